Source: an optimization exercise on an open RTL-to-GDS flow (aim: small area). Production flows keep margins and buffers that such runs may drop.
Where RTL was checked, it was by simulation tests only, not by an equivalence proof against the original.
Runs are listed by start time; runs that overlapped did not see each other's results, and the first one shown may already differ from the original design.
Some runs may be left out. An edit can pass the tests and still lose a function that they never use.
The RTL of runs 5, 23 and 24 was laid out without a check of its function.
The flow treats the clock pin as an ideal source, which a real chip does not have.
Power is estimated from default activity; no workload was simulated.

===== config.mk =====
export PLATFORM = sky130hd
export DESIGN_NAME = BankTicketMachineFSM
export DESIGN_NICKNAME = BankTicketMachineFSM
export VERILOG_FILES = /design/flow/design.v
export SDC_FILE = /design/flow/constraint.sdc
export NUM_CORES = 4
export LEC_CHECK = 0
export CAP_MARGIN = 20
export CORE_MARGIN = 2
export CORE_UTILIZATION = 40
export SLEW_MARGIN = 20

===== constraint.sdc =====
create_clock -name core_clock -period 5.0 [get_ports {clk}]
set_input_delay 1.0000 -clock core_clock [delete_from_list [all_inputs] [get_ports {clk}]]
set_output_delay 1.0000 -clock core_clock [all_outputs]
set_load 0.01 [all_outputs]

===== design.v =====
module BankTicketMachineFSM (
    input clk,
    input rst_n,
    input [2:0] service_ButtonPress,  
    input [3:0] officer_ButtonPress,    
    output reg [6:0] Tickernum,   
    output reg [1:0] Desknum,    
    output reg [15:0] ticket_WaitingCustomers,   
    output reg [2:0] ticket_ServiceType  
    );
parameter IDLE = 3'b001;
parameter SERVICE = 3'b010;   
parameter DISPLAY = 3'b100;   
parameter General_Serivces = 3'b001;
parameter Loan_Services = 3'b010;
parameter Coustemer_Service = 3'b100;
parameter Officer1 = 4'b0001;
parameter Officer2 = 4'b0010;
parameter Officer3 = 4'b0100;
parameter Officer4 = 4'b1000;
reg [2:0] service_ButtonPress_reg;
reg [3:0] officer_ButtonPress_reg;
reg [15:0] queuingNumber[2:0];  
reg [2:0] state, nextState;  
always @(posedge clk or negedge rst_n) begin
    if(!rst_n)begin
        service_ButtonPress_reg <= 'b0;
        officer_ButtonPress_reg <= 'b0;
    end
    else begin
        service_ButtonPress_reg <= service_ButtonPress;
        officer_ButtonPress_reg <= officer_ButtonPress;
    end
end
always @(posedge clk or negedge rst_n) begin
    if (!rst_n) begin
        state <= IDLE;  
    end 
    else begin
        state <= nextState;  
    end
end
always @(*)begin
    if(!rst_n)begin
        nextState <= IDLE;
    end
    else begin
        if(service_ButtonPress!=3'b000)begin
            nextState <= SERVICE;
        end
        else if (officer_ButtonPress!=4'b0000) begin
            nextState <= DISPLAY;
        end
        else begin
            nextState <= IDLE;
        end
    end
end
always@(posedge clk or negedge rst_n)begin
    if (!rst_n) begin
        Tickernum <= 'b0;
        Desknum <= 'b0;
        ticket_WaitingCustomers <= 'b0;
        ticket_ServiceType <= 'b0;
        queuingNumber[0] <= 'b0;  
        queuingNumber[1] <= 'b0;  
        queuingNumber[2] <= 'b0;  
    end
    else begin
        case(state)
        IDLE:begin
            Tickernum <= Tickernum;
            Desknum <= Desknum;
            ticket_WaitingCustomers <= ticket_WaitingCustomers;
            ticket_ServiceType <= ticket_ServiceType;
            queuingNumber[0] <= queuingNumber[0];  
            queuingNumber[1] <= queuingNumber[1];  
            queuingNumber[2] <= queuingNumber[2];  
        end
        SERVICE:begin
            case(service_ButtonPress_reg)
                General_Serivces:begin
                    queuingNumber[0] <= queuingNumber[0] + 1'b1;
                    ticket_WaitingCustomers <= queuingNumber[0];
                    ticket_ServiceType <= General_Serivces;
                end
                Loan_Services:begin
                    queuingNumber[1] <= queuingNumber[1] + 1'b1;
                    ticket_WaitingCustomers <= queuingNumber[1];
                    ticket_ServiceType <= Loan_Services;
                end
                Coustemer_Service:begin
                    queuingNumber[2] <= queuingNumber[2] + 1'b1;
                    ticket_WaitingCustomers <= queuingNumber[2];
                    ticket_ServiceType <= Coustemer_Service;
                end
                default:begin
                    ticket_WaitingCustomers <= ticket_WaitingCustomers;
                    ticket_ServiceType <= ticket_ServiceType;
                end
            endcase
        end
        DISPLAY:begin
            case(officer_ButtonPress_reg)
                Officer1:begin
                    Desknum <= 2'd0;
                    if(queuingNumber[0]>0)begin
                        queuingNumber[0]<=queuingNumber[0]-1'b1;
                        Tickernum <= Tickernum + 1'b1;
                    end
                    else if(queuingNumber[1]>0)begin
                        queuingNumber[1]<=queuingNumber[1]-1'b1;
                        Tickernum <= Tickernum + 1'b1;
                    end
                    else if(queuingNumber[2]>0)begin
                        queuingNumber[2]<=queuingNumber[2]-1'b1;
                        Tickernum <= Tickernum + 1'b1;
                    end
                    else begin
                        Tickernum <= Tickernum;
                    end
                end
                Officer2:begin
                    Desknum <= 2'd1;
                    if(queuingNumber[1]>0)begin
                        queuingNumber[1]<=queuingNumber[1]-1'b1;
                        Tickernum <= Tickernum + 1'b1;
                    end
                    else if(queuingNumber[2]>0)begin
                        queuingNumber[2]<=queuingNumber[2]-1'b1;
                        Tickernum <= Tickernum + 1'b1;
                    end
                    else if(queuingNumber[2]>0)begin
                        queuingNumber[0]<=queuingNumber[0]-1'b1;
                        Tickernum <= Tickernum + 1'b1;
                    end
                    else begin
                        Tickernum <= Tickernum;
                    end
                end
                Officer3:begin
                    Desknum <= 2'd2;
                    if(queuingNumber[2]>0)begin
                        queuingNumber[2]<=queuingNumber[2]-1'b1;
                        Tickernum <= Tickernum + 1'b1;
                    end
                    else if(queuingNumber[0]>0)begin
                        queuingNumber[0]<=queuingNumber[0]-1'b1;
                        Tickernum <= Tickernum + 1'b1;
                    end
                    else if(queuingNumber[1]>0)begin
                        queuingNumber[1]<=queuingNumber[1]-1'b1;
                        Tickernum <= Tickernum + 1'b1;
                    end
                    else begin
                        Tickernum <= Tickernum;
                    end
                end
                Officer4:begin
                    if(queuingNumber[0]>0)begin
                        queuingNumber[0]<=queuingNumber[0]-1'b1;
                        Tickernum <= Tickernum + 1'b1;
                    end
                    else if(queuingNumber[2]>0)begin
                        queuingNumber[2]<=queuingNumber[2]-1'b1;
                        Tickernum <= Tickernum + 1'b1;
                    end
                    else if(queuingNumber[2]>0)begin
                        queuingNumber[1]<=queuingNumber[1]-1'b1;
                        Tickernum <= Tickernum + 1'b1;
                    end
                    else begin
                        Tickernum <= Tickernum;
                    end
                end
                default:begin
                    Tickernum <= Tickernum;
                    Desknum <= Desknum;
                end
            endcase
        end
        endcase
    end
end
endmodule

===== run.sh =====
#!/bin/bash
# synth_recipe.tcl (not shown) runs the flow's synth.tcl, then flattens the netlist and writes it again
# the make line also repeats each setting of config.mk as NAME=value (left out here)
make -C /OpenROAD-flow-scripts/flow DESIGN_CONFIG=/design/flow/config.mk WORK_HOME=/design/flow/orfs CLKGATE_MAP_FILE= SYNTH_SCRIPT=/design/flow/synth_recipe.tcl finish

==> results of run 1 <==
==> cells by family (layout without fill, tap and decap cells) <==
| group | after synthesis | after routing | synth area share |
|---|---|---|---|
| AO/OA/AOI/OAI | 203 | 203 | 0.227 |
| XOR/XNOR | 48 | 48 | 0.0738 |
| adder cells (fa/ha/maj) | 46 | 46 | 0.105 |
| buffers and inverters | 34 | 71 | 0.0253 |
| flip-flops | 86 | 86 | 0.378 |
| multiplexers | 7 | 7 | 0.0149 |
| AND/OR/NAND/NOR | 201 | 201 | 0.176 |
==> worst paths after layout <==
check	startpoint	endpoint	slack, ns	depth (start not counted)
max	state[0]	queuingNumber[1][14]	1.32	14
min	Tickernum[6]	Tickernum[6]	0.48	1
max reg2reg	state[0]	queuingNumber[1][14]	1.32	14
min reg2reg	Tickernum[6]	Tickernum[6]	0.48	1
max in group asynchronous	rst_n	ticket_WaitingCustomers[7]	3.36	2
min in group asynchronous	rst_n	Tickernum[1]	0.74	1
==> placed cells by master, fill, tap and decap left out, types with 8 or more instances in the layout <==
| cell | n |
|---|---|
| clkdlybuf4s50_1 | 35 |
| xor2_1 | 22 |
| nor4_1 | 12 |
| nor2_1 | 28 |
| o22ai_1 | 19 |
| dfrtp_1 | 85 |
| xnor2_1 | 26 |
| nand3_1 | 13 |
| clkbuf_16 | 9 |
| o21ai_0 | 67 |
| o22a_1 | 16 |
| inv_1 | 11 |
| o31ai_1 | 8 |
| a21oi_1 | 33 |
| nand2b_1 | 10 |
| nor3_1 | 17 |
| a21o_1 | 8 |
| nand2_1 | 80 |
| ha_1 | 43 |
| buf_4 | 8 |
==> power breakdown <==
| part | switching (uW) | internal [uW] |
|---|---|---|
| combinational | 369 | 375 |
| sequential | 198 | 844 |
| clock | 283 | 350 |
==> through the flow <==
stage / setup WS (ns) / utilization / power (uW) / std cells
after floorplan: 0.867 / - / 1510 / 625
after global placement: 1.48 / 0.449 / 1770 / 826
after detailed placement: 1.35 / 0.449 / 1800 / 826
after CTS: 1.34 / 0.469 / 2440 / 842
after global routing: 1.09 / 0.470 / 2590 / 842
final: 1.32 / 0.470 / 2420 / 842
==> routing by layer <==
layer	track usage	routed length, um	share of wire	up-vias
met4	0.0689	340	0.024	0
met3	0.0392	461	0.033	22
met5	0	0	0	-
met2	0.335	6680	0.48	78
met1	0.254	6550	0.47	2286
li1	-	-	-	2371
==> layout make-up <==
class | instances | area (um2)
fill | 1313 | 7360
multi-input combinational | 505 | 3410
sequential | 86 | 2150
tap | 180 | 225
clock buffer | 11 | 243
inverter | 12 | 45.0
clock inverter | 5 | 33.8
timing repair buffer | 43 | 410
==> impl_metrics.py, run 1 <==
metrics = {
    "synth": {
        "synth-seq-area-share": 0.378,
        "synth_ff_type": "dfrtp_1",
        "synth_top_area_share": 0.373,
        "synthTopCellsByArea": "dfrtp_1 (37%), ha_1 (9.4%), o21ai_0 (5.9%)",
        "synth_warnings": 2,
        "yosysMostFrequentCell": "dfrtp_1",
        "ys_seq_elements": 86,
        "synth_commonest_cells": "dfrtp_1 (85), nand2_1 (80), o21ai_0 (67)",
        "syn_inst": 625,
        "synth-edff-count": 0,
        "synth_cell_types": 65,
        "syn_area_um2": 5700,
        "async_flop_share": 1.00,
        "syn_avg_cell_area_um2": 9.12,
        "yosys.area.top_type": "dfrtp_1",
    },
    "placed_design": {
        "place_congestion": 0.850,
        "placed_area_um2": 6240,
        "io_buffers": 36,
        "dpl.hpwl_um": 10100,
    },
    "critical_path": {
        "crit_slowest_cell": "dfstp_2",
        "critPathMaxFanout": 31,
        "crit_buf_inv": 3,
        "timing.critical_path.cells": "nor2_1 -> nand2_1 -> clkinv_1 -> buf_4 -> buf_4 -> fa_1 -> a21o_1 -> a21oi_1 -> o21ai_0 -> a21o_1 -> a211o_1 -> a31oi_1 -> xor2_1 -> o21ai_0",
        "crit_family": "compound AO/OA/AOI/OAI gates",
        "worstSetupEndpointType": "flop",
        "max_stage_delay_ns": 0.54,
        "crit_path_start_kind": "flop",
        "crit_type": "flop to flop",
        "cp.arrival_ns": 3.90,
        "cp.required_ns": 5.22,
    },
    "sta": {
        "skew_ns": 0.00550,
        "rsz0062_at_grt": "false",
        "hold_violations": 0,
        "maxSlewViolCount": 0,
        "tightestPinTransition_ns": 0.853,
        "fin_crit_ns": 3.68,
        "max-slew-margin-rel": 0.432,
        "fin_crit_sh": 0.736,
        "max_freq_mhz": 272,
        "setup-violations-final": 0,
        "holdWs_ns": 0.476,
        "tns_ns": 0,
    },
    "grt": {
        "grt_max_degree": 64,
        "antenna_found_initial": 0,
        "gr-total-overflow": 0,
        "grt_pass1_wl_um": 23600,
        "grt_pass1_vias": 4763,
        "grtUsageTotal": 0.199,
    },
    "clock_tree": {
        "hold_buffers": 0,
        "clock_latency_ns": 0.35,
        "postCtsSetupBuffers": 0,
        "cts.sinks": 86,
        "ctsRootBufferMaster": "clkbuf_16",
        "cts-resized-gates": 0,
        "cts_made_buffers": 9,
        "htreeDepth": 3,
        "cts.path.max_buffers": 2,
        "clkTransAtPathRegs_ns": 0.06,
        "cts_tree": "done",
    },
    "detailed_routing": {
        "drc": 0,
        "wl_um": 14000,
        "vias_per_cell": 5.65,
        "dr.pass1.iters": 4,
        "first_iter_violations": 315,
        "ant_nets": 0,
        "dr_total_vias": 4757,
        "wire_per_inst_um": 16.7,
    },
    "floorplan": {
        "rows": 43,
        "ios": 37,
        "fp.dieArea_um2": 15200,
        "core_um2": 13900,
        "initial_core_util": 0.410,
        "die_w_um": 123,
        "die_height_um": 123,
    },
    "cells_and_area": {
        "top_regs": "queuingNumber (48), ticket_WaitingCustomers (16), Tickernum (7)",
        "postLayoutCellArea_um2": 6520,
        "regMostFlops": "queuingNumber",
        "nNetsFinal": 712,
        "area_growth_pct": 14.5,
        "drive_gt1_frac": 0.0680,
        "n_antenna_cell": 0,
        "largest_reg_flops": 48,
    },
    "run": {
        "max_cap_viol_count": 0,
    },
    "hold_path": {
        "hp-class": "flop to flop",
    },
    "pwr": {
        "pwr_density_cell_nw_per_um2": 371,
        "ir_drop_mv": 0.222,
        "p_leak_uw": 0.00291,
    },
    "outcome": {
        "outcome": "no timing/DRC/antenna violations",
    },
}
==> run 2: changes to the inputs <==
==> design.v (replaced) <==
module BankTicketMachineFSM (
    input clk,
    input rst_n,
    input [2:0] service_ButtonPress,
    input [3:0] officer_ButtonPress,
    output reg [6:0] Tickernum,
    output reg [1:0] Desknum,
    output reg [15:0] ticket_WaitingCustomers,
    output reg [2:0] ticket_ServiceType
    );
wire [2:0] s = service_ButtonPress;
wire [3:0] o = officer_ButtonPress;
wire s_oh = (s == 3'b001) | (s == 3'b010) | (s == 3'b100);
wire o_oh = (o == 4'b0001) | (o == 4'b0010) | (o == 4'b0100) | (o == 4'b1000);
wire [2:0] act_d = (s != 3'b000) ? (s_oh ? {1'b0, s[2] | s[1], s[2] | s[0]} : 3'b000)
                                 : (o_oh ? {1'b1, o[3] | o[2], o[3] | o[1]} : 3'b000);
reg [2:0] act;
reg vld;
always @(posedge clk or negedge rst_n) begin
    if (!rst_n) begin
        act <= 3'b000;
        vld <= 1'b0;
    end else begin
        act <= act_d;
        vld <= 1'b1;
    end
end
reg [15:0] q0, q1, q2;
wire nz0 = |q0;
wire nz1 = |q1;
wire nz2 = |q2;
wire isS = ~act[2] & (act[1] | act[0]);
wire S0 = (act == 3'b001);
wire S1 = (act == 3'b010);
wire S2 = (act == 3'b011);
wire O1 = (act == 3'b100);
wire O2 = (act == 3'b101);
wire O3 = (act == 3'b110);
wire O4 = (act == 3'b111);
wire sel0 = S0 | ((O1 | O4) & nz0) | (O3 & ~nz2 & nz0);
wire sel1 = S1 | (O1 & ~nz0 & nz1) | (O2 & nz1) | (O3 & ~nz2 & ~nz0 & nz1);
wire sel2 = S2 | (O1 & ~nz0 & ~nz1 & nz2) | (O2 & ~nz1 & nz2) | (O3 & nz2) | (O4 & ~nz0 & nz2);
wire found = act[2] & (sel0 | sel1 | sel2);
wire [15:0] qs = ({16{sel0}} & q0) | ({16{sel1}} & q1) | ({16{sel2}} & q2);
wire [15:0] x = qs ^ {16{act[2]}};
wire [15:0] t;
assign t[0] = vld;
genvar i;
generate for (i = 1; i < 16; i = i + 1) begin : chain
    assign t[i] = t[i-1] & x[i-1];
end endgenerate
wire [15:0] nq = qs ^ t;
always @(posedge clk) begin
    if (sel0 | ~vld) q0 <= nq;
    if (sel1 | ~vld) q1 <= nq;
    if (sel2 | ~vld) q2 <= nq;
end
always @(posedge clk or negedge rst_n) begin
    if (!rst_n) begin
        Tickernum <= 7'd0;
        Desknum <= 2'd0;
        ticket_WaitingCustomers <= 16'd0;
        ticket_ServiceType <= 3'b000;
    end else begin
        if (found) Tickernum <= Tickernum + 1'b1;
        if (O1) Desknum <= 2'd0;
        if (O2) Desknum <= 2'd1;
        if (O3) Desknum <= 2'd2;
        if (isS) begin
            ticket_WaitingCustomers <= qs;
            ticket_ServiceType <= {S2, S1, S0};
        end
    end
end
endmodule
==> run 2 against run 1 <==
Effect of this change: largest cell class is now sequential cells; die area is 37% lower; core utilization grew 2.5 points; via count shrank 47%; synthesized cell count decreased by 55%; highest routed layer unchanged; clock skew rose by 0.0048 ns; largest power group unchanged; combinational power is 57% lower; sequential power decreased by 13%; global-route usage fell by 1.6 points.
==> impl_metrics.py, run 2 <==
metrics = {
    "grt": {
        "gr-total-overflow": 0,
        "grt_pass1_vias": 2486,
        "grt_max_degree": 33,
        "grtUsageTotal": 0.183,
        "grt_pass1_wl_um": 13600,
        "antenna_found_initial": 0,
    },
    "critical_path": {
        "worstSetupEndpointType": "flop",
        "critPathMaxFanout": 16,
        "r2r-start": "q0[0]",
        "crit_type": "flop to flop",
        "r2r_cells": 12,
        "r2r_slack_ns": 1.01,
        "r2r-end": "q0[15]",
        "critPathLaunch": "q0[0]",
        "cp.arrival_ns": 4.04,
        "cp-endpoint": "q0[15]",
        "crit_path_start_kind": "flop",
        "cp.required_ns": 5.05,
    },
    "pwr": {
        "pwr-share-comb": 0.188,
        "pwr_density_cell_nw_per_um2": 399,
        "p_int_uw": 1210,
        "finalPower_uw": 1700,
        "p_leak_uw": 0.00157,
        "swShare": 0.285,
        "clockPowerShare": 0.281,
        "ir_drop_mv": 0.166,
        "p_seq_frac": 0.532,
        "switchingPower_uw": 483,
    },
    "run": {
        "max_cap_viol_count": 0,
    },
    "outcome": {
        "outcome": "no timing/DRC/antenna violations",
    },
    "sta": {
        "fin_crit_ns": 3.99,
        "fin_crit_sh": 0.797,
        "max_freq_mhz": 251,
        "max-slew-margin-rel": 0.373,
        "tightestPinTransition_ns": 0.937,
        "skew_ns": 0.0103,
        "maxSlewViolCount": 0,
        "rsz0062_at_grt": "false",
        "hold_violations": 0,
        "tns_ns": 0,
        "setup-violations-final": 0,
    },
    "synth": {
        "synth-edff-count": 48,
        "syn_inst": 279,
        "syn_avg_cell_area_um2": 12.6,
        "syn_area_um2": 3510,
        "yosys.area.top_type": "edfxtp_1",
        "synth_commonest_cells": "edfxtp_1 (48), dfrtp_1 (32), nand2_1 (22)",
        "async_flop_share": 0.400,
        "synth_cell_types": 40,
        "synth-seq-area-share": 0.639,
        "synthTopCellsByArea": "edfxtp_1 (41%), dfrtp_1 (23%), a222oi_1 (4.6%)",
        "synth_ff_type": "edfxtp_1",
        "yosysMostFrequentCell": "edfxtp_1",
        "synth_top_area_share": 0.411,
        "synth_warnings": 1,
        "ys_seq_elements": 80,
    },
    "clock_tree": {
        "ctsRootBufferMaster": "clkbuf_8",
        "clkTransAtPathRegs_ns": 0.09,
        "cts.sinks": 80,
        "cts_made_buffers": 9,
        "htreeDepth": 3,
        "clock_latency_ns": 0.35,
        "hold_buffers": 0,
        "cts.path.max_buffers": 2,
        "cts-resized-gates": 0,
        "cts_tree": "done",
        "postCtsSetupBuffers": 0,
    },
    "detailed_routing": {
        "wire_per_inst_um": 18.6,
        "ant_nets": 0,
        "vias_per_cell": 5.77,
        "wl_um": 8140,
        "first_iter_violations": 227,
        "dr.pass1.iters": 8,
        "drc": 0,
        "dr_total_vias": 2531,
    },
    "placed_design": {
        "place_congestion": 0.833,
        "io_buffers": 36,
        "dpl.hpwl_um": 5860,
    },
    "floorplan": {
        "initial_core_util": 0.408,
        "rows": 34,
        "fp.dieArea_um2": 9540,
        "die_height_um": 97.7,
        "core_um2": 8590,
        "die_w_um": 97.7,
        "ios": 37,
    },
    "cells_and_area": {
        "drive_gt1_frac": 0.103,
        "nNetsFinal": 336,
        "seqCellArea_um2": 2240,
        "utilization": 0.495,
        "most-common-layout-cells": "edfxtp_1 (48), clkdlybuf4s50_1 (36), dfrtp_1 (32)",
        "layout_commonest_cell": "edfxtp_1",
        "num-fill-cells": 790,
        "n_antenna_cell": 0,
        "area_growth_pct": 21.1,
        "multi_input_area_um2": 1210,
    },
    "hold_path": {
        "hp-class": "flop to flop",
    },
}
run 2: cell count changes after synthesis, sizes merged, moves of 9 or more:
cell	delta
nand2	-59
xnor2	-11
dfrtp	-53
edfxtp	+48
o22ai	-18
o21ai	-50
a21oi	-31
nand2b	-9
nand3	-9
a222oi	+16
nor3	-10
ha	-42
o22a	-16
run 2: power groups by stage:
| stage | clock, uW | sequential, uW | combinational [uW] |
|---|---|---|---|
| CTS | 493 | 902 | 320 |
| global route | 520 | 915 | 346 |
| finish | 477 | 902 | 318 |
| global placement | 0 | 914 | 316 |
| floorplan | 0 | 912 | 133 |
| detailed placement | 0 | 914 | 321 |
run 2: final cells by class:
type	count	share of cell area
Timing Repair Buffer	47	0.104
Tap cell	108	0.0318
Multi-Input combinational cell	184	0.286
Inverter	4	0.00353
Clock buffer	9	0.0291
Sequential cell	80	0.528
Clock inverter	7	0.0180
run 2: how the worst min path moves through the flow:
stage,startpoint,end,slack [ns],cells after the start
floorplan,Tickernum[6],Tickernum[6],0.51,1
global placement,Tickernum[6],Tickernum[6],0.46,1
detailed placement,Tickernum[6],Tickernum[6],0.47,1
CTS,Tickernum[6],Tickernum[6],0.48,1
global route,Tickernum[6],Tickernum[6],0.49,1
finish,Tickernum[6],Tickernum[6],0.47,1
run 2: stage by stage:
stage               std cells  hold slack [ns]  worst slack [ns]  instance area [um2]
floorplan                 279            0.508              1.87                 3510
global placement          423            0.463              1.13                 4040
detailed placement        423            0.467              1.07                 4040
CTS                       439            0.479              1.04                 4240
global route              439            0.487             0.684                 4250
finish                    439            0.472              1.01                 4250
run 2: per-layer routing:
layer,routed length (um),GRT usage
met3,384,0.0396
met1,3570,0.247
met4,110,0.0641
met5,0,0
met2,4080,0.293
run 2: critical path, stage by stage (launching register included):
cell and delay [ns]:
edfxtp_1 0.42, nor4_1 0.48, nand4_1 0.26, nor2_1 0.22
o211ai_1 0.12, nand2_1 0.45, a222oi_1 0.14, buf_4 0.22
or4_1 0.55, a221oi_2 0.29, buf_4 0.22, o2111ai_1 0.14
xor2_1 0.19
run 2: cells by family (layout without fill, tap and decap cells):
| kind of cell | Yosys count | after routing | share of synthesized area |
|---|---|---|---|
| and+or+nand+nor | 94 | 94 | 0.137 |
| buffers and inverters | 15 | 67 | 0.0175 |
| muxes | 3 | 3 | 0.00963 |
| adders and majority gates | 1 | 1 | 0.00357 |
| AOI/OAI and AO/OA | 56 | 56 | 0.120 |
| DFF | 80 | 80 | 0.639 |
| xor gates and xnor gates | 29 | 29 | 0.0724 |
| other | 1 | 1 | 0.00107 |
==> run 3: changes to the inputs <==
==> design.v (replaced) <==
module BankTicketMachineFSM (
    input clk,
    input rst_n,
    input [2:0] service_ButtonPress,
    input [3:0] officer_ButtonPress,
    output reg [6:0] Tickernum,
    output reg [1:0] Desknum,
    output reg [15:0] ticket_WaitingCustomers,
    output reg [2:0] ticket_ServiceType
    );
reg [2:0] act;
reg vld;
reg [15:0] q0, q1, q2;
wire [2:0] act_d;
wire nz0, nz1, nz2;
wire sel0, sel1, sel2, en0, en1, en2, up, ld_n;
wire [6:0] tn_d;
wire [1:0] dk_d;
wire [2:0] st_d;
bank_ctrl ctrl (
    .s(service_ButtonPress), .o(officer_ButtonPress), .act(act), .vld(vld),
    .nz0(nz0), .nz1(nz1), .nz2(nz2), .tn(Tickernum), .dk(Desknum), .st(ticket_ServiceType),
    .act_d(act_d), .sel0(sel0), .sel1(sel1), .sel2(sel2), .en0(en0), .en1(en1), .en2(en2),
    .up(up), .ld_n(ld_n), .tn_d(tn_d), .dk_d(dk_d), .st_d(st_d));
bank_nz z0 (.q(q0), .nz(nz0));
bank_nz z1 (.q(q1), .nz(nz1));
bank_nz z2 (.q(q2), .nz(nz2));
wire [15:0] qs_n, nq, wc_d;
wire [16:0] tc;
assign tc[0] = vld;
genvar i;
generate for (i = 0; i < 16; i = i + 1) begin : bits
    wire wc_h;
    bank_aoi222 mx (.a1(sel0), .a2(q0[i]), .b1(sel1), .b2(q1[i]), .c1(sel2), .c2(q2[i]), .y(qs_n[i]));
    if (i % 2 == 0) begin : e
        wire x;
        bank_xor2 xg (.a(qs_n[i]), .b(up), .y(x));
        bank_nand2 tg (.a(tc[i]), .b(x), .y(tc[i+1]));
        bank_xnor2 ng (.a(qs_n[i]), .b(tc[i]), .y(nq[i]));
    end else begin : o
        wire x_n;
        bank_xnor2 xg (.a(qs_n[i]), .b(up), .y(x_n));
        bank_nor2 tg (.a(tc[i]), .b(x_n), .y(tc[i+1]));
        bank_xor2 ng (.a(qs_n[i]), .b(tc[i]), .y(nq[i]));
    end
    bank_nand2 wh (.a(ticket_WaitingCustomers[i]), .b(ld_n), .y(wc_h));
    bank_o21ai wm (.a1(qs_n[i]), .a2(ld_n), .b1(wc_h), .y(wc_d[i]));
end endgenerate
always @(posedge clk or negedge rst_n) begin
    if (!rst_n) begin
        act <= 3'b000;
        vld <= 1'b0;
    end else begin
        act <= act_d;
        vld <= 1'b1;
    end
end
always @(posedge clk) begin
    if (en0) q0 <= nq;
    if (en1) q1 <= nq;
    if (en2) q2 <= nq;
end
always @(posedge clk or negedge rst_n) begin
    if (!rst_n) begin
        Tickernum <= 7'd0;
        Desknum <= 2'd0;
        ticket_WaitingCustomers <= 16'd0;
        ticket_ServiceType <= 3'b000;
    end else begin
        Tickernum <= tn_d;
        Desknum <= dk_d;
        ticket_WaitingCustomers <= wc_d;
        ticket_ServiceType <= st_d;
    end
end
endmodule
module bank_ctrl (
    input [2:0] s, input [3:0] o, input [2:0] act, input vld,
    input nz0, input nz1, input nz2,
    input [6:0] tn, input [1:0] dk, input [2:0] st,
    output [2:0] act_d,
    output sel0, output sel1, output sel2, output en0, output en1, output en2,
    output up, output ld_n,
    output [6:0] tn_d, output [1:0] dk_d, output [2:0] st_d
    );
wire s_oh = (s == 3'b001) | (s == 3'b010) | (s == 3'b100);
wire o_oh = (o == 4'b0001) | (o == 4'b0010) | (o == 4'b0100) | (o == 4'b1000);
assign act_d = (s != 3'b000) ? (s_oh ? {1'b0, s[2] | s[1], s[2] | s[0]} : 3'b000)
                             : (o_oh ? {1'b1, o[3] | o[2], o[3] | o[1]} : 3'b000);
wire isS = ~act[2] & (act[1] | act[0]);
wire S0 = (act == 3'b001);
wire S1 = (act == 3'b010);
wire S2 = (act == 3'b011);
wire O1 = (act == 3'b100);
wire O2 = (act == 3'b101);
wire O3 = (act == 3'b110);
wire O4 = (act == 3'b111);
assign sel0 = S0 | ((O1 | O4) & nz0) | (O3 & ~nz2 & nz0);
assign sel1 = S1 | (O1 & ~nz0 & nz1) | (O2 & nz1) | (O3 & ~nz2 & ~nz0 & nz1);
assign sel2 = S2 | (O1 & ~nz0 & ~nz1 & nz2) | (O2 & ~nz1 & nz2) | (O3 & nz2) | (O4 & ~nz0 & nz2);
assign en0 = sel0 | ~vld;
assign en1 = sel1 | ~vld;
assign en2 = sel2 | ~vld;
assign up = ~act[2];
assign ld_n = ~isS;
wire found = act[2] & (sel0 | sel1 | sel2);
assign tn_d = tn + found;
assign dk_d = O1 ? 2'd0 : O2 ? 2'd1 : O3 ? 2'd2 : dk;
assign st_d = isS ? {S2, S1, S0} : st;
endmodule
module bank_nz (input [15:0] q, output nz);
assign nz = |q;
endmodule
module bank_aoi222 (input a1, input a2, input b1, input b2, input c1, input c2, output y);
assign y = ~((a1 & a2) | (b1 & b2) | (c1 & c2));
endmodule
module bank_xor2 (input a, input b, output y);
assign y = a ^ b;
endmodule
module bank_xnor2 (input a, input b, output y);
assign y = ~(a ^ b);
endmodule
module bank_nand2 (input a, input b, output y);
assign y = ~(a & b);
endmodule
module bank_nor2 (input a, input b, output y);
assign y = ~(a | b);
endmodule
module bank_o21ai (input a1, input a2, input b1, output y);
assign y = ~((a1 | a2) & b1);
endmodule
--- a/config.mk
+++ b/config.mk
@@ -10,2 +10,5 @@
 export CORE_UTILIZATION = 40
+export GPL_TIMING_DRIVEN = 0
 export SLEW_MARGIN = 20
+export SYNTH_HIERARCHICAL = 1
+export SYNTH_MINIMUM_KEEP_SIZE = 0
==> run 3 against run 2 <==
Effect of this change: wire length down 7.6%; register-to-register slack lost 0.65 ns; flip-flop and latch count is the same; area after synthesis is 3.2% lower; clock-buffer cell count increased by 1; synthesized cell count down 7.9%; critical path depth rose by 12; highest routed layer unchanged.
==> impl_metrics.py, run 3 <==
metrics = {
    "outcome": {
        "outcome": "no timing/DRC/antenna violations",
    },
    "placed_design": {
        "placed_area_um2": 3940,
        "dpl.hpwl_um": 4910,
        "io_buffers": 36,
        "place_congestion": 0.789,
    },
    "sta": {
        "fin_crit_ns": 4.63,
        "setup-violations-final": 0,
        "maxSlewViolCount": 0,
        "max-slew-margin-rel": 0.513,
        "skew_ns": 0.0114,
        "hold_violations": 0,
        "tightestPinTransition_ns": 0.728,
        "fin_crit_sh": 0.926,
        "max_freq_mhz": 216,
    },
    "critical_path": {
        "crit_family": "simple AND/OR/NAND/NOR gates",
        "max_stage_delay_ns": 0.43,
        "critPathMaxFanout": 4,
        "r2r_slack_ns": 0.37,
        "crit_slowest_cell": "edfxtp_1",
        "timing.critical_path.cells": "nor4_2 -> nand4_1 -> nor3b_1 -> o21ai_1 -> o21ai_4 -> a222oi_1 -> buf_4 -> xor2_1 -> nand2_1 -> nor2_2 -> nand2_1 -> nor2_2 -> nand2_1 -> nor2_2 -> nand2_1 -> nor2_2 -> nand2_1 -> nor2_4 -> nand2_1 -> nor2_2 -> nand2_1 -> nor2_2 -> nand2_1 -> xor2_1",
        "worstSetupEndpointType": "flop",
        "r2r_cells": 24,
        "crit_path_start_kind": "flop",
        "crit_type": "flop to flop",
        "r2r-end": "q0[15]",
        "cp.required_ns": 5.07,
        "crit_buf_inv": 1,
        "path_common_cell": "nand2_1",
        "critPathLaunch": "q1[11]",
        "cp.arrival_ns": 4.70,
        "r2r-start": "q1[11]",
    },
    "synth": {
        "synthTopCellsByArea": "edfxtp_1 (42%), dfrtp_1 (24%), xnor2_1 (5.4%)",
        "syn_area_um2": 3400,
        "synth_commonest_cells": "edfxtp_1 (48), dfrtp_1 (32), nand2_1 (29)",
        "yosys.area.top_type": "edfxtp_1",
        "yosysMostFrequentCell": "edfxtp_1",
        "syn_avg_cell_area_um2": 13.2,
        "synth-seq-area-share": 0.660,
        "synth_warnings": 7,
        "ys_seq_elements": 80,
        "synth-edff-count": 48,
        "synth_ff_type": "edfxtp_1",
        "synth_top_area_share": 0.424,
        "async_flop_share": 0.400,
        "syn_inst": 257,
        "synth_cell_types": 33,
    },
    "hold_path": {
        "min_from": "Tickernum[6]",
        "min_path_cells": 1,
        "hold_end": "Tickernum[6]",
        "hp-class": "flop to flop",
    },
    "cells_and_area": {
        "layout_commonest_cell": "edfxtp_1",
        "area_growth_pct": 30.3,
        "postLayoutCellArea_um2": 4420,
        "n_antenna_cell": 0,
        "nNetsFinal": 340,
        "drive_gt1_frac": 0.186,
        "most-common-layout-cells": "edfxtp_1 (48), clkdlybuf4s50_1 (35), dfrtp_1 (32)",
    },
    "pwr": {
        "p_leak_uw": 0.00164,
        "swShare": 0.262,
        "ir_drop_mv": 0.226,
        "clockPowerShare": 0.297,
        "pwr-share-comb": 0.183,
        "switchingPower_uw": 444,
        "p_seq_frac": 0.520,
        "pwr_density_cell_nw_per_um2": 383,
        "p_int_uw": 1250,
        "finalPower_uw": 1700,
    },
    "floorplan": {
        "fp.dieArea_um2": 9240,
        "die_w_um": 96.1,
        "initial_core_util": 0.413,
        "core_um2": 8220,
        "die_height_um": 96.1,
        "rows": 33,
        "ios": 37,
    },
    "clock_tree": {
        "clkTransAtPathRegs_ns": 0.08,
        "cts_tree": "done",
        "hold_buffers": 0,
        "cts.sinks": 80,
        "ctsRootBufferMaster": "clkbuf_8",
        "cts.path.max_buffers": 2,
        "cts_made_buffers": 9,
        "htreeDepth": 3,
        "clock_latency_ns": 0.35,
    },
    "grt": {
        "antenna_found_initial": 0,
        "grt_use_met3": 0.0501,
        "grtUsageMet1": 0.212,
        "grt_pass1_wl_um": 11900,
        "grt_most_used_layer": "met2",
        "gr-total-overflow": 0,
        "grt_pass1_vias": 2409,
        "grt_max_degree": 34,
        "grtUsageTotal": 0.176,
        "use_met2": 0.304,
    },
    "detailed_routing": {
        "drc": 0,
        "dr.pass1.iters": 5,
        "wl_um": 7530,
        "vias_per_cell": 5.53,
        "wire_per_inst_um": 17.1,
        "dr_total_vias": 2429,
        "ant_nets": 0,
        "first_iter_violations": 218,
    },
    "run": {
        "max_cap_viol_count": 0,
    },
}
==> run 3: final cells by class <==
cell class | instances | area [um2]
Fill cell | 690 | 3790
Sequential cell | 80 | 2240
Multi-Input combinational cell | 172 | 1260
Timing Repair Buffer | 61 | 558
Tap cell | 105 | 131
Clock buffer | 10 | 128
Clock inverter | 6 | 83.8
Inverter | 3 | 11.3
Buffer | 2 | 10.0
==> run 3: worst max-delay path by stage <==
stage,cells past startpoint,slack (ns),to
floorplan,23,0.71,q0[15]
global placement,23,-0.93,q1[15]
detailed placement,23,-0.77,q2[15]
CTS,24,0.008,q1[15]
global route,24,-0.02,q2[15]
finish,24,0.37,q0[15]
==> run 3: metal layers <==
metal  part of all wire  routed length [um]
met1               0.43                3270
met4              0.016                 122
met5                  0                   0
met2               0.49                3720
met3              0.055                 412
==> run 3: logic make-up (layout without fill, tap and decap cells) <==
logic type | count (synthesis) | after routing | share of synthesized area
mux | 1 | 1 | 0.00295
simple gates | 82 | 82 | 0.118
compound gates | 48 | 48 | 0.106
other cells | 1 | 1 | 0.00110
flops | 80 | 80 | 0.660
buf+inv | 5 | 82 | 0.00626
xor+xnor | 38 | 38 | 0.0980
fa+ha+maj | 2 | 2 | 0.00737
==> run 3: per-module statistics from Yosys, one instance, submodules excluded, a selection <==
module / times used / flops+latches / cell area (um2) / cells inside
BankTicketMachineFSM: 1 / 80 / 2250 / 81
bank_aoi222: 16 / 0 / 10.0 / 1
bank_ctrl: 1 / 0 / 428 / 67
bank_nand2: 24 / 0 / 3.75 / 1
bank_nor2: 7 / 0 / 3.75 / 1
bank_nz: 3 / 0 / 31.3 / 5
bank_xnor2: 15 / 0 / 8.76 / 1
bank_xor2: 16 / 0 / 8.76 / 1
==> run 3: repair_timing <==
item | 4_1_cts | 5_1_grt
gates resized for setup | 9 | 11
endpoints found under the setup margin | 18 | 12
pin swaps | 7 | 5
setup buffers | 13 | 8
==> run 3: per-stage QoR <==
stage | setup TNS (ns) | hold slack [ns] | setup WS (ns) | utilization | std cells
floorplan | 0 | 0.507 | 0.714 | - | 257
global placement | -10.19 | 0.460 | -0.925 | 0.473 | 398
detailed placement | -7.29 | 0.471 | -0.770 | 0.479 | 401
CTS | 0 | 0.486 | 0.00766 | 0.523 | 430
global route | -0.0511 | 0.510 | -0.0171 | 0.538 | 439
finish | 0 | 0.481 | 0.368 | 0.538 | 439
==> run 3: worst register-to-register path, delay by kind of cell, from the launching register on <==
family                 cells  cell delay [ns]
XOR/XNOR                   2             0.33
AND/OR/NAND/NOR           18             2.70
flip-flops                 1             0.43
buffers and inverters      1             0.19
AO/OA/AOI/OAI              3             0.69
==> run 3: power groups by stage <==
stage               Combinational [uW]  Clock [uW]  Sequential, uW
floorplan                          122           0             893
global placement                   268           0             885
detailed placement                 280           0             888
CTS                                297         512             877
global route                       338         543             894
finish                             310         504             882
==> run 4: changes to the inputs <==
==> flow/run.sh (new file) <==
#!/bin/bash
# The standard ORFS layout (standard.sh) with three changes:
#  - the port buffers are sky130_fd_sc_hd__buf_1 cells;
#  - the clock is buffered by flow/clkbuf.tcl before CTS: a root buffer on
#    the clock port drives one buffer per group of registers. The clock net
#    then has a single sink and clock_tree_synthesis leaves it as it is;
#  - no dummy clock loads.
# make's output goes to flow_make.log; each ORFS step logs to orfs/logs.
set -euo pipefail
here=$(pwd)
export BUFFER_PORTS_ARGS="-buffer_cell sky130_fd_sc_hd__buf_1"
export PRE_CTS_TCL="$here/flow/clkbuf.tcl"
export CTS_ARGS="-clk_nets clk -dont_use_dummy_load -buf_list sky130_fd_sc_hd__clkbuf_16"
export CLKROOT_CELL=sky130_fd_sc_hd__clkbuf_4
export CLKLEAF_CELL=sky130_fd_sc_hd__clkbuf_8
export CLK_COLS=3
export CLK_ROWS=2
bash standard.sh > flow_make.log 2>&1
==> flow/clkbuf.tcl (new file) <==
# Clock buffering in place of the H-tree: split the register clock pins into
# CLK_COLS x CLK_ROWS groups of equal size by position, drive each group from
# one CLKLEAF_CELL buffer at the group's centre, and drive those buffers from
# one CLKROOT_CELL buffer on the clock port. The clock net then has a single
# sink, so clock_tree_synthesis leaves it alone.
set block [ord::get_db_block]
set clknet [$block findNet clk]
set leafm [[ord::get_db] findMaster $::env(CLKLEAF_CELL)]
set rootm [[ord::get_db] findMaster $::env(CLKROOT_CELL)]
set cols $::env(CLK_COLS)
set rows $::env(CLK_ROWS)
set pins {}
foreach it [$clknet getITerms] {
  set bb [[$it getInst] getBBox]
  lappend pins [list $it [expr {([$bb xMin] + [$bb xMax]) / 2}] [expr {([$bb yMin] + [$bb yMax]) / 2}]]
}
set n [llength $pins]
set groups {}
set byx [lsort -integer -index 1 $pins]
for {set c 0} {$c < $cols} {incr c} {
  set slice [lrange $byx [expr {$c * $n / $cols}] [expr {($c + 1) * $n / $cols - 1}]]
  set m [llength $slice]
  set byy [lsort -integer -index 2 $slice]
  for {set r 0} {$r < $rows} {incr r} {
    lappend groups [lrange $byy [expr {$r * $m / $rows}] [expr {($r + 1) * $m / $rows - 1}]]
  }
}
set root [odb::dbInst_create $block $rootm clkbuf_root]
set rnet [odb::dbNet_create $block clknet_root]
$rnet setSigType CLOCK
[$root findITerm A] connect $clknet
[$root findITerm X] connect $rnet
set ax 0; set ay 0; set k 0; set sizes {}
foreach g $groups {
  set sx 0; set sy 0
  foreach p $g { incr sx [lindex $p 1]; incr sy [lindex $p 2] }
  set gx [expr {$sx / [llength $g]}]; set gy [expr {$sy / [llength $g]}]
  incr ax $gx; incr ay $gy
  set inst [odb::dbInst_create $block $leafm clkbuf_leaf_$k]
  set net [odb::dbNet_create $block clknet_leaf_$k]
  $net setSigType CLOCK
  [$inst findITerm A] connect $rnet
  [$inst findITerm X] connect $net
  $inst setLocation [expr {$gx - [$leafm getWidth] / 2}] [expr {$gy - [$leafm getHeight] / 2}]
  $inst setPlacementStatus PLACED
  foreach p $g {
    set it [lindex $p 0]
    $it disconnect
    $it connect $net
  }
  lappend sizes [llength $g]
  incr k
}
$root setLocation [expr {$ax / $k - [$rootm getWidth] / 2}] [expr {$ay / $k - [$rootm getHeight] / 2}]
$root setPlacementStatus PLACED
puts "clkbuf: $n clock pins in groups of $sizes"
==> standard.sh (new file) <==
#!/bin/bash
# synth_recipe.tcl (not shown) runs the flow's synth.tcl, then flattens the netlist and writes it again
# the make line also repeats each setting of config.mk as NAME=value (left out here)
make -C /OpenROAD-flow-scripts/flow DESIGN_CONFIG=/design/flow/config.mk WORK_HOME=/design/flow/orfs CLKGATE_MAP_FILE= SYNTH_SCRIPT=/design/flow/synth_recipe.tcl "${@:-finish}"
removed: run.sh
==> run 4 against run 3 <==
Effect of this change: still clean; total power is 15% lower; die area unchanged; first-iteration DRC count down 22%; clock skew is 0.0028 ns lower; area after synthesis did not move; wire length decreased by 6.9%; worst setup slack improved by 0.059 ns; core utilization decreased by 4.7 points; maximum frequency is 1.3% higher; final cell count shrank 3.9%; combinational power shrank 21%; global-route usage decreased by 2.3 points; largest cell class unchanged.
==> impl_metrics.py, run 4 <==
metrics = {
    "grt": {
        "grtUsageMet1": 0.229,
        "grt_use_met3": 0.0180,
        "use_met2": 0.241,
        "grtUsageTotal": 0.153,
        "grt_max_degree": 34,
        "grt_pass1_vias": 2141,
        "gr-total-overflow": 0,
        "grt_pass1_wl_um": 11200,
        "antenna_found_initial": 0,
        "grt_most_used_layer": "met2",
    },
    "run": {
        "max_cap_viol_count": 0,
    },
    "pwr": {
        "swShare": 0.283,
        "p_leak_uw": 0.00147,
        "pwr-share-comb": 0.170,
        "pwr_density_cell_nw_per_um2": 355,
        "clockPowerShare": 0.213,
        "ir_drop_mv": 0.173,
        "p_seq_frac": 0.617,
        "switchingPower_uw": 406,
        "p_int_uw": 1030,
    },
    "floorplan": {
        "initial_core_util": 0.413,
        "core_um2": 8220,
        "ios": 37,
        "fp.dieArea_um2": 9240,
        "die_w_um": 96.1,
        "rows": 33,
        "die_height_um": 96.1,
    },
    "synth": {
        "synth_cell_types": 33,
        "yosys.area.top_type": "edfxtp_1",
        "syn_inst": 257,
        "synth_warnings": 7,
        "yosysMostFrequentCell": "edfxtp_1",
        "synth_commonest_cells": "edfxtp_1 (48), dfrtp_1 (32), nand2_1 (29)",
        "ys_seq_elements": 80,
        "synthTopCellsByArea": "edfxtp_1 (42%), dfrtp_1 (24%), xnor2_1 (5.4%)",
        "syn_avg_cell_area_um2": 13.2,
        "synth_top_area_share": 0.424,
        "syn_area_um2": 3400,
        "synth_ff_type": "edfxtp_1",
        "synth-seq-area-share": 0.660,
        "async_flop_share": 0.400,
        "synth-edff-count": 48,
    },
    "cells_and_area": {
        "area_growth_pct": 19.0,
        "most-common-layout-cells": "edfxtp_1 (48), buf_1 (35), dfrtp_1 (32)",
        "layout_commonest_cell": "edfxtp_1",
        "layoutNonFillerInstCount": 422,
        "drive_gt1_frac": 0.151,
        "n_antenna_cell": 0,
        "nNetsFinal": 330,
    },
    "sta": {
        "setup_ws_ns": 0.426,
        "hold_violations": 0,
        "maxSlewViolCount": 0,
        "fin_crit_sh": 0.915,
        "fin_crit_ns": 4.57,
        "tightestPinTransition_ns": 0.976,
        "setup-violations-final": 0,
        "max-slew-margin-rel": 0.348,
        "skew_ns": 0.00859,
        "max_freq_mhz": 219,
    },
    "hold_path": {
        "hp-class": "flop to flop",
        "min_from": "Tickernum[6]",
        "hold_end": "Tickernum[6]",
        "min_path_cells": 1,
    },
    "critical_path": {
        "crit_path_start_kind": "flop",
        "crit_type": "flop to flop",
        "cp.required_ns": 5.15,
        "cp.arrival_ns": 4.72,
        "r2r-end": "q2[15]",
        "r2r-start": "q2[11]",
        "worstSetupEndpointType": "flop",
        "critPathMaxFanout": 9,
        "r2r_slack_ns": 0.43,
        "r2r_cells": 22,
        "critPathLaunch": "q2[11]",
    },
    "detailed_routing": {
        "ant_nets": 0,
        "vias_per_cell": 5.45,
        "dr.pass1.iters": 4,
        "wl_um": 7010,
        "drc": 0,
        "dr_total_vias": 2300,
        "first_iter_violations": 171,
        "wire_per_inst_um": 16.6,
    },
    "placed_design": {
        "dp_slack_ns": -0.718,
        "dpl.hpwl_um": 4650,
        "place_congestion": 0.799,
        "dp_cells": 401,
        "io_buffers": 36,
    },
    "clock_tree": {
        "clkTransAtPathRegs_ns": 0.09,
        "clock_latency_ns": 0.42,
    },
    "outcome": {
        "outcome": "no timing/DRC/antenna violations",
    },
}
==> run 4: logic make-up (layout without fill, tap and decap cells) <==
kind of cell | Yosys count | count (layout) | share of synthesized area
simple gates | 82 | 82 | 0.118
flops | 80 | 80 | 0.660
compound gates | 48 | 48 | 0.106
xor+xnor | 38 | 38 | 0.0980
buf+inv | 5 | 65 | 0.00626
fa+ha+maj | 2 | 2 | 0.00737
other cells | 1 | 1 | 0.00110
mux | 1 | 1 | 0.00295
==> run 4: critical path, cell delays in order, from the launching register on <==
cell,delay (ns)
edfxtp_1,0.43
nor4_2,0.35
nand4_1,0.12
buf_4,0.18
inv_1,0.07
a2111o_1,0.15
nand3_4,0.16
buf_4,0.21
a222oi_1,0.68
xnor2_1,0.17
nor2_2,0.17
nand2_1,0.12
nor2_2,0.13
nand2_1,0.10
nor2_2,0.15
nand2_1,0.14
nor2_4,0.15
nand2_1,0.10
nor2_1,0.18
nand2_1,0.13
nor2_2,0.15
nand2_1,0.09
xor2_1,0.18
==> run 4: power groups by stage <==
stage	logic, uW	clock network [uW]	registers, uW
CTS	236	230	888
detailed placement	225	0	885
finish	244	306	885
global route	274	344	896
floorplan	122	0	893
global placement	213	0	884
==> run 4: timing repair <==
action,4_1_cts,5_1_grt
endpoints found under the setup margin,15,12
pin swaps,6,4
gates resized for setup,7,15
buffers inserted,8,6
hold buffers,0,0
==> run 4: stage by stage <==
| step | instance area, um2 | TNS (ns) | utilization | total power (uW) | hold WS (ns) |
|---|---|---|---|---|---|
| global route | 4040 | -0.0917 | 0.492 | 1510 | 0.504 |
| detailed placement | 3720 | -6.53 | 0.452 | 1110 | 0.462 |
| finish | 4040 | 0 | 0.492 | 1430 | 0.477 |
| CTS | 3910 | 0 | 0.476 | 1350 | 0.467 |
| floorplan | 3400 | 0 | - | 1020 | 0.507 |
| global placement | 3660 | -9.82 | 0.446 | 1100 | 0.459 |
==> run 4: worst max-delay path by stage <==
stage	end	slack, ns	cells after the start
floorplan	q0[15]	0.71	23
global placement	q1[15]	-0.90	23
detailed placement	q1[15]	-0.72	23
CTS	q1[15]	0.01	25
global route	q1[15]	-0.03	25
finish	q2[15]	0.43	22
==> run 4: per-module statistics from Yosys, one instance, submodules excluded <==
module / copies in the design / cells / flops+latches / cell area, um2
BankTicketMachineFSM: 1 / 81 / 80 / 2250
bank_o21ai: 16 / 1 / 0 / 5.00
bank_xnor2: 15 / 1 / 0 / 8.76
bank_nand2: 24 / 1 / 0 / 3.75
bank_nor2: 7 / 1 / 0 / 3.75
bank_nz: 3 / 5 / 0 / 31.3
bank_aoi222: 16 / 1 / 0 / 10.0
bank_xor2: 16 / 1 / 0 / 8.76
bank_ctrl: 1 / 67 / 0 / 428
==> run 4: area by class of cell <==
| cell class | instances | area, um2 |
|---|---|---|
| buffer | 9 | 100 |
| fill | 740 | 4180 |
| inverter | 3 | 11.3 |
| multi-input combinational | 172 | 1280 |
| sequential | 80 | 2240 |
| tap | 105 | 131 |
| timing repair buffer | 53 | 272 |
==> run 4: layer usage <==
metal / wire, um / vias to the layer above / share of wire
met2: 3200 / 77 / 0.46
met1: 3160 / 1108 / 0.45
met3: 499 / 13 / 0.071
met5: 0 / - / 0
li1: - / 1102 / -
met4: 153 / 0 / 0.022
==> run 5: changes to the inputs <==
--- a/design.v
+++ b/design.v
@@ -15,3 +15,3 @@
 wire nz0, nz1, nz2;
-wire sel0, sel1, sel2, en0, en1, en2, up, ld_n;
+wire sel0, sel1, sel2, en0, en1, en2, dn, ld_n, vld_n;
 wire [6:0] tn_d;
@@ -23,3 +23,3 @@
     .act_d(act_d), .sel0(sel0), .sel1(sel1), .sel2(sel2), .en0(en0), .en1(en1), .en2(en2),
-    .up(up), .ld_n(ld_n), .tn_d(tn_d), .dk_d(dk_d), .st_d(st_d));
+    .dn(dn), .ld_n(ld_n), .vld_n(vld_n), .tn_d(tn_d), .dk_d(dk_d), .st_d(st_d));
 bank_nz z0 (.q(q0), .nz(nz0));
@@ -27,5 +27,4 @@
 bank_nz z2 (.q(q2), .nz(nz2));
-wire [15:0] qs_n, nq, wc_d;
-wire [16:0] tc;
-assign tc[0] = vld;
+wire [15:0] qs_n, x, t_n, nq, wc_d;
+wire [3:0] tg, pg_n;
 genvar i;
@@ -34,12 +33,19 @@
     bank_aoi222 mx (.a1(sel0), .a2(q0[i]), .b1(sel1), .b2(q1[i]), .c1(sel2), .c2(q2[i]), .y(qs_n[i]));
-    if (i % 2 == 0) begin : e
-        wire x;
-        bank_xor2 xg (.a(qs_n[i]), .b(up), .y(x));
-        bank_nand2 tg (.a(tc[i]), .b(x), .y(tc[i+1]));
-        bank_xnor2 ng (.a(qs_n[i]), .b(tc[i]), .y(nq[i]));
-    end else begin : o
-        wire x_n;
-        bank_xnor2 xg (.a(qs_n[i]), .b(up), .y(x_n));
-        bank_nor2 tg (.a(tc[i]), .b(x_n), .y(tc[i+1]));
-        bank_xor2 ng (.a(qs_n[i]), .b(tc[i]), .y(nq[i]));
+    if (i < 15) begin : xb
+        bank_xnor2 xg (.a(qs_n[i]), .b(dn), .y(x[i]));
+    end else begin : xn
+        assign x[i] = 1'b0;
+    end
+    if (i % 4 == 0) begin : g0
+        bank_xnor2 ng (.a(qs_n[i]), .b(tg[i/4]), .y(nq[i]));
+        assign t_n[i] = 1'b0;
+    end else begin : gn
+        if (i % 4 == 1) begin : n1
+            bank_nand2 tg1 (.a(tg[i/4]), .b(x[i-1]), .y(t_n[i]));
+        end else if (i % 4 == 2) begin : n2
+            bank_nand3 tg2 (.a(tg[i/4]), .b(x[i-2]), .c(x[i-1]), .y(t_n[i]));
+        end else begin : n3
+            bank_nand4 tg3 (.a(tg[i/4]), .b(x[i-3]), .c(x[i-2]), .d(x[i-1]), .y(t_n[i]));
+        end
+        bank_xor2 ng (.a(qs_n[i]), .b(t_n[i]), .y(nq[i]));
     end
@@ -48,2 +54,10 @@
 end endgenerate
+generate for (i = 0; i < 3; i = i + 1) begin : grp
+    bank_nand4 pg (.a(x[4*i]), .b(x[4*i+1]), .c(x[4*i+2]), .d(x[4*i+3]), .y(pg_n[i]));
+end endgenerate
+assign pg_n[3] = 1'b1;
+assign tg[0] = vld;
+bank_nor2 tg1 (.a(vld_n), .b(pg_n[0]), .y(tg[1]));
+bank_nor3 tg2 (.a(vld_n), .b(pg_n[0]), .c(pg_n[1]), .y(tg[2]));
+bank_nor4 tg3 (.a(vld_n), .b(pg_n[0]), .c(pg_n[1]), .d(pg_n[2]), .y(tg[3]));
 always @(posedge clk or negedge rst_n) begin
@@ -82,3 +96,3 @@
     output sel0, output sel1, output sel2, output en0, output en1, output en2,
-    output up, output ld_n,
+    output dn, output ld_n, output vld_n,
     output [6:0] tn_d, output [1:0] dk_d, output [2:0] st_d
@@ -100,6 +114,7 @@
 assign sel2 = S2 | (O1 & ~nz0 & ~nz1 & nz2) | (O2 & ~nz1 & nz2) | (O3 & nz2) | (O4 & ~nz0 & nz2);
-assign en0 = sel0 | ~vld;
-assign en1 = sel1 | ~vld;
-assign en2 = sel2 | ~vld;
-assign up = ~act[2];
+assign vld_n = ~vld;
+assign en0 = sel0 | vld_n;
+assign en1 = sel1 | vld_n;
+assign en2 = sel2 | vld_n;
+assign dn = act[2];
 assign ld_n = ~isS;
@@ -131 +146,13 @@
 endmodule
+module bank_nand3 (input a, input b, input c, output y);
+assign y = ~(a & b & c);
+endmodule
+module bank_nand4 (input a, input b, input c, input d, output y);
+assign y = ~(a & b & c & d);
+endmodule
+module bank_nor3 (input a, input b, input c, output y);
+assign y = ~(a | b | c);
+endmodule
+module bank_nor4 (input a, input b, input c, input d, output y);
+assign y = ~(a | b | c | d);
+endmodule
--- a/flow/run.sh
+++ b/flow/run.sh
@@ -6,3 +6,6 @@
 #    then has a single sink and clock_tree_synthesis leaves it as it is;
-#  - no dummy clock loads.
+#  - no dummy clock loads;
+#  - after synthesis, flow/downsize.tcl gives each gate its smallest drive
+#    strength, and the buffers synthesis added are removed; the repairs
+#    size up what the layout needs.
 # make's output goes to flow_make.log; each ORFS step logs to orfs/logs.
@@ -13,2 +16,4 @@
 export CTS_ARGS="-clk_nets clk -dont_use_dummy_load -buf_list sky130_fd_sc_hd__clkbuf_16"
+export PRE_FLOORPLAN_TCL="$here/flow/downsize.tcl"
+export REMOVE_ABC_BUFFERS=1
 export CLKROOT_CELL=sky130_fd_sc_hd__clkbuf_4
==> flow/downsize.tcl (new file) <==
# Synthesis sizes some gates for speed it does not need. Give every
# combinational cell the smallest-area drive strength of its kind; the
# timing repairs that follow size up whatever the layout needs.
set n 0
foreach inst [get_cells *] {
  set m [get_property $inst ref_name]
  if {![regexp {^(sky130_fd_sc_hd__[a-z0-9]+)_([0-9]+)$} $m -> base drive]} continue
  if {[regexp {__(df|edf|sdf|dl|conb|tap|fill|decap)} $base]} continue
  set best $m
  set best_area [get_property [get_lib_cells */$m] area]
  foreach d {0 1 2} {
    set c [get_lib_cells -quiet */${base}_$d]
    if {$c eq ""} continue
    if {[get_property $c dont_use]} continue
    set a [get_property $c area]
    if {$a < $best_area - 1e-6} { set best ${base}_$d; set best_area $a }
  }
  if {$best ne $m} {
    replace_cell $inst [get_lib_cells */$best]
    incr n
  }
}
puts "downsize: replaced $n cells"
==> run 5 against run 4 <==
Effect of this change: sequential power fell by 1%; final cell count shrank 1.2%; wire length is 1.3% higher; critical path depth is 11 lower; combinational power barely moved; global-route usage is 0.57 points higher; via count about the same; first-iteration DRC count grew 34%; total power decreased by 0.74%; sequential share of layout area up 1.3 points.
==> impl_metrics.py, run 5 <==
metrics = {
    "sta": {
        "hold_violations": 0,
        "max-slew-margin-rel": 0.392,
        "fin_crit_sh": 0.910,
        "skew_ns": 0.00701,
        "maxSlewViolCount": 0,
        "setup-violations-final": 0,
        "fin_crit_ns": 4.55,
        "tightestPinTransition_ns": 0.909,
        "setup_ws_ns": 0.452,
        "tns_ns": 0,
        "max_freq_mhz": 220,
        "rsz0062_at_grt": "false",
    },
    "grt": {
        "grt_max_degree": 25,
        "grtUsageTotal": 0.159,
        "gr-total-overflow": 0,
        "grt_pass1_wl_um": 11600,
        "antenna_found_initial": 0,
        "grt_pass1_vias": 2235,
    },
    "critical_path": {
        "crit_type": "flop to flop",
        "worstSetupEndpointType": "flop",
        "r2r_slack_ns": 0.45,
        "timing.critical_path.cells": "nor4_1 -> nand4_1 -> and4bb_1 -> o21ai_0 -> nand2_1 -> a222oi_1 -> xnor2_1 -> nand4_1 -> nor3_1 -> nand4_1 -> xor2_1",
        "crit_path_start_kind": "flop",
        "r2r_cells": 11,
        "path_common_cell": "nand4_1",
        "crit_slowest_cell": "a222oi_1",
        "critPathLaunch": "q2[15]",
        "r2r-end": "q2[11]",
        "critPathMaxFanout": 16,
        "cp.required_ns": 5.12,
        "r2r-start": "q2[15]",
        "max_stage_delay_ns": 0.76,
        "cp-endpoint": "q2[11]",
        "cp.arrival_ns": 4.67,
    },
    "detailed_routing": {
        "vias_per_cell": 5.51,
        "dr_total_vias": 2298,
        "ant_nets": 0,
        "wire_per_inst_um": 17.0,
        "dr.pass1.iters": 5,
        "drc": 0,
        "first_iter_violations": 229,
        "wl_um": 7100,
    },
    "floorplan": {
        "core_um2": 8260,
        "fp.dieArea_um2": 9310,
        "die_height_um": 96.5,
        "die_w_um": 96.5,
        "initial_core_util": 0.415,
        "rows": 33,
        "ios": 37,
    },
    "cells_and_area": {
        "num-fill-cells": 784,
        "nNetsFinal": 325,
        "layout_commonest_cell": "edfxtp_1",
        "seqCellArea_um2": 2240,
        "utilization": 0.478,
        "most-common-layout-cells": "edfxtp_1 (48), buf_1 (35), dfrtp_1 (32)",
        "drive_gt1_frac": 0.0769,
        "n_antenna_cell": 0,
        "multi_input_area_um2": 1180,
    },
    "pwr": {
        "p_int_uw": 1030,
        "pwr_density_cell_nw_per_um2": 361,
        "swShare": 0.279,
        "clockPowerShare": 0.214,
        "p_leak_uw": 0.00142,
        "switchingPower_uw": 398,
        "p_seq_frac": 0.614,
        "pwr-share-comb": 0.173,
        "ir_drop_mv": 0.153,
    },
    "placed_design": {
        "io_buffers": 36,
        "dp_slack_ns": 0.109,
        "place_congestion": 0.770,
        "dpl.hpwl_um": 5050,
    },
    "outcome": {
        "outcome": "no timing/DRC/antenna violations",
    },
    "hold_path": {
        "hp-class": "input pin to asynchronous set/reset pin",
    },
    "clock_tree": {
        "clkTransAtPathRegs_ns": 0.08,
        "clock_latency_ns": 0.41,
    },
    "synth": {
        "synth_warnings": 7,
        "syn_inst": 261,
    },
    "run": {
        "max_cap_viol_count": 0,
    },
}
## run 5: changes by cell type in the layout (fill, tap and decap cells not counted), moves of 4 or more
| cell | change |
|---|---|
| xor2_1 | -4 |
| nand3_1 | +5 |
| xnor2_1 | +4 |
| buf_4 | -8 |
| nor4_1 | +9 |
| nor2_2 | -4 |
| nand2_1 | -6 |
| nor4_2 | -5 |
| nand4_1 | +6 |
## run 5: stage by stage
stage	power, uW	hold slack, ns	area (um2)	std cells
after floorplan	1020	0.507	3410	257
final	1420	0.459	3950	417
after detailed placement	1120	0.466	3800	404
after CTS	1360	0.466	3890	411
after global routing	1500	0.448	3950	417
after global placement	1100	0.459	3670	398
## run 5: final cells by class
cell class,count,area share
Timing Repair Buffer,48,0.0745
Tap cell,105,0.0333
Buffer,7,0.0228
Multi-Input combinational cell,175,0.299
Sequential cell,80,0.568
Inverter,2,0.00190
## run 5: worst max-delay path, delay by kind of cell (launching register included)
kind	cells	cell delay (ns)
flip-flops	1	0.41
AO/OA/AOI/OAI	2	0.99
XOR/XNOR	2	0.48
AND/OR/NAND/NOR	7	2.37
## run 5: per-layer routing
| layer | global-route usage | share of wire | vias to the layer above |
|---|---|---|---|
| met3 | 0.0178 | 0.052 | 8 |
| met2 | 0.270 | 0.49 | 58 |
| met1 | 0.228 | 0.45 | 1121 |
| met4 | 0.0188 | 0.012 | 0 |
| li1 | - | - | 1111 |
| met5 | 0 | 0 | - |
## run 5: power groups by stage
| stage | clock network (uW) | logic (uW) | registers (uW) |
|---|---|---|---|
| 6_report | 304 | 246 | 874 |
| 3_5_place_dp | 0 | 237 | 887 |
| 4_1_cts | 230 | 238 | 889 |
| 2_1_floorplan | 0 | 124 | 894 |
| 3_3_place_gp | 0 | 217 | 887 |
| 5_1_grt | 342 | 274 | 886 |
## run 5: worst min-delay path by stage
stage / startpoint / to / slack (ns) / depth (start not counted)
after floorplan: Tickernum[6] / Tickernum[6] / 0.51 / 1
after global placement: Tickernum[6] / Tickernum[6] / 0.46 / 1
after CTS: Tickernum[6] / Tickernum[6] / 0.47 / 1
final: rst_n / ticket_WaitingCustomers[9] / 0.46 / 1
after detailed placement: Tickernum[6] / Tickernum[6] / 0.47 / 1
after global routing: rst_n / ticket_WaitingCustomers[9] / 0.45 / 1
## run 5: repair_timing
action                                  CTS  global route
endpoints found under the setup margin    0            21
gates resized for setup                   0             1
hold buffers                              0             0
buffers inserted                          0             6
endpoints found under the hold margin     0             0
==> run 6: changes to the inputs <==
==> design.v (replaced) <==
module BankTicketMachineFSM (
    input clk,
    input rst_n,
    input [2:0] service_ButtonPress,
    input [3:0] officer_ButtonPress,
    output reg [6:0] Tickernum,
    output reg [1:0] Desknum,
    output reg [15:0] ticket_WaitingCustomers,
    output reg [2:0] ticket_ServiceType
    );
wire [2:0] s = service_ButtonPress;
wire [3:0] o = officer_ButtonPress;
wire s_oh = (s == 3'b001) | (s == 3'b010) | (s == 3'b100);
wire o_oh = (o == 4'b0001) | (o == 4'b0010) | (o == 4'b0100) | (o == 4'b1000);
wire [2:0] act_d = (s != 3'b000) ? (s_oh ? {1'b0, s[2] | s[1], s[2] | s[0]} : 3'b000)
                                 : (o_oh ? {1'b1, o[3] | o[2], o[3] | o[1]} : 3'b000);
reg [2:0] act;
reg vld;
always @(posedge clk or negedge rst_n) begin
    if (!rst_n) begin
        act <= 3'b000;
        vld <= 1'b0;
    end else begin
        act <= act_d;
        vld <= 1'b1;
    end
end
reg [15:0] q0, q1, q2;
wire nz0 = |q0;
wire nz1 = |q1;
wire nz2 = |q2;
wire isS = ~act[2] & (act[1] | act[0]);
wire S0 = (act == 3'b001);
wire S1 = (act == 3'b010);
wire S2 = (act == 3'b011);
wire O1 = (act == 3'b100);
wire O2 = (act == 3'b101);
wire O3 = (act == 3'b110);
wire O4 = (act == 3'b111);
wire sel0 = S0 | ((O1 | O4) & nz0) | (O3 & ~nz2 & nz0);
wire sel1 = S1 | (O1 & ~nz0 & nz1) | (O2 & nz1) | (O3 & ~nz2 & ~nz0 & nz1);
wire sel2 = S2 | (O1 & ~nz0 & ~nz1 & nz2) | (O2 & ~nz1 & nz2) | (O3 & nz2) | (O4 & ~nz0 & nz2);
wire found = act[2] & (sel0 | sel1 | sel2);
wire [15:0] qs = ({16{sel0}} & q0) | ({16{sel1}} & q1) | ({16{sel2}} & q2);
wire [15:0] x = qs ^ {16{act[2]}};
wire [15:0] t;
assign t[0] = vld;
genvar i;
generate for (i = 1; i < 16; i = i + 1) begin : chain
    assign t[i] = t[i-1] & x[i-1];
end endgenerate
wire [15:0] nq = qs ^ t;
always @(posedge clk) begin
    if (sel0 | ~vld) q0 <= nq;
    if (sel1 | ~vld) q1 <= nq;
    if (sel2 | ~vld) q2 <= nq;
end
always @(posedge clk or negedge rst_n) begin
    if (!rst_n) begin
        Tickernum <= 7'd0;
        Desknum <= 2'd0;
        ticket_WaitingCustomers <= 16'd0;
        ticket_ServiceType <= 3'b000;
    end else begin
        if (found) Tickernum <= Tickernum + 1'b1;
        if (O1) Desknum <= 2'd0;
        if (O2) Desknum <= 2'd1;
        if (O3) Desknum <= 2'd2;
        if (isS) begin
            ticket_WaitingCustomers <= qs;
            ticket_ServiceType <= {S2, S1, S0};
        end
    end
end
endmodule
--- a/config.mk
+++ b/config.mk
@@ -12,3 +12 @@
 export SLEW_MARGIN = 20
-export SYNTH_HIERARCHICAL = 1
-export SYNTH_MINIMUM_KEEP_SIZE = 0
==> run 6 against run 5 <==
Effect of this change: core utilization fell by 2.5 points; synthesized cell count increased by 6.9%; via count grew 7.9%; critical endpoint is now q0[15]; clock power increased by 3%; sequential share of layout area up 0.80 points; wire length is 4.6% higher; design area shrank 1.3%; register-to-register slack gained 0.03 ns; sequential power increased by 2.4%; final cell count grew 1.7%; global-route usage down 0.34 points.
==> impl_metrics.py, run 6 <==
metrics = {
    "outcome": {
        "outcome": "no timing/DRC/antenna violations",
    },
    "cells_and_area": {
        "most-common-layout-cells": "edfxtp_1 (48), buf_1 (35), dfrtp_1 (31)",
        "utilization": 0.453,
        "nNetsFinal": 328,
        "n_antenna_cell": 0,
        "layout_commonest_cell": "edfxtp_1",
        "drive_gt1_frac": 0.0696,
    },
    "run": {
        "max_cap_viol_count": 0,
    },
    "sta": {
        "max-slew-margin-rel": 0.251,
        "skew_ns": 0.0141,
        "rsz0062_at_grt": "false",
        "holdWs_ns": 0.373,
        "fin_crit_ns": 4.52,
        "setup-violations-final": 0,
        "hold_violations": 0,
        "maxSlewViolCount": 0,
        "tightestPinTransition_ns": 1.12,
        "fin_crit_sh": 0.904,
        "max_freq_mhz": 221,
    },
    "synth": {
        "synth-area-yosys_um2": 3510,
        "synth_commonest_cells": "edfxtp_1 (48), dfrtp_1 (32), nand2_1 (22)",
        "yosys.area.top_type": "edfxtp_1",
        "synth_top_area_share": 0.411,
        "synth_cell_types": 40,
        "syn_inst": 279,
        "ys_seq_elements": 80,
        "async_flop_share": 0.400,
        "synth-seq-area-share": 0.639,
        "synth_warnings": 1,
        "synth-edff-count": 48,
        "yosysMostFrequentCell": "edfxtp_1",
        "synthTopCellsByArea": "edfxtp_1 (41%), dfrtp_1 (23%), a222oi_1 (4.6%)",
        "synth_ff_type": "edfxtp_1",
    },
    "clock_tree": {
        "postCtsSetupBuffers": 0,
        "clock_latency_ns": 0.42,
        "hold_buffers": 0,
        "cts-resized-gates": 0,
        "clkTransAtPathRegs_ns": 0.08,
    },
    "floorplan": {
        "die_w_um": 97.3,
        "die_height_um": 97.3,
        "ios": 37,
        "fp.dieArea_um2": 9470,
        "rows": 34,
        "core_um2": 8590,
        "initial_core_util": 0.406,
    },
    "critical_path": {
        "r2r_cells": 11,
        "worstSetupEndpointType": "flop",
        "cp.required_ns": 5.12,
        "critPathMaxFanout": 16,
        "r2r-start": "q0[12]",
        "timing.critical_path.cells": "nor4_1 -> nand4_1 -> o22ai_1 -> a31oi_1 -> nand2_1 -> a222oi_1 -> or4_1 -> a221oi_2 -> buf_4 -> o2111ai_1 -> xor2_1",
        "max_stage_delay_ns": 0.63,
        "crit_path_start_kind": "flop",
        "crit_slowest_cell": "or4_1",
        "cp.arrival_ns": 4.65,
        "r2r-end": "q0[15]",
        "r2r_slack_ns": 0.48,
        "crit_type": "flop to flop",
    },
    "detailed_routing": {
        "ant_nets": 0,
        "wl_um": 7430,
        "drc": 0,
        "vias_per_cell": 5.85,
        "first_iter_violations": 153,
        "wire_per_inst_um": 17.5,
        "dr.pass1.iters": 7,
        "dr_total_vias": 2480,
    },
    "placed_design": {
        "place_congestion": 0.796,
        "dpl.hpwl_um": 5200,
        "io_buffers": 36,
    },
    "pwr": {
        "p_leak_uw": 0.00140,
        "pwr_density_cell_nw_per_um2": 373,
        "ir_drop_mv": 0.217,
    },
    "grt": {
        "gr-total-overflow": 0,
        "grtUsageTotal": 0.156,
        "grt_max_degree": 36,
        "grt_pass1_wl_um": 12400,
        "grt_pass1_vias": 2404,
        "antenna_found_initial": 0,
    },
    "hold_path": {
        "hp-class": "input pin to asynchronous set/reset pin",
    },
}
## run 6: kinds of logic after synthesis
family / after synthesis / share of synthesized area
AOI/OAI and AO/OA: 56 / 0.120
xor gates and xnor gates: 29 / 0.0724
adders and majority gates: 1 / 0.00357
buffers and inverters: 15 / 0.0175
DFF: 80 / 0.639
muxes: 3 / 0.00963
other: 1 / 0.00107
and+or+nand+nor: 94 / 0.137
## run 6: how the worst max path moves through the flow
stage,cells past startpoint,startpoint,to
finish,11,q0[12],q0[15]
global route,10,act[2],q1[15]
CTS,10,act[2],q0[15]
detailed placement,10,act[2],q0[15]
global placement,6,act[2],q0[12]
floorplan,6,act[2],q0[15]
## run 6: critical path, delay by kind of cell (launching register included)
kind,cells,cell delay [ns]
flip-flops,1,0.42
AO/OA/AOI/OAI,5,1.38
AND/OR/NAND/NOR,4,1.99
buffers and inverters,1,0.25
XOR/XNOR,1,0.19
## run 6: layout make-up
cell class	instances	area, um2
inverters	4	15.0
flip-flops and latches	80	2240
well taps	108	135
multi-input cells	184	1210
plain buffers	7	90.1
fillers	822	4700
repair buffers	41	201
## run 6: layer usage
metal	vias to the layer above	GRT usage	part of all wire
met4	0	0.0256	0.016
met2	80	0.264	0.48
met3	10	0.0187	0.063
li1	1160	-	-
met1	1230	0.221	0.44
met5	-	0	0
## run 6: report_power, final
group          switching, uW  internal [uW]  leakage, uW  total [uW]
Combinational            157           87.4     0.000440         244
Clock                    195            117    0.0000477         312
Sequential              71.6            824     0.000913         895
## run 6: through the flow
step	cell area, um2	power (uW)	TNS [ns]	instances	setup slack [ns]
6_report	3890	1450	0	424	0.479
4_1_cts	3890	1390	0	424	0.0508
3_5_place_dp	3800	1160	0	417	0.0618
2_1_floorplan	3440	1040	0	268	0.127
5_1_grt	3890	1530	0	424	0.0541
3_3_place_gp	3710	1140	-69.32	412	-2.06
==> run 7: changes to the inputs <==
==> design.v (replaced) <==
module BankTicketMachineFSM (
    input clk,
    input rst_n,
    input [2:0] service_ButtonPress,
    input [3:0] officer_ButtonPress,
    output reg [6:0] Tickernum,
    output reg [1:0] Desknum,
    output reg [15:0] ticket_WaitingCustomers,
    output reg [2:0] ticket_ServiceType
    );
reg [2:0] act;
reg vld;
reg [15:0] q0, q1, q2;
wire [2:0] act_d;
wire nz0, nz1, nz2;
wire sel0, sel1, sel2, en0, en1, en2, dn, ld_n;
wire [6:0] tn_d;
wire [1:0] dk_d;
wire [2:0] st_d;
bank_ctrl ctrl (
    .s(service_ButtonPress), .o(officer_ButtonPress), .act(act), .vld(vld),
    .nz0(nz0), .nz1(nz1), .nz2(nz2), .tn(Tickernum), .dk(Desknum), .st(ticket_ServiceType),
    .act_d(act_d), .sel0(sel0), .sel1(sel1), .sel2(sel2), .en0(en0), .en1(en1), .en2(en2),
    .dn(dn), .ld_n(ld_n), .tn_d(tn_d), .dk_d(dk_d), .st_d(st_d));
bank_nz z0 (.q(q0), .nz(nz0));
bank_nz z1 (.q(q1), .nz(nz1));
bank_nz z2 (.q(q2), .nz(nz2));
wire [15:0] qs_n, x, t_n, nq, wc_d;
wire [3:0] tg, pg_n;
genvar i;
generate for (i = 0; i < 16; i = i + 1) begin : bits
    wire wc_h;
    bank_aoi222 mx (.a1(sel0), .a2(q0[i]), .b1(sel1), .b2(q1[i]), .c1(sel2), .c2(q2[i]), .y(qs_n[i]));
    if (i < 15) begin : xb
        bank_xnor2 xg (.a(qs_n[i]), .b(dn), .y(x[i]));
    end else begin : xn
        assign x[i] = 1'b0;
    end
    if (i % 4 == 0) begin : g0
        bank_xnor2 ng (.a(qs_n[i]), .b(tg[i/4]), .y(nq[i]));
        assign t_n[i] = 1'b0;
    end else begin : gn
        if (i % 4 == 1) begin : n1
            bank_nand2 tg1 (.a(tg[i/4]), .b(x[i-1]), .y(t_n[i]));
        end else if (i % 4 == 2) begin : n2
            bank_nand3 tg2 (.a(tg[i/4]), .b(x[i-2]), .c(x[i-1]), .y(t_n[i]));
        end else begin : n3
            bank_nand4 tg3 (.a(tg[i/4]), .b(x[i-3]), .c(x[i-2]), .d(x[i-1]), .y(t_n[i]));
        end
        bank_xor2 ng (.a(qs_n[i]), .b(t_n[i]), .y(nq[i]));
    end
    bank_nand2 wh (.a(ticket_WaitingCustomers[i]), .b(ld_n), .y(wc_h));
    bank_o21ai wm (.a1(qs_n[i]), .a2(ld_n), .b1(wc_h), .y(wc_d[i]));
end endgenerate
generate for (i = 0; i < 3; i = i + 1) begin : grp
    bank_nand4 pg (.a(x[4*i]), .b(x[4*i+1]), .c(x[4*i+2]), .d(x[4*i+3]), .y(pg_n[i]));
end endgenerate
assign pg_n[3] = 1'b1;
assign tg[0] = vld;
bank_inv tg1 (.a(pg_n[0]), .y(tg[1]));
bank_nor2 tg2 (.a(pg_n[0]), .b(pg_n[1]), .y(tg[2]));
bank_nor3 tg3 (.a(pg_n[0]), .b(pg_n[1]), .c(pg_n[2]), .y(tg[3]));
always @(posedge clk or negedge rst_n) begin
    if (!rst_n) begin
        act <= 3'b000;
        vld <= 1'b0;
    end else begin
        act <= act_d;
        vld <= 1'b1;
    end
end
always @(posedge clk) begin
    if (en0) q0 <= nq;
    if (en1) q1 <= nq;
    if (en2) q2 <= nq;
end
always @(posedge clk or negedge rst_n) begin
    if (!rst_n) begin
        Tickernum <= 7'd0;
        Desknum <= 2'd0;
        ticket_WaitingCustomers <= 16'd0;
        ticket_ServiceType <= 3'b000;
    end else begin
        Tickernum <= tn_d;
        Desknum <= dk_d;
        ticket_WaitingCustomers <= wc_d;
        ticket_ServiceType <= st_d;
    end
end
endmodule
module bank_ctrl (
    input [2:0] s, input [3:0] o, input [2:0] act, input vld,
    input nz0, input nz1, input nz2,
    input [6:0] tn, input [1:0] dk, input [2:0] st,
    output [2:0] act_d,
    output sel0, output sel1, output sel2, output en0, output en1, output en2,
    output dn, output ld_n,
    output [6:0] tn_d, output [1:0] dk_d, output [2:0] st_d
    );
wire s_oh = (s == 3'b001) | (s == 3'b010) | (s == 3'b100);
wire o_oh = (o == 4'b0001) | (o == 4'b0010) | (o == 4'b0100) | (o == 4'b1000);
assign act_d = (s != 3'b000) ? (s_oh ? {1'b0, s[2] | s[1], s[2] | s[0]} : 3'b000)
                             : (o_oh ? {1'b1, o[3] | o[2], o[3] | o[1]} : 3'b000);
wire isS = ~act[2] & (act[1] | act[0]);
wire S0 = (act == 3'b001);
wire S1 = (act == 3'b010);
wire S2 = (act == 3'b011);
wire O1 = (act == 3'b100);
wire O2 = (act == 3'b101);
wire O3 = (act == 3'b110);
wire O4 = (act == 3'b111);
assign sel0 = S0 | ((O1 | O4) & nz0) | (O3 & ~nz2 & nz0);
assign sel1 = S1 | (O1 & ~nz0 & nz1) | (O2 & nz1) | (O3 & ~nz2 & ~nz0 & nz1);
assign sel2 = S2 | (O1 & ~nz0 & ~nz1 & nz2) | (O2 & ~nz1 & nz2) | (O3 & nz2) | (O4 & ~nz0 & nz2);
assign en0 = sel0 | ~vld;
assign en1 = sel1 | ~vld;
assign en2 = sel2 | ~vld;
assign dn = act[2];
assign ld_n = ~isS;
wire found = act[2] & (sel0 | sel1 | sel2);
assign tn_d = tn + found;
assign dk_d = O1 ? 2'd0 : O2 ? 2'd1 : O3 ? 2'd2 : dk;
assign st_d = isS ? {S2, S1, S0} : st;
endmodule
module bank_nz (input [15:0] q, output nz);
assign nz = |q;
endmodule
module bank_aoi222 (input a1, input a2, input b1, input b2, input c1, input c2, output y);
assign y = ~((a1 & a2) | (b1 & b2) | (c1 & c2));
endmodule
module bank_xor2 (input a, input b, output y);
assign y = a ^ b;
endmodule
module bank_xnor2 (input a, input b, output y);
assign y = ~(a ^ b);
endmodule
module bank_nand2 (input a, input b, output y);
assign y = ~(a & b);
endmodule
module bank_nor2 (input a, input b, output y);
assign y = ~(a | b);
endmodule
module bank_o21ai (input a1, input a2, input b1, output y);
assign y = ~((a1 | a2) & b1);
endmodule
module bank_nand3 (input a, input b, input c, output y);
assign y = ~(a & b & c);
endmodule
module bank_nand4 (input a, input b, input c, input d, output y);
assign y = ~(a & b & c & d);
endmodule
module bank_nor3 (input a, input b, input c, output y);
assign y = ~(a | b | c);
endmodule
module bank_nor4 (input a, input b, input c, input d, output y);
assign y = ~(a | b | c | d);
endmodule
module bank_inv (input a, output y);
assign y = ~a;
endmodule
--- a/config.mk
+++ b/config.mk
@@ -12 +12,3 @@
 export SLEW_MARGIN = 20
+export SYNTH_HIERARCHICAL = 1
+export SYNTH_MINIMUM_KEEP_SIZE = 0
==> run 7 against run 6 <==
Effect of this change: largest power group unchanged; first-iteration DRC count fell by 6.5%; critical path type unchanged; highest routed layer unchanged; total power fell by 2.9%; hold slack improved by 0.088 ns; die area fell by 1.9%; core utilization rose by 1.6 points; sequential power fell by 2.3%.
==> impl_metrics.py, run 7 <==
metrics = {
    "sta": {
        "max-slew-margin-rel": 0.390,
        "setup-violations-final": 0,
        "hold_violations": 0,
        "tightestPinTransition_ns": 0.912,
        "rsz0062_at_grt": "false",
        "fin_crit_sh": 0.908,
        "skew_ns": 0.00920,
        "max_freq_mhz": 220,
        "fin_crit_ns": 4.54,
        "maxSlewViolCount": 0,
        "tns_ns": 0,
    },
    "critical_path": {
        "r2r_cells": 11,
        "crit_type": "flop to flop",
        "crit_path_start_kind": "flop",
        "r2r_slack_ns": 0.46,
        "worstSetupEndpointType": "flop",
        "cp.arrival_ns": 4.67,
        "cp.required_ns": 5.13,
        "critPathMaxFanout": 16,
    },
    "grt": {
        "grt_pass1_wl_um": 11100,
        "grt_pass1_vias": 2211,
        "antenna_found_initial": 0,
        "grt_max_degree": 29,
        "grtUsageTotal": 0.152,
        "gr-total-overflow": 0,
    },
    "pwr": {
        "pwr-share-comb": 0.164,
        "switchingPower_uw": 392,
        "pwr_density_cell_nw_per_um2": 364,
        "p_leak_uw": 0.00139,
        "clockPowerShare": 0.216,
        "swShare": 0.278,
        "p_int_uw": 1020,
        "p_seq_frac": 0.620,
        "finalPower_uw": 1410,
        "ir_drop_mv": 0.203,
    },
    "clock_tree": {
        "clkTransAtPathRegs_ns": 0.09,
        "clock_latency_ns": 0.40,
        "postCtsSetupBuffers": 0,
    },
    "placed_design": {
        "dpl.hpwl_um": 4930,
        "io_buffers": 36,
        "place_congestion": 0.745,
    },
    "detailed_routing": {
        "dr_total_vias": 2295,
        "drc": 0,
        "wl_um": 6960,
        "vias_per_cell": 5.61,
        "dr.pass1.iters": 5,
        "wire_per_inst_um": 17.0,
        "ant_nets": 0,
        "first_iter_violations": 143,
    },
    "cells_and_area": {
        "nNetsFinal": 317,
        "most-common-layout-cells": "edfxtp_1 (48), buf_1 (35), dfrtp_1 (31)",
        "num-fill-cells": 775,
        "n_antenna_cell": 0,
        "drive_gt1_frac": 0.0592,
        "layout_commonest_cell": "edfxtp_1",
    },
    "floorplan": {
        "core_um2": 8260,
        "fp.dieArea_um2": 9300,
        "rows": 33,
        "initial_core_util": 0.414,
        "ios": 37,
        "die_height_um": 96.4,
        "die_w_um": 96.4,
    },
    "synth": {
        "syn_inst": 260,
        "synth_warnings": 7,
    },
    "run": {
        "max_cap_viol_count": 0,
    },
    "outcome": {
        "outcome": "no timing/DRC/antenna violations",
    },
    "hold_path": {
        "hp-class": "input pin to asynchronous set/reset pin",
    },
}
run 7: path summary, 6_finish.rpt:
| kind | startpoint | endpoint |
|---|---|---|
| max | q2[15] | q2[15] |
| max in group asynchronous | rst_n | act[2] |
| max reg2reg | q2[15] | q2[15] |
| min reg2reg | Tickernum[6] | Tickernum[6] |
| min in group core_clock | Tickernum[6] | Tickernum[6] |
| min | rst_n | ticket_WaitingCustomers[12] |
run 7: cell type report:
class                   count  area, um2  share of cell area
flip-flops and latches     80       2240               0.580
inverters                   2       7.51             0.00194
plain buffers               7       90.1              0.0233
well taps                 105        131              0.0339
multi-input cells         174       1170               0.303
repair buffers             41        225              0.0582
run 7: per-layer routing:
| metal | up-vias | wire length [um] | GRT usage |
|---|---|---|---|
| met5 | - | 0 | 0 |
| met4 | 0 | 89 | 0.0164 |
| met3 | 10 | 388 | 0.0186 |
| met2 | 65 | 3380 | 0.267 |
| met1 | 1128 | 3110 | 0.210 |
| li1 | 1092 | - | - |
run 7: repair_timing:
item,in CTS,in global routing
gates resized for setup,0,1
hold buffers,0,0
endpoints found under the hold margin,0,0
setup endpoints to repair,0,9
run 7: stage by stage:
stage          instance area (um2)  cells  hold slack (ns)  setup WS [ns]  utilization
2_1_floorplan                 3400    256            0.507           1.35            -
3_3_place_gp                  3670    397            0.458         -0.169        0.444
3_5_place_dp                  3770    402            0.467          0.300        0.457
4_1_cts                       3860    409            0.467          0.296        0.468
5_1_grt                       3870    409            0.456         0.0734        0.469
6_report                      3870    409            0.461          0.462        0.469
run 7: power by group through the flow:
| stage | combinational, uW | clock, uW | sequential [uW] |
|---|---|---|---|
| 2_1_floorplan | 124 | 0 | 894 |
| 3_3_place_gp | 215 | 0 | 887 |
| 3_5_place_dp | 233 | 0 | 890 |
| 4_1_cts | 234 | 230 | 890 |
| 5_1_grt | 259 | 339 | 888 |
| 6_report | 231 | 304 | 874 |
run 7: critical path, cell delays in order, from the launching register on:
cell and delay (ns):
edfxtp_1 0.40, nor4_1 0.43, nand4_1 0.40, and4bb_1 0.33, o21ai_0 0.24, nand2_1 0.42
a222oi_1 0.75, xnor2_1 0.24, nand4_1 0.25, nor3_2 0.41, nand4_1 0.17, xor2_1 0.21
==> run 8: changes to the inputs <==
--- a/config.mk
+++ b/config.mk
@@ -7,3 +7,3 @@
 export LEC_CHECK = 0
-export CAP_MARGIN = 20
+export CAP_MARGIN = 0
 export CORE_MARGIN = 2
@@ -11,3 +11,3 @@
 export GPL_TIMING_DRIVEN = 0
-export SLEW_MARGIN = 20
+export SLEW_MARGIN = 0
 export SYNTH_HIERARCHICAL = 1
==> run 8 against run 7 <==
Effect of this change: combinational power about the same; final cell count increased by 0.49%; die area unchanged; global-route usage increased by 0.11 points; total power increased by 0.14%; flip-flop and latch count unchanged; first-iteration DRC count decreased by 5.6%; synthesized cell count unchanged; hold slack improved by 0.021 ns; via count decreased by 0.74%; highest routed layer unchanged.
==> impl_metrics.py, run 8 <==
metrics = {
    "critical_path": {
        "r2r-start": "q2[15]",
        "max_stage_delay_ns": 0.70,
        "path_common_cell": "nand4_1",
        "crit_path_start_kind": "flop",
        "crit_slowest_cell": "a222oi_1",
        "cp.required_ns": 5.13,
        "timing.critical_path.cells": "nor4_1 -> nand4_1 -> and4bb_1 -> o21ai_0 -> nand2_1 -> a222oi_1 -> xnor2_1 -> nand4_1 -> nor3_2 -> nand4_1 -> xor2_1",
        "crit_type": "flop to flop",
        "critPathMaxFanout": 16,
        "crit_family": "simple AND/OR/NAND/NOR gates",
        "crit_buf_inv": 0,
        "critPathLaunch": "q2[15]",
        "cp.arrival_ns": 4.58,
        "worstSetupEndpointType": "flop",
    },
    "floorplan": {
        "fp.dieArea_um2": 9300,
        "rows": 33,
        "core_um2": 8260,
        "die_w_um": 96.4,
        "initial_core_util": 0.414,
        "ios": 37,
        "die_height_um": 96.4,
    },
    "placed_design": {
        "dpl.hpwl_um": 4880,
        "place_congestion": 0.745,
        "dp_slack_ns": 0.156,
        "placed_area_um2": 3750,
        "io_buffers": 36,
        "dp_cells": 402,
    },
    "run": {
        "max_cap_viol_count": 0,
    },
    "pwr": {
        "p_leak_uw": 0.00139,
        "pwr_density_cell_nw_per_um2": 365,
        "ir_drop_mv": 0.226,
    },
    "sta": {
        "hold_violations": 0,
        "tightestPinTransition_ns": 1.19,
        "max-slew-margin-rel": 0.206,
        "fin_crit_sh": 0.889,
        "setup_ws_ns": 0.555,
        "rsz0062_at_grt": "false",
        "fin_crit_ns": 4.45,
        "max_freq_mhz": 225,
        "maxSlewViolCount": 0,
        "skew_ns": 0.0101,
        "setup-violations-final": 0,
    },
    "grt": {
        "antenna_found_initial": 0,
        "grt_max_degree": 33,
        "grt_pass1_wl_um": 11200,
        "gr-total-overflow": 0,
        "grt_pass1_vias": 2189,
        "grtUsageTotal": 0.153,
    },
    "cells_and_area": {
        "most-common-layout-cells": "edfxtp_1 (48), buf_1 (35), dfrtp_1 (32)",
        "drive_gt1_frac": 0.0588,
        "layoutNonFillerInstCount": 411,
        "n_antenna_cell": 0,
        "nNetsFinal": 319,
        "postLayoutCellArea_um2": 3860,
        "layout_commonest_cell": "edfxtp_1",
    },
    "clock_tree": {
        "clkTransAtPathRegs_ns": 0.09,
        "hold_buffers": 0,
        "clock_latency_ns": 0.41,
    },
    "outcome": {
        "outcome": "no timing/DRC/antenna violations",
    },
    "detailed_routing": {
        "wl_um": 6940,
        "vias_per_cell": 5.54,
        "wire_per_inst_um": 16.9,
        "first_iter_violations": 135,
        "dr_total_vias": 2278,
        "ant_nets": 0,
        "drc": 0,
        "dr.pass1.iters": 5,
    },
    "hold_path": {
        "min_from": "Tickernum[6]",
        "hp-class": "flop to flop",
    },
    "synth": {
        "syn_inst": 260,
        "synth_warnings": 7,
    },
}
run 8: what timing repair did:
| action | in CTS | in global routing |
|---|---|---|
| setup buffers | 0 | 2 |
| endpoints found under the setup margin | 0 | 9 |
| gates resized for setup | 0 | 1 |
run 8: final timing paths:
check / to / slack (ns) / depth (start not counted)
max: q2[15] / 0.55 / 11
min: Tickernum[6] / 0.48 / 1
max reg2reg: q2[15] / 0.55 / 11
min reg2reg: Tickernum[6] / 0.48 / 1
max in group asynchronous: ticket_WaitingCustomers[8] / 3.88 / 1
min in group asynchronous: Tickernum[6] / 0.64 / 1
run 8: cell type report:
type / count / area, um2
Sequential cell: 80 / 2240
Tap cell: 105 / 131
Fill cell: 772 / 4390
Inverter: 2 / 7.51
Buffer: 7 / 90.1
Multi-Input combinational cell: 174 / 1170
Timing Repair Buffer: 43 / 224
run 8: where the power goes:
part / switching (uW) / internal, uW / leakage (uW) / total [uW]
registers: 59.9 / 815 / 0.000921 / 875
clock network: 189 / 117 / 0.0000477 / 305
logic: 144 / 87.1 / 0.000421 / 231
run 8: metrics by stage:
stage | setup TNS, ns | power (uW) | util | hold slack, ns
floorplan | 0 | 1020 | - | 0.507
global placement | -1.28 | 1100 | 0.444 | 0.458
detailed placement | 0 | 1120 | 0.454 | 0.467
CTS | 0 | 1350 | 0.465 | 0.467
global route | 0 | 1490 | 0.468 | 0.517
finish | 0 | 1410 | 0.468 | 0.481
run 8: routing by layer:
layer	GRT usage	share of wire	up-vias
li1	-	-	1099
met1	0.217	0.43	1091
met2	0.265	0.49	82
met3	0.0171	0.071	6
met4	0.0141	0.010	0
met5	0	0	-
==> run 9: changes to the inputs <==
--- a/flow/run.sh
+++ b/flow/run.sh
@@ -9,3 +9,6 @@
 #    strength, and the buffers synthesis added are removed; the repairs
-#    size up what the layout needs.
+#    size up what the layout needs;
+#  - the repairs may resize a cell to any drive strength, not only to one
+#    of the same footprint (MATCH_CELL_FOOTPRINT 0, passed to make as a
+#    command-line variable so that it overrides the platform's setting).
 # make's output goes to flow_make.log; each ORFS step logs to orfs/logs.
@@ -22,2 +25,3 @@
 export CLK_ROWS=2
+export MAKEFLAGS="MATCH_CELL_FOOTPRINT=0"
 bash standard.sh > flow_make.log 2>&1
--- a/config.mk
+++ b/config.mk
@@ -7,3 +7,3 @@
 export LEC_CHECK = 0
-export CAP_MARGIN = 0
+export CAP_MARGIN = 20
 export CORE_MARGIN = 2
@@ -11,3 +11,3 @@
 export GPL_TIMING_DRIVEN = 0
-export SLEW_MARGIN = 0
+export SLEW_MARGIN = 20
 export SYNTH_HIERARCHICAL = 1
==> run 9 against run 8 <==
Effect of this change: still clean; final cell count decreased by 0.49%; clock power hardly changed; design area increased by 0.16%.
==> impl_metrics.py, run 9 <==
metrics = {
    "pwr": {
        "pwr-share-comb": 0.164,
        "clockPowerShare": 0.216,
        "ir_drop_mv": 0.203,
        "p_seq_frac": 0.620,
        "switchingPower_uw": 392,
        "pwr_density_cell_nw_per_um2": 364,
        "p_leak_uw": 0.00139,
        "p_int_uw": 1020,
        "swShare": 0.278,
    },
    "sta": {
        "fin_crit_ns": 4.54,
        "max-slew-margin-rel": 0.390,
        "maxSlewViolCount": 0,
        "rsz0062_at_grt": "false",
        "fin_crit_sh": 0.908,
        "tightestPinTransition_ns": 0.912,
        "hold_violations": 0,
        "setup-violations-final": 0,
        "setup_ws_ns": 0.462,
        "holdWs_ns": 0.469,
        "max_freq_mhz": 220,
        "skew_ns": 0.00920,
        "tns_ns": 0,
    },
    "clock_tree": {
        "postCtsSetupBuffers": 0,
        "clock_latency_ns": 0.40,
        "hold_buffers": 0,
        "clkTransAtPathRegs_ns": 0.09,
        "cts-resized-gates": 0,
    },
    "synth": {
        "synth_warnings": 7,
        "syn_inst": 260,
    },
    "cells_and_area": {
        "layout_commonest_cell": "edfxtp_1",
        "n_antenna_cell": 0,
        "utilization": 0.469,
        "most-common-layout-cells": "edfxtp_1 (48), buf_1 (35), dfrtp_1 (31)",
        "drive_gt1_frac": 0.0592,
        "nNetsFinal": 317,
        "postLayoutCellArea_um2": 3870,
    },
    "floorplan": {
        "rows": 33,
        "die_w_um": 96.4,
        "ios": 37,
        "die_height_um": 96.4,
        "fp.dieArea_um2": 9300,
        "initial_core_util": 0.414,
        "core_um2": 8260,
    },
    "critical_path": {
        "crit_type": "flop to flop",
        "path_common_cell": "nand4_1",
        "max_stage_delay_ns": 0.75,
        "worstSetupEndpointType": "flop",
        "timing.critical_path.cells": "nor4_1 -> nand4_1 -> and4bb_1 -> o21ai_0 -> nand2_1 -> a222oi_1 -> xnor2_1 -> nand4_1 -> nor3_2 -> nand4_1 -> xor2_1",
        "critPathMaxFanout": 16,
        "cp.required_ns": 5.13,
        "crit_path_start_kind": "flop",
        "cp.arrival_ns": 4.67,
        "crit_slowest_cell": "a222oi_1",
    },
    "placed_design": {
        "dpl.hpwl_um": 4930,
        "dp_slack_ns": 0.300,
        "placed_area_um2": 3770,
        "place_congestion": 0.745,
        "io_buffers": 36,
    },
    "grt": {
        "grt_max_degree": 29,
        "grt_use_met3": 0.0186,
        "grtUsageTotal": 0.152,
        "grt_pass1_wl_um": 11100,
        "gr-total-overflow": 0,
        "grtUsageMet1": 0.210,
        "use_met2": 0.267,
        "grt_most_used_layer": "met2",
        "antenna_found_initial": 0,
        "grt_pass1_vias": 2211,
    },
    "detailed_routing": {
        "dr.pass1.iters": 5,
        "vias_per_cell": 5.61,
        "wire_per_inst_um": 17.0,
        "drc": 0,
        "dr_total_vias": 2294,
        "first_iter_violations": 143,
        "wl_um": 6960,
        "ant_nets": 0,
    },
    "hold_path": {
        "hp-class": "input pin to asynchronous set/reset pin",
    },
    "run": {
        "max_cap_viol_count": 0,
    },
    "outcome": {
        "outcome": "no timing/DRC/antenna violations",
    },
}
-- run 9: per-stage QoR --
step | cells | power, uW
5_1_grt | 409 | 1490
2_1_floorplan | 256 | 1020
6_report | 409 | 1410
4_1_cts | 409 | 1350
3_3_place_gp | 397 | 1100
3_5_place_dp | 402 | 1120
-- run 9: area by class of cell --
cell class / instances / area [um2]
timing repair buffer: 41 / 225
sequential: 80 / 2240
multi-input combinational: 174 / 1170
fill: 775 / 4390
buffer: 7 / 90.1
tap: 105 / 131
inverter: 2 / 7.51
-- run 9: layer usage --
| metal | wire, um | vias up | part of all wire |
|---|---|---|---|
| met4 | 89 | 0 | 0.013 |
| met1 | 3100 | 1127 | 0.45 |
| met2 | 3380 | 65 | 0.49 |
| li1 | - | 1092 | - |
| met5 | 0 | - | 0 |
| met3 | 388 | 10 | 0.056 |
-- run 9: worst paths after layout --
check	startpoint	to	slack, ns	cells after the start
setup / recovery	q2[15]	q2[15]	0.46	11
hold / removal	rst_n	ticket_WaitingCustomers[12]	0.47	1
setup reg to reg	q2[15]	q2[15]	0.46	11
hold reg to reg	Tickernum[6]	Tickernum[6]	0.48	1
max in group asynchronous	rst_n	act[2]	4.10	2
min in group core_clock	Tickernum[6]	Tickernum[6]	0.48	1
-- run 9: power groups by stage --
stage	registers [uW]	logic, uW	clock network [uW]
after floorplan	894	124	0
after global placement	887	215	0
after detailed placement	890	233	0
after CTS	890	234	230
after global routing	888	259	339
final	874	231	304
-- run 9: critical path, delay by kind of cell (launching register included) --
kind            cells  cell delay, ns
simple gates        7            2.41
compound gates      2            0.99
xor+xnor            2            0.45
flops               1            0.40
==> run 10: changes to the inputs <==
--- a/flow/run.sh
+++ b/flow/run.sh
@@ -25,3 +25,3 @@
 export CLK_ROWS=2
-export MAKEFLAGS="MATCH_CELL_FOOTPRINT=0"
+export MAKEFLAGS="MATCH_CELL_FOOTPRINT=0 RECOVER_POWER=100"
 bash standard.sh > flow_make.log 2>&1
--- a/config.mk
+++ b/config.mk
@@ -7,3 +7,3 @@
 export LEC_CHECK = 0
-export CAP_MARGIN = 20
+export CAP_MARGIN = 0
 export CORE_MARGIN = 2
@@ -11,3 +11,3 @@
 export GPL_TIMING_DRIVEN = 0
-export SLEW_MARGIN = 20
+export SLEW_MARGIN = 0
 export SYNTH_HIERARCHICAL = 1
==> run 10 against run 9 <==
Effect of this change: now fails the layout checks on max-capacitance violations, max-slew violations; die area unchanged; sequential power about the same; largest power group unchanged; final cell count unchanged; hold slack improved by 0.0085 ns.
==> impl_metrics.py, run 10 <==
metrics = {
    "critical_path": {
        "worstSetupEndpointType": "flop",
        "r2r_cells": 11,
        "crit_path_start_kind": "flop",
        "crit_slowest_cell": "a222oi_1",
        "critPathMaxFanout": 16,
        "max_stage_delay_ns": 0.69,
        "path_common_cell": "nand4_1",
        "crit_type": "flop to flop",
        "cp.required_ns": 5.13,
        "timing.critical_path.cells": "nor4_1 -> nand4_1 -> and4bb_1 -> o21ai_0 -> nand2_1 -> a222oi_1 -> xnor2_1 -> nand4_1 -> nor3_2 -> nand4_1 -> xor2_1",
        "cp.arrival_ns": 4.57,
    },
    "placed_design": {
        "place_congestion": 0.745,
        "dpl.hpwl_um": 4900,
        "placed_area_um2": 3750,
        "io_buffers": 36,
    },
    "sta": {
        "fin_crit_ns": 4.44,
        "maxSlewViolCount": 33,
        "holdWs_ns": 0.477,
        "skew_ns": 0.0115,
        "max-slew-margin-rel": -0.158,
        "rsz0062_at_grt": "false",
        "max_freq_mhz": 225,
        "tns_ns": 0,
        "fin_crit_sh": 0.889,
        "setup-violations-final": 0,
        "tightestPinTransition_ns": 1.74,
        "hold_violations": 0,
    },
    "floorplan": {
        "die_w_um": 96.4,
        "ios": 37,
        "core_um2": 8260,
        "fp.dieArea_um2": 9300,
        "initial_core_util": 0.414,
        "die_height_um": 96.4,
        "rows": 33,
    },
    "synth": {
        "syn_inst": 260,
        "synth_warnings": 7,
    },
    "clock_tree": {
        "clock_latency_ns": 0.40,
        "clkTransAtPathRegs_ns": 0.09,
        "postCtsSetupBuffers": 0,
    },
    "detailed_routing": {
        "wl_um": 6900,
        "drc": 0,
        "first_iter_violations": 147,
        "wire_per_inst_um": 16.9,
        "dr_total_vias": 2248,
        "ant_nets": 0,
        "dr.pass1.iters": 4,
        "vias_per_cell": 5.50,
    },
    "cells_and_area": {
        "num-fill-cells": 791,
        "most-common-layout-cells": "edfxtp_1 (48), buf_1 (35), dfrtp_1 (32)",
        "nNetsFinal": 317,
        "postLayoutCellArea_um2": 3820,
        "n_antenna_cell": 0,
        "layout_commonest_cell": "edfxtp_1",
        "drive_gt1_frac": 0.0362,
    },
    "grt": {
        "grt_pass1_vias": 2206,
        "grtUsageTotal": 0.152,
        "grt_max_degree": 33,
        "gr-total-overflow": 0,
        "antenna_found_initial": 0,
        "grt_pass1_wl_um": 11100,
    },
    "outcome": {
        "outcome": "complete, but fails checks",
        "so_faults": "max-capacitance violations, max-slew violations",
    },
    "pwr": {
        "pwr_density_cell_nw_per_um2": 366,
        "p_leak_uw": 0.00136,
        "finalPower_uw": 1400,
        "ir_drop_mv": 0.196,
    },
    "hold_path": {
        "min_path_cells": 1,
        "hp-class": "flop to flop",
    },
    "run": {
        "max_cap_viol_count": 1,
    },
}
run 10: final timing paths:
| kind | from | to | slack, ns |
|---|---|---|---|
| max | q2[15] | q2[15] | 0.56 |
| min reg2reg | Tickernum[6] | Tickernum[6] | 0.48 |
| max reg2reg | q2[15] | q2[15] | 0.56 |
| min in group asynchronous | rst_n | ticket_WaitingCustomers[12] | 1.05 |
| min | Tickernum[6] | Tickernum[6] | 0.48 |
| max in group asynchronous | rst_n | ticket_WaitingCustomers[8] | 2.94 |
run 10: what timing repair did:
| item | 4_1_cts | 5_1_grt |
|---|---|---|
| hold buffers | 0 | 0 |
| resized for setup | 0 | 1 |
| endpoints found under the setup margin | 0 | 9 |
run 10: layout make-up:
| cell class | count | area (um2) | area share |
|---|---|---|---|
| sequential | 80 | 2240 | 0.587 |
| tap | 105 | 131 | 0.0344 |
| multi-input combinational | 174 | 1160 | 0.305 |
| inverter | 2 | 7.51 | 0.00197 |
| timing repair buffer | 41 | 185 | 0.0485 |
| buffer | 7 | 90.1 | 0.0236 |
run 10: worst max-delay path: cells and delay by family, from the launching register on:
kind,cells,cell delay [ns]
flip-flops,1,0.40
AND/OR/NAND/NOR,7,2.41
AO/OA/AOI/OAI,2,0.89
XOR/XNOR,2,0.46
run 10: routing by layer:
layer / vias to the layer above / part of all wire / GRT usage
met2: 54 / 0.50 / 0.271
met5: - / 0 / 0
li1: 1094 / - / -
met4: 0 / 0.010 / 0.0164
met3: 5 / 0.060 / 0.0186
met1: 1095 / 0.43 / 0.208
run 10: power by group:
| group | switching (uW) | internal (uW) | leakage, uW | total (uW) |
|---|---|---|---|---|
| logic | 141 | 79.9 | 0.000394 | 221 |
| clock network | 188 | 117 | 0.0000477 | 304 |
| registers | 58.8 | 815 | 0.000921 | 874 |
| total | 387 | 1010 | 0.00136 | 1400 |
run 10: through the flow:
| stage | util | instances | setup slack (ns) |
|---|---|---|---|
| final | 0.463 | 409 | 0.556 |
| after global routing | 0.463 | 409 | 0.203 |
| after CTS | 0.465 | 409 | 0.109 |
| after detailed placement | 0.454 | 402 | 0.119 |
| after global placement | 0.444 | 397 | -0.169 |
| after floorplan | - | 256 | 1.35 |
==> run 11: changes to the inputs <==
--- a/flow/run.sh
+++ b/flow/run.sh
@@ -9,6 +9,3 @@
 #    strength, and the buffers synthesis added are removed; the repairs
-#    size up what the layout needs;
-#  - the repairs may resize a cell to any drive strength, not only to one
-#    of the same footprint (MATCH_CELL_FOOTPRINT 0, passed to make as a
-#    command-line variable so that it overrides the platform's setting).
+#    size up what the layout needs.
 # make's output goes to flow_make.log; each ORFS step logs to orfs/logs.
@@ -25,3 +22,2 @@
 export CLK_ROWS=2
-export MAKEFLAGS="MATCH_CELL_FOOTPRINT=0 RECOVER_POWER=100"
 bash standard.sh > flow_make.log 2>&1
--- a/config.mk
+++ b/config.mk
@@ -9,3 +9,3 @@
 export CORE_MARGIN = 2
-export CORE_UTILIZATION = 40
+export CORE_UTILIZATION = 65
 export GPL_TIMING_DRIVEN = 0
==> run 11 against run 10 <==
Effect of this change: now clean on timing, DRC and antenna; register-to-register slack hardly changed; via count up 4.8%; hold slack gained 0.0056 ns; critical endpoint is now q0[15]; largest cell class unchanged; highest routed layer unchanged.
==> impl_metrics.py, run 11 <==
metrics = {
    "sta": {
        "tightestPinTransition_ns": 1.17,
        "max_freq_mhz": 224,
        "maxSlewViolCount": 0,
        "hold_violations": 0,
        "skew_ns": 0.0109,
        "max-slew-margin-rel": 0.218,
        "fin_crit_sh": 0.892,
        "fin_crit_ns": 4.46,
        "setup_ws_ns": 0.542,
        "rsz0062_at_grt": "false",
        "tns_ns": 0,
        "setup-violations-final": 0,
    },
    "critical_path": {
        "crit_path_start_kind": "flop",
        "timing.critical_path.cells": "nor4_1 -> nand4_1 -> and4bb_1 -> o21ai_0 -> nand2_1 -> a222oi_1 -> xnor2_1 -> nand4_1 -> nor3_2 -> nand4_1 -> xor2_1",
        "crit_type": "flop to flop",
        "cp.arrival_ns": 4.60,
        "worstSetupEndpointType": "flop",
        "path_common_cell": "nand4_1",
        "cp.required_ns": 5.14,
        "r2r_cells": 11,
        "critPathMaxFanout": 16,
        "max_stage_delay_ns": 0.72,
        "crit_slowest_cell": "a222oi_1",
    },
    "detailed_routing": {
        "dr_total_vias": 2356,
        "ant_nets": 0,
        "wire_per_inst_um": 18.0,
        "drc": 0,
        "dr.pass1.iters": 5,
        "vias_per_cell": 6.17,
        "first_iter_violations": 171,
        "wl_um": 6860,
    },
    "synth": {
        "syn_inst": 260,
        "synth_warnings": 7,
    },
    "floorplan": {
        "die_height_um": 76.5,
        "ios": 37,
        "die_w_um": 76.5,
        "initial_core_util": 0.673,
        "rows": 26,
        "fp.dieArea_um2": 5850,
        "core_um2": 5070,
    },
    "cells_and_area": {
        "drive_gt1_frac": 0.0769,
        "n_antenna_cell": 0,
        "layout_commonest_cell": "edfxtp_1",
        "postLayoutCellArea_um2": 3850,
        "nNetsFinal": 325,
        "num-fill-cells": 354,
        "most-common-layout-cells": "edfxtp_1 (48), buf_1 (35), dfrtp_1 (32)",
    },
    "clock_tree": {
        "clkTransAtPathRegs_ns": 0.08,
        "clock_latency_ns": 0.43,
    },
    "grt": {
        "grt_max_degree": 33,
        "grt_pass1_vias": 2287,
        "gr-total-overflow": 0,
        "grtUsageTotal": 0.242,
        "grt_pass1_wl_um": 11400,
        "antenna_found_initial": 0,
    },
    "placed_design": {
        "placed_area_um2": 3690,
        "place_congestion": 0.779,
        "dpl.hpwl_um": 4760,
        "dp_slack_ns": 0.155,
        "io_buffers": 36,
    },
    "pwr": {
        "ir_drop_mv": 0.264,
        "p_leak_uw": 0.00141,
        "pwr_density_cell_nw_per_um2": 369,
    },
    "outcome": {
        "outcome": "no timing/DRC/antenna violations",
    },
    "hold_path": {
        "min_path_cells": 1,
        "hp-class": "flop to flop",
    },
    "run": {
        "max_cap_viol_count": 0,
    },
}
-- run 11: path summary, 6_finish.rpt --
path | from | to | slack (ns)
worst min-delay path | Tickernum[6] | Tickernum[6] | 0.48
worst max-delay path | q2[15] | q0[15] | 0.54
min in group asynchronous | rst_n | ticket_WaitingCustomers[0] | 0.64
max in group asynchronous | rst_n | ticket_WaitingCustomers[6] | 3.88
worst max register to register | q2[15] | q0[15] | 0.54
worst min register to register | Tickernum[6] | Tickernum[6] | 0.48
-- run 11: layout make-up --
class                           count  area (um2)  share of cell area
Buffer                              7        90.1              0.0234
Inverter                            2        7.51             0.00195
Multi-Input combinational cell    174        1170               0.304
Sequential cell                    80        2240               0.582
Tap cell                           70        87.6              0.0227
Timing Repair Buffer               49         253              0.0656
-- run 11: where the power goes --
group	total, uW	leakage (uW)	internal, uW	switching [uW]
logic	239	0.000441	92.5	147
clock network	306	0.0000477	116	190
registers	876	0.000921	815	61.1
total	1420	0.00141	1020	397
-- run 11: critical path: cells and delay by family, from the launching register on --
family                    cells  cell delay, ns
AOI/OAI and AO/OA             2            0.96
xor gates and xnor gates      2            0.44
DFF                           1            0.42
and+or+nand+nor               7            2.35
-- run 11: routing by layer --
layer | wire [um] | GRT usage
met1 | 2900 | 0.339
met5 | 0 | 0
met2 | 3420 | 0.429
met3 | 474 | 0.0261
met4 | 64 | 0.0255
-- run 11: metrics by stage --
step | instances | total power, uW | utilization | hold slack (ns)
final | 382 | 1420 | 0.759 | 0.483
after global routing | 382 | 1490 | 0.759 | 0.491
after CTS | 374 | 1350 | 0.745 | 0.476
after detailed placement | 367 | 1120 | 0.727 | 0.476
after global placement | 362 | 1100 | 0.714 | 0.458
after floorplan | 256 | 1020 | - | 0.507
-- run 11: what timing repair did --
action / 4_1_cts / 5_1_grt
hold buffers: 0 / 0
buffers inserted: 0 / 8
endpoints found under the setup margin: 0 / 9
endpoints found under the hold margin: 0 / 0
gates resized for setup: 0 / 1
==> run 12: changes to the inputs <==
--- a/flow/run.sh
+++ b/flow/run.sh
@@ -1,3 +1,3 @@
 #!/bin/bash
-# The standard ORFS layout (standard.sh) with three changes:
+# The standard ORFS layout (standard.sh) with these changes:
 #  - the port buffers are sky130_fd_sc_hd__buf_1 cells;
@@ -9,3 +9,5 @@
 #    strength, and the buffers synthesis added are removed; the repairs
-#    size up what the layout needs.
+#    size up what the layout needs;
+#  - after CTS, flow/shrink.tcl gives each gate the smallest drive strength
+#    that keeps the slew, capacitance and fanout limits and some setup slack.
 # make's output goes to flow_make.log; each ORFS step logs to orfs/logs.
@@ -18,2 +20,4 @@
 export REMOVE_ABC_BUFFERS=1
+export POST_CTS_TCL="$here/flow/shrink.tcl"
+export SHRINK_SETUP_MARGIN=0.2
 export CLKROOT_CELL=sky130_fd_sc_hd__clkbuf_4
==> flow/shrink.tcl (new file) <==
# Area recovery after CTS: give each gate, largest first, the smallest
# drive strength of its kind that keeps every slew, capacitance and fanout
# limit, and keeps the worst setup slack above SHRINK_SETUP_MARGIN ns (or
# its current value, if that is lower) and the worst hold slack at or above
# zero. Registers and clock buffers keep their cells.
estimate_parasitics -placement
proc shrink_limits_ok {} {
  return [expr {[sta::max_slew_violation_count] == 0
                && [sta::max_capacitance_violation_count] == 0
                && [sta::max_fanout_violation_count] == 0}]
}
set setup_floor [expr {min($::env(SHRINK_SETUP_MARGIN) * 1e-9, [sta::worst_slack_cmd max])}]
set hold_floor [expr {min(0.0, [sta::worst_slack_cmd min])}]
set limits0 [shrink_limits_ok]
set items {}
foreach inst [get_cells *] {
  set m [get_property $inst ref_name]
  if {[regexp {__(df|edf|sdf|dl|conb|tap|fill|decap|clkbuf|clkinv)} $m]} continue
  if {![regexp {^(sky130_fd_sc_hd__[a-z0-9]+)_([0-9]+)$} $m -> base drive]} continue
  lappend items [list $inst $m $base [get_property [get_lib_cells */$m] area]]
}
set items [lsort -real -decreasing -index 3 $items]
set n 0
set saved 0.0
foreach it $items {
  lassign $it inst m base area
  set cands {}
  foreach c [get_lib_cells */${base}_*] {
    set cn [get_name $c]
    if {![regexp "^${base}_\[0-9\]+\$" $cn]} continue
    if {[get_property $c dont_use]} continue
    set a [get_property $c area]
    if {$a < $area - 1e-6} { lappend cands [list $cn $a] }
  }
  foreach c [lsort -real -index 1 $cands] {
    lassign $c cn a
    replace_cell $inst [get_lib_cells */$cn]
    if {[sta::worst_slack_cmd max] >= $setup_floor && [sta::worst_slack_cmd min] >= $hold_floor
        && (![expr {$limits0}] || [shrink_limits_ok])} {
      incr n
      set saved [expr {$saved + $area - $a}]
      break
    }
    replace_cell $inst [get_lib_cells */$m]
  }
}
puts [format "shrink: resized %d cells, %.1f um2 less; worst setup slack %.3f ns" $n $saved [expr {[sta::worst_slack_cmd max] * 1e9}]]
detailed_placement
check_placement
--- a/config.mk
+++ b/config.mk
@@ -9,3 +9,3 @@
 export CORE_MARGIN = 2
-export CORE_UTILIZATION = 65
+export CORE_UTILIZATION = 40
 export GPL_TIMING_DRIVEN = 0
==> run 12 against run 11 <==
Effect of this change: via count fell by 2.8%; wire length increased by 1.9%; design area fell by 1.2%.
==> impl_metrics.py, run 12 <==
metrics = {
    "outcome": {
        "outcome": "no timing/DRC/antenna violations",
    },
    "placed_design": {
        "dpl.hpwl_um": 4880,
        "io_buffers": 36,
        "dp_cells": 402,
        "place_congestion": 0.745,
        "placed_area_um2": 3750,
    },
    "grt": {
        "grt_pass1_wl_um": 11200,
        "grt_max_degree": 33,
        "gr-total-overflow": 0,
        "grt_most_used_layer": "met2",
        "use_met2": 0.262,
        "grt_pass1_vias": 2188,
        "grt_use_met3": 0.0171,
        "grtUsageTotal": 0.153,
        "grtUsageMet1": 0.220,
        "antenna_found_initial": 0,
    },
    "detailed_routing": {
        "ant_nets": 0,
        "drc": 0,
        "wire_per_inst_um": 17.0,
        "vias_per_cell": 5.57,
        "dr_total_vias": 2289,
        "dr.pass1.iters": 5,
        "first_iter_violations": 168,
        "wl_um": 6990,
    },
    "cells_and_area": {
        "layout_commonest_cell": "edfxtp_1",
        "postLayoutCellArea_um2": 3800,
        "drive_gt1_frac": 0.0392,
        "n_antenna_cell": 0,
        "nNetsFinal": 319,
        "most-common-layout-cells": "edfxtp_1 (48), buf_1 (40), dfrtp_1 (32)",
        "layoutNonFillerInstCount": 411,
    },
    "critical_path": {
        "critPathMaxFanout": 16,
        "crit_type": "flop to flop",
        "path_common_cell": "nand4_1",
        "cp.arrival_ns": 4.59,
        "cp.required_ns": 5.14,
        "worstSetupEndpointType": "flop",
        "crit_path_start_kind": "flop",
        "timing.critical_path.cells": "nor4_1 -> nand4_1 -> and4bb_1 -> o21ai_0 -> nand2_1 -> a222oi_1 -> xnor2_1 -> nand4_1 -> nor3_2 -> nand4_1 -> xor2_1",
        "max_stage_delay_ns": 0.75,
        "crit_slowest_cell": "a222oi_1",
        "crit_buf_inv": 0,
        "crit_family": "simple AND/OR/NAND/NOR gates",
    },
    "sta": {
        "max-slew-margin-rel": 0.227,
        "rsz0062_at_grt": "false",
        "max_freq_mhz": 225,
        "fin_crit_ns": 4.45,
        "tns_ns": 0,
        "maxSlewViolCount": 0,
        "hold_violations": 0,
        "skew_ns": 0.0123,
        "fin_crit_sh": 0.891,
        "tightestPinTransition_ns": 1.16,
        "setup-violations-final": 0,
    },
    "floorplan": {
        "fp.dieArea_um2": 9300,
        "die_height_um": 96.4,
        "core_um2": 8260,
        "ios": 37,
        "rows": 33,
        "die_w_um": 96.4,
        "initial_core_util": 0.414,
    },
    "run": {
        "max_cap_viol_count": 0,
    },
    "synth": {
        "synth_warnings": 7,
        "syn_inst": 260,
    },
    "pwr": {
        "p_int_uw": 1010,
        "ir_drop_mv": 0.239,
        "pwr_density_cell_nw_per_um2": 369,
        "swShare": 0.281,
        "switchingPower_uw": 394,
        "pwr-share-comb": 0.157,
        "p_seq_frac": 0.623,
        "clockPowerShare": 0.220,
        "finalPower_uw": 1400,
        "p_leak_uw": 0.00136,
    },
    "clock_tree": {
        "clkTransAtPathRegs_ns": 0.09,
        "clock_latency_ns": 0.41,
    },
    "hold_path": {
        "hp-class": "flop to flop",
    },
}
==> run 12: per-layer routing <==
metal | wire length, um | vias to the layer above
met5 | 0 | -
met3 | 406 | 8
met4 | 75 | 0
li1 | - | 1097
met2 | 3370 | 63
met1 | 3130 | 1121
==> run 12: power by group through the flow <==
| stage | combinational [uW] | clock, uW | sequential, uW |
|---|---|---|---|
| 2_1_floorplan | 124 | 0 | 894 |
| 3_3_place_gp | 215 | 0 | 887 |
| 3_5_place_dp | 231 | 0 | 889 |
| 5_1_grt | 250 | 342 | 888 |
| 6_report | 221 | 309 | 875 |
==> run 12: area by class of cell <==
class,instances,area (um2)
fill,779,4450
sequential,80,2240
multi-input combinational,174,1160
timing repair buffer,43,170
tap,105,131
buffer,7,90.1
inverter,2,7.51
==> run 12: final timing paths <==
| kind | slack [ns] | endpoint | start | depth (start not counted) |
|---|---|---|---|---|
| hold reg to reg | 0.48 | Tickernum[6] | Tickernum[6] | 1 |
| hold / removal | 0.48 | Tickernum[6] | Tickernum[6] | 1 |
| min in group asynchronous | 0.64 | Tickernum[6] | rst_n | 1 |
| max in group asynchronous | 3.89 | ticket_WaitingCustomers[8] | rst_n | 1 |
| setup reg to reg | 0.55 | q0[15] | q2[12] | 11 |
| setup / recovery | 0.55 | q0[15] | q2[12] | 11 |
==> run 12: through the flow <==
step,worst slack [ns],utilization,hold WS [ns]
detailed placement,0.156,0.454,0.467
floorplan,1.35,-,0.507
global route,0.181,0.461,0.517
global placement,-0.169,0.444,0.458
finish,0.547,0.461,0.481
==> run 13: changes to the inputs <==
--- a/design.v
+++ b/design.v
@@ -90,23 +90,29 @@
 endmodule
-module bank_ctrl (
-    input [2:0] s, input [3:0] o, input [2:0] act, input vld,
-    input nz0, input nz1, input nz2,
+module bank_ctrl (input [2:0] s, input [3:0] o, input [2:0] act, input vld, input nz0, input nz1, input nz2,
     input [6:0] tn, input [1:0] dk, input [2:0] st,
-    output [2:0] act_d,
-    output sel0, output sel1, output sel2, output en0, output en1, output en2,
-    output dn, output ld_n,
-    output [6:0] tn_d, output [1:0] dk_d, output [2:0] st_d
-    );
-wire s_oh = (s == 3'b001) | (s == 3'b010) | (s == 3'b100);
-wire o_oh = (o == 4'b0001) | (o == 4'b0010) | (o == 4'b0100) | (o == 4'b1000);
-assign act_d = (s != 3'b000) ? (s_oh ? {1'b0, s[2] | s[1], s[2] | s[0]} : 3'b000)
-                             : (o_oh ? {1'b1, o[3] | o[2], o[3] | o[1]} : 3'b000);
-wire isS = ~act[2] & (act[1] | act[0]);
-wire S0 = (act == 3'b001);
-wire S1 = (act == 3'b010);
-wire S2 = (act == 3'b011);
-wire O1 = (act == 3'b100);
-wire O2 = (act == 3'b101);
-wire O3 = (act == 3'b110);
-wire O4 = (act == 3'b111);
+    output reg [2:0] act_d, output sel0, output sel1, output sel2, output en0, output en1, output en2,
+    output dn, output ld_n, output [6:0] tn_d, output [1:0] dk_d, output [2:0] st_d);
+always @(*) begin
+    case (s)
+        3'b001: act_d = 3'd1;
+        3'b010: act_d = 3'd2;
+        3'b100: act_d = 3'd3;
+        3'b000: case (o)
+            4'b0001: act_d = 3'd4;
+            4'b0010: act_d = 3'd5;
+            4'b0100: act_d = 3'd7;
+            4'b1000: act_d = 3'd6;
+            default: act_d = 3'd0;
+        endcase
+        default: act_d = 3'd0;
+    endcase
+end
+wire S0 = (act == 3'd1);
+wire S1 = (act == 3'd2);
+wire S2 = (act == 3'd3);
+wire O1 = (act == 3'd4);
+wire O2 = (act == 3'd5);
+wire O3 = (act == 3'd7);
+wire O4 = (act == 3'd6);
+wire isS = S0 | S1 | S2;
 assign sel0 = S0 | ((O1 | O4) & nz0) | (O3 & ~nz2 & nz0);
==> run 13 against run 12 <==
Effect of this change: still clean on timing, DRC and antenna; clock skew grew 0.0011 ns; wire length shrank 0.82%; core utilization shrank 0.23 points; die area shrank 0.74%; combinational power shrank 11%; critical path type unchanged.
==> impl_metrics.py, run 13 <==
metrics = {
    "detailed_routing": {
        "dr.pass1.iters": 4,
        "first_iter_violations": 160,
        "vias_per_cell": 5.55,
        "drc": 0,
        "wire_per_inst_um": 17.2,
        "wl_met2_um": 3370,
        "dr_total_vias": 2236,
        "highest_layer": "met4",
        "wl_met3_um": 362,
        "ant_nets": 0,
        "wl_met1_um": 3110,
        "wl_um": 6930,
    },
    "synth": {
        "synth_warnings": 8,
        "synth_top_area_share": 0.422,
        "synth-edff-count": 48,
        "syn_inst": 254,
        "async_flop_share": 0.400,
        "synth_commonest_cells": "edfxtp_1 (48), dfrtp_1 (32), xnor2_1 (25)",
        "synthTopCellsByArea": "edfxtp_1 (42%), dfrtp_1 (23%), xnor2_1 (6.4%)",
        "yosysMostFrequentCell": "edfxtp_1",
        "yosys.area.top_type": "edfxtp_1",
        "synth-area-yosys_um2": 3410,
        "synth-seq-area-share": 0.657,
        "synth_cell_types": 34,
        "synth_ff_type": "edfxtp_1",
        "ys_seq_elements": 80,
    },
    "critical_path": {
        "max_stage_delay_ns": 0.66,
        "critPathMaxFanout": 16,
        "crit_slowest_cell": "o22ai_2",
        "timing.critical_path.cells": "nor4_1 -> nand4_1 -> nor2b_1 -> a2bb2oi_1 -> o22ai_2 -> a222oi_1 -> xnor2_1 -> nand4_1 -> nor3_1 -> nand3_1 -> xor2_1",
        "crit_type": "flop to flop",
        "worstSetupEndpointType": "flop",
        "cp.arrival_ns": 4.47,
        "cp.required_ns": 5.12,
        "path_common_cell": "nand4_1",
        "crit_path_start_kind": "flop",
    },
    "sta": {
        "max_freq_mhz": 230,
        "hold_violations": 0,
        "skew_ns": 0.0135,
        "rsz0062_at_grt": "false",
        "tightestPinTransition_ns": 1.24,
        "fin_crit_ns": 4.35,
        "maxSlewViolCount": 0,
        "setup-violations-final": 0,
        "fin_crit_sh": 0.870,
        "setup_ws_ns": 0.651,
        "tns_ns": 0,
        "max-slew-margin-rel": 0.173,
    },
    "clock_tree": {
        "clock_latency_ns": 0.41,
        "clkTransAtPathRegs_ns": 0.09,
    },
    "floorplan": {
        "core_um2": 8220,
        "die_w_um": 96.1,
        "ios": 37,
        "initial_core_util": 0.413,
        "die_height_um": 96.1,
        "fp.dieArea_um2": 9230,
        "rows": 33,
    },
    "grt": {
        "grt_pass1_vias": 2252,
        "grt_pass1_wl_um": 11300,
        "grt_max_degree": 33,
        "antenna_found_initial": 0,
        "gr-total-overflow": 0,
        "grtUsageTotal": 0.156,
    },
    "cells_and_area": {
        "drive_gt1_frac": 0.0369,
        "utilization": 0.459,
        "nNetsFinal": 311,
        "most-common-layout-cells": "edfxtp_1 (48), buf_1 (39), dfrtp_1 (32)",
        "n_antenna_cell": 0,
        "layoutNonFillerInstCount": 403,
        "layout_commonest_cell": "edfxtp_1",
    },
    "pwr": {
        "finalPower_uw": 1360,
        "pwr_density_cell_nw_per_um2": 360,
        "ir_drop_mv": 0.161,
        "p_leak_uw": 0.00133,
    },
    "placed_design": {
        "io_buffers": 36,
        "dp_cells": 396,
        "dp_slack_ns": 0.210,
        "dpl.hpwl_um": 4900,
        "place_congestion": 0.789,
    },
    "hold_path": {
        "hp-class": "flop to flop",
    },
    "outcome": {
        "outcome": "no timing/DRC/antenna violations",
    },
    "run": {
        "max_cap_viol_count": 0,
    },
}
==> run 13: cell types whose count changed in the layout (fill, tap and decap cells not counted), moves of 2 or more <==
cell and change:
nand2b_1 -3, buf_4 -2, and2b_1 -2, nor4b_1 +2, a21oi_1 +3, nor2_1 -6, o21ai_1 -2, inv_1 +2
a211oi_1 -2, o211ai_1 -2
==> run 13: worst max-delay path: cells and delay by family (launching register included) <==
family / cells / cell delay, ns
AOI/OAI and AO/OA: 3 / 1.12
and+or+nand+nor: 6 / 1.95
xor gates and xnor gates: 2 / 0.57
DFF: 1 / 0.40
==> run 13: report_power, final <==
| part | switching (uW) | leakage [uW] | internal (uW) |
|---|---|---|---|
| Sequential | 53.0 | 0.000924 | 800 |
| Combinational | 128 | 0.000357 | 68.2 |
| Clock | 190 | 0.0000477 | 116 |
| Total | 371 | 0.00133 | 985 |
==> run 13: area by class of cell <==
type	count	area, um2
fill	766	4450
sequential	80	2240
multi-input combinational	167	1140
timing repair buffer	40	151
tap	105	131
buffer	7	90.1
inverter	4	15.0
==> run 13: final timing paths <==
check                                  start                          end  slack [ns]  cells after the start
worst max-delay path                  q0[11]                       q1[14]        0.65                     11
worst min register to register  Tickernum[6]                 Tickernum[6]        0.47                      1
max in group asynchronous              rst_n  ticket_WaitingCustomers[15]        3.88                      1
worst min-delay path            Tickernum[6]                 Tickernum[6]        0.47                      1
worst max register to register        q0[11]                       q1[14]        0.65                     11
min in group asynchronous              rst_n        ticket_ServiceType[1]        0.65                      1
==> run 13: logic make-up after synthesis <==
group,synth area share
flip-flops,0.657
AND/OR/NAND/NOR,0.111
AO/OA/AOI/OAI,0.116
XOR/XNOR,0.0975
buffers and inverters,0.0103
adder cells (fa/ha/maj),0.00733
other,0.00110
==> run 13: modules after synthesis (local to each module, per instance) <==
module	times used	cells inside
BankTicketMachineFSM	1	81
bank_aoi222	16	1
bank_ctrl	1	61
bank_inv	1	1
bank_nand2	20	1
bank_nand3	4	1
bank_nand4	7	1
bank_nor2	1	1
bank_nor3	1	1
bank_nz	3	5
bank_o21ai	16	1
bank_xnor2	19	1
bank_xor2	12	1
==> run 13: metrics by stage <==
stage	instance area, um2	hold WS, ns
after floorplan	3380	0.507
after global placement	3650	0.460
after detailed placement	3720	0.468
after global routing	3770	0.517
final	3770	0.473
==> run 13: routing by layer <==
| metal | vias up | GRT usage |
|---|---|---|
| li1 | 1083 | - |
| met1 | 1097 | 0.214 |
| met2 | 48 | 0.274 |
| met3 | 8 | 0.0157 |
| met4 | 0 | 0.0274 |
| met5 | - | 0 |
==> run 14: changes to the inputs <==
--- a/flow/run.sh
+++ b/flow/run.sh
@@ -24,4 +24,4 @@
 export CLKLEAF_CELL=sky130_fd_sc_hd__clkbuf_8
-export CLK_COLS=3
-export CLK_ROWS=2
+export CLK_COLS=5
+export CLK_ROWS=1
 bash standard.sh > flow_make.log 2>&1
==> run 14 against run 13 <==
Effect of this change: still clean; die area is the same; wire length shrank 0.14%; total power shrank 1.8%; critical path depth shrank 3; synthesized cell count is the same; first-iteration DRC count grew 3.8%; hold slack gained 0.0041 ns; flip-flop and latch count is the same; largest power group unchanged.
==> impl_metrics.py, run 14 <==
metrics = {
    "outcome": {
        "outcome": "no timing/DRC/antenna violations",
    },
    "hold_path": {
        "min_from": "Tickernum[6]",
        "hp-class": "flop to flop",
    },
    "sta": {
        "fin_crit_sh": 0.890,
        "tns_ns": 0,
        "max_freq_mhz": 225,
        "maxSlewViolCount": 0,
        "tightestPinTransition_ns": 1.26,
        "setup_ws_ns": 0.549,
        "setup-violations-final": 0,
        "max-slew-margin-rel": 0.160,
        "hold_violations": 0,
        "fin_crit_ns": 4.45,
        "rsz0062_at_grt": "false",
        "skew_ns": 0.0103,
    },
    "synth": {
        "synthMuxAreaShare": 0,
        "synth_xor_area_frac": 0.0975,
        "syn_inst": 254,
        "synth_commonest_cells": "edfxtp_1 (48), dfrtp_1 (32), xnor2_1 (25)",
        "synth_top_family_by_area": "compound AO/OA/AOI/OAI gates",
        "synth_top_area_share": 0.422,
        "async_flop_share": 0.400,
        "synth_ff_type": "edfxtp_1",
        "synth_cell_types": 34,
        "yosys.area_share.adder": 0.00733,
        "yosysMostFrequentCell": "edfxtp_1",
        "synth-seq-area-share": 0.657,
        "synthTopCellsByArea": "edfxtp_1 (42%), dfrtp_1 (23%), xnor2_1 (6.4%)",
        "synth-compound-area-share": 0.116,
        "synth-area-yosys_um2": 3410,
        "synth-edff-count": 48,
        "ys_seq_elements": 80,
        "synth_warnings": 8,
        "yosys.area.top_type": "edfxtp_1",
        "synthSimpleGateAreaFrac": 0.111,
    },
    "pwr": {
        "p_leak_uw": 0.00132,
        "swShare": 0.273,
        "pwr-share-comb": 0.148,
        "pwr_density_cell_nw_per_um2": 355,
        "p_seq_frac": 0.640,
        "clockPowerShare": 0.211,
        "p_int_uw": 968,
        "switchingPower_uw": 363,
        "ir_drop_mv": 0.278,
    },
    "detailed_routing": {
        "ant_nets": 0,
        "dr.pass1.iters": 7,
        "wl_um": 6920,
        "dr_total_vias": 2244,
        "first_iter_violations": 166,
        "drc": 0,
        "vias_per_cell": 5.57,
        "wire_per_inst_um": 17.2,
    },
    "grt": {
        "grt_pass1_vias": 2231,
        "grtUsageTotal": 0.156,
        "grt_use_met3": 0.0110,
        "gr-total-overflow": 0,
        "grt_pass1_wl_um": 11300,
        "antenna_found_initial": 0,
        "grt_most_used_layer": "met2",
        "grtUsageMet1": 0.212,
        "grt_max_degree": 33,
        "use_met2": 0.281,
    },
    "critical_path": {
        "max_stage_delay_ns": 1.19,
        "critPathLaunch": "act[2]",
        "timing.critical_path.cells": "o22ai_1 -> buf_4 -> a222oi_1 -> xnor2_1 -> nand4_1 -> nor3_1 -> nand4_1 -> xor2_1",
        "crit_type": "flop to flop",
        "r2r-start": "act[2]",
        "cp.arrival_ns": 4.55,
        "crit_slowest_cell": "dfrtp_1",
        "worstSetupEndpointType": "flop",
        "cp.required_ns": 5.10,
        "path_common_cell": "nand4_1",
        "crit_path_start_kind": "flop",
        "critPathMaxFanout": 30,
    },
    "floorplan": {
        "initial_core_util": 0.413,
        "rows": 33,
        "die_height_um": 96.1,
        "core_um2": 8220,
        "ios": 37,
        "die_w_um": 96.1,
        "fp.dieArea_um2": 9230,
    },
    "clock_tree": {
        "clock_latency_ns": 0.38,
        "clkTransAtPathRegs_ns": 0.10,
    },
    "cells_and_area": {
        "most-common-layout-cells": "edfxtp_1 (48), buf_1 (39), dfrtp_1 (32)",
        "drive_gt1_frac": 0.0336,
        "n_antenna_cell": 0,
        "layout_commonest_cell": "edfxtp_1",
        "num-fill-cells": 767,
        "nNetsFinal": 311,
    },
    "placed_design": {
        "io_buffers": 36,
        "dp_slack_ns": 0.210,
        "dpl.hpwl_um": 4900,
        "place_congestion": 0.789,
    },
    "run": {
        "max_cap_viol_count": 0,
    },
}
[run 14: cell types whose count changed in the layout (fill, tap and decap cells not counted), sizes merged]
cell / before / now
buf: 40 / 41
clkbuf: 7 / 6
[run 14: kinds of logic (layout without fill, tap and decap cells)]
kind of cell,count (synthesis),count (layout)
xor+xnor,38,38
fa+ha+maj,2,2
flops,80,80
buf+inv,7,51
simple gates,72,72
other cells,1,1
compound gates,54,54
[run 14: cell type report]
type                            count  area [um2]  share of cell area
Inverter                            4        15.0             0.00400
Buffer                              6        76.3              0.0203
Sequential cell                    80        2240               0.597
Tap cell                          105         131              0.0350
Timing Repair Buffer               41         159              0.0423
Multi-Input combinational cell    167        1130               0.301
[run 14: metal layers]
| layer | share of wire | wire length (um) |
|---|---|---|
| met1 | 0.43 | 2950 |
| met2 | 0.51 | 3510 |
| met3 | 0.052 | 363 |
| met4 | 0.014 | 100 |
| met5 | 0 | 0 |
[run 14: power by group through the flow]
stage / sequential (uW) / combinational [uW] / clock, uW
3_3_place_gp: 866 / 193 / 0
6_report: 853 / 198 / 281
3_5_place_dp: 866 / 206 / 0
2_1_floorplan: 872 / 109 / 0
5_1_grt: 863 / 223 / 316
[run 14: path summary, 6_finish.rpt]
check / end / slack (ns) / depth (start not counted)
max: q0[15] / 0.55 / 8
min: Tickernum[6] / 0.48 / 1
max reg2reg: q0[15] / 0.55 / 8
min reg2reg: Tickernum[6] / 0.48 / 1
max in group asynchronous: ticket_WaitingCustomers[2] / 3.85 / 1
min in group asynchronous: Desknum[0] / 0.68 / 1
[run 14: per-module statistics from Yosys (local to each module, per instance), excerpt]
module / cells inside / times used
bank_inv: 1 / 1
BankTicketMachineFSM: 81 / 1
bank_ctrl: 61 / 1
bank_nor3: 1 / 1
bank_nor2: 1 / 1
bank_nand4: 1 / 7
bank_o21ai: 1 / 16
[run 14: per-stage QoR]
step	area [um2]	power [uW]	util	hold WS [ns]	cells
2_1_floorplan	3380	981	-	0.507	251
3_3_place_gp	3650	1060	0.444	0.460	392
3_5_place_dp	3720	1070	0.452	0.468	396
5_1_grt	3750	1400	0.457	0.520	403
6_report	3750	1330	0.457	0.477	403
[run 14: worst max-delay path: cells and delay by family (launching register included)]
kind / cells / cell delay, ns
AOI/OAI and AO/OA: 2 / 1.24
DFF: 1 / 1.19
and+or+nand+nor: 3 / 0.99
xor gates and xnor gates: 2 / 0.43
buffers and inverters: 1 / 0.31
==> run 15: changes to the inputs <==
--- a/flow/run.sh
+++ b/flow/run.sh
@@ -24,4 +24,4 @@
 export CLKLEAF_CELL=sky130_fd_sc_hd__clkbuf_8
-export CLK_COLS=5
-export CLK_ROWS=1
+export CLK_COLS=2
+export CLK_ROWS=2
 bash standard.sh > flow_make.log 2>&1
==> run 15 against run 14 <==
Effect of this change: critical path type unchanged; die area did not move; via count barely moved; highest routed layer unchanged; total power fell by 1.9%.
==> impl_metrics.py, run 15 <==
metrics = {
    "pwr": {
        "ir_drop_mv": 0.144,
        "p_leak_uw": 0.00131,
        "finalPower_uw": 1310,
        "pwr_density_cell_nw_per_um2": 349,
    },
    "grt": {
        "grt_max_degree": 33,
        "grt_pass1_wl_um": 11200,
        "antenna_found_initial": 0,
        "gr-total-overflow": 0,
        "grt_pass1_vias": 2229,
        "grtUsageTotal": 0.155,
    },
    "critical_path": {
        "crit_path_start_kind": "flop",
        "timing.critical_path.cells": "nor4_1 -> nand4_1 -> nor2b_1 -> a2bb2oi_1 -> o22ai_2 -> a222oi_1 -> xnor2_1 -> nand4_1 -> nor3_1 -> nand4_1 -> xor2_1",
        "worstSetupEndpointType": "flop",
        "cp.required_ns": 5.11,
        "path_common_cell": "nand4_1",
        "max_stage_delay_ns": 0.66,
        "cp.arrival_ns": 4.48,
        "crit_type": "flop to flop",
        "crit_family": "simple AND/OR/NAND/NOR gates",
        "crit_buf_inv": 0,
        "crit_slowest_cell": "o22ai_2",
        "critPathMaxFanout": 16,
    },
    "cells_and_area": {
        "postLayoutCellArea_um2": 3740,
        "num-fill-cells": 769,
        "multi_input_area_um2": 1140,
        "nNetsFinal": 309,
        "n_antenna_cell": 0,
        "seqCellArea_um2": 2240,
        "layout_commonest_cell": "edfxtp_1",
        "most-common-layout-cells": "edfxtp_1 (48), buf_1 (39), dfrtp_1 (32)",
        "layoutNonFillerInstCount": 401,
        "drive_gt1_frac": 0.0304,
    },
    "outcome": {
        "outcome": "no timing/DRC/antenna violations",
    },
    "synth": {
        "synth_commonest_cells": "edfxtp_1 (48), dfrtp_1 (32), xnor2_1 (25)",
        "synthTopCellsByArea": "edfxtp_1 (42%), dfrtp_1 (23%), xnor2_1 (6.4%)",
        "synth_warnings": 8,
        "async_flop_share": 0.400,
        "synth-area-yosys_um2": 3410,
        "synth-edff-count": 48,
        "ys_seq_elements": 80,
        "yosys.area.top_type": "edfxtp_1",
        "syn_inst": 254,
        "yosysMostFrequentCell": "edfxtp_1",
        "synth_ff_type": "edfxtp_1",
        "synth_cell_types": 34,
        "synth_top_area_share": 0.422,
        "synth-seq-area-share": 0.657,
    },
    "floorplan": {
        "ios": 37,
        "fp.dieArea_um2": 9230,
        "initial_core_util": 0.413,
        "core_um2": 8220,
        "die_w_um": 96.1,
        "rows": 33,
        "die_height_um": 96.1,
    },
    "placed_design": {
        "io_buffers": 36,
        "place_congestion": 0.789,
        "dp_cells": 396,
        "dpl.hpwl_um": 4900,
        "placed_area_um2": 3720,
    },
    "sta": {
        "rsz0062_at_grt": "false",
        "fin_crit_ns": 4.37,
        "skew_ns": 0.00450,
        "hold_violations": 0,
        "holdWs_ns": 0.478,
        "maxSlewViolCount": 0,
        "max-slew-margin-rel": 0.168,
        "tns_ns": 0,
        "fin_crit_sh": 0.874,
        "setup-violations-final": 0,
        "tightestPinTransition_ns": 1.25,
        "max_freq_mhz": 229,
    },
    "detailed_routing": {
        "ant_nets": 0,
        "wire_per_inst_um": 17.0,
        "wl_um": 6820,
        "vias_per_cell": 5.60,
        "first_iter_violations": 147,
        "dr_total_vias": 2245,
        "drc": 0,
        "dr.pass1.iters": 6,
    },
    "run": {
        "max_cap_viol_count": 0,
    },
    "clock_tree": {
        "clock_latency_ns": 0.38,
        "clkTransAtPathRegs_ns": 0.11,
    },
    "hold_path": {
        "hp-class": "flop to flop",
    },
}
## run 15: cell counts after synthesis
Identical to the previous run, type by type.
## run 15: Yosys stat by module (local to each module, per instance), excerpt
module	area, um2	copies in the design	cells	flops+latches
bank_nor2	3.75	1	1	0
bank_nand2	3.75	20	1	0
bank_ctrl	404	1	61	0
bank_o21ai	5.00	16	1	0
bank_nand3	5.00	4	1	0
bank_xor2	8.76	12	1	0
bank_nor3	10.0	1	1	0
bank_aoi222	10.0	16	1	0
bank_xnor2	8.76	19	1	0
BankTicketMachineFSM	2250	1	81	80
## run 15: path summary, 6_finish.rpt
check                              from                           to  slack [ns]  depth (start not counted)
setup / recovery                 q0[11]                       q1[15]        0.63                         11
hold reg to reg            Tickernum[6]                 Tickernum[6]        0.48                          1
setup reg to reg                 q0[11]                       q1[15]        0.63                         11
max in group asynchronous         rst_n  ticket_WaitingCustomers[11]        3.87                          1
hold / removal             Tickernum[6]                 Tickernum[6]        0.48                          1
min in group asynchronous         rst_n                 Tickernum[1]        0.67                          1
## run 15: per-layer routing
metal  wire length (um)  track usage
met1               2930        0.216
met2               3300        0.270
met3                451      0.00861
met4                135       0.0286
met5                  0            0
## run 15: area by class of cell
type / instances / share of cell area
inverter: 4 / 0.00401
timing repair buffer: 40 / 0.0405
multi-input combinational: 167 / 0.304
buffer: 5 / 0.0167
tap: 105 / 0.0351
sequential: 80 / 0.600
## run 15: per-stage QoR
step                      utilization  worst slack, ns
after global placement          0.444            0.197
after floorplan                     -             1.46
after global routing            0.455            0.156
after detailed placement        0.452            0.210
final                           0.455            0.630
## run 15: power by group
part	switching (uW)	internal [uW]
registers	53.0	800
logic	129	68.2
clock network	175	82.6
total	356	950
## run 15: kinds of logic (layout without fill, tap and decap cells)
family,after synthesis,count (layout),synth area share
xor gates and xnor gates,38,38,0.0975
buffers and inverters,7,49,0.0103
and+or+nand+nor,72,72,0.111
other,1,1,0.00110
DFF,80,80,0.657
adders and majority gates,2,2,0.00733
AOI/OAI and AO/OA,54,54,0.116
==> run 16: changes to the inputs <==
--- a/flow/run.sh
+++ b/flow/run.sh
@@ -24,4 +24,4 @@
 export CLKLEAF_CELL=sky130_fd_sc_hd__clkbuf_8
-export CLK_COLS=2
-export CLK_ROWS=2
+export CLK_COLS=4
+export CLK_ROWS=1
 bash standard.sh > flow_make.log 2>&1
==> run 16 against run 15 <==
Effect of this change: total power is 0.14% lower; critical path depth is 3 lower; final cell count is 0.25% higher; synthesized cell count did not move; sequential power about the same; largest cell class unchanged; largest power group unchanged.
==> impl_metrics.py, run 16 <==
metrics = {
    "cells_and_area": {
        "multi_input_area_um2": 1130,
        "num-fill-cells": 761,
        "most-common-layout-cells": "edfxtp_1 (48), buf_1 (39), dfrtp_1 (32)",
        "drive_gt1_frac": 0.0303,
        "n_antenna_cell": 0,
        "seqCellArea_um2": 2240,
        "layout_commonest_cell": "edfxtp_1",
        "nNetsFinal": 310,
    },
    "detailed_routing": {
        "wl_um": 6820,
        "first_iter_violations": 135,
        "wire_per_inst_um": 17.0,
        "dr_total_vias": 2225,
        "drc": 0,
        "ant_nets": 0,
        "dr.pass1.iters": 5,
        "vias_per_cell": 5.53,
    },
    "critical_path": {
        "r2r_slack_ns": 0.56,
        "worstSetupEndpointType": "flop",
        "r2r-end": "q0[15]",
        "critPathMaxFanout": 30,
        "r2r-start": "act[2]",
        "r2r_cells": 8,
        "crit_path_start_kind": "flop",
        "cp.arrival_ns": 4.53,
        "cp.required_ns": 5.10,
        "crit_type": "flop to flop",
    },
    "floorplan": {
        "fp.dieArea_um2": 9230,
        "initial_core_util": 0.413,
        "die_w_um": 96.1,
        "ios": 37,
        "rows": 33,
        "core_um2": 8220,
        "die_height_um": 96.1,
    },
    "sta": {
        "tns_ns": 0,
        "skew_ns": 0.0102,
        "hold_violations": 0,
        "maxSlewViolCount": 0,
        "fin_crit_ns": 4.44,
        "rsz0062_at_grt": "false",
        "setup-violations-final": 0,
        "fin_crit_sh": 0.887,
        "max-slew-margin-rel": 0.160,
        "max_freq_mhz": 225,
        "holdWs_ns": 0.478,
        "tightestPinTransition_ns": 1.26,
    },
    "grt": {
        "grt_pass1_vias": 2229,
        "antenna_found_initial": 0,
        "grtUsageTotal": 0.154,
        "gr-total-overflow": 0,
        "grt_pass1_wl_um": 11200,
        "grt_max_degree": 33,
    },
    "synth": {
        "synth_top_area_share": 0.422,
        "yosys.area_share.adder": 0.00733,
        "synth_commonest_cells": "edfxtp_1 (48), dfrtp_1 (32), xnor2_1 (25)",
        "synth-seq-area-share": 0.657,
        "synth_xor_area_frac": 0.0975,
        "async_flop_share": 0.400,
        "synth_warnings": 8,
        "ys_seq_elements": 80,
        "synth-area-yosys_um2": 3410,
        "synth-edff-count": 48,
        "synthMuxAreaShare": 0,
        "synth_ff_type": "edfxtp_1",
        "yosys.area.top_type": "edfxtp_1",
        "synthTopCellsByArea": "edfxtp_1 (42%), dfrtp_1 (23%), xnor2_1 (6.4%)",
        "yosysMostFrequentCell": "edfxtp_1",
        "synthSimpleGateAreaFrac": 0.111,
        "syn_inst": 254,
        "synth_top_family_by_area": "compound AO/OA/AOI/OAI gates",
        "synth-compound-area-share": 0.116,
        "synth_cell_types": 34,
    },
    "pwr": {
        "switchingPower_uw": 354,
        "p_leak_uw": 0.00132,
        "finalPower_uw": 1310,
        "ir_drop_mv": 0.282,
        "clockPowerShare": 0.196,
        "pwr-share-comb": 0.151,
        "swShare": 0.271,
        "p_int_uw": 951,
        "pwr_density_cell_nw_per_um2": 349,
        "p_seq_frac": 0.653,
    },
    "placed_design": {
        "dpl.hpwl_um": 4900,
        "place_congestion": 0.789,
        "io_buffers": 36,
    },
    "hold_path": {
        "hold_end": "Tickernum[6]",
        "min_path_cells": 1,
        "min_from": "Tickernum[6]",
        "hp-class": "flop to flop",
    },
    "clock_tree": {
        "clock_latency_ns": 0.37,
        "clkTransAtPathRegs_ns": 0.11,
    },
    "run": {
        "max_cap_viol_count": 0,
    },
    "outcome": {
        "outcome": "no timing/DRC/antenna violations",
    },
}
## run 16: how the worst max path moves through the flow
stage | endpoint | startpoint | cells past startpoint
2_1_floorplan | q0[15] | q0[12] | 11
3_3_place_gp | q1[15] | q0[10] | 11
3_5_place_dp | q1[15] | act[2] | 8
5_1_grt | q0[15] | act[2] | 9
6_report | q0[15] | act[2] | 8
## run 16: cell families after synthesis
kind of cell               after synthesis
DFF                                     80
and+or+nand+nor                         72
AOI/OAI and AO/OA                       54
xor gates and xnor gates                38
buffers and inverters                    7
adders and majority gates                2
other                                    1
## run 16: cell type report
cell class / instances / area share
Buffer: 5 / 0.0167
Inverter: 4 / 0.00401
Multi-Input combinational cell: 167 / 0.302
Sequential cell: 80 / 0.599
Tap cell: 105 / 0.0351
Timing Repair Buffer: 41 / 0.0425
## run 16: critical path, stage by stage (launching register included)
cell and delay [ns]:
dfrtp_1 1.20, o22ai_1 0.48, buf_4 0.31, a222oi_1 0.76, xnor2_1 0.21, nand4_1 0.22
nor3_1 0.56, nand4_1 0.20, xor2_1 0.22
## run 16: layer usage
layer | share of wire | wire, um | GRT usage | vias up
li1 | - | - | - | 1082
met1 | 0.44 | 3030 | 0.209 | 1079
met2 | 0.49 | 3370 | 0.275 | 56
met3 | 0.048 | 326 | 0.0141 | 8
met4 | 0.014 | 95 | 0.0214 | 0
met5 | 0 | 0 | 0 | -
## run 16: stage by stage
step	util	cells	area (um2)	setup WS, ns
after floorplan	-	251	3380	1.46
after global placement	0.444	392	3650	0.197
after detailed placement	0.452	396	3720	0.210
after global routing	0.455	402	3740	0.176
final	0.455	402	3740	0.565
## run 16: power by group through the flow
stage | sequential [uW] | combinational (uW) | clock (uW)
after floorplan | 872 | 109 | 0
after global placement | 866 | 193 | 0
after detailed placement | 866 | 206 | 0
after global routing | 863 | 223 | 287
final | 853 | 197 | 255
## run 16: per-module statistics from Yosys, one instance, submodules excluded, a selection
module	times used	cell area, um2	cells inside	flops+latches
BankTicketMachineFSM	1	2250	81	80
bank_ctrl	1	404	61	0
bank_nz	3	31.3	5	0
bank_nor3	1	10.0	1	0
bank_aoi222	16	10.0	1	0
bank_xor2	12	8.76	1	0
bank_nand4	7	6.26	1	0
bank_nor2	1	3.75	1	0
==> run 17: changes to the inputs <==
--- a/flow/run.sh
+++ b/flow/run.sh
@@ -22,6 +22,6 @@
 export SHRINK_SETUP_MARGIN=0.2
-export CLKROOT_CELL=sky130_fd_sc_hd__clkbuf_4
+export CLKROOT_CELL=sky130_fd_sc_hd__clkbuf_8
 export CLKLEAF_CELL=sky130_fd_sc_hd__clkbuf_8
-export CLK_COLS=4
-export CLK_ROWS=1
+export CLK_COLS=2
+export CLK_ROWS=2
 bash standard.sh > flow_make.log 2>&1
==> run 17 against run 16 <==
Effect of this change: maximum frequency is 0.67% higher; critical path depth rose by 3; worst setup slack gained 0.029 ns; total power grew 0.79%; clock skew decreased by 0.0063 ns; first-iteration DRC count is 1.5% higher; register-to-register slack better by 0.03 ns; combinational power is essentially flat; via count rose by 1.8%; sequential share of layout area fell by 0.080 points; synthesized cell count unchanged; die area is the same; critical path type unchanged; largest cell class unchanged; largest power group unchanged; highest routed layer unchanged.
==> impl_metrics.py, run 17 <==
metrics = {
    "detailed_routing": {
        "drc": 0,
        "dr.pass1.iters": 5,
        "first_iter_violations": 137,
        "wire_per_inst_um": 17.0,
        "dr_total_vias": 2264,
        "ant_nets": 0,
        "vias_per_cell": 5.65,
        "wl_um": 6840,
    },
    "hold_path": {
        "min_path_cells": 1,
        "hp-class": "flop to flop",
    },
    "pwr": {
        "pwr_density_cell_nw_per_um2": 351,
        "p_seq_frac": 0.648,
        "pwr-share-comb": 0.150,
        "switchingPower_uw": 356,
        "ir_drop_mv": 0.156,
        "clockPowerShare": 0.202,
        "swShare": 0.270,
        "p_int_uw": 960,
        "p_leak_uw": 0.00132,
        "finalPower_uw": 1320,
    },
    "floorplan": {
        "die_height_um": 96.1,
        "rows": 33,
        "die_w_um": 96.1,
        "core_um2": 8220,
        "fp.dieArea_um2": 9230,
        "initial_core_util": 0.413,
        "ios": 37,
    },
    "placed_design": {
        "dpl.hpwl_um": 4900,
        "place_congestion": 0.789,
        "io_buffers": 36,
        "placed_area_um2": 3720,
    },
    "cells_and_area": {
        "num-fill-cells": 771,
        "n_antenna_cell": 0,
        "layout_commonest_cell": "edfxtp_1",
        "postLayoutCellArea_um2": 3750,
        "most-common-layout-cells": "edfxtp_1 (48), buf_1 (39), dfrtp_1 (32)",
        "drive_gt1_frac": 0.0304,
        "nNetsFinal": 309,
    },
    "critical_path": {
        "r2r_slack_ns": 0.59,
        "crit_type": "flop to flop",
        "cp.arrival_ns": 4.46,
        "worstSetupEndpointType": "flop",
        "critPathMaxFanout": 16,
        "r2r_cells": 11,
        "crit_path_start_kind": "flop",
        "cp.required_ns": 5.06,
    },
    "sta": {
        "fin_crit_ns": 4.41,
        "tightestPinTransition_ns": 1.26,
        "setup-violations-final": 0,
        "tns_ns": 0,
        "hold_violations": 0,
        "max-slew-margin-rel": 0.161,
        "fin_crit_sh": 0.881,
        "maxSlewViolCount": 0,
        "skew_ns": 0.00397,
        "max_freq_mhz": 227,
        "rsz0062_at_grt": "false",
    },
    "synth": {
        "synth_cell_types": 34,
        "synth_xor_area_frac": 0.0975,
        "synthMuxAreaShare": 0,
        "syn_inst": 254,
        "synth_top_family_by_area": "compound AO/OA/AOI/OAI gates",
        "synthSimpleGateAreaFrac": 0.111,
        "synth-area-yosys_um2": 3410,
        "yosysMostFrequentCell": "edfxtp_1",
        "synth_commonest_cells": "edfxtp_1 (48), dfrtp_1 (32), xnor2_1 (25)",
        "synthTopCellsByArea": "edfxtp_1 (42%), dfrtp_1 (23%), xnor2_1 (6.4%)",
        "synth_warnings": 8,
        "synth-compound-area-share": 0.116,
        "yosys.area_share.adder": 0.00733,
        "synth-seq-area-share": 0.657,
        "synth_top_area_share": 0.422,
        "synth-edff-count": 48,
        "ys_seq_elements": 80,
        "async_flop_share": 0.400,
        "synth_ff_type": "edfxtp_1",
        "yosys.area.top_type": "edfxtp_1",
    },
    "run": {
        "max_cap_viol_count": 0,
    },
    "grt": {
        "grt_pass1_wl_um": 11200,
        "gr-total-overflow": 0,
        "antenna_found_initial": 0,
        "grtUsageTotal": 0.154,
        "grt_max_degree": 33,
        "grt_pass1_vias": 2224,
    },
    "outcome": {
        "outcome": "no timing/DRC/antenna violations",
    },
    "clock_tree": {
        "clock_latency_ns": 0.33,
        "clkTransAtPathRegs_ns": 0.11,
    },
}
## run 17: cells by family after synthesis
| kind of cell | Yosys count |
|---|---|
| compound gates | 54 |
| xor+xnor | 38 |
| buf+inv | 7 |
| other cells | 1 |
| flops | 80 |
| fa+ha+maj | 2 |
| simple gates | 72 |
## run 17: through the flow
stage	worst slack (ns)	std cells	hold slack [ns]	utilization
final	0.594	401	0.478	0.456
after global routing	0.156	401	0.522	0.456
after detailed placement	0.210	396	0.468	0.452
after global placement	0.197	392	0.460	0.444
after floorplan	1.46	251	0.507	-
## run 17: per-layer routing
layer  vias up  part of all wire  global-route usage
met5         -                 0                   0
met3        14             0.061             0.00861
li1       1074                 -                   -
met1      1104              0.44               0.216
met4         0             0.021              0.0262
met2        72              0.48               0.270
## run 17: cell type report
class                   count  area, um2  area share
inverters                   4       15.0     0.00401
multi-input cells         167       1140       0.304
flip-flops and latches     80       2240       0.599
well taps                 105        131      0.0351
repair buffers             40        151      0.0404
plain buffers               5       68.8      0.0184
## run 17: worst max-delay path, stage by stage, from the launching register on
cell and delay (ns):
edfxtp_1 0.43, nor4_1 0.46, nand4_1 0.30, nor2b_1 0.24, a2bb2oi_1 0.16, o22ai_2 0.66
a222oi_1 0.30, xnor2_1 0.35, nand4_1 0.25, nor3_1 0.57, nand4_1 0.20, xor2_1 0.22
## run 17: final timing paths
check / start / end
worst min register to register: Tickernum[6] / Tickernum[6]
worst min-delay path: Tickernum[6] / Tickernum[6]
max in group asynchronous: rst_n / ticket_WaitingCustomers[11]
worst max register to register: q0[12] / q0[15]
worst max-delay path: q0[12] / q0[15]
min in group asynchronous: rst_n / Tickernum[1]
## run 17: Yosys stat by module (local to each module, per instance), a selection
module       flops+latches  area, um2  cells
bank_nz                  0       31.3      5
bank_nor3                0       10.0      1
bank_aoi222              0       10.0      1
bank_xnor2               0       8.76      1
bank_xor2                0       8.76      1
bank_nand4               0       6.26      1
bank_nand3               0       5.00      1
bank_o21ai               0       5.00      1
bank_inv                 0       3.75      1
bank_nand2               0       3.75      1
## run 17: power groups by stage
stage / clock network, uW / logic [uW] / registers [uW]
detailed placement: 0 / 206 / 866
global route: 297 / 223 / 863
global placement: 0 / 193 / 866
finish: 266 / 197 / 853
floorplan: 0 / 109 / 872
==> run 18: changes to the inputs <==
--- a/flow/run.sh
+++ b/flow/run.sh
@@ -22,3 +22,3 @@
 export SHRINK_SETUP_MARGIN=0.2
-export CLKROOT_CELL=sky130_fd_sc_hd__clkbuf_8
+export CLKROOT_CELL=sky130_fd_sc_hd__clkbuf_4
 export CLKLEAF_CELL=sky130_fd_sc_hd__clkbuf_8
--- a/config.mk
+++ b/config.mk
@@ -9,3 +9,3 @@
 export CORE_MARGIN = 2
-export CORE_UTILIZATION = 40
+export CORE_UTILIZATION = 50
 export GPL_TIMING_DRIVEN = 0
==> run 18 against run 17 <==
Effect of this change: still clean; register-to-register slack worse by 0.11 ns; critical path depth unchanged; maximum frequency down 2.4%; die area down 19%.
==> impl_metrics.py, run 18 <==
metrics = {
    "grt": {
        "grtUsageTotal": 0.189,
        "grt_max_degree": 33,
        "antenna_found_initial": 0,
        "gr-total-overflow": 0,
        "grt_pass1_wl_um": 11200,
        "grt_pass1_vias": 2255,
    },
    "synth": {
        "synth_ff_type": "edfxtp_1",
        "synth_top_area_share": 0.422,
        "synthTopCellsByArea": "edfxtp_1 (42%), dfrtp_1 (23%), xnor2_1 (6.4%)",
        "synth-seq-area-share": 0.657,
        "syn_inst": 254,
        "synth_cell_types": 34,
        "synth_commonest_cells": "edfxtp_1 (48), dfrtp_1 (32), xnor2_1 (25)",
        "yosysMostFrequentCell": "edfxtp_1",
        "synth-area-yosys_um2": 3410,
        "ys_seq_elements": 80,
        "yosys.area.top_type": "edfxtp_1",
        "synth_warnings": 8,
        "synth-edff-count": 48,
        "async_flop_share": 0.400,
    },
    "pwr": {
        "finalPower_uw": 1310,
        "pwr_density_cell_nw_per_um2": 354,
        "p_leak_uw": 0.00132,
        "ir_drop_mv": 0.185,
    },
    "sta": {
        "skew_ns": 0.00447,
        "max_freq_mhz": 221,
        "tightestPinTransition_ns": 1.22,
        "fin_crit_sh": 0.903,
        "fin_crit_ns": 4.52,
        "hold_violations": 0,
        "setup-violations-final": 0,
        "maxSlewViolCount": 0,
        "max-slew-margin-rel": 0.184,
        "rsz0062_at_grt": "false",
        "tns_ns": 0,
    },
    "cells_and_area": {
        "layout_commonest_cell": "edfxtp_1",
        "n_antenna_cell": 0,
        "drive_gt1_frac": 0.0303,
        "nNetsFinal": 310,
        "most-common-layout-cells": "edfxtp_1 (48), buf_1 (39), dfrtp_1 (32)",
    },
    "critical_path": {
        "critPathLaunch": "q0[12]",
        "crit_path_start_kind": "flop",
        "r2r-start": "q0[12]",
        "worstSetupEndpointType": "flop",
        "critPathMaxFanout": 16,
        "cp.arrival_ns": 4.64,
        "crit_type": "flop to flop",
        "cp.required_ns": 5.13,
    },
    "floorplan": {
        "initial_core_util": 0.507,
        "die_w_um": 86.4,
        "core_um2": 6680,
        "die_height_um": 86.4,
        "fp.dieArea_um2": 7460,
        "ios": 37,
        "rows": 30,
    },
    "clock_tree": {
        "clock_latency_ns": 0.40,
        "clkTransAtPathRegs_ns": 0.11,
    },
    "detailed_routing": {
        "drc": 0,
        "dr_total_vias": 2271,
        "ant_nets": 0,
        "first_iter_violations": 235,
        "wl_um": 6840,
        "vias_per_cell": 6.02,
        "dr.pass1.iters": 4,
        "wire_per_inst_um": 18.1,
    },
    "hold_path": {
        "hp-class": "flop to flop",
        "min_from": "Tickernum[6]",
    },
    "outcome": {
        "outcome": "no timing/DRC/antenna violations",
    },
    "placed_design": {
        "place_congestion": 0.761,
        "dpl.hpwl_um": 4910,
        "io_buffers": 36,
    },
    "run": {
        "max_cap_viol_count": 0,
    },
}
## run 18: cell types whose count changed in the layout (fill, tap and decap cells not counted)
cell,change
o22ai_2,-1
o22ai_1,+1
clkbuf_8,-1
clkbuf_4,+1
buf_4,+1
## run 18: critical path: stages, from the launching register on
cell and delay (ns):
edfxtp_1 0.43, nor4_1 0.47, nand4_1 0.30, nor2b_1 0.23, a2bb2oi_1 0.16, o22ai_2 0.66
a222oi_1 0.30, xnor2_1 0.37, nand4_1 0.26, nor3_1 0.60, nand4_1 0.21, xor2_1 0.22
## run 18: layer usage
metal | vias to the layer above | global-route usage | wire (um)
met4 | 0 | 0.0440 | 153
met5 | - | 0 | 0
li1 | 1077 | - | -
met2 | 69 | 0.324 | 3300
met1 | 1111 | 0.267 | 3000
met3 | 14 | 0.0133 | 382
## run 18: cells by family after synthesis
group	share of synthesized area
AOI/OAI and AO/OA	0.116
DFF	0.657
other	0.00110
and+or+nand+nor	0.111
buffers and inverters	0.0103
xor gates and xnor gates	0.0975
adders and majority gates	0.00733
## run 18: through the flow
stage / setup WS, ns / hold slack, ns / instance area, um2 / cells / util
global route: 0.0498 / 0.523 / 3710 / 377 / 0.555
global placement: 0.0851 / 0.464 / 3610 / 367 / 0.541
floorplan: 1.46 / 0.507 / 3380 / 251 / -
detailed placement: 0.0326 / 0.468 / 3700 / 371 / 0.553
finish: 0.484 / 0.487 / 3710 / 377 / 0.555
## run 18: worst paths after layout
kind / endpoint / slack [ns] / cells past startpoint
setup / recovery: q0[15] / 0.48 / 11
hold / removal: Tickernum[6] / 0.49 / 1
setup reg to reg: q0[15] / 0.48 / 11
hold reg to reg: Tickernum[6] / 0.49 / 1
max in group asynchronous: ticket_WaitingCustomers[7] / 3.88 / 1
min in group asynchronous: Tickernum[6] / 0.65 / 1
## run 18: cell type report
class	count	area [um2]
fillers	592	2970
flip-flops and latches	80	2240
multi-input cells	167	1130
repair buffers	41	159
well taps	80	100
plain buffers	5	62.6
inverters	4	15.0
## run 18: modules after synthesis, one instance, submodules excluded, a selection
module       cells  copies in the design
bank_nand4       1                     7
bank_nor2        1                     1
bank_xor2        1                    12
bank_inv         1                     1
bank_aoi222      1                    16
bank_o21ai       1                    16
bank_nor3        1                     1
bank_nand2       1                    20
bank_ctrl       61                     1
## run 18: power by group
| group | total (uW) | internal (uW) | switching [uW] |
|---|---|---|---|
| clock network | 262 | 82.5 | 179 |
| logic | 197 | 68.9 | 128 |
| registers | 853 | 800 | 53.5 |
| total | 1310 | 951 | 361 |
==> run 19: changes to the inputs <==
--- a/flow/run.sh
+++ b/flow/run.sh
@@ -21,3 +21,3 @@
 export POST_CTS_TCL="$here/flow/shrink.tcl"
-export SHRINK_SETUP_MARGIN=0.2
+export SHRINK_SETUP_MARGIN=0.1
 export CLKROOT_CELL=sky130_fd_sc_hd__clkbuf_4
--- a/flow/shrink.tcl
+++ b/flow/shrink.tcl
@@ -4,3 +4,4 @@
 # its current value, if that is lower) and the worst hold slack at or above
-# zero. Registers and clock buffers keep their cells.
+# zero. Clock buffers keep their cells; registers keep their cell type and
+# may only change drive strength.
 estimate_parasitics -placement
@@ -17,3 +18,3 @@
   set m [get_property $inst ref_name]
-  if {[regexp {__(df|edf|sdf|dl|conb|tap|fill|decap|clkbuf|clkinv)} $m]} continue
+  if {[regexp {__(dl|conb|tap|fill|decap|clkbuf|clkinv)} $m]} continue
   if {![regexp {^(sky130_fd_sc_hd__[a-z0-9]+)_([0-9]+)$} $m -> base drive]} continue
--- a/config.mk
+++ b/config.mk
@@ -9,3 +9,3 @@
 export CORE_MARGIN = 2
-export CORE_UTILIZATION = 50
+export CORE_UTILIZATION = 40
 export GPL_TIMING_DRIVEN = 0
==> run 19 against run 18 <==
Effect of this change: sequential power barely moved; total power down 0.36%; global-route usage decreased by 3.4 points; maximum frequency up 3.3%; sequential share of layout area down 0.49 points; core utilization decreased by 10 points; still clean; hold slack lost 0.0090 ns; via count is 1.1% lower; die area grew 24%; critical path depth did not move; synthesized cell count is the same.
==> impl_metrics.py, run 19 <==
metrics = {
    "critical_path": {
        "crit_path_start_kind": "flop",
        "crit_type": "flop to flop",
        "worstSetupEndpointType": "flop",
        "cp.required_ns": 5.11,
        "critPathMaxFanout": 16,
        "cp.arrival_ns": 4.48,
    },
    "floorplan": {
        "rows": 33,
        "ios": 37,
        "die_height_um": 96.1,
        "initial_core_util": 0.413,
        "fp.dieArea_um2": 9230,
        "core_um2": 8220,
        "die_w_um": 96.1,
    },
    "synth": {
        "yosysMostFrequentCell": "edfxtp_1",
        "synthSimpleGateAreaFrac": 0.111,
        "yosys.area_share.adder": 0.00733,
        "async_flop_share": 0.400,
        "synth_ff_type": "edfxtp_1",
        "synthTopCellsByArea": "edfxtp_1 (42%), dfrtp_1 (23%), xnor2_1 (6.4%)",
        "synthMuxAreaShare": 0,
        "synth_cell_types": 34,
        "synth-edff-count": 48,
        "synth_top_area_share": 0.422,
        "synth_commonest_cells": "edfxtp_1 (48), dfrtp_1 (32), xnor2_1 (25)",
        "yosys.area.top_type": "edfxtp_1",
        "synth_xor_area_frac": 0.0975,
        "ys_seq_elements": 80,
        "syn_inst": 254,
        "synth-area-yosys_um2": 3410,
        "synth-compound-area-share": 0.116,
        "synth-seq-area-share": 0.657,
        "synth_warnings": 8,
        "synth_top_family_by_area": "compound AO/OA/AOI/OAI gates",
    },
    "pwr": {
        "finalPower_uw": 1310,
        "p_leak_uw": 0.00131,
        "ir_drop_mv": 0.144,
        "pwr_density_cell_nw_per_um2": 349,
    },
    "detailed_routing": {
        "ant_nets": 0,
        "dr.pass1.iters": 6,
        "dr_total_vias": 2245,
        "first_iter_violations": 147,
        "wire_per_inst_um": 17.0,
        "vias_per_cell": 5.60,
        "drc": 0,
        "wl_um": 6820,
    },
    "grt": {
        "grt_pass1_wl_um": 11200,
        "antenna_found_initial": 0,
        "grt_max_degree": 33,
        "gr-total-overflow": 0,
        "grt_pass1_vias": 2229,
        "grtUsageTotal": 0.155,
    },
    "sta": {
        "setup-violations-final": 0,
        "fin_crit_ns": 4.37,
        "fin_crit_sh": 0.874,
        "skew_ns": 0.00450,
        "tightestPinTransition_ns": 1.25,
        "max-slew-margin-rel": 0.168,
        "maxSlewViolCount": 0,
        "holdWs_ns": 0.478,
        "hold_violations": 0,
        "rsz0062_at_grt": "false",
        "max_freq_mhz": 229,
        "tns_ns": 0,
    },
    "cells_and_area": {
        "utilization": 0.455,
        "drive_gt1_frac": 0.0304,
        "layout_commonest_cell": "edfxtp_1",
        "most-common-layout-cells": "edfxtp_1 (48), buf_1 (39), dfrtp_1 (32)",
        "num-fill-cells": 769,
        "nNetsFinal": 309,
        "layoutNonFillerInstCount": 401,
        "n_antenna_cell": 0,
    },
    "clock_tree": {
        "clkTransAtPathRegs_ns": 0.11,
        "clock_latency_ns": 0.38,
    },
    "run": {
        "max_cap_viol_count": 0,
    },
    "placed_design": {
        "dpl.hpwl_um": 4900,
        "place_congestion": 0.789,
        "dp_cells": 396,
        "io_buffers": 36,
    },
    "outcome": {
        "outcome": "no timing/DRC/antenna violations",
    },
    "hold_path": {
        "hp-class": "flop to flop",
    },
}
run 19: cell types whose count changed in the layout (fill, tap and decap cells not counted):
| cell | previous run | this run |
|---|---|---|
| buf_4 | 1 | 0 |
| o22ai_2 | 1 | 2 |
| o22ai_1 | 1 | 0 |
run 19: layer usage:
metal | vias up | track usage | wire length, um
met1 | 1088 | 0.216 | 2930
met5 | - | 0 | 0
met2 | 69 | 0.270 | 3300
met3 | 13 | 0.00861 | 451
li1 | 1075 | - | -
met4 | 0 | 0.0286 | 135
run 19: area by class of cell:
class	instances	area, um2	area share
inverters	4	15.0	0.00401
repair buffers	40	151	0.0405
well taps	105	131	0.0351
flip-flops and latches	80	2240	0.600
multi-input cells	167	1140	0.304
plain buffers	5	62.6	0.0167
run 19: worst max-delay path, stage by stage (launching register included):
cell	delay [ns]
edfxtp_1	0.42
nor4_1	0.45
nand4_1	0.29
nor2b_1	0.24
a2bb2oi_1	0.16
o22ai_2	0.66
a222oi_1	0.30
xnor2_1	0.35
nand4_1	0.25
nor3_1	0.57
nand4_1	0.20
xor2_1	0.22
run 19: cell families after synthesis:
| logic type | Yosys count |
|---|---|
| compound gates | 54 |
| xor+xnor | 38 |
| fa+ha+maj | 2 |
| buf+inv | 7 |
| flops | 80 |
| other cells | 1 |
| simple gates | 72 |
run 19: worst paths after layout:
check,start,to,slack (ns),cells after the start
worst max-delay path,q0[11],q1[15],0.63,11
worst min-delay path,Tickernum[6],Tickernum[6],0.48,1
worst max register to register,q0[11],q1[15],0.63,11
worst min register to register,Tickernum[6],Tickernum[6],0.48,1
max in group asynchronous,rst_n,ticket_WaitingCustomers[11],3.87,1
min in group asynchronous,rst_n,Tickernum[1],0.67,1
run 19: stage by stage:
stage	setup slack (ns)	cell area [um2]
after floorplan	1.46	3380
after global placement	0.197	3650
after detailed placement	0.210	3720
after global routing	0.156	3740
final	0.630	3740
run 19: power by group:
part           internal (uW)  total, uW  switching (uW)
registers                800        853            53.0
clock network           82.6        258             175
logic                   68.2        197             129
total                    950       1310             356
run 19: Yosys stat by module (local to each module, per instance), a selection:
module                flops+latches  area (um2)
BankTicketMachineFSM             80        2250
bank_ctrl                         0         404
bank_nz                           0        31.3
bank_aoi222                       0        10.0
bank_nor3                         0        10.0
bank_xnor2                        0        8.76
bank_xor2                         0        8.76
bank_nand4                        0        6.26
bank_nand3                        0        5.00
bank_inv                          0        3.75
bank_nand2                        0        3.75
==> run 20: changes to the inputs <==
--- a/flow/run.sh
+++ b/flow/run.sh
@@ -20,3 +20,3 @@
 export REMOVE_ABC_BUFFERS=1
-export POST_CTS_TCL="$here/flow/shrink.tcl"
+export POST_CTS_TCL="$here/flow/post_cts.tcl"
 export SHRINK_SETUP_MARGIN=0.1
@@ -24,2 +24,4 @@
 export CLKLEAF_CELL=sky130_fd_sc_hd__clkbuf_8
+export CLKROOT_INV=sky130_fd_sc_hd__inv_2
+export CLKLEAF_INV=sky130_fd_sc_hd__inv_8
 export CLK_COLS=2
--- a/flow/clkbuf.tcl
+++ b/flow/clkbuf.tcl
@@ -4,3 +4,4 @@
 # one CLKROOT_CELL buffer on the clock port. The clock net then has a single
-# sink, so clock_tree_synthesis leaves it alone.
+# sink, so clock_tree_synthesis leaves it alone. The two cells may both be
+# inverters, which gives the registers the clock's own polarity.
 set block [ord::get_db_block]
@@ -9,2 +10,13 @@
 set rootm [[ord::get_db] findMaster $::env(CLKROOT_CELL)]
+# input and output pin names of a one-input cell (buffer or inverter)
+proc clk_pins {m} {
+  set in ""; set out ""
+  foreach t [$m getMTerms] {
+    if {[$t getSigType] ne "SIGNAL"} continue
+    if {[$t getIoType] eq "INPUT"} { set in [$t getName] } elseif {[$t getIoType] eq "OUTPUT"} { set out [$t getName] }
+  }
+  return [list $in $out]
+}
+lassign [clk_pins $leafm] leaf_in leaf_out
+lassign [clk_pins $rootm] root_in root_out
 set cols $::env(CLK_COLS)
@@ -30,4 +42,4 @@
 $rnet setSigType CLOCK
-[$root findITerm A] connect $clknet
-[$root findITerm X] connect $rnet
+[$root findITerm $root_in] connect $clknet
+[$root findITerm $root_out] connect $rnet
 set ax 0; set ay 0; set k 0; set sizes {}
@@ -41,4 +53,4 @@
   $net setSigType CLOCK
-  [$inst findITerm A] connect $rnet
-  [$inst findITerm X] connect $net
+  [$inst findITerm $leaf_in] connect $rnet
+  [$inst findITerm $leaf_out] connect $net
   $inst setLocation [expr {$gx - [$leafm getWidth] / 2}] [expr {$gy - [$leafm getHeight] / 2}]
==> flow/clkinv.tcl (new file) <==
# After CTS (which leaves the single-sink clock net alone): replace the
# clock buffers that flow/clkbuf.tcl placed, the root and the group
# buffers, by inverters, CLKROOT_INV and CLKLEAF_INV. The two inversions
# cancel, so every register still sees the clock's own polarity.
set block [ord::get_db_block]
proc clk_to_inv {block inst master} {
  set in ""; set out ""
  foreach t [$master getMTerms] {
    if {[$t getSigType] ne "SIGNAL"} continue
    if {[$t getIoType] eq "INPUT"} { set in [$t getName] } elseif {[$t getIoType] eq "OUTPUT"} { set out [$t getName] }
  }
  set a [[$inst findITerm A] getNet]
  set x [[$inst findITerm X] getNet]
  set loc [$inst getLocation]
  set name [$inst getName]
  odb::dbInst_destroy $inst
  set new [odb::dbInst_create $block $master ${name}_inv]
  [$new findITerm $in] connect $a
  [$new findITerm $out] connect $x
  $new setLocation [lindex $loc 0] [lindex $loc 1]
  $new setPlacementStatus PLACED
}
set rootm [[ord::get_db] findMaster $::env(CLKROOT_INV)]
set leafm [[ord::get_db] findMaster $::env(CLKLEAF_INV)]
set n 0
foreach inst [$block getInsts] {
  set name [$inst getName]
  if {$name eq "clkbuf_root"} { clk_to_inv $block $inst $rootm; incr n }
}
foreach inst [$block getInsts] {
  set name [$inst getName]
  if {[string match clkbuf_leaf_* $name]} { clk_to_inv $block $inst $leafm; incr n }
}
puts "clkinv: $n clock buffers replaced by inverters"
==> flow/post_cts.tcl (new file) <==
# After CTS: clock buffers to inverters, then area recovery (which ends with
# detailed placement).
source [file join [file dirname [info script]] clkinv.tcl]
source [file join [file dirname [info script]] shrink.tcl]
--- a/flow/shrink.tcl
+++ b/flow/shrink.tcl
@@ -18,2 +18,3 @@
   set m [get_property $inst ref_name]
+  if {[string match clkbuf_* [get_full_name $inst]]} continue
   if {[regexp {__(dl|conb|tap|fill|decap|clkbuf|clkinv)} $m]} continue
==> run 20 against run 19 <==
Effect of this change: still clean on timing, DRC and antenna; sequential power hardly changed; clock power is 7% lower; combinational power hardly changed; clock skew is 0.0017 ns higher; design area is 0.37% lower; largest cell class unchanged.
==> impl_metrics.py, run 20 <==
metrics = {
    "clock_tree": {
        "clkTransAtPathRegs_ns": 0.11,
        "clock_latency_ns": 0.31,
    },
    "synth": {
        "synth_ff_type": "edfxtp_1",
        "synth_cell_types": 34,
        "syn_inst": 254,
        "ys_seq_elements": 80,
        "synth_warnings": 8,
        "synth-edff-count": 48,
        "yosysMostFrequentCell": "edfxtp_1",
        "synth_commonest_cells": "edfxtp_1 (48), dfrtp_1 (32), xnor2_1 (25)",
        "synth-seq-area-share": 0.657,
        "synth_top_area_share": 0.422,
        "yosys.area.top_type": "edfxtp_1",
        "synth-area-yosys_um2": 3410,
        "synthTopCellsByArea": "edfxtp_1 (42%), dfrtp_1 (23%), xnor2_1 (6.4%)",
        "async_flop_share": 0.400,
    },
    "grt": {
        "grtUsageTotal": 0.155,
        "gr-total-overflow": 0,
        "grt_pass1_vias": 2229,
        "grt_max_degree": 33,
        "antenna_found_initial": 0,
        "grt_pass1_wl_um": 11200,
    },
    "critical_path": {
        "cp.required_ns": 5.04,
        "cp.arrival_ns": 4.43,
        "critPathMaxFanout": 16,
        "crit_type": "flop to flop",
        "worstSetupEndpointType": "flop",
        "crit_path_start_kind": "flop",
    },
    "cells_and_area": {
        "utilization": 0.453,
        "nNetsFinal": 309,
        "num-fill-cells": 766,
        "drive_gt1_frac": 0.0304,
        "layout_commonest_cell": "edfxtp_1",
        "postLayoutCellArea_um2": 3730,
        "most-common-layout-cells": "edfxtp_1 (48), buf_1 (39), dfrtp_1 (32)",
        "n_antenna_cell": 0,
    },
    "pwr": {
        "ir_drop_mv": 0.136,
        "clockPowerShare": 0.186,
        "swShare": 0.304,
        "pwr_density_cell_nw_per_um2": 346,
        "p_int_uw": 898,
        "pwr-share-comb": 0.152,
        "p_seq_frac": 0.661,
        "p_leak_uw": 0.00131,
        "switchingPower_uw": 392,
    },
    "floorplan": {
        "fp.dieArea_um2": 9230,
        "initial_core_util": 0.413,
        "rows": 33,
        "core_um2": 8220,
        "die_w_um": 96.1,
        "die_height_um": 96.1,
        "ios": 37,
    },
    "sta": {
        "hold_violations": 0,
        "maxSlewViolCount": 0,
        "fin_crit_sh": 0.879,
        "setup-violations-final": 0,
        "skew_ns": 0.00625,
        "rsz0062_at_grt": "false",
        "tns_ns": 0,
        "max_freq_mhz": 227,
        "max-slew-margin-rel": 0.165,
        "tightestPinTransition_ns": 1.25,
        "fin_crit_ns": 4.40,
    },
    "detailed_routing": {
        "wl_met3_um": 349,
        "drc": 0,
        "first_iter_violations": 144,
        "wl_met2_um": 3350,
        "vias_per_cell": 5.66,
        "dr_total_vias": 2270,
        "wl_um": 6850,
        "highest_layer": "met4",
        "wl_met1_um": 3030,
        "dr.pass1.iters": 6,
        "ant_nets": 0,
        "wire_per_inst_um": 17.1,
    },
    "placed_design": {
        "placed_area_um2": 3720,
        "dpl.hpwl_um": 4900,
        "place_congestion": 0.789,
        "io_buffers": 36,
    },
    "run": {
        "max_cap_viol_count": 0,
    },
    "outcome": {
        "outcome": "no timing/DRC/antenna violations",
    },
    "hold_path": {
        "hp-class": "flop to flop",
    },
}
-- run 20: cell counts after synthesis --
No cell type changed its count.
-- run 20: critical path, stage by stage, from the launching register on --
cell and delay, ns:
edfxtp_1 0.41, nor4_1 0.46, nand4_1 0.30, nor2b_1 0.24, a2bb2oi_1 0.16, o22ai_2 0.67
a222oi_1 0.30, xnor2_1 0.35, nand4_1 0.25, nor3_1 0.57, nand4_1 0.20, xor2_1 0.22
-- run 20: Yosys stat by module, one instance, submodules excluded, a selection --
module | flops+latches | area [um2] | copies in the design
BankTicketMachineFSM | 80 | 2250 | 1
bank_nz | 0 | 31.3 | 3
bank_xnor2 | 0 | 8.76 | 19
bank_xor2 | 0 | 8.76 | 12
bank_o21ai | 0 | 5.00 | 16
bank_nand3 | 0 | 5.00 | 4
bank_nand2 | 0 | 3.75 | 20
bank_nor2 | 0 | 3.75 | 1
-- run 20: power groups by stage --
stage / Sequential (uW) / Clock [uW] / Combinational (uW)
5_1_grt: 863 / 270 / 223
3_5_place_dp: 866 / 0 / 206
6_report: 853 / 240 / 197
3_3_place_gp: 866 / 0 / 193
2_1_floorplan: 872 / 0 / 109
-- run 20: cell families after synthesis --
group,synth area share
flops,0.657
simple gates,0.111
compound gates,0.116
xor+xnor,0.0975
buf+inv,0.0103
fa+ha+maj,0.00733
other cells,0.00110
-- run 20: layer usage --
layer,GRT usage,vias up
li1,-,1075
met1,0.216,1116
met2,0.270,69
met3,0.00861,10
met4,0.0286,0
met5,0,-
-- run 20: final timing paths --
path,slack [ns],start,cells after the start,end
max,0.60,q0[11],11,q0[15]
min,0.48,Tickernum[6],1,Tickernum[6]
max reg2reg,0.60,q0[11],11,q0[15]
min reg2reg,0.48,Tickernum[6],1,Tickernum[6]
max in group asynchronous,3.80,rst_n,1,ticket_WaitingCustomers[6]
min in group asynchronous,0.74,rst_n,1,Tickernum[1]
-- run 20: cell type report --
class | instances | area (um2) | area share
inverters | 9 | 63.8 | 0.0171
flip-flops and latches | 80 | 2240 | 0.602
multi-input cells | 167 | 1140 | 0.305
repair buffers | 40 | 151 | 0.0406
well taps | 105 | 131 | 0.0353
-- run 20: stage by stage --
stage | instances | total power (uW) | setup WS [ns] | hold slack [ns]
after global routing | 401 | 1360 | 0.157 | 0.521
after global placement | 392 | 1060 | 0.197 | 0.460
after detailed placement | 396 | 1070 | 0.210 | 0.468
after floorplan | 251 | 981 | 1.46 | 0.507
final | 401 | 1290 | 0.603 | 0.477
==> run 21: changes to the inputs <==
--- a/flow/run.sh
+++ b/flow/run.sh
@@ -25,5 +25,5 @@
 export CLKROOT_INV=sky130_fd_sc_hd__inv_2
-export CLKLEAF_INV=sky130_fd_sc_hd__inv_8
+export CLKLEAF_INV=sky130_fd_sc_hd__inv_16
 export CLK_COLS=2
-export CLK_ROWS=2
+export CLK_ROWS=1
 bash standard.sh > flow_make.log 2>&1
==> run 21 against run 20 <==
Effect of this change: maximum frequency is 0.98% lower; final cell count is 0.25% lower; register-to-register slack got worse by 0.04 ns; die area stayed put; clock power fell by 6%; total power decreased by 1.1%; worst setup slack got worse by 0.043 ns.
==> impl_metrics.py, run 21 <==
metrics = {
    "critical_path": {
        "critPathLaunch": "q0[12]",
        "worstSetupEndpointType": "flop",
        "r2r-end": "q2[14]",
        "crit_path_start_kind": "flop",
        "cp.arrival_ns": 4.45,
        "critPathMaxFanout": 16,
        "cp.required_ns": 5.01,
        "r2r-start": "q0[12]",
        "r2r_cells": 11,
        "crit_type": "flop to flop",
        "r2r_slack_ns": 0.56,
    },
    "placed_design": {
        "dpl.hpwl_um": 4900,
        "place_congestion": 0.789,
        "io_buffers": 36,
    },
    "floorplan": {
        "fp.dieArea_um2": 9230,
        "rows": 33,
        "core_um2": 8220,
        "initial_core_util": 0.413,
        "die_w_um": 96.1,
        "die_height_um": 96.1,
        "ios": 37,
    },
    "grt": {
        "antenna_found_initial": 0,
        "grt_pass1_vias": 2199,
        "grt_max_degree": 41,
        "gr-total-overflow": 0,
        "grt_pass1_wl_um": 11000,
        "grtUsageTotal": 0.152,
    },
    "synth": {
        "synthTopCellsByArea": "edfxtp_1 (42%), dfrtp_1 (23%), xnor2_1 (6.4%)",
        "synth-seq-area-share": 0.657,
        "synth-edff-count": 48,
        "synth_cell_types": 34,
        "synth-area-yosys_um2": 3410,
        "synth_ff_type": "edfxtp_1",
        "synth_commonest_cells": "edfxtp_1 (48), dfrtp_1 (32), xnor2_1 (25)",
        "ys_seq_elements": 80,
        "syn_inst": 254,
        "yosys.area.top_type": "edfxtp_1",
        "async_flop_share": 0.400,
        "synth_warnings": 8,
        "synth_top_area_share": 0.422,
        "yosysMostFrequentCell": "edfxtp_1",
    },
    "cells_and_area": {
        "layout_commonest_cell": "edfxtp_1",
        "nNetsFinal": 308,
        "most-common-layout-cells": "edfxtp_1 (48), buf_1 (39), dfrtp_1 (32)",
        "n_antenna_cell": 0,
        "num-fill-cells": 765,
        "drive_gt1_frac": 0.0237,
    },
    "sta": {
        "max_freq_mhz": 225,
        "fin_crit_sh": 0.888,
        "tns_ns": 0,
        "tightestPinTransition_ns": 1.22,
        "maxSlewViolCount": 0,
        "fin_crit_ns": 4.44,
        "skew_ns": 0.0152,
        "setup-violations-final": 0,
        "max-slew-margin-rel": 0.185,
        "rsz0062_at_grt": "false",
        "hold_violations": 0,
    },
    "detailed_routing": {
        "wire_per_inst_um": 16.7,
        "drc": 0,
        "vias_per_cell": 5.57,
        "dr_total_vias": 2229,
        "ant_nets": 0,
        "first_iter_violations": 148,
        "wl_um": 6690,
        "dr.pass1.iters": 6,
    },
    "clock_tree": {
        "clkTransAtPathRegs_ns": 0.12,
        "clock_latency_ns": 0.29,
    },
    "outcome": {
        "outcome": "no timing/DRC/antenna violations",
    },
    "pwr": {
        "p_leak_uw": 0.00131,
        "ir_drop_mv": 0.226,
        "finalPower_uw": 1280,
        "pwr_density_cell_nw_per_um2": 343,
    },
    "hold_path": {
        "min_path_cells": 1,
        "min_from": "Tickernum[6]",
        "hold_end": "Tickernum[6]",
        "hp-class": "flop to flop",
    },
    "run": {
        "max_cap_viol_count": 0,
    },
}
## run 21: cell count changes in the layout (fill, tap and decap cells not counted)
cell     delta
inv_16      +2
inv_8       -4
o22ai_1     +1
o22ai_2     -1
buf_4       +1
## run 21: critical path, stage by stage (launching register included)
cell       delay, ns
edfxtp_1        0.43
nor4_1          0.46
nand4_1         0.30
nor2b_1         0.23
a2bb2oi_1       0.16
o22ai_2         0.67
a222oi_1        0.30
xnor2_1         0.35
nand4_1         0.27
nor3_1          0.57
nand3_1         0.17
xor2_1          0.22
## run 21: modules after synthesis (local to each module, per instance), excerpt
module,flops+latches,cells,copies in the design
BankTicketMachineFSM,80,81,1
bank_aoi222,0,1,16
bank_ctrl,0,61,1
bank_inv,0,1,1
bank_nand3,0,1,4
bank_nand4,0,1,7
bank_nor2,0,1,1
bank_nor3,0,1,1
bank_o21ai,0,1,16
bank_xnor2,0,1,19
bank_xor2,0,1,12
## run 21: worst max path at each step
stage | slack (ns) | cells after the start | endpoint
finish | 0.56 | 11 | q2[14]
detailed placement | 0.21 | 8 | q1[15]
floorplan | 1.46 | 11 | q0[15]
global route | 0.17 | 9 | q1[15]
global placement | 0.20 | 11 | q1[15]
## run 21: where the power goes
group	internal [uW]	leakage [uW]	switching, uW
clock	27.8	0.0000238	198
combinational	68.7	0.000359	128
sequential	800	0.000924	53.1
total	896	0.00131	379
## run 21: final cells by class
class | instances | area (um2) | share of cell area
inverter | 7 | 58.8 | 0.0158
tap | 105 | 131 | 0.0353
sequential | 80 | 2240 | 0.602
timing repair buffer | 41 | 159 | 0.0427
multi-input combinational | 167 | 1130 | 0.304
## run 21: cells by family (layout without fill, tap and decap cells)
family,Yosys count,in the layout,synth area share
adders and majority gates,2,2,0.00733
AOI/OAI and AO/OA,54,54,0.116
other,1,1,0.00110
DFF,80,80,0.657
and+or+nand+nor,72,72,0.111
buffers and inverters,7,48,0.0103
xor gates and xnor gates,38,38,0.0975
## run 21: per-stage QoR
stage	setup WS [ns]	hold slack, ns	std cells	util	area, um2
final	0.560	0.479	400	0.453	3720
after floorplan	1.46	0.507	251	-	3380
after detailed placement	0.210	0.468	396	0.452	3720
after global placement	0.197	0.460	392	0.444	3650
after global routing	0.173	0.523	400	0.453	3720
## run 21: per-layer routing
layer,wire [um],vias to the layer above,global-route usage
met5,0,-,0
met4,121,0,0.0202
met3,264,12,0.00861
met2,3270,51,0.269
met1,3040,1090,0.213
li1,-,1076,-
==> run 22: changes to the inputs <==
--- a/flow/run.sh
+++ b/flow/run.sh
@@ -4,4 +4,7 @@
 #  - the clock is buffered by flow/clkbuf.tcl before CTS: a root buffer on
-#    the clock port drives one buffer per group of registers. The clock net
-#    then has a single sink and clock_tree_synthesis leaves it as it is;
+#    the clock port drives one buffer per group of registers (2 x 2 groups
+#    of equal size). The clock net then has a single sink and
+#    clock_tree_synthesis leaves it as it is. After CTS, flow/clkinv.tcl
+#    turns the root and group buffers into inverters (two inversions, so
+#    the registers keep the clock's polarity);
 #  - no dummy clock loads;
@@ -10,3 +13,3 @@
 #    size up what the layout needs;
-#  - after CTS, flow/shrink.tcl gives each gate the smallest drive strength
+#  - after CTS (flow/post_cts.tcl), flow/shrink.tcl gives each gate the smallest drive strength
 #    that keeps the slew, capacitance and fanout limits and some setup slack.
@@ -25,5 +28,5 @@
 export CLKROOT_INV=sky130_fd_sc_hd__inv_2
-export CLKLEAF_INV=sky130_fd_sc_hd__inv_16
+export CLKLEAF_INV=sky130_fd_sc_hd__inv_8
 export CLK_COLS=2
-export CLK_ROWS=1
+export CLK_ROWS=2
 bash standard.sh > flow_make.log 2>&1
==> run 22 against run 21 <==
Effect of this change: worst setup slack gained 0.043 ns; register-to-register slack gained 0.04 ns; design area grew 0.10%.
==> impl_metrics.py, run 22 <==
metrics = {
    "critical_path": {
        "path_common_cell": "nand4_1",
        "timing.critical_path.cells": "nor4_1 -> nand4_1 -> nor2b_1 -> a2bb2oi_1 -> o22ai_2 -> a222oi_1 -> xnor2_1 -> nand4_1 -> nor3_1 -> nand4_1 -> xor2_1",
        "crit_buf_inv": 0,
        "cp.required_ns": 5.04,
        "crit_path_start_kind": "flop",
        "crit_family": "simple AND/OR/NAND/NOR gates",
        "critPathMaxFanout": 16,
        "crit_type": "flop to flop",
        "cp.arrival_ns": 4.43,
        "worstSetupEndpointType": "flop",
        "max_stage_delay_ns": 0.67,
        "crit_slowest_cell": "o22ai_2",
    },
    "floorplan": {
        "die_height_um": 96.1,
        "ios": 37,
        "rows": 33,
        "fp.dieArea_um2": 9230,
        "die_w_um": 96.1,
        "core_um2": 8220,
        "initial_core_util": 0.413,
    },
    "synth": {
        "synth_top_area_share": 0.422,
        "yosys.area.top_type": "edfxtp_1",
        "synth-seq-area-share": 0.657,
        "synth_ff_type": "edfxtp_1",
        "yosysMostFrequentCell": "edfxtp_1",
        "synth_cell_types": 34,
        "synth-area-yosys_um2": 3410,
        "async_flop_share": 0.400,
        "synth-edff-count": 48,
        "synth_warnings": 8,
        "synth_commonest_cells": "edfxtp_1 (48), dfrtp_1 (32), xnor2_1 (25)",
        "ys_seq_elements": 80,
        "synthTopCellsByArea": "edfxtp_1 (42%), dfrtp_1 (23%), xnor2_1 (6.4%)",
        "syn_inst": 254,
    },
    "cells_and_area": {
        "layout_commonest_cell": "edfxtp_1",
        "utilization": 0.453,
        "drive_gt1_frac": 0.0304,
        "most-common-layout-cells": "edfxtp_1 (48), buf_1 (39), dfrtp_1 (32)",
        "postLayoutCellArea_um2": 3730,
        "n_antenna_cell": 0,
        "nNetsFinal": 309,
    },
    "detailed_routing": {
        "first_iter_violations": 144,
        "dr.pass1.iters": 6,
        "drc": 0,
        "dr_total_vias": 2270,
        "vias_per_cell": 5.66,
        "ant_nets": 0,
        "wl_um": 6850,
        "wire_per_inst_um": 17.1,
    },
    "pwr": {
        "pwr_density_cell_nw_per_um2": 346,
        "finalPower_uw": 1290,
        "p_leak_uw": 0.00131,
        "ir_drop_mv": 0.136,
    },
    "sta": {
        "max-slew-margin-rel": 0.165,
        "max_freq_mhz": 227,
        "skew_ns": 0.00625,
        "fin_crit_ns": 4.40,
        "tns_ns": 0,
        "fin_crit_sh": 0.879,
        "setup-violations-final": 0,
        "maxSlewViolCount": 0,
        "setup_ws_ns": 0.603,
        "tightestPinTransition_ns": 1.25,
        "rsz0062_at_grt": "false",
        "hold_violations": 0,
    },
    "hold_path": {
        "hp-class": "flop to flop",
    },
    "placed_design": {
        "place_congestion": 0.789,
        "dpl.hpwl_um": 4900,
        "placed_area_um2": 3720,
        "io_buffers": 36,
        "dp_slack_ns": 0.210,
    },
    "grt": {
        "grtUsageTotal": 0.155,
        "grt_max_degree": 33,
        "gr-total-overflow": 0,
        "grt_pass1_vias": 2229,
        "antenna_found_initial": 0,
        "grt_pass1_wl_um": 11200,
    },
    "run": {
        "max_cap_viol_count": 0,
    },
    "outcome": {
        "outcome": "no timing/DRC/antenna violations",
    },
    "clock_tree": {
        "clock_latency_ns": 0.31,
        "clkTransAtPathRegs_ns": 0.11,
    },
}
-- run 22: cell counts after synthesis --
Identical to the previous run, type by type.
-- run 22: modules after synthesis, one instance, submodules excluded, excerpt --
| module | area [um2] | flops+latches | cells inside | times used |
|---|---|---|---|---|
| BankTicketMachineFSM | 2250 | 80 | 81 | 1 |
| bank_nor2 | 3.75 | 0 | 1 | 1 |
| bank_ctrl | 404 | 0 | 61 | 1 |
| bank_xnor2 | 8.76 | 0 | 1 | 19 |
| bank_aoi222 | 10.0 | 0 | 1 | 16 |
| bank_nand4 | 6.26 | 0 | 1 | 7 |
-- run 22: worst reg2reg max path, stage by stage (launching register included) --
cell	delay, ns
edfxtp_1	0.41
nor4_1	0.46
nand4_1	0.30
nor2b_1	0.24
a2bb2oi_1	0.16
o22ai_2	0.67
a222oi_1	0.30
xnor2_1	0.35
nand4_1	0.25
nor3_1	0.57
nand4_1	0.20
xor2_1	0.22
-- run 22: area by class of cell --
type	count	area, um2
Multi-Input combinational cell	167	1140
Inverter	9	63.8
Tap cell	105	131
Sequential cell	80	2240
Timing Repair Buffer	40	151
Fill cell	766	4490
-- run 22: path summary, 6_finish.rpt --
check / endpoint / cells past startpoint / slack (ns) / start
worst min-delay path: Tickernum[6] / 1 / 0.48 / Tickernum[6]
worst max-delay path: q0[15] / 11 / 0.60 / q0[11]
worst min register to register: Tickernum[6] / 1 / 0.48 / Tickernum[6]
min in group asynchronous: Tickernum[1] / 1 / 0.74 / rst_n
worst max register to register: q0[15] / 11 / 0.60 / q0[11]
max in group asynchronous: ticket_WaitingCustomers[6] / 1 / 3.80 / rst_n
-- run 22: report_power, final --
part           internal, uW  switching, uW  total (uW)  leakage (uW)
clock                  29.7            211         240     0.0000284
combinational          68.2            128         197      0.000357
sequential              800           53.2         853      0.000924
total                   898            392        1290       0.00131
-- run 22: stage by stage --
stage | hold slack (ns) | std cells
after detailed placement | 0.468 | 396
after global placement | 0.460 | 392
after global routing | 0.521 | 401
final | 0.477 | 401
after floorplan | 0.507 | 251
-- run 22: cell families (layout without fill, tap and decap cells) --
kind of cell,after synthesis,in the layout,share of synthesized area
fa+ha+maj,2,2,0.00733
xor+xnor,38,38,0.0975
other cells,1,1,0.00110
simple gates,72,72,0.111
flops,80,80,0.657
compound gates,54,54,0.116
buf+inv,7,49,0.0103
-- run 22: per-layer routing --
metal | vias up | global-route usage | routed length [um]
met4 | 0 | 0.0286 | 114
met2 | 69 | 0.270 | 3350
met5 | - | 0 | 0
li1 | 1075 | - | -
met3 | 10 | 0.00861 | 349
met1 | 1116 | 0.216 | 3030
==> run 23: changes to the inputs <==
--- a/design.v
+++ b/design.v
@@ -97,8 +97,8 @@
         3'b001: act_d = 3'd1;
-        3'b010: act_d = 3'd2;
-        3'b100: act_d = 3'd3;
+        3'b010: act_d = 3'd3;
+        3'b100: act_d = 3'd2;
         3'b000: case (o)
-            4'b0001: act_d = 3'd4;
+            4'b0001: act_d = 3'd7;
             4'b0010: act_d = 3'd5;
-            4'b0100: act_d = 3'd7;
+            4'b0100: act_d = 3'd4;
             4'b1000: act_d = 3'd6;
@@ -110,7 +110,7 @@
 wire S0 = (act == 3'd1);
-wire S1 = (act == 3'd2);
-wire S2 = (act == 3'd3);
-wire O1 = (act == 3'd4);
+wire S1 = (act == 3'd3);
+wire S2 = (act == 3'd2);
+wire O1 = (act == 3'd7);
 wire O2 = (act == 3'd5);
-wire O3 = (act == 3'd7);
+wire O3 = (act == 3'd4);
 wire O4 = (act == 3'd6);
==> run 23 against run 22 <==
Effect of this change: still clean; combinational power increased by 12%; first-iteration DRC count increased by 41%; hold slack improved by 0.0043 ns; die area increased by 0.10%; design area increased by 0.64%; clock skew increased by 0.0041 ns; sequential power increased by 2.5%; maximum frequency decreased by 5.2%; worst setup slack got worse by 0.24 ns; register-to-register slack got worse by 0.24 ns; critical path depth unchanged; critical path type unchanged; largest power group unchanged.
==> impl_metrics.py, run 23 <==
metrics = {
    "cells_and_area": {
        "nNetsFinal": 313,
        "most-common-layout-cells": "edfxtp_1 (48), buf_1 (40), dfrtp_1 (32)",
        "num-fill-cells": 782,
        "n_antenna_cell": 0,
        "drive_gt1_frac": 0.0333,
        "layout_commonest_cell": "edfxtp_1",
    },
    "critical_path": {
        "worstSetupEndpointType": "flop",
        "r2r_slack_ns": 0.36,
        "cp.arrival_ns": 4.67,
        "r2r_cells": 11,
        "r2r-start": "q0[11]",
        "crit_path_start_kind": "flop",
        "r2r-end": "q1[15]",
        "cp.required_ns": 5.03,
        "crit_type": "flop to flop",
        "critPathMaxFanout": 16,
    },
    "placed_design": {
        "dp_slack_ns": 0.362,
        "io_buffers": 36,
        "dpl.hpwl_um": 4890,
        "place_congestion": 0.780,
    },
    "synth": {
        "synth-area-yosys_um2": 3410,
        "yosysMostFrequentCell": "edfxtp_1",
        "synth_top_area_share": 0.423,
        "synth-seq-area-share": 0.657,
        "synth_cell_types": 36,
        "synth-edff-count": 48,
        "synth_commonest_cells": "edfxtp_1 (48), dfrtp_1 (32), xnor2_1 (25)",
        "synthTopCellsByArea": "edfxtp_1 (42%), dfrtp_1 (23%), xnor2_1 (6.4%)",
        "yosys.area.top_type": "edfxtp_1",
        "synth_warnings": 8,
        "async_flop_share": 0.400,
        "syn_inst": 256,
        "synth_ff_type": "edfxtp_1",
        "ys_seq_elements": 80,
    },
    "clock_tree": {
        "clock_latency_ns": 0.31,
        "clkTransAtPathRegs_ns": 0.11,
    },
    "sta": {
        "setup-violations-final": 0,
        "tightestPinTransition_ns": 1.19,
        "setup_ws_ns": 0.363,
        "max_freq_mhz": 216,
        "maxSlewViolCount": 0,
        "skew_ns": 0.0103,
        "rsz0062_at_grt": "false",
        "fin_crit_ns": 4.64,
        "fin_crit_sh": 0.927,
        "max-slew-margin-rel": 0.209,
        "hold_violations": 0,
    },
    "pwr": {
        "p_int_uw": 922,
        "p_seq_frac": 0.653,
        "pwr-share-comb": 0.165,
        "finalPower_uw": 1340,
        "clockPowerShare": 0.182,
        "pwr_density_cell_nw_per_um2": 357,
        "swShare": 0.311,
        "p_leak_uw": 0.00134,
        "switchingPower_uw": 415,
        "ir_drop_mv": 0.161,
    },
    "hold_path": {
        "min_from": "Tickernum[6]",
        "min_path_cells": 1,
        "hp-class": "flop to flop",
        "hold_end": "Tickernum[6]",
    },
    "floorplan": {
        "core_um2": 8220,
        "rows": 33,
        "fp.dieArea_um2": 9240,
        "initial_core_util": 0.413,
        "ios": 37,
        "die_w_um": 96.1,
        "die_height_um": 96.1,
    },
    "detailed_routing": {
        "wire_per_inst_um": 16.7,
        "ant_nets": 0,
        "vias_per_cell": 5.60,
        "first_iter_violations": 203,
        "drc": 0,
        "dr_total_vias": 2269,
        "wl_um": 6770,
        "dr.pass1.iters": 5,
    },
    "grt": {
        "gr-total-overflow": 0,
        "antenna_found_initial": 0,
        "grt_max_degree": 33,
        "grtUsageTotal": 0.151,
        "grt_pass1_wl_um": 11000,
        "grt_pass1_vias": 2165,
    },
    "run": {
        "max_cap_viol_count": 0,
    },
    "outcome": {
        "outcome": "no timing/DRC/antenna violations",
    },
}
## run 23: worst max path at each step
stage | startpoint | to | slack, ns | depth (start not counted)
final | q0[11] | q1[15] | 0.36 | 11
after global routing | act[2] | q0[15] | 0.01 | 8
after detailed placement | act[2] | q1[15] | 0.36 | 9
after global placement | q0[11] | q2[15] | -0.38 | 10
after floorplan | act[2] | q0[15] | 1.17 | 8
## run 23: cell families after synthesis
logic type                 share of synthesized area
DFF                                            0.657
and+or+nand+nor                                0.109
AOI/OAI and AO/OA                              0.116
xor gates and xnor gates                       0.100
buffers and inverters                        0.00917
adders and majority gates                    0.00734
other                                        0.00110
## run 23: area by class of cell
type | count | area [um2] | area share
well taps | 105 | 131 | 0.0350
repair buffers | 42 | 160 | 0.0427
inverters | 9 | 63.8 | 0.0170
flip-flops and latches | 80 | 2240 | 0.598
multi-input cells | 169 | 1150 | 0.307
## run 23: power by group through the flow
stage / sequential (uW) / combinational, uW / clock, uW
floorplan: 893 / 124 / 0
global placement: 886 / 216 / 0
detailed placement: 887 / 230 / 0
global route: 886 / 249 / 273
finish: 874 / 221 / 244
## run 23: Yosys stat by module (local to each module, per instance), a selection
| module | cells | flip-flops and latches | cell area (um2) |
|---|---|---|---|
| bank_nor2 | 1 | 0 | 3.75 |
| bank_o21ai | 1 | 0 | 5.00 |
| bank_nand2 | 1 | 0 | 3.75 |
| BankTicketMachineFSM | 81 | 80 | 2250 |
| bank_aoi222 | 1 | 0 | 10.0 |
| bank_nand3 | 1 | 0 | 5.00 |
## run 23: critical path, stage by stage, from the launching register on
cell and delay, ns:
edfxtp_1 0.42, nor4_1 0.44, nand4_1 0.29, nand2_1 0.14, a31oi_1 0.10, nor2_1 0.94, a222oi_1 0.38, xnor2_1 0.37
nand4_1 0.27, nor3_1 0.56, nand4_1 0.21, xor2_1 0.22
## run 23: per-layer routing
layer / part of all wire / track usage
met1: 0.46 / 0.222
met2: 0.47 / 0.249
met3: 0.058 / 0.0117
met4: 0.013 / 0.0250
met5: 0 / 0
## run 23: per-stage QoR
step | cells | util | hold WS (ns) | cell area (um2) | TNS (ns)
6_report | 405 | 0.456 | 0.481 | 3750 | 0
5_1_grt | 405 | 0.456 | 0.506 | 3750 | 0
3_5_place_dp | 399 | 0.454 | 0.465 | 3730 | 0
3_3_place_gp | 394 | 0.444 | 0.460 | 3650 | -3.96
2_1_floorplan | 253 | - | 0.505 | 3380 | 0
==> run 24: changes to the inputs <==
--- a/design.v
+++ b/design.v
@@ -96,10 +96,10 @@
     case (s)
-        3'b001: act_d = 3'd1;
-        3'b010: act_d = 3'd3;
-        3'b100: act_d = 3'd2;
+        3'b001: act_d = 3'd2;
+        3'b010: act_d = 3'd1;
+        3'b100: act_d = 3'd3;
         3'b000: case (o)
-            4'b0001: act_d = 3'd7;
-            4'b0010: act_d = 3'd5;
-            4'b0100: act_d = 3'd4;
-            4'b1000: act_d = 3'd6;
+            4'b0001: act_d = 3'd4;
+            4'b0010: act_d = 3'd6;
+            4'b0100: act_d = 3'd7;
+            4'b1000: act_d = 3'd5;
             default: act_d = 3'd0;
@@ -109,9 +109,9 @@
 end
-wire S0 = (act == 3'd1);
-wire S1 = (act == 3'd3);
-wire S2 = (act == 3'd2);
-wire O1 = (act == 3'd7);
-wire O2 = (act == 3'd5);
-wire O3 = (act == 3'd4);
-wire O4 = (act == 3'd6);
+wire S0 = (act == 3'd2);
+wire S1 = (act == 3'd1);
+wire S2 = (act == 3'd3);
+wire O1 = (act == 3'd4);
+wire O2 = (act == 3'd6);
+wire O3 = (act == 3'd7);
+wire O4 = (act == 3'd5);
 wire isS = S0 | S1 | S2;
==> run 24 against run 23 <==
Effect of this change: worst setup slack gained 0.15 ns; die area down 0.21%; hold slack worse by 0.0015 ns; clock power hardly changed; wire length up 2.7%; critical path type unchanged; clock skew up 0.00062 ns; still clean; combinational power decreased by about 10%; final cell count fell by 0.99%; global-route usage grew 0.82 points; design area shrank 0.73%; core utilization is 0.33 points lower.
==> impl_metrics.py, run 24 <==
metrics = {
    "pwr": {
        "pwr-share-comb": 0.153,
        "p_seq_frac": 0.659,
        "switchingPower_uw": 398,
        "ir_drop_mv": 0.142,
        "swShare": 0.307,
        "p_leak_uw": 0.00131,
        "clockPowerShare": 0.188,
        "pwr_density_cell_nw_per_um2": 348,
        "p_int_uw": 899,
    },
    "floorplan": {
        "ios": 37,
        "fp.dieArea_um2": 9220,
        "die_height_um": 96.0,
        "rows": 33,
        "die_w_um": 96.0,
        "core_um2": 8220,
        "initial_core_util": 0.412,
    },
    "synth": {
        "synth_cell_types": 34,
        "yosys.area.top_type": "edfxtp_1",
        "synth_ff_type": "edfxtp_1",
        "synthTopCellsByArea": "edfxtp_1 (42%), dfrtp_1 (24%), xnor2_1 (6.7%)",
        "ys_seq_elements": 80,
        "syn_inst": 254,
        "synth_warnings": 8,
        "synth_commonest_cells": "edfxtp_1 (48), dfrtp_1 (32), xnor2_1 (26)",
        "synth-seq-area-share": 0.659,
        "synth_top_area_share": 0.424,
        "synth-edff-count": 48,
        "yosysMostFrequentCell": "edfxtp_1",
        "synth-area-yosys_um2": 3400,
        "async_flop_share": 0.400,
    },
    "run": {
        "max_cap_viol_count": 0,
    },
    "placed_design": {
        "io_buffers": 36,
        "dpl.hpwl_um": 4940,
        "place_congestion": 0.756,
        "placed_area_um2": 3720,
    },
    "cells_and_area": {
        "most-common-layout-cells": "edfxtp_1 (48), buf_1 (39), dfrtp_1 (32)",
        "layout_commonest_cell": "edfxtp_1",
        "drive_gt1_frac": 0.0304,
        "nNetsFinal": 309,
        "num-fill-cells": 762,
        "postLayoutCellArea_um2": 3720,
        "utilization": 0.453,
        "n_antenna_cell": 0,
    },
    "sta": {
        "rsz0062_at_grt": "false",
        "max-slew-margin-rel": 0.165,
        "max_freq_mhz": 223,
        "fin_crit_ns": 4.48,
        "hold_violations": 0,
        "setup-violations-final": 0,
        "skew_ns": 0.0110,
        "fin_crit_sh": 0.897,
        "tightestPinTransition_ns": 1.25,
        "maxSlewViolCount": 0,
        "tns_ns": 0,
    },
    "critical_path": {
        "cp.required_ns": 5.03,
        "crit_path_start_kind": "flop",
        "crit_type": "flop to flop",
        "worstSetupEndpointType": "flop",
        "critPathMaxFanout": 16,
        "cp.arrival_ns": 4.52,
    },
    "grt": {
        "grt_pass1_vias": 2227,
        "grt_max_degree": 33,
        "gr-total-overflow": 0,
        "antenna_found_initial": 0,
        "grtUsageTotal": 0.159,
        "grt_pass1_wl_um": 11500,
    },
    "detailed_routing": {
        "drc": 0,
        "vias_per_cell": 5.65,
        "ant_nets": 0,
        "dr.pass1.iters": 5,
        "first_iter_violations": 180,
        "wl_um": 6950,
        "dr_total_vias": 2265,
        "wire_per_inst_um": 17.3,
    },
    "clock_tree": {
        "clock_latency_ns": 0.31,
        "clkTransAtPathRegs_ns": 0.11,
    },
    "outcome": {
        "outcome": "no timing/DRC/antenna violations",
    },
    "hold_path": {
        "hp-class": "flop to flop",
    },
}
[run 24: cell types whose count changed after synthesis, moves of 2 or more]
| cell | delta |
|---|---|
| nor2_1 | -3 |
| o211ai_1 | -2 |
| o22ai_1 | +2 |
| o221ai_1 | +2 |
[run 24: logic make-up after synthesis]
group           Yosys count  share of synthesized area
other cells               1                    0.00110
fa+ha+maj                 2                    0.00735
compound gates           54                      0.118
flops                    80                      0.659
buf+inv                   7                    0.00883
xor+xnor                 39                      0.100
simple gates             71                      0.106
[run 24: worst max-delay path, stage by stage (launching register included)]
cell       delay, ns
edfxtp_1        0.43
nor4_1          0.48
nand4_1         0.30
nor2b_1         0.23
a2bb2oi_1       0.17
o22ai_2         0.67
a222oi_1        0.29
xnor2_1         0.39
nand4_1         0.26
nor3_1          0.56
nand4_1         0.21
xor2_1          0.22
[run 24: stage by stage]
stage	std cells	setup slack, ns	power [uW]	hold slack, ns
detailed placement	396	0.130	1080	0.464
global route	401	0.117	1370	0.531
global placement	392	0.176	1060	0.459
floorplan	251	1.46	983	0.507
finish	401	0.517	1300	0.480
[run 24: modules after synthesis, one instance, submodules excluded, a selection]
module / cell area, um2 / copies in the design
bank_aoi222: 10.0 / 16
bank_ctrl: 394 / 1
bank_inv: 3.75 / 1
bank_nand2: 3.75 / 20
bank_nand4: 6.26 / 7
bank_o21ai: 5.00 / 16
bank_xor2: 8.76 / 12
[run 24: power groups by stage]
stage          Clock, uW  Combinational [uW]  Sequential (uW)
3_5_place_dp           0                 209              867
5_1_grt              276                 225              865
6_report             244                 199              854
2_1_floorplan          0                 110              873
3_3_place_gp           0                 194              867
[run 24: worst paths after layout]
kind	slack, ns	endpoint	depth (start not counted)	from
max reg2reg	0.52	q1[15]	11	q0[12]
max in group asynchronous	3.78	ticket_WaitingCustomers[15]	1	rst_n
min reg2reg	0.48	Tickernum[6]	1	Tickernum[6]
min in group asynchronous	0.74	ticket_WaitingCustomers[9]	1	rst_n
min	0.48	Tickernum[6]	1	Tickernum[6]
max	0.52	q1[15]	11	q0[12]
[run 24: cell type report]
cell class	instances	area [um2]	share of cell area
Multi-Input combinational cell	167	1130	0.305
Tap cell	105	131	0.0353
Sequential cell	80	2240	0.602
Timing Repair Buffer	40	151	0.0407
Inverter	9	63.8	0.0171
[run 24: per-layer routing]
layer / GRT usage / up-vias / routed length (um)
met3: 0.00861 / 10 / 433
met1: 0.244 / 1110 / 3150
met2: 0.255 / 76 / 3250
li1: - / 1069 / -
met4: 0.0274 / 0 / 125
met5: 0 / - / 0

-- re-timing with driven ports --
No port has a modelled driver above. Below, the same layouts with a new extraction and two added sets of constraints. Step 1: set_driving_cell puts a clkbuf_16 on clk and a buf_2 on each other input, an assumption about the parent block. Step 2 also shifts input and output timing later by t, the mid clock arrival at the registers, as if the neighbouring blocks saw the same clock. Three values: ideal, step 1, step 2; two values: the first two.
| run | t (ns) | setup slack, ns | cell pins on the clock port's net |
|---|---|---|---|
| run 1 | 0.389 | 1.321 / 1.321 / 1.321 | 1 |
| run 2 | 0.374 | 1.014 / 1.014 / 1.014 | 1 |
| run 3 | 0.379 | 0.368 / 0.368 / 0.368 | 1 |
| run 4 | 0.447 | 0.426 / 0.426 / 0.426 | 1 |
| run 5 | 0.439 | 0.452 / 0.452 / 0.452 | 1 |
| run 6 | 0.438 | 0.479 / 0.479 / 0.479 | 1 |
| run 7 | 0.425 | 0.462 / 0.462 / 0.462 | 1 |
| run 8 | 0.426 | 0.555 / 0.555 / 0.555 | 1 |
| run 9 | 0.425 | 0.462 / 0.462 / 0.462 | 1 |
| run 10 | 0.421 | 0.556 / 0.556 / 0.556 | 1 |
| run 11 | 0.446 | 0.542 / 0.542 / 0.542 | 1 |
| run 12 | 0.435 | 0.547 / 0.547 / 0.547 | 1 |
| run 13 | 0.437 | 0.651 / 0.651 / 0.651 | 1 |
| run 14 | 0.403 | 0.549 / 0.549 / 0.549 | 1 |
| run 15 | 0.407 | 0.630 / 0.630 / 0.630 | 1 |
| run 16 | 0.392 | 0.565 / 0.565 / 0.565 | 1 |
| run 17 | 0.353 | 0.594 / 0.594 / 0.594 | 1 |
| run 18 | 0.420 | 0.484 / 0.484 / 0.484 | 1 |
| run 19 | 0.407 | 0.630 / 0.630 / 0.630 | 1 |
| run 20 | 0.337 | 0.603 / 0.603 / 0.603 | 1 |
| run 21 | 0.319 | 0.560 / 0.560 / 0.560 | 1 |
| run 22 | 0.337 | 0.603 / 0.603 / 0.603 | 1 |
| run 23 | 0.337 | 0.363 / 0.363 / 0.363 | 1 |
| run 24 | 0.337 | 0.517 / 0.517 / 0.517 | 1 |
